From an optimization exercise on the open Yosys and OpenROAD flow, aimed at small area; shortcuts taken in it are not production practice.
At most, simulation tests tie the RTL to the original design; equivalence was not proved.
Runs are listed by start time; runs that overlapped did not see each other's results, and the first one shown may already differ from the original design.
Not every run is shown, and edits may drop behaviour that the tests do not exercise.
For runs 1 to 7, 10 and 11, only the layout was checked, not whether the RTL still works.

==> design.v <==
module	top(clk, reset_n, M0_req, M0_address, M0_wr, M0_dout, M0_grant, M_din, timer_interrupt, fifo_cnt, fifo_flag);
	input					clk;
	input					reset_n;
	input					M0_req;
	input		[7:0]		M0_address;
	input					M0_wr;
	input		[7:0]		M0_dout;
	output				M0_grant;
	output	[7:0]		M_din;
	output				timer_interrupt;
	output	[3:0]		fifo_cnt;
	output	[5:0]		fifo_flag;
	wire		[7:0]		M_din_w;
	wire					fifo_sel_w, timer_sel_w;
	wire					S_wr_w;
	wire		[7:0]		S_address_w;
	wire		[7:0]		S_din_w;
	wire		[7:0]		fifo_dout_w;
	wire		[7:0]		timer_dout_w;
	wire 					M1_req_w;
	wire					M1_grant_w;
	wire					M1_wr_w;
	wire		[7:0]		M1_address_w;
	wire		[7:0]		M1_dout_w;
	bus				U0_bus(.clk(clk), 						.reset_n(reset_n),	 .M0_req(M0_req), 			.M0_address(M0_address),
								 .M0_wr(M0_wr),					.M0_dout(M0_dout), 	 .M0_grant(M0_grant), 		.M1_req(M1_req_w),
								 .M1_address(M1_address_w), 	.M1_wr(M1_wr_w), 		 .M1_dout(M1_dout_w), 		.M1_grant(M1_grant_w),
								 .M_din(M_din_w), 				.S0_sel(fifo_sel_w),	 .S1_sel(timer_sel_w), 		.S_address(S_address_w),
								 .S_wr(S_wr_w), 					.S_din(S_din_w), 		 .S0_dout(fifo_dout_w), 	.S1_dout(timer_dout_w));
	fifo_top		U1_fifo_top(.clk(clk), 		.reset_n(reset_n),	 .sel(fifo_sel_w), 	.wr(S_wr_w), 	.address(S_address_w),
									.din(S_din_w), .dout(fifo_dout_w), 	 .fifo_cnt(fifo_cnt), 		.fifo_flag(fifo_flag));
	timer			U2_timer(.clk(clk), 					.reset_n(reset_n), 				 .M_req(M1_req_w), 		.M_address(M1_address_w),
								.M_wr(M1_wr_w), 			.M_dout(M1_dout_w), 				 .M_din(M_din_w), 		.M_grant(M1_grant_w),
								.S_sel(timer_sel_w), 	.S_address(S_address_w), 		 .S_wr(S_wr_w), 			.S_din(S_din_w),
								.S_dout(timer_dout_w), 	.interrupt(timer_interrupt));
	assign	M_din = M_din_w;
endmodule
module	bus(clk, reset_n, M0_req, M0_address, M0_wr, M0_dout, M0_grant, M1_req, M1_address, M1_wr, M1_dout, M1_grant, M_din, S0_sel, S1_sel, S_address, S_wr, S_din, S0_dout, S1_dout);
	input					clk;
	input					reset_n;
	input					M0_req;
	input		[7:0]		M0_address;
	input					M0_wr;
	input		[7:0]		M0_dout;
	input					M1_req;
	input		[7:0]		M1_address;
	input					M1_wr;
	input		[7:0]		M1_dout;
	input		[7:0]		S0_dout;
	input		[7:0]		S1_dout;
	output				M0_grant;
	output				M1_grant;
	output	[7:0]		M_din;
	output				S0_sel;
	output				S1_sel;
	output	[7:0]		S_address;
	output				S_wr;
	output	[7:0]		S_din;
	reg					bus_mx_S1, bus_mx_S2;					 
	reg					NEXT_bus_mx_S1, NEXT_bus_mx_S2;
	wire					M0_grant_w;
	wire		[7:0]		S_address_w;
	wire					S0_sel_w, S1_sel_w;
	wire		[7:0]		M_din_1_w, M_din_2_w;					 
	Arbitrator		 U0_Arbitrator(clk, reset_n, M0_req, M1_req, M0_grant_w, M1_grant);
	mx2_bus				U1_S_wr_mx2(M1_wr, 		M0_wr,	 	M0_grant_w, 	S_wr);
	mx2_addr			 U2_S_addr_mx2(M1_address,	M0_address,	M0_grant_w,		S_address_w);
	mx2_addr			  U3_S_din_mx2(M1_dout,		M0_dout,		M0_grant_w,		S_din);
	Address_decoder U4_addr_decoder(S_address_w, S0_sel_w, S1_sel_w);
	mx2_addr			 U5_M_din_mx2(8'b0,			S0_dout,		bus_mx_S1,		M_din_1_w);
	mx2_addr			 U6_M_din_mx2(S1_dout,		8'b0,			bus_mx_S1,		M_din_2_w);
	mx2_addr			 U7_M_din_mx2(M_din_1_w,	M_din_2_w,	bus_mx_S2,		M_din);
	always @ (posedge clk or negedge reset_n)
	begin
		if(reset_n == 1'b0)
			begin
				bus_mx_S1	<= 1'b0;
				bus_mx_S2 	<= 1'b0;
			end
		else
			begin
				bus_mx_S1	<= NEXT_bus_mx_S1;
				bus_mx_S2 	<= NEXT_bus_mx_S2;
			end
	end
	always @ (S0_sel_w or S1_sel_w)
	begin
		if((S0_sel_w == 1'b1) && (S1_sel_w == 1'b0))
			begin
				NEXT_bus_mx_S1	<=	1'b1;
				NEXT_bus_mx_S2	<=	1'b0;
			end
		else if((S0_sel_w == 1'b0) && (S1_sel_w == 1'b1))
			begin
				NEXT_bus_mx_S1 <= 1'b0;
				NEXT_bus_mx_S2 <= 1'b1;
			end
		else if((S0_sel_w == 1'b0) && (S1_sel_w == 1'b0))
			begin
				NEXT_bus_mx_S1 <= 1'b0;
				NEXT_bus_mx_S2 <= 1'b0;
			end
		else
			begin
				NEXT_bus_mx_S1 <= 1'b1;
				NEXT_bus_mx_S2 <= 1'b1;			
			end
	end
	assign	M0_grant  = M0_grant_w;															 
	assign	S_address = S_address_w;														 
	assign	S0_sel	 = S0_sel_w;
	assign	S1_sel	 = S1_sel_w;
endmodule
module	mx2_addr(d0, d1, s, y);
	input		[7:0]		d0, d1;
	input					s;
	output	[7:0]		y;
	assign	y = (s == 0) ? d0 : d1;
endmodule
module	mx2_bus(d0, d1, s, y);
	input		d0, d1, s;
	output	y;
	assign	y = (s == 0) ? d0 : d1;
endmodule
module	Arbitrator(clk, reset_n, M0_req, M1_req, M0_grant, M1_grant);
	input			clk, reset_n, M0_req, M1_req;
	output reg	M0_grant, M1_grant;
	parameter	M0GRANT	= 1'b0;
	parameter	M1GRANT	= 1'b1;
	reg			Arbit_STATE;														
	reg			Arbit_NEXT_STATE;
	always @ (posedge clk or negedge reset_n)
	begin
	if(reset_n == 1'b0)	Arbit_STATE <= M0GRANT;
	else 						Arbit_STATE <= Arbit_NEXT_STATE;
	end
	always @ (reset_n or M0_req or M1_req or Arbit_STATE or M0GRANT or M1GRANT)
	begin
	case(Arbit_STATE)
	M0GRANT:
		begin
			if(reset_n == 1'b0)									 Arbit_NEXT_STATE <= M0GRANT;
			else if((M0_req == 1'b0) && (M1_req == 1'b0)) Arbit_NEXT_STATE <= M0GRANT;
			else if(M0_req == 1'b1)								 Arbit_NEXT_STATE <= M0GRANT;
			else if((M0_req == 1'b0) && (M1_req == 1'b1)) Arbit_NEXT_STATE <= M1GRANT;
			else														 Arbit_NEXT_STATE <= M0GRANT;
		end
	M1GRANT:
		begin
			if(reset_n == 1'b0) 									 Arbit_NEXT_STATE <= M0GRANT;
			else if(M1_req == 1'b1) 							 Arbit_NEXT_STATE <= M1GRANT;
			else if(M1_req == 1'b0) 							 Arbit_NEXT_STATE <= M0GRANT;
			else														 Arbit_NEXT_STATE <= M0GRANT;
		end
	default:															 Arbit_NEXT_STATE <= M0GRANT;
	endcase
	end
	always @ (Arbit_STATE)
	begin
	case(Arbit_STATE)
		M0GRANT : 
		begin
			M0_grant = 1'b1;
			M1_grant = 1'b0;
		end
		M1GRANT : 
		begin
			M0_grant = 1'b0;
			M1_grant = 1'b1;
		end
	endcase
	end
endmodule
module	Address_decoder(sel_address, S0_sel, S1_sel);   
	input			[7:0]	sel_address;
	output reg			S0_sel, S1_sel;
	always @ (sel_address)										   
	begin
		if((sel_address[4] == 1) && (sel_address[5] == 0) && (sel_address[6] == 0) && (sel_address[7] == 0))
			begin
				S0_sel <= 1'b1;
				S1_sel <= 1'b0;
			end
		else if((sel_address[4] == 0) && (sel_address[5] == 1) && (sel_address[6] == 0) && (sel_address[7] == 0))
			begin
				S0_sel <= 1'b0;
				S1_sel <= 1'b1;
			end
		else
			begin
				S0_sel <= 1'b0;
				S1_sel <= 1'b0;			
			end
	end
endmodule
module	fifo_top(clk, reset_n, sel, wr, address, din, dout, fifo_cnt, fifo_flag);
	input						clk;
	input						reset_n;
	input						sel;
	input						wr;
	input			[7:0]		address;
	input			[7:0]		din;
	output 		[7:0]		dout;
	output 		[3:0]		fifo_cnt;
	output 		[5:0]		fifo_flag;
	reg						cur_sel;
	reg			[7:0]		next_address;
	wire						cur_sel_w;
	wire 			[3:0]		wr_dec;														 
	wire						F0WR_EN, F1WR_EN, F2WR_EN, F3WR_EN;									 
	wire						F0RD_EN, F1RD_EN, F2RD_EN, F3RD_EN;									 
	wire						wr_wr, rd_wr;												 
	wire						wr_wr1, rd_wr1;											 
	wire			[7:0]		dout1, 		dout2, 		dout3, 		dout4;
	wire			[3:0]		fifo_cnt1, 	fifo_cnt2, 	fifo_cnt3, 	fifo_cnt4;
	wire						full1, 		full2, 		full3, 		full4;
	wire						empty1, 		empty2, 		empty3, 		empty4;
	wire						wr_ack1,		wr_ack2,		wr_ack3,		wr_ack4;
	wire						wr_err1,		wr_err2,		wr_err3,		wr_err4;
	wire						rd_ack1,		rd_ack2,		rd_ack3,		rd_ack4;
	wire						rd_err1,		rd_err2,		rd_err3,		rd_err4;
	wire			[7:0]		mx_out_U0_w1,	mx_out_U0_w2,	mx_out_U0_w3,	mx_out_U0_w4;
	wire			[7:0]		mx_out_U0_w5,	mx_out_U0_w6,	mx_out_U0_w7,	mx_out_U0_w8;
	wire			[7:0]		mx_out_U1_w1,	mx_out_U1_w2,	mx_out_U1_w3,	mx_out_U1_w4;
	wire			[7:0]		mx_out_U2_w1,	mx_out_U2_w2;
	wire			[7:0]		mx_out_U3_w1;
	wire			[3:0]		mx_cnt_U0_w1,	mx_cnt_U0_w2,	mx_cnt_U0_w3,	mx_cnt_U0_w4;
	wire			[3:0]		mx_cnt_U0_w5,	mx_cnt_U0_w6,	mx_cnt_U0_w7,	mx_cnt_U0_w8;
	wire			[3:0]		mx_cnt_U1_w1,	mx_cnt_U1_w2,	mx_cnt_U1_w3,	mx_cnt_U1_w4;
	wire			[3:0]		mx_cnt_U2_w1,	mx_cnt_U2_w2;
	wire			[3:0]		mx_cnt_U3_w1;
	wire						mx_ful_U0_w1,	mx_ful_U0_w2,	mx_ful_U0_w3,	mx_ful_U0_w4;
	wire						mx_ful_U0_w5,	mx_ful_U0_w6,	mx_ful_U0_w7,	mx_ful_U0_w8;
	wire						mx_ful_U1_w1,	mx_ful_U1_w2,	mx_ful_U1_w3,	mx_ful_U1_w4;
	wire						mx_ful_U2_w1,	mx_ful_U2_w2;
	wire						mx_ful_U3_w1;
	wire						mx_emp_U0_w1,	mx_emp_U0_w2,	mx_emp_U0_w3,	mx_emp_U0_w4;
	wire						mx_emp_U0_w5,	mx_emp_U0_w6,	mx_emp_U0_w7,	mx_emp_U0_w8;
	wire						mx_emp_U1_w1,	mx_emp_U1_w2,	mx_emp_U1_w3,	mx_emp_U1_w4;
	wire						mx_emp_U2_w1,	mx_emp_U2_w2;
	wire						mx_emp_U3_w1;
	wire						mx_wr_ack_U0_w1,	mx_wr_ack_U0_w2,	mx_wr_ack_U0_w3,	mx_wr_ack_U0_w4;
	wire						mx_wr_ack_U0_w5,	mx_wr_ack_U0_w6,	mx_wr_ack_U0_w7,	mx_wr_ack_U0_w8;
	wire						mx_wr_ack_U1_w1,	mx_wr_ack_U1_w2,	mx_wr_ack_U1_w3,	mx_wr_ack_U1_w4;
	wire						mx_wr_ack_U2_w1,	mx_wr_ack_U2_w2;
	wire						mx_wr_ack_U3_w1;
	wire						mx_wr_err_U0_w1,	mx_wr_err_U0_w2,	mx_wr_err_U0_w3,	mx_wr_err_U0_w4;
	wire						mx_wr_err_U0_w5,	mx_wr_err_U0_w6,	mx_wr_err_U0_w7,	mx_wr_err_U0_w8;
	wire						mx_wr_err_U1_w1,	mx_wr_err_U1_w2,	mx_wr_err_U1_w3,	mx_wr_err_U1_w4;
	wire						mx_wr_err_U2_w1,	mx_wr_err_U2_w2;
	wire						mx_wr_err_U3_w1;
	wire						mx_rd_ack_U0_w1,	mx_rd_ack_U0_w2,	mx_rd_ack_U0_w3,	mx_rd_ack_U0_w4;
	wire						mx_rd_ack_U0_w5,	mx_rd_ack_U0_w6,	mx_rd_ack_U0_w7,	mx_rd_ack_U0_w8;
	wire						mx_rd_ack_U1_w1,	mx_rd_ack_U1_w2,	mx_rd_ack_U1_w3,	mx_rd_ack_U1_w4;
	wire						mx_rd_ack_U2_w1,	mx_rd_ack_U2_w2;
	wire						mx_rd_ack_U3_w1;
	wire						mx_rd_err_U0_w1,	mx_rd_err_U0_w2,	mx_rd_err_U0_w3,	mx_rd_err_U0_w4;
	wire						mx_rd_err_U0_w5,	mx_rd_err_U0_w6,	mx_rd_err_U0_w7,	mx_rd_err_U0_w8;
	wire						mx_rd_err_U1_w1,	mx_rd_err_U1_w2,	mx_rd_err_U1_w3,	mx_rd_err_U1_w4;
	wire						mx_rd_err_U2_w1,	mx_rd_err_U2_w2;
	wire						mx_rd_err_U3_w1;
	wire			 [7:0]	sel_dout_w;
	wire	 		 [3:0]	sel_fifo_cnt_w;
	wire						sel_full_w;
	wire						sel_empty_w;
	wire						sel_wr_ack_w;
	wire						sel_wr_err_w;
	wire						sel_rd_ack_w;
	wire						sel_rd_err_w;
	wire			 [7:0]	last_dout_w;
	wire	 		 [3:0]	last_fifo_cnt_w;
	wire						last_full_w;
	wire						last_empty_w;
	wire						last_wr_ack_w;
	wire						last_wr_err_w;
	wire						last_rd_ack_w;
	wire						last_rd_err_w;
	mx2			 U00_read_mx2(1'b1, 1'b0, wr, rd_wr1);
	mx2			U11_write_mx2(1'b0, 1'b1, wr, wr_wr1);
	mx2			 U00_sel_mx2(1'b0, rd_wr1, sel, rd_wr);
	mx2			 U11_sel_mx2(1'b0, wr_wr1, sel, wr_wr);
	decoder 		U0_decoder(reset_n, address, wr_dec);
	_andcn 		U1_wr_and(wr_dec[0], wr_wr, F0WR_EN);
	_andcn 		U2_wr_and(wr_dec[1], wr_wr, F1WR_EN);
	_andcn 		U3_wr_and(wr_dec[2], wr_wr, F2WR_EN);
	_andcn 		U4_wr_and(wr_dec[3], wr_wr, F3WR_EN);
	_andcn 		U1_rd_and(wr_dec[0], rd_wr, F0RD_EN);
	_andcn 		U2_rd_and(wr_dec[1], rd_wr, F1RD_EN);
	_andcn 		U3_rd_and(wr_dec[2], rd_wr, F2RD_EN);
	_andcn 		U4_rd_and(wr_dec[3], rd_wr, F3RD_EN);
	fifo			U0_fifo(.clk(clk), .reset_n(reset_n), .wr_en(F0WR_EN), .rd_en(F0RD_EN), .din(din), .dout(dout1), .data_count(fifo_cnt1), .full(full1), .empty(empty1), .wr_ack(wr_ack1), .wr_err(wr_err1), .rd_ack(rd_ack1), .rd_err(rd_err1));
	fifo			U1_fifo(.clk(clk), .reset_n(reset_n), .wr_en(F1WR_EN), .rd_en(F1RD_EN), .din(din), .dout(dout2), .data_count(fifo_cnt2), .full(full2), .empty(empty2), .wr_ack(wr_ack2), .wr_err(wr_err2), .rd_ack(rd_ack2), .rd_err(rd_err2));
	fifo			U2_fifo(.clk(clk), .reset_n(reset_n), .wr_en(F2WR_EN), .rd_en(F2RD_EN), .din(din), .dout(dout3), .data_count(fifo_cnt3), .full(full3), .empty(empty3), .wr_ack(wr_ack3), .wr_err(wr_err3), .rd_ack(rd_ack3), .rd_err(rd_err3));
	fifo			U3_fifo(.clk(clk), .reset_n(reset_n), .wr_en(F3WR_EN), .rd_en(F3RD_EN), .din(din), .dout(dout4), .data_count(fifo_cnt4), .full(full4), .empty(empty4), .wr_ack(wr_ack4), .wr_err(wr_err4), .rd_ack(rd_ack4), .rd_err(rd_err4));
	ot_mx2		U0_1_ot_mx2(8'b0,		dout1,	next_address[0],	mx_out_U0_w1);
	ot_mx2		U0_2_ot_mx2(dout2,	dout3,	next_address[0],	mx_out_U0_w2);
	ot_mx2		U0_3_ot_mx2(dout4,	8'b0,		next_address[0],	mx_out_U0_w3);
	ot_mx2		U0_4_ot_mx2(8'b0,		8'b0,		next_address[0],	mx_out_U0_w4);
	ot_mx2		U0_5_ot_mx2(8'b0,		8'b0,		next_address[0],	mx_out_U0_w5);
	ot_mx2		U0_6_ot_mx2(8'b0,		8'b0,		next_address[0],	mx_out_U0_w6);
	ot_mx2		U0_7_ot_mx2(8'b0,		8'b0,		next_address[0],	mx_out_U0_w7);
	ot_mx2		U0_8_ot_mx2(8'b0,		8'b0,		next_address[0],	mx_out_U0_w8);
	ot_mx2		U1_1_ot_mx2(mx_out_U0_w1,		mx_out_U0_w2,		next_address[1],	mx_out_U1_w1);
	ot_mx2		U1_2_ot_mx2(mx_out_U0_w3,		mx_out_U0_w4,		next_address[1],	mx_out_U1_w2);
	ot_mx2		U1_3_ot_mx2(mx_out_U0_w5,		mx_out_U0_w6,		next_address[1],	mx_out_U1_w3);
	ot_mx2		U1_4_ot_mx2(mx_out_U0_w7,		mx_out_U0_w8,		next_address[1],	mx_out_U1_w4);
	ot_mx2		U2_1_ot_mx2(mx_out_U1_w1,		mx_out_U1_w2,		next_address[2],	mx_out_U2_w1);
	ot_mx2		U2_2_ot_mx2(mx_out_U1_w3,		mx_out_U1_w4,		next_address[2],	mx_out_U2_w2);
	ot_mx2		U3_1_ot_mx2(mx_out_U2_w1,		mx_out_U2_w2,		next_address[3],	mx_out_U3_w1);
	cnt_mx2		U0_1_cnt_mx2(4'b0,			fifo_cnt1,		next_address[0],	mx_cnt_U0_w1);
	cnt_mx2		U0_2_cnt_mx2(fifo_cnt2,		fifo_cnt3,		next_address[0],	mx_cnt_U0_w2);
	cnt_mx2		U0_3_cnt_mx2(fifo_cnt4,		4'b0,				next_address[0],	mx_cnt_U0_w3);
	cnt_mx2		U0_4_cnt_mx2(4'b0,			4'b0,				next_address[0],	mx_cnt_U0_w4);
	cnt_mx2		U0_5_cnt_mx2(4'b0,			4'b0,				next_address[0],	mx_cnt_U0_w5);
	cnt_mx2		U0_6_cnt_mx2(4'b0,			4'b0,				next_address[0],	mx_cnt_U0_w6);
	cnt_mx2		U0_7_cnt_mx2(4'b0,			4'b0,				next_address[0],	mx_cnt_U0_w7);
	cnt_mx2		U0_8_cnt_mx2(4'b0,			4'b0,				next_address[0],	mx_cnt_U0_w8);
	cnt_mx2		U1_1_cnt_mx2(mx_cnt_U0_w1,	mx_cnt_U0_w2,	next_address[1],	mx_cnt_U1_w1);
	cnt_mx2		U1_2_cnt_mx2(mx_cnt_U0_w3,	mx_cnt_U0_w4,	next_address[1],	mx_cnt_U1_w2);
	cnt_mx2		U1_3_cnt_mx2(mx_cnt_U0_w5,	mx_cnt_U0_w6,	next_address[1],	mx_cnt_U1_w3);
	cnt_mx2		U1_4_cnt_mx2(mx_cnt_U0_w7,	mx_cnt_U0_w8,	next_address[1],	mx_cnt_U1_w4);
	cnt_mx2		U2_1_cnt_mx2(mx_cnt_U1_w1,	mx_cnt_U1_w2,	next_address[2],	mx_cnt_U2_w1);
	cnt_mx2		U2_2_cnt_mx2(mx_cnt_U1_w3,	mx_cnt_U1_w4,	next_address[2],	mx_cnt_U2_w2);
	cnt_mx2		U3_1_cnt_mx2(mx_cnt_U2_w1,	mx_cnt_U2_w2,	next_address[3],	mx_cnt_U3_w1);
	mx2			U0_1_full_mx2(1'b0,			full1,			next_address[0],	mx_ful_U0_w1);
	mx2			U0_2_full_mx2(full2,			full3,			next_address[0],	mx_ful_U0_w2);
	mx2			U0_3_full_mx2(full4,			1'b0,				next_address[0],	mx_ful_U0_w3);
	mx2			U0_4_full_mx2(1'b0,			1'b0,				next_address[0],	mx_ful_U0_w4);
	mx2			U0_5_full_mx2(1'b0,			1'b0,				next_address[0],	mx_ful_U0_w5);
	mx2			U0_6_full_mx2(1'b0,			1'b0,				next_address[0],	mx_ful_U0_w6);
	mx2			U0_7_full_mx2(1'b0,			1'b0,				next_address[0],	mx_ful_U0_w7);
	mx2			U0_8_full_mx2(1'b0,			1'b0,				next_address[0],	mx_ful_U0_w8);
	mx2			U1_1_full_mx2(mx_ful_U0_w1,	mx_ful_U0_w2,		next_address[1],	mx_ful_U1_w1);
	mx2			U1_2_full_mx2(mx_ful_U0_w3,	mx_ful_U0_w4,		next_address[1],	mx_ful_U1_w2);
	mx2			U1_3_full_mx2(mx_ful_U0_w5,	mx_ful_U0_w6,		next_address[1],	mx_ful_U1_w3);
	mx2			U1_4_full_mx2(mx_ful_U0_w7,	mx_ful_U0_w8,		next_address[1],	mx_ful_U1_w4);
	mx2			U2_1_full_mx2(mx_ful_U1_w1,	mx_ful_U1_w2,		next_address[2],	mx_ful_U2_w1);
	mx2			U2_2_full_mx2(mx_ful_U1_w3,	mx_ful_U1_w4,		next_address[2],	mx_ful_U2_w2);
	mx2			U3_1_full_mx2(mx_ful_U2_w1,	mx_ful_U2_w2,		next_address[3],	mx_ful_U3_w1);
	mx2			U0_1_empty_mx2(1'b0,			empty1,			next_address[0],	mx_emp_U0_w1);
	mx2			U0_2_empty_mx2(empty2,		empty3,			next_address[0],	mx_emp_U0_w2);
	mx2			U0_3_empty_mx2(empty4,		1'b0,				next_address[0],	mx_emp_U0_w3);
	mx2			U0_4_empty_mx2(1'b0,			1'b0,				next_address[0],	mx_emp_U0_w4);
	mx2			U0_5_empty_mx2(1'b0,			1'b0,				next_address[0],	mx_emp_U0_w5);
	mx2			U0_6_empty_mx2(1'b0,			1'b0,				next_address[0],	mx_emp_U0_w6);
	mx2			U0_7_empty_mx2(1'b0,			1'b0,				next_address[0],	mx_emp_U0_w7);
	mx2			U0_8_empty_mx2(1'b0,			1'b0,				next_address[0],	mx_emp_U0_w8);
	mx2			U1_1_empty_mx2(mx_emp_U0_w1,	mx_emp_U0_w2,		next_address[1],	mx_emp_U1_w1);
	mx2			U1_2_empty_mx2(mx_emp_U0_w3,	mx_emp_U0_w4,		next_address[1],	mx_emp_U1_w2);
	mx2			U1_3_empty_mx2(mx_emp_U0_w5,	mx_emp_U0_w6,		next_address[1],	mx_emp_U1_w3);
	mx2			U1_4_empty_mx2(mx_emp_U0_w7,	mx_emp_U0_w8,		next_address[1],	mx_emp_U1_w4);
	mx2			U2_1_empty_mx2(mx_emp_U1_w1,	mx_emp_U1_w2,		next_address[2],	mx_emp_U2_w1);
	mx2			U2_2_empty_mx2(mx_emp_U1_w3,	mx_emp_U1_w4,		next_address[2],	mx_emp_U2_w2);
	mx2			U3_1_empty_mx2(mx_emp_U2_w1,	mx_emp_U2_w2,		next_address[3],	mx_emp_U3_w1);
	mx2			U0_1_wr_ack_mx2(1'b0,		wr_ack1,			next_address[0],	mx_wr_ack_U0_w1);
	mx2			U0_2_wr_ack_mx2(wr_ack2,	wr_ack3,			next_address[0],	mx_wr_ack_U0_w2);
	mx2			U0_3_wr_ack_mx2(wr_ack4,	1'b0,				next_address[0],	mx_wr_ack_U0_w3);
	mx2			U0_4_wr_ack_mx2(1'b0,		1'b0,				next_address[0],	mx_wr_ack_U0_w4);
	mx2			U0_5_wr_ack_mx2(1'b0,		1'b0,				next_address[0],	mx_wr_ack_U0_w5);
	mx2			U0_6_wr_ack_mx2(1'b0,		1'b0,				next_address[0],	mx_wr_ack_U0_w6);
	mx2			U0_7_wr_ack_mx2(1'b0,		1'b0,				next_address[0],	mx_wr_ack_U0_w7);
	mx2			U0_8_wr_ack_mx2(1'b0,		1'b0,				next_address[0],	mx_wr_ack_U0_w8);
	mx2			U1_1_wr_ack_mx2(mx_wr_ack_U0_w1,		mx_wr_ack_U0_w2,		next_address[1],	mx_wr_ack_U1_w1);
	mx2			U1_2_wr_ack_mx2(mx_wr_ack_U0_w3,		mx_wr_ack_U0_w4,		next_address[1],	mx_wr_ack_U1_w2);
	mx2			U1_3_wr_ack_mx2(mx_wr_ack_U0_w5,		mx_wr_ack_U0_w6,		next_address[1],	mx_wr_ack_U1_w3);
	mx2			U1_4_wr_ack_mx2(mx_wr_ack_U0_w7,		mx_wr_ack_U0_w8,		next_address[1],	mx_wr_ack_U1_w4);
	mx2			U2_1_wr_ack_mx2(mx_wr_ack_U1_w1,		mx_wr_ack_U1_w2,		next_address[2],	mx_wr_ack_U2_w1);
	mx2			U2_2_wr_ack_mx2(mx_wr_ack_U1_w3,		mx_wr_ack_U1_w4,		next_address[2],	mx_wr_ack_U2_w2);
	mx2			U3_1_wr_ack_mx2(mx_wr_ack_U2_w1,		mx_wr_ack_U2_w2,		next_address[3],	mx_wr_ack_U3_w1);
	mx2			U0_1_wr_err_mx2(1'b0,		wr_err1,			next_address[0],	mx_wr_err_U0_w1);
	mx2			U0_2_wr_err_mx2(wr_err2,	wr_err3,			next_address[0],	mx_wr_err_U0_w2);
	mx2			U0_3_wr_err_mx2(wr_err4,	1'b0,				next_address[0],	mx_wr_err_U0_w3);
	mx2			U0_4_wr_err_mx2(1'b0,		1'b0,				next_address[0],	mx_wr_err_U0_w4);
	mx2			U0_5_wr_err_mx2(1'b0,		1'b0,				next_address[0],	mx_wr_err_U0_w5);
	mx2			U0_6_wr_err_mx2(1'b0,		1'b0,				next_address[0],	mx_wr_err_U0_w6);
	mx2			U0_7_wr_err_mx2(1'b0,		1'b0,				next_address[0],	mx_wr_err_U0_w7);
	mx2			U0_8_wr_err_mx2(1'b0,		1'b0,				next_address[0],	mx_wr_err_U0_w8);
	mx2			U1_1_wr_err_mx2(mx_wr_err_U0_w1,		mx_wr_err_U0_w2,		next_address[1],	mx_wr_err_U1_w1);
	mx2			U1_2_wr_err_mx2(mx_wr_err_U0_w3,		mx_wr_err_U0_w4,		next_address[1],	mx_wr_err_U1_w2);
	mx2			U1_3_wr_err_mx2(mx_wr_err_U0_w5,		mx_wr_err_U0_w6,		next_address[1],	mx_wr_err_U1_w3);
	mx2			U1_4_wr_err_mx2(mx_wr_err_U0_w7,		mx_wr_err_U0_w8,		next_address[1],	mx_wr_err_U1_w4);
	mx2			U2_1_wr_err_mx2(mx_wr_err_U1_w1,		mx_wr_err_U1_w2,		next_address[2],	mx_wr_err_U2_w1);
	mx2			U2_2_wr_err_mx2(mx_wr_err_U1_w3,		mx_wr_err_U1_w4,		next_address[2],	mx_wr_err_U2_w2);
	mx2			U3_1_wr_err_mx2(mx_wr_err_U2_w1,		mx_wr_err_U2_w2,		next_address[3],	mx_wr_err_U3_w1);
	mx2			U0_1_rd_ack_mx2(1'b0,		rd_ack1,			next_address[0],	mx_rd_ack_U0_w1);
	mx2			U0_2_rd_ack_mx2(rd_ack2,	rd_ack3,			next_address[0],	mx_rd_ack_U0_w2);
	mx2			U0_3_rd_ack_mx2(rd_ack4,	1'b0,				next_address[0],	mx_rd_ack_U0_w3);
	mx2			U0_4_rd_ack_mx2(1'b0,		1'b0,				next_address[0],	mx_rd_ack_U0_w4);
	mx2			U0_5_rd_ack_mx2(1'b0,		1'b0,				next_address[0],	mx_rd_ack_U0_w5);
	mx2			U0_6_rd_ack_mx2(1'b0,		1'b0,				next_address[0],	mx_rd_ack_U0_w6);
	mx2			U0_7_rd_ack_mx2(1'b0,		1'b0,				next_address[0],	mx_rd_ack_U0_w7);
	mx2			U0_8_rd_ack_mx2(1'b0,		1'b0,				next_address[0],	mx_rd_ack_U0_w8);
	mx2			U1_1_rd_ack_mx2(mx_rd_ack_U0_w1,		mx_rd_ack_U0_w2,		next_address[1],	mx_rd_ack_U1_w1);
	mx2			U1_2_rd_ack_mx2(mx_rd_ack_U0_w3,		mx_rd_ack_U0_w4,		next_address[1],	mx_rd_ack_U1_w2);
	mx2			U1_3_rd_ack_mx2(mx_rd_ack_U0_w5,		mx_rd_ack_U0_w6,		next_address[1],	mx_rd_ack_U1_w3);
	mx2			U1_4_rd_ack_mx2(mx_rd_ack_U0_w7,		mx_rd_ack_U0_w8,		next_address[1],	mx_rd_ack_U1_w4);
	mx2			U2_1_rd_ack_mx2(mx_rd_ack_U1_w1,		mx_rd_ack_U1_w2,		next_address[2],	mx_rd_ack_U2_w1);
	mx2			U2_2_rd_ack_mx2(mx_rd_ack_U1_w3,		mx_rd_ack_U1_w4,		next_address[2],	mx_rd_ack_U2_w2);
	mx2			U3_1_rd_ack_mx2(mx_rd_ack_U2_w1,		mx_rd_ack_U2_w2,		next_address[3],	mx_rd_ack_U3_w1);
	mx2			U0_1_rd_err_mx2(1'b0,		rd_err1,			next_address[0],	mx_rd_err_U0_w1);
	mx2			U0_2_rd_err_mx2(rd_err2,	rd_err3,			next_address[0],	mx_rd_err_U0_w2);
	mx2			U0_3_rd_err_mx2(rd_err4,	1'b0,				next_address[0],	mx_rd_err_U0_w3);
	mx2			U0_4_rd_err_mx2(1'b0,		1'b0,				next_address[0],	mx_rd_err_U0_w4);
	mx2			U0_5_rd_err_mx2(1'b0,		1'b0,				next_address[0],	mx_rd_err_U0_w5);
	mx2			U0_6_rd_err_mx2(1'b0,		1'b0,				next_address[0],	mx_rd_err_U0_w6);
	mx2			U0_7_rd_err_mx2(1'b0,		1'b0,				next_address[0],	mx_rd_err_U0_w7);
	mx2			U0_8_rd_err_mx2(1'b0,		1'b0,				next_address[0],	mx_rd_err_U0_w8);
	mx2			U1_1_rd_err_mx2(mx_rd_err_U0_w1,		mx_rd_err_U0_w2,		next_address[1],	mx_rd_err_U1_w1);
	mx2			U1_2_rd_err_mx2(mx_rd_err_U0_w3,		mx_rd_err_U0_w4,		next_address[1],	mx_rd_err_U1_w2);
	mx2			U1_3_rd_err_mx2(mx_rd_err_U0_w5,		mx_rd_err_U0_w6,		next_address[1],	mx_rd_err_U1_w3);
	mx2			U1_4_rd_err_mx2(mx_rd_err_U0_w7,		mx_rd_err_U0_w8,		next_address[1],	mx_rd_err_U1_w4);
	mx2			U2_1_rd_err_mx2(mx_rd_err_U1_w1,		mx_rd_err_U1_w2,		next_address[2],	mx_rd_err_U2_w1);
	mx2			U2_2_rd_err_mx2(mx_rd_err_U1_w3,		mx_rd_err_U1_w4,		next_address[2],	mx_rd_err_U2_w2);
	mx2			U3_1_rd_err_mx2(mx_rd_err_U2_w1,		mx_rd_err_U2_w2,		next_address[3],	mx_rd_err_U3_w1);
	always @ (posedge clk or negedge reset_n)
	begin
		if(reset_n == 1'b0)
			cur_sel <= 1'b0;
		else
			cur_sel <= sel;
	end
	assign 	cur_sel_w = cur_sel;
	ot_mx2	U1_dout_last_mx(8'b00000000, 8'b11111111, cur_sel_w, sel_dout_w);
	_andcn8	U1_dout_last_and(sel_dout_w, mx_out_U3_w1, last_dout_w);
	cnt_mx2	U2_fifo_cnt_last_mx(4'b0000, 4'b1111, cur_sel_w, sel_fifo_cnt_w);
	_andcn4	U2_fifo_cnt_last_and(sel_fifo_cnt_w, mx_cnt_U3_w1, last_fifo_cnt_w);
	mx2		U3_full_last_mx(1'b0, 1'b1, cur_sel_w, sel_full_w);
	_andcn	U3_full_last_and(sel_full_w, mx_ful_U3_w1, last_full_w);
	mx2		U4_empty_last_mx(1'b0, 1'b1, cur_sel_w, sel_empty_w);
	_andcn	U4_empty_last_and(sel_empty_w, mx_emp_U3_w1, last_empty_w);
	mx2		U5_wr_ack_last_mx(1'b0, 1'b1, cur_sel_w, sel_wr_ack_w);
	_andcn	U5_wr_ack_last_and(sel_wr_ack_w, mx_wr_ack_U3_w1, last_wr_ack_w);
	mx2		U6_wr_err_last_mx(1'b0, 1'b1, cur_sel_w, sel_wr_err_w);
	_andcn	U6_wr_err_last_and(sel_wr_err_w, mx_wr_err_U3_w1, last_wr_err_w);
	mx2		U7_rd_ack_last_mx(1'b0, 1'b1, cur_sel_w, sel_rd_ack_w);
	_andcn	U7_rd_ack_last_and(sel_rd_ack_w, mx_rd_ack_U3_w1, last_rd_ack_w);	
	mx2		U8_rd_err_last_mx(1'b0, 1'b1, cur_sel_w, sel_rd_err_w);
	_andcn	U8_rd_err_last_and(sel_rd_err_w, mx_rd_err_U3_w1, last_rd_err_w);	
	assign		dout 				= last_dout_w;
	assign		fifo_cnt 		= last_fifo_cnt_w;
	assign		fifo_flag[5]	= last_full_w;
	assign		fifo_flag[4]	= last_empty_w;
	assign		fifo_flag[3]	= last_wr_ack_w;
	assign		fifo_flag[2]	= last_wr_err_w;
	assign		fifo_flag[1]	= last_rd_ack_w;
	assign		fifo_flag[0]	= last_rd_err_w;
	always @ (posedge clk or negedge reset_n)
	begin
		if(reset_n == 1'b0)
			next_address <= 8'b0;
		else
			next_address <= address;
	end
endmodule
module	decoder(reset_n, address, wr_dec);   
	input					reset_n;
	input			[7:0]	address;
	output reg	[3:0]	wr_dec;
	always @ (reset_n or address)
	begin
	if(reset_n == 1'b0)
			wr_dec = 4'b0000;
	else if(reset_n == 1'b1)
		begin
		  if((address[0] == 1) && (address[1] == 0) && (address[2] == 0) && (address[3] == 0))
			wr_dec = 4'b0001;
		else if((address[0] == 0) && (address[1] == 1) && (address[2] == 0) && (address[3] == 0))
			wr_dec = 4'b0010;
		else if((address[0] == 1) && (address[1] == 1) && (address[2] == 0) && (address[3] == 0))
			wr_dec = 4'b0100;
		else if((address[0] == 0) && (address[1] == 0) && (address[2] == 1) && (address[3] == 0))
			wr_dec = 4'b1000;
		else
			wr_dec = 4'b0000;
		end
	else
			wr_dec = 4'b0000;
	end
endmodule
module	_andcn(a, b, y);					 
	input	a, b;
	output	y;
	assign y = a & b;
endmodule
module	_andcn4(a, b, y);					 
	input		[3:0]		a, b;
	output	[3:0]		y;
	assign	y = a & b;
endmodule
module	_andcn8(a, b, y);					 
	input		[7:0]		a, b;
	output	[7:0]		y;
	assign	y = a & b;
endmodule
module	cnt_mx2(d0, d1, s, y);				 
	input		s;
	input		[3:0] d0, d1;
	output	[3:0]	y;
	assign	y = (s == 0 ) ? d0 : d1; 
endmodule
module	ot_mx2(d0, d1, s, y);				 
	input		s;
	input		[7:0] d0, d1;
	output	[7:0]	y;
	assign	y = (s == 0 ) ? d0 : d1; 
endmodule
module	mx2(d0, d1, s, y);
	input		d0, d1, s;
	output	y;
	assign y = (s == 0) ? d0 : d1;
endmodule
module fifo(clk, reset_n, wr_en, rd_en, din, dout, data_count, full, empty, wr_ack, wr_err, rd_ack, rd_err);
	input 				clk, reset_n, wr_en, rd_en;
	input			[7:0]	din;
	output reg	[7:0]	dout;
	output reg	[3:0]	data_count;
	output reg			full, empty, wr_ack, wr_err, rd_ack, rd_err;
	reg			[3:0] fifo_STATE;										 
	reg			[3:0]	NEXT_fifo_STATE;								 
	reg 			[2:0]	head;  
	reg 			[2:0]	tail;  
	reg			[2:0]	NEXT_head;
	reg			[2:0]	NEXT_tail;
	reg			[3:0]	NEXT_data_count;
	reg			[7:0]	NEXT_dout;
	parameter	fifo_INIT_STATE				= 4'b0000;
	parameter	fifo_INIT_READ_ERR_STATE 	= 4'b0001;
	parameter	fifo_WRITE_STATE 				= 4'b0010;
	parameter	fifo_FULL_STATE 				= 4'b0011;
	parameter	fifo_WRITE_ERR_STATE  		= 4'b0100;
	parameter	fifo_READ_STATE				= 4'b0101;
	parameter	fifo_EMPTY_STATE				= 4'b0110;
	parameter	fifo_READ_ERR_STATE			= 4'b0111;
	parameter	fifo_NOP_STATE					= 4'b1000;
	wire			[7:0]	reg_r_out;		 
	wire					we_w;
	register_file	U0_register_file(.clk(clk), .wAddr(NEXT_tail), .wData(din), .we(wr_en), .no_full(we_w), .rAddr(NEXT_head), .rData(reg_r_out));
	fifo_mx2				  U0_rf_mx_we(1'b1, 1'b0, full, we_w);
	always @ (posedge clk or negedge reset_n)
	begin
	if(reset_n==1'b0)												 
		begin
			data_count	<= 4'b0000;
			tail 			<= 3'b000;
			head 			<= 3'b000;
		end
	else 
		begin
			data_count	<= NEXT_data_count;
			tail 			<= NEXT_tail;
			head 			<= NEXT_head;
		end
	end
		always @ (fifo_STATE or wr_en or rd_en or full or empty or tail or head or data_count)
	begin
				if((wr_en==1'b1) && (rd_en==1'b0))
					begin
						if(full == 1'b1)
							begin
								NEXT_data_count 	<= data_count;
								NEXT_head 		 	<= head;
								NEXT_tail		 	<= tail;
							end						
						else
							begin
								NEXT_data_count 	<= data_count + 4'b0001;
								NEXT_head 			<= head;
								if(tail == 3'b111)
									NEXT_tail 		<= 3'b000;
								else
									NEXT_tail 		<= tail + 3'b001;
							end
					end
				else if((wr_en==1'b0) && (rd_en==1'b1))
					begin
						if(empty == 1'b1)
							begin
								NEXT_data_count 	<= data_count;
								NEXT_tail 		 	<= tail;
								NEXT_head 		 	<= head;
							end
						else
							begin
								NEXT_data_count 	<= data_count - 4'b0001;
								NEXT_tail 		 	<= tail;
								if(head == 3'b111)
									NEXT_head 		<= 3'b000;
								else
									NEXT_head 	 	<= head + 3'b001;
							end
					end
				else if((wr_en==1'b0) && (rd_en==1'b0))
					begin
								NEXT_data_count	<= data_count;
								NEXT_tail			<= tail;
								NEXT_head			<= head;					
					end
				else
					begin
								NEXT_data_count	<= data_count;
								NEXT_tail			<= tail;
								NEXT_head			<= head;						
					end
	end
	always @ (posedge clk or negedge reset_n)
	begin
		if(reset_n == 1'b0) 		fifo_STATE <= fifo_INIT_STATE;
		else							fifo_STATE <= NEXT_fifo_STATE;
	end
	always @ (fifo_STATE or reset_n or rd_en or wr_en or full or empty or data_count )
	begin
	case(fifo_STATE)
	fifo_INIT_STATE:
		begin
			if(~reset_n) 													NEXT_fifo_STATE <= fifo_INIT_STATE;
			else
				begin
					if((wr_en==1'b0) && (rd_en==1'b1))				NEXT_fifo_STATE <= fifo_INIT_READ_ERR_STATE;
					else if((wr_en==1'b1) && (rd_en==1'b0))		NEXT_fifo_STATE <= fifo_WRITE_STATE;
					else if((wr_en==1'b0) && (rd_en==1'b0))		NEXT_fifo_STATE <= fifo_NOP_STATE;
					else														NEXT_fifo_STATE <= fifo_NOP_STATE;
				end
		end
	fifo_INIT_READ_ERR_STATE:
		begin
			if(~reset_n) 													NEXT_fifo_STATE <= fifo_INIT_STATE;
			else
				begin
					if((wr_en==1'b0) && (rd_en==1'b1))				NEXT_fifo_STATE <= fifo_INIT_READ_ERR_STATE;
					else if((wr_en==1'b1) && (rd_en==1'b0))		NEXT_fifo_STATE <= fifo_WRITE_STATE;
					else if((wr_en==1'b0) && (rd_en==1'b0))		NEXT_fifo_STATE <= fifo_NOP_STATE;
					else														NEXT_fifo_STATE <= fifo_NOP_STATE;
				end
		end
	fifo_WRITE_STATE:
		begin
			if(~reset_n) 													NEXT_fifo_STATE <= fifo_INIT_STATE;
			else
				begin
					if((wr_en==1'b1) && (rd_en==1'b0)) 
					begin
						if(data_count == 4'b0111)						NEXT_fifo_STATE <= fifo_FULL_STATE;
						else													NEXT_fifo_STATE <= fifo_WRITE_STATE;
					end
					else if((wr_en==1'b0) && (rd_en==1'b1))		NEXT_fifo_STATE <= fifo_READ_STATE;
					else if((wr_en==1'b0) && (rd_en==1'b0))		NEXT_fifo_STATE <= fifo_NOP_STATE;
					else														NEXT_fifo_STATE <= fifo_NOP_STATE;
				end
		end
	fifo_FULL_STATE:
		begin
			if(~reset_n) 													NEXT_fifo_STATE <= fifo_INIT_STATE;
			else
				begin
					if((wr_en==1'b1) && (rd_en==1'b0))				NEXT_fifo_STATE <= fifo_WRITE_ERR_STATE;
					else if((wr_en==1'b0) && (rd_en==1'b1))	 	NEXT_fifo_STATE <= fifo_READ_STATE;
					else if((wr_en==1'b0) && (rd_en==1'b0))		NEXT_fifo_STATE <= fifo_NOP_STATE;
					else														NEXT_fifo_STATE <= fifo_NOP_STATE;
				end
		end
	fifo_WRITE_ERR_STATE:
		begin
			if(~reset_n)		 											NEXT_fifo_STATE <= fifo_INIT_STATE;
			else
				begin
					if((wr_en==1'b1) && (rd_en==1'b0))				NEXT_fifo_STATE <= fifo_WRITE_ERR_STATE;
					else if((wr_en==1'b0) && (rd_en==1'b1))	 	NEXT_fifo_STATE <= fifo_READ_STATE;
					else if((wr_en==1'b0) && (rd_en==1'b0))		NEXT_fifo_STATE <= fifo_NOP_STATE;
					else														NEXT_fifo_STATE <= fifo_NOP_STATE;
				end
		end
	fifo_READ_STATE:
		begin
			if(~reset_n) 													NEXT_fifo_STATE <= fifo_INIT_STATE;
			else
				begin
					if((wr_en==1'b1) && (rd_en==1'b0))				NEXT_fifo_STATE <= fifo_WRITE_STATE;
					else if((wr_en==1'b0) && (rd_en==1'b1))
					begin
						if(data_count == 4'b0001)						NEXT_fifo_STATE <= fifo_EMPTY_STATE;
						else													NEXT_fifo_STATE <= fifo_READ_STATE;
					end
					else if((wr_en==1'b0) && (rd_en==1'b0))		NEXT_fifo_STATE <= fifo_NOP_STATE;
					else														NEXT_fifo_STATE <= fifo_NOP_STATE;
				end
		end
	fifo_EMPTY_STATE:
		begin
			if(~reset_n) 													NEXT_fifo_STATE <= fifo_INIT_STATE;
			else
				begin
					if((wr_en==1'b1) && (rd_en==1'b0))				NEXT_fifo_STATE <= fifo_WRITE_STATE;
					else if((wr_en==1'b0) && (rd_en==1'b1))		NEXT_fifo_STATE <= fifo_READ_ERR_STATE;
					else if((wr_en==1'b0) && (rd_en==1'b0))		NEXT_fifo_STATE <= fifo_NOP_STATE;
					else														NEXT_fifo_STATE <= fifo_NOP_STATE;
				end
		end
	fifo_READ_ERR_STATE:
		begin
			if(~reset_n) 													NEXT_fifo_STATE <= fifo_INIT_STATE;
			else
			begin
					if((wr_en==1'b1) && (rd_en==1'b0))				NEXT_fifo_STATE <= fifo_WRITE_STATE;
					else if((wr_en==1'b0) && (rd_en==1'b1))		NEXT_fifo_STATE <= fifo_READ_ERR_STATE;
					else if((wr_en==1'b0) && (rd_en==1'b0))		NEXT_fifo_STATE <= fifo_NOP_STATE;
					else														NEXT_fifo_STATE <= fifo_NOP_STATE;
			end
		end
	fifo_NOP_STATE:
		begin
			if(~reset_n) 													NEXT_fifo_STATE <= fifo_INIT_STATE;
			else
				begin
					if((wr_en==1'b1) && (rd_en==1'b0))
					begin
						if(data_count==4'b0111)							NEXT_fifo_STATE <= fifo_FULL_STATE;		
						else if(full == 1'b1)							NEXT_fifo_STATE <= fifo_WRITE_ERR_STATE;
						else													NEXT_fifo_STATE <= fifo_WRITE_STATE;
					end
					else if((wr_en==1'b0) && (rd_en==1'b1))
					begin
						if(data_count==4'b0001)							NEXT_fifo_STATE <= fifo_EMPTY_STATE;
						else if(empty == 1'b1)							NEXT_fifo_STATE <= fifo_READ_ERR_STATE;
						else													NEXT_fifo_STATE <= fifo_READ_STATE;
					end
					else if((wr_en==1'b0) && (rd_en==1'b0))		NEXT_fifo_STATE <= fifo_NOP_STATE;
					else														NEXT_fifo_STATE <= fifo_NOP_STATE;					
				end
		end
	default:																	NEXT_fifo_STATE <= fifo_INIT_STATE;
	endcase
	end
	always @ (posedge clk or negedge reset_n)
	begin
		if(reset_n == 1'b0)
			dout <= 8'b0;
		else
			dout <= NEXT_dout;
	end
	always @ (wr_en or rd_en or reg_r_out or empty)
	begin
		if((wr_en == 1'b0) && (rd_en == 1'b1))
			begin
				if(empty == 1'b1)
					NEXT_dout	<= 8'b0;
				else
					NEXT_dout	<= reg_r_out;
			end
		else if((wr_en==1'b0) && (rd_en==1'b0))
					NEXT_dout	<= 8'b0;
		else
					NEXT_dout	<= 8'b0;
	end
	always @ (fifo_STATE or data_count)
	begin
		case(fifo_STATE)
		fifo_INIT_STATE : 
		begin
			full			<= 1'b0;
			empty			<= 1'b1;
			wr_ack		<= 1'b0;
			wr_err		<= 1'b0;
			rd_ack		<= 1'b0;
			rd_err		<= 1'b0;
		end
		fifo_INIT_READ_ERR_STATE:
		begin
			full			<= 1'b0;
			empty			<= 1'b1;
			wr_ack		<= 1'b0;
			wr_err		<= 1'b0;
			rd_ack		<= 1'b0;
			rd_err		<= 1'b1;
		end
		fifo_WRITE_STATE:
		begin
			empty			<= 1'b0;
			wr_ack		<= 1'b1;
			wr_err		<= 1'b0;
			rd_ack		<= 1'b0;
			rd_err		<= 1'b0;
			if(data_count == 4'b1000)
				full		<= 1'b1;
			else
				full		<= 1'b0;
		end
		fifo_FULL_STATE:
		begin
			full			<= 1'b1;
			empty			<= 1'b0;
			wr_ack		<= 1'b1;	
			wr_err		<= 1'b0;
			rd_ack		<= 1'b0;
			rd_err		<= 1'b0;
		end
		fifo_WRITE_ERR_STATE:
		begin
			full			<= 1'b1;
			empty			<= 1'b0;		
			wr_ack		<= 1'b0;
			wr_err		<= 1'b1;
			rd_ack		<= 1'b0;
			rd_err		<= 1'b0;
		end
		fifo_READ_STATE:
		begin
			full			<= 1'b0;
			wr_ack		<= 1'b0;
			wr_err		<= 1'b0;
			rd_ack		<= 1'b1;
			rd_err		<= 1'b0;
			if(data_count == 4'b0000)
				empty		<= 1'b1;
			else
				empty		<= 1'b0;
		end
		fifo_EMPTY_STATE:
		begin
			full			<= 1'b0;
			empty			<= 1'b1;
			wr_ack		<= 1'b0;
			wr_err		<= 1'b0;
			rd_ack		<= 1'b1;
			rd_err		<= 1'b0;
		end
		fifo_READ_ERR_STATE:
		begin			
			full			<= 1'b0;
			empty			<= 1'b1;
			wr_ack		<= 1'b0;
			wr_err		<= 1'b0;
			rd_ack		<= 1'b0;
			rd_err		<= 1'b1;
		end
		fifo_NOP_STATE:
		begin
			wr_ack		<= 1'b0;
			wr_err		<= 1'b0;
			rd_ack		<= 1'b0;
			rd_err		<= 1'b0;
			if(data_count == 4'b1000)
				begin
				full		<= 1'b1;
				empty		<= 1'b0;
				end
			else if(data_count == 4'b0000)
				begin
				full		<= 1'b0;
				empty		<= 1'b1;
				end
			else
				begin
				full		<= 1'b0;
				empty		<= 1'b0;						
				end
		end
		default:
		begin
			full			<= 1'bx;
			empty			<= 1'bx;
			wr_ack		<= 1'bx;
			wr_err		<= 1'bx;
			rd_ack		<= 1'bx;
			rd_err		<= 1'bx;
		end
		endcase
	end
endmodule
module	register_file(clk, wAddr, wData, we, no_full, rAddr, rData);
	input					clk;
	input			[2:0]	wAddr;			 
	input			[7:0]	wData;			 
	input					we;
	input					no_full;
	input			[2:0]	rAddr;
	output reg	[7:0]	rData;
	reg			[7:0]	wDecoder;
	reg			[7:0]	reg0;
	reg			[7:0]	reg1;
	reg			[7:0]	reg2;
	reg			[7:0]	reg3;
	reg			[7:0]	reg4;
	reg			[7:0]	reg5;
	reg			[7:0]	reg6;
	reg			[7:0]	reg7;
	reg			[7:0]	NEXT_reg0;
	reg			[7:0]	NEXT_reg1;
	reg			[7:0]	NEXT_reg2;
	reg			[7:0]	NEXT_reg3;
	reg			[7:0]	NEXT_reg4;
	reg			[7:0]	NEXT_reg5;
	reg			[7:0]	NEXT_reg6;
	reg			[7:0]	NEXT_reg7;
	wire					we_w;
	always @ (wAddr)
	begin
	case(wAddr)						
	3'b000: wDecoder = 8'b00000001;	 
	3'b001: wDecoder = 8'b00000010;	 
	3'b010: wDecoder = 8'b00000100;	 
	3'b011: wDecoder = 8'b00001000;	 
	3'b100: wDecoder = 8'b00010000;	 
	3'b101: wDecoder = 8'b00100000;	 
	3'b110: wDecoder = 8'b01000000;	 
	3'b111: wDecoder = 8'b10000000;	 
	endcase							
	end
	always @ (posedge clk)
	begin
		reg0 	<=		NEXT_reg0;
		reg1 	<=		NEXT_reg1;
		reg2 	<=		NEXT_reg2;
		reg3 	<=		NEXT_reg3;
		reg4 	<=		NEXT_reg4;
		reg5 	<=		NEXT_reg5;
		reg6 	<=		NEXT_reg6;
		reg7 	<=		NEXT_reg7;
	end
	fifo_and1		U0_rf_we(we, no_full, we_w);
	always @ (wDecoder or we_w or wData or reg0 or reg1 or reg2 or reg3 or reg4 or reg5 or reg6 or reg7)
	begin
		if(we_w == 1'b1)
			begin
				if(wDecoder == 8'b00000001)
					begin
						NEXT_reg0 <= reg0;
						NEXT_reg1 <= reg1;
						NEXT_reg2 <= reg2;
						NEXT_reg3 <= reg3;
						NEXT_reg4 <= reg4;
						NEXT_reg5 <= reg5;
						NEXT_reg6 <= reg6;
						NEXT_reg7 <= wData;
					end
				else if(wDecoder == 8'b00000010)
					begin
						NEXT_reg0 <= wData;				
						NEXT_reg1 <= reg1;
						NEXT_reg2 <= reg2;
						NEXT_reg3 <= reg3;
						NEXT_reg4 <= reg4;
						NEXT_reg5 <= reg5;
						NEXT_reg6 <= reg6;
						NEXT_reg7 <= reg7;
					end
				else if(wDecoder == 8'b00000100)
					begin
						NEXT_reg0 <= reg0;
						NEXT_reg1 <= wData;				
						NEXT_reg2 <= reg2;
						NEXT_reg3 <= reg3;
						NEXT_reg4 <= reg4;
						NEXT_reg5 <= reg5;
						NEXT_reg6 <= reg6;
						NEXT_reg7 <= reg7;						
					end
				else if(wDecoder == 8'b00001000)
					begin
						NEXT_reg0 <= reg0;
						NEXT_reg1 <= reg1;
						NEXT_reg2 <= wData;
						NEXT_reg3 <= reg3;
						NEXT_reg4 <= reg4;
						NEXT_reg5 <= reg5;
						NEXT_reg6 <= reg6;
						NEXT_reg7 <= reg7;						
					end
				else if(wDecoder == 8'b00010000)
					begin
						NEXT_reg0 <= reg0;
						NEXT_reg1 <= reg1;
						NEXT_reg2 <= reg2;
						NEXT_reg3 <= wData;
						NEXT_reg4 <= reg4;
						NEXT_reg5 <= reg5;
						NEXT_reg6 <= reg6;
						NEXT_reg7 <= reg7;					
					end
				else if(wDecoder == 8'b00100000)
					begin
						NEXT_reg0 <= reg0;
						NEXT_reg1 <= reg1;
						NEXT_reg2 <= reg2;
						NEXT_reg3 <= reg3;
						NEXT_reg4 <= wData;						
						NEXT_reg5 <= reg5;
						NEXT_reg6 <= reg6;
						NEXT_reg7 <= reg7;						
					end
				else if(wDecoder == 8'b01000000)
					begin
						NEXT_reg0 <= reg0;
						NEXT_reg1 <= reg1;
						NEXT_reg2 <= reg2;
						NEXT_reg3 <= reg3;
						NEXT_reg4 <= reg4;
						NEXT_reg5 <= wData;						
						NEXT_reg6 <= reg6;
						NEXT_reg7 <= reg7;						
					end
				else if(wDecoder == 8'b10000000)
					begin
						NEXT_reg0 <= reg0;
						NEXT_reg1 <= reg1;
						NEXT_reg2 <= reg2;
						NEXT_reg3 <= reg3;
						NEXT_reg4 <= reg4;
						NEXT_reg5 <= reg5;
						NEXT_reg6 <= wData;						
						NEXT_reg7 <= reg7;		
					end
				else
					begin
						NEXT_reg0 <= reg0;
						NEXT_reg1 <= reg1;
						NEXT_reg2 <= reg2;
						NEXT_reg3 <= reg3;
						NEXT_reg4 <= reg4;
						NEXT_reg5 <= reg5;
						NEXT_reg6 <= reg6;
						NEXT_reg7 <= reg7;
					end
			end
		else
			begin
						NEXT_reg0 <= reg0;
						NEXT_reg1 <= reg1;
						NEXT_reg2 <= reg2;
						NEXT_reg3 <= reg3;
						NEXT_reg4 <= reg4;
						NEXT_reg5 <= reg5;
						NEXT_reg6 <= reg6;
						NEXT_reg7 <= reg7;			
			end
	end
	always @ (rAddr or reg0 or reg1 or reg2 or reg3 or reg4 or reg5 or reg6 or reg7)
	begin
		if(rAddr == 3'b001)
			rData	<= reg0;
		else if(rAddr == 3'b010)
			rData <= reg1;
		else if(rAddr == 3'b011)
			rData <= reg2;
		else if(rAddr == 3'b100)
			rData <= reg3;
		else if(rAddr == 3'b101)
			rData	<= reg4;
		else if(rAddr == 3'b110)
			rData <= reg5;
		else if(rAddr == 3'b111)
			rData <= reg6;
		else if(rAddr == 3'b000)
			rData <= reg7;
		else
			rData <= 8'b0;
	end
endmodule
module	fifo_mx2(d0, d1, s, y);
	input		d0, d1, s;
	output	y;
	assign	y = (s == 0) ? d0 : d1;
endmodule
module	fifo_and1(a, b, y);
	input		a, b;
	output	y;
	assign	y = a & b;
endmodule
module	timer(clk, reset_n, M_req, M_address, M_wr, M_dout, M_din, M_grant, S_sel, S_address, S_wr, S_din, S_dout, interrupt);
	input						clk;
	input						reset_n;
	input			[7:0]		M_din;
	input						M_grant;
	input						S_sel;
	input			[7:0]		S_address;
	input						S_wr;
	input			[7:0]		S_din;
	output					M_req;
	output		[7:0]		M_address;
	output					M_wr;
	output		[7:0]		M_dout;
	output 		[7:0]		S_dout;
	output					interrupt;
	wire						CNT_EN;
	wire						read_req, int_clear, CNT_CON;
	wire			[7:0]		LOAD_ADDRESS;
	wire			[2:0]		NEXT_master_state;
	wire			[7:0]		NEXT_LOAD_VALUE, LOAD_VALUE, NEXT_COUNT_VALUE;
	wire			[1:0]		NEXT_counter_state;
	timer_reg			U0_timer_reg(clk, reset_n, S_sel, S_address, S_wr, S_din, NEXT_master_state, NEXT_LOAD_VALUE,
											 NEXT_COUNT_VALUE, NEXT_counter_state, S_dout, read_req, LOAD_ADDRESS, int_clear,
											 CNT_CON, interrupt);
	timer_master	U1_timer_master(clk, reset_n, read_req, LOAD_ADDRESS, M_grant, M_din, NEXT_master_state,
											 NEXT_LOAD_VALUE, LOAD_VALUE, CNT_EN, M_req, M_address, M_wr, M_dout);
	timer_counter	U2_timer_counter(clk, reset_n, CNT_EN, LOAD_VALUE, int_clear, CNT_CON, NEXT_COUNT_VALUE, NEXT_counter_state);
endmodule
module	timer_reg(clk, reset_n, S_sel, S_address, S_wr, S_din, NEXT_master_state, NEXT_LOAD_VALUE, NEXT_COUNT_VALUE, NEXT_counter_state, S_dout, read_req, LOAD_ADDRESS, int_clear, CNT_CON, interrupt);
	input						clk, reset_n;
	input						S_sel;
	input			[7:0]		S_address;
	input						S_wr;
	input			[7:0]		S_din;
	input			[2:0]		NEXT_master_state;
	input			[7:0]		NEXT_LOAD_VALUE, NEXT_COUNT_VALUE;
	input			[1:0]		NEXT_counter_state;
	output reg	[7:0]		S_dout;
	output reg				read_req;
	output reg	[7:0]		LOAD_ADDRESS;
	output reg				int_clear;
	output reg				CNT_CON;
	output					interrupt;
	parameter				CNT_EN_IDLE_STATE  = 1'b0;
	parameter				CNT_EN_READ_REQ	 = 1'b1;
	parameter				INTRRT_IDLE_STATE	 = 1'b0;
	parameter				INTRRT_CLEAR_STATE = 1'b1;
	reg			[7:0]		NEXT_S_dout;
	reg						CNT_EN_NEXT_STATE;			 
	reg						CNT_EN_STATE;					 
	reg						INTRRT_NEXT_STATE;
	reg						INTRRT_STATE;
	reg						NEXT_INTRRUPT;
	reg						INTRRUPT;
	reg						NEXT_CNT_CON;
	reg			[7:0]		NEXT_LOAD_ADDRESS;
	reg			[7:0]		CUR_STATE;
	wire			[7:0]		CUR_STATE_w;
	timer_reg_mx2	U0_counter_state0_mx2(1'b0, 1'b1, NEXT_counter_state[0], CUR_STATE_w[0]);
	timer_reg_mx2	U1_counter_state1_mx2(1'b0, 1'b1, NEXT_counter_state[1], CUR_STATE_w[1]);
	timer_reg_mx2	 U2_master_state0_mx2(1'b0, 1'b1, NEXT_master_state[0],  CUR_STATE_w[2]);
	timer_reg_mx2	 U3_master_state1_mx2(1'b0, 1'b1, NEXT_master_state[1],  CUR_STATE_w[3]);
	timer_reg_mx2	 U4_master_state2_mx2(1'b0, 1'b1, NEXT_master_state[2],  CUR_STATE_w[4]);
	assign	CUR_STATE_w[7:5]	= 3'b0;								 
	assign	interrupt = INTRRUPT;
	always @ (posedge clk or negedge reset_n)
	begin
		if(reset_n == 1'b0)			S_dout <= 8'b0;
		else								S_dout <= NEXT_S_dout;
	end	
	always @ (NEXT_INTRRUPT or NEXT_CNT_CON or NEXT_LOAD_ADDRESS or NEXT_LOAD_VALUE or NEXT_COUNT_VALUE or CUR_STATE_w or S_sel  or S_address or S_wr)
	begin
			if((S_sel == 1'b1) && (S_address == 8'b00100001) && (S_wr == 1'b0) && (NEXT_INTRRUPT == 1'b0))
					NEXT_S_dout <= 8'b00000000;
			else if((S_sel == 1'b1) && (S_address == 8'b00100001) && (S_wr == 1'b0) && (NEXT_INTRRUPT == 1'b1))
					NEXT_S_dout <= 8'b00000001;
			else if((S_sel == 1'b1) && (S_address == 8'b00100010) && (S_wr == 1'b0) && (NEXT_CNT_CON == 1'b0))
					NEXT_S_dout <= 8'b00000000;
			else if((S_sel == 1'b1) && (S_address == 8'b00100010) && (S_wr == 1'b0) && (NEXT_CNT_CON == 1'b1))
					NEXT_S_dout <= 8'b00000001;
			else if((S_sel == 1'b1) && (S_address == 8'b00100011) && (S_wr == 1'b0))
					NEXT_S_dout <= NEXT_LOAD_ADDRESS;
			else if((S_sel == 1'b1) && (S_address == 8'b00100100) && (S_wr == 1'b0))
					NEXT_S_dout <= NEXT_LOAD_VALUE;
			else if((S_sel == 1'b1) && (S_address == 8'b00100101) && (S_wr == 1'b0))
					NEXT_S_dout <= NEXT_COUNT_VALUE;
			else if((S_address == 8'b00100110) && (S_sel==1'b1) && (S_wr == 1'b0))
					NEXT_S_dout <= CUR_STATE_w;
			else	NEXT_S_dout <= 8'b00000000;			
	end
	always @ (posedge clk or negedge reset_n)
	begin
	if(reset_n == 1'b0)
		begin
			CNT_EN_STATE <= CNT_EN_IDLE_STATE;
		end
		else
		begin
			CNT_EN_STATE <= CNT_EN_NEXT_STATE;
		end
	end
	always @ (CNT_EN_STATE or reset_n or CUR_STATE or S_wr or S_sel or S_address or S_din)
	begin
	case(CNT_EN_STATE)
		CNT_EN_IDLE_STATE:
		begin
				if(reset_n == 0)			CNT_EN_NEXT_STATE <= CNT_EN_IDLE_STATE;
				else if((CUR_STATE == 8'b0) && (S_wr == 1'b1) && (S_sel == 1'b1) && (S_address == 8'b00100000) && (S_din == 8'b00000001))
												CNT_EN_NEXT_STATE <= CNT_EN_READ_REQ;
				else							CNT_EN_NEXT_STATE <= CNT_EN_IDLE_STATE;
		end
		CNT_EN_READ_REQ:
		begin
			CNT_EN_NEXT_STATE <= CNT_EN_IDLE_STATE;
		end
		default:
		begin
			CNT_EN_NEXT_STATE <= CNT_EN_IDLE_STATE;
		end
	endcase
	end
		always @ (CNT_EN_STATE)
	begin
		case(CNT_EN_STATE)
		CNT_EN_IDLE_STATE:	read_req <= 1'b0;	
		CNT_EN_READ_REQ:		read_req <= 1'b1;			
		default:					read_req <= 1'b0;		
		endcase
	end
	always @ (posedge clk or negedge reset_n)
	begin
	if(reset_n == 1'b0)
		begin
			INTRRT_STATE <= INTRRT_IDLE_STATE;
			INTRRUPT	 	 <= 1'b0;
		end
		else
		begin
			INTRRT_STATE <= INTRRT_NEXT_STATE;
			INTRRUPT		 <= NEXT_INTRRUPT;
		end
	end
	always @ (INTRRT_STATE or reset_n or interrupt or S_wr or S_sel or S_address or S_din)
	begin
	case(INTRRT_STATE)
		INTRRT_IDLE_STATE:
			begin
				if(reset_n == 1'b0)		INTRRT_NEXT_STATE <= INTRRT_IDLE_STATE;
				else if((interrupt == 1'b1) && (S_wr == 1'b1) && (S_sel == 1'b1) && (S_address == 8'b00100001) && (S_din == 8'b00000000))
												INTRRT_NEXT_STATE <= INTRRT_CLEAR_STATE;
				else							INTRRT_NEXT_STATE <= INTRRT_IDLE_STATE;			
			end
		INTRRT_CLEAR_STATE:				INTRRT_NEXT_STATE <= INTRRT_IDLE_STATE;
		default:								INTRRT_NEXT_STATE <= INTRRT_IDLE_STATE;	
	endcase
	end
	always @ (INTRRT_STATE or NEXT_counter_state or NEXT_COUNT_VALUE)
	begin
		case(INTRRT_STATE)
		INTRRT_IDLE_STATE:
		begin
				if((NEXT_counter_state == 2'b10) && (NEXT_COUNT_VALUE == 8'b00000000))
										NEXT_INTRRUPT 		<= 1'b1;
				else
										NEXT_INTRRUPT 		<= 1'b0;	
		end
		INTRRT_CLEAR_STATE:		NEXT_INTRRUPT		<= 1'b0;
		default:						NEXT_INTRRUPT		<= 1'b0;
		endcase
	end
	always @ (INTRRT_STATE)
	begin
		case(INTRRT_STATE)
		INTRRT_IDLE_STATE:	int_clear <= 1'b0;
		INTRRT_CLEAR_STATE:	int_clear <= 1'b1;
		default: 				int_clear <= 1'bx;
		endcase
	end
	always @ (posedge clk or negedge reset_n)
	begin
		if(reset_n == 1'b0)	CNT_CON <= 1'b0;
		else 						CNT_CON <= NEXT_CNT_CON;
	end
	always @ (S_sel or S_address or S_wr or S_din or CNT_CON)
	begin
			if((S_sel == 1'b1) && (S_address == 8'b00100010) && (S_wr == 1'b1) && (S_din == 8'b00000001))
					NEXT_CNT_CON <= 1'b1;
			else if((S_sel == 1'b1) && (S_address == 8'b00100010) && (S_wr == 1'b1) && (S_din == 8'b00000000))
					NEXT_CNT_CON <= 1'b0;
			else	NEXT_CNT_CON <= CNT_CON;
	end
	always @ (posedge clk or negedge reset_n)
	begin
		if(reset_n == 1'b0)	LOAD_ADDRESS <= 8'b0;
		else 						LOAD_ADDRESS <= NEXT_LOAD_ADDRESS;
	end		
	always @ (S_sel or S_address or S_wr or S_din or LOAD_ADDRESS)
	begin
			if((S_sel == 1'b1) && (S_address == 8'b00100011) && (S_wr == 1'b1))
					NEXT_LOAD_ADDRESS <= S_din;
			else
					NEXT_LOAD_ADDRESS <= LOAD_ADDRESS;
	end	
	always @ (posedge clk or negedge reset_n)
	begin
		if(reset_n == 1'b0)
			CUR_STATE <= 8'b0;
		else
			CUR_STATE <= CUR_STATE_w;
	end
endmodule
module	timer_reg_mx2(d0, d1, s, y);
	input		d0, d1, s;
	output	y;
	assign	y = (s == 0) ? d0 : d1;
endmodule
module	timer_master(clk, reset_n, read_req, LOAD_ADDRESS, M_grant, M_din, NEXT_master_state, NEXT_LOAD_VALUE, LOAD_VALUE, CNT_EN, M_req, M_address, M_wr, M_dout);
	input						clk, reset_n;
	input						read_req;
	input			[7:0]		LOAD_ADDRESS;
	input						M_grant;
	input			[7:0]		M_din;
	output reg	[2:0]		NEXT_master_state;
	output reg	[7:0]		NEXT_LOAD_VALUE;
	output reg	[7:0]		LOAD_VALUE;
	output reg				CNT_EN;
	output reg				M_req;
	output reg	[7:0]		M_address;
	output reg				M_wr;
	output reg	[7:0]		M_dout;
	reg			[2:0]		master_state;
	parameter	master_IDLE_STATE			=	3'b000;
	parameter	master_READ_REQ_STATE	=	3'b001;
	parameter	master_READ_GRA_STATE	=	3'b010;
	parameter	master_READ_DEL_STATE 	= 	3'b011;
	parameter	master_CNT_EN_STATE		=	3'b100;
	always @ (posedge clk or negedge reset_n)
	begin
		if(reset_n == 1'b0) 			master_state <= master_IDLE_STATE;
		else								master_state <= NEXT_master_state;
	end
	always @ (master_state or reset_n or read_req or M_grant)
	begin
	case(master_state)
	master_IDLE_STATE:
		begin
			if(reset_n==1'b0)									NEXT_master_state <= master_IDLE_STATE;
			else if(read_req == 1'b0)						NEXT_master_state <= master_IDLE_STATE;
			else if(read_req == 1'b1)						NEXT_master_state <= master_READ_REQ_STATE;
			else													NEXT_master_state <= master_IDLE_STATE;
		end
	master_READ_REQ_STATE:
		begin
			if(reset_n==1'b0)									NEXT_master_state <= master_IDLE_STATE;
			else if(M_grant == 1'b0)						NEXT_master_state <= master_READ_REQ_STATE;
			else if(M_grant == 1'b1)						NEXT_master_state <= master_READ_GRA_STATE;
			else													NEXT_master_state <= master_READ_REQ_STATE;
		end
	master_READ_GRA_STATE:
		begin
			if(reset_n==0)										NEXT_master_state <= master_IDLE_STATE;
			else													NEXT_master_state <= master_READ_DEL_STATE;
		end
	master_READ_DEL_STATE:
		begin
			if(reset_n==0)										NEXT_master_state <= master_IDLE_STATE;
			else													NEXT_master_state <= master_CNT_EN_STATE;
		end
	master_CNT_EN_STATE:
		begin
																	NEXT_master_state <= master_IDLE_STATE;
		end
	default:
		begin
																	NEXT_master_state <= master_IDLE_STATE;
		end
	endcase
	end
	always @ (posedge clk or negedge reset_n)
	begin
		if(reset_n == 1'b0)
				LOAD_VALUE	 <= 8'b0;
		else
				LOAD_VALUE	 <= NEXT_LOAD_VALUE;
	end
	always @ (master_state or LOAD_VALUE or M_din)
	begin
		case(master_state)
		master_IDLE_STATE:		NEXT_LOAD_VALUE	<= LOAD_VALUE;
		master_READ_REQ_STATE:	NEXT_LOAD_VALUE	<= LOAD_VALUE;
		master_READ_GRA_STATE:	NEXT_LOAD_VALUE	<= LOAD_VALUE;
		master_READ_DEL_STATE:	NEXT_LOAD_VALUE	<= M_din;
		master_CNT_EN_STATE:		NEXT_LOAD_VALUE	<= LOAD_VALUE;
		default:						NEXT_LOAD_VALUE	<=	8'bx;
		endcase
	end
	always @ (master_state or LOAD_ADDRESS)
	begin
		case(master_state)
		master_IDLE_STATE:
		begin
				M_req 				<= 1'b0;
				M_wr					<= 1'b0;
				M_dout				<= 8'b0;
				CNT_EN 				<= 1'b0;
				M_address 			<= 8'b0;
		end
		master_READ_REQ_STATE:
		begin	
				M_req 				<= 1'b1;
				M_wr					<= 1'b0;
				M_dout				<= 8'b0;
				CNT_EN 				<= 1'b0;
				M_address	  		<= 8'b0;
		end
		master_READ_GRA_STATE:
		begin
				M_req 				<= 1'b1;
				M_wr					<= 1'b0;
				M_dout				<= 8'b0;		
				CNT_EN 				<= 1'b0;
				M_address			<= LOAD_ADDRESS;
		end
		master_READ_DEL_STATE:
		begin
				M_req 				<= 1'b0;
				M_wr					<= 1'b0;
				M_dout				<= 8'b0;		
				CNT_EN 				<= 1'b0;
				M_address 			<= 8'b0;				
		end
		master_CNT_EN_STATE:
		begin
				M_req 				<= 1'b0;
				M_wr					<= 1'b0;
				M_dout				<= 8'b0;		
				CNT_EN 				<= 1'b1;
				M_address 			<= 8'b0;				
		end
		default:
		begin
				M_req 				<= 1'bx;
				M_wr					<= 1'bx;
				M_dout				<= 8'bx;		
				CNT_EN 				<= 1'bx;
				M_address 			<= 8'bx;		
		end
		endcase
	end
endmodule
module	timer_counter(clk, reset_n, CNT_EN, LOAD_VALUE, int_clear, CNT_CON, NEXT_COUNT_VALUE, NEXT_counter_state);
	input					clk, reset_n;
	input					CNT_EN;
	input			[7:0]	LOAD_VALUE;
	input					int_clear;
	input					CNT_CON;
	output reg	[7:0]	NEXT_COUNT_VALUE;				 
	output reg	[1:0]	NEXT_counter_state;			 
	reg			[1:0]	counter_state;
	reg			[7:0]	COUNT_VALUE;
	parameter		counter_IDLE_STATE  		=	2'b00;
	parameter		counter_COUNT_STATE 		=	2'b01;
	parameter		counter_INTRRUPT_STATE	=	2'b10;
	always @ (posedge clk or negedge reset_n)
	begin
		if(reset_n == 1'b0) 			counter_state <= counter_IDLE_STATE;
		else								counter_state <= NEXT_counter_state;
	end
	always @ (counter_state or reset_n or LOAD_VALUE or CNT_EN or COUNT_VALUE or int_clear or CNT_CON)
	begin
	case(counter_state)
	counter_IDLE_STATE:
		begin
		if(reset_n==1'b0)												NEXT_counter_state <= counter_IDLE_STATE;
		else if(CNT_EN == 1'b0)										NEXT_counter_state <= counter_IDLE_STATE;
		else if(LOAD_VALUE == 8'b0)								NEXT_counter_state <= counter_IDLE_STATE;
		else if((CNT_EN == 1'b1) && (LOAD_VALUE != 8'b0))	NEXT_counter_state <= counter_COUNT_STATE;
		else																NEXT_counter_state <= counter_IDLE_STATE;
		end
	counter_COUNT_STATE:
		begin
		if(reset_n==1'b0)												NEXT_counter_state <= counter_IDLE_STATE;
		else if(COUNT_VALUE == 8'b0)								NEXT_counter_state <= counter_INTRRUPT_STATE;
		else																NEXT_counter_state <= counter_COUNT_STATE;
		end
	counter_INTRRUPT_STATE:
		begin
		if(reset_n == 1'b0)											NEXT_counter_state <= counter_IDLE_STATE;
		else if((int_clear == 1'b1) && (CNT_CON == 1'b0))	NEXT_counter_state <= counter_IDLE_STATE;
		else if((int_clear == 1'b1) && (CNT_CON == 1'b1))	NEXT_counter_state <= counter_COUNT_STATE;
		else																NEXT_counter_state <= counter_INTRRUPT_STATE;
		end
	default:
		begin
				NEXT_counter_state 	<= counter_IDLE_STATE;
		end
	endcase
	end	
	always @ (posedge clk or negedge reset_n)
	begin
		if(reset_n == 1'b0)			COUNT_VALUE <= 8'b0;
		else								COUNT_VALUE <= NEXT_COUNT_VALUE;
	end
	always @ (counter_state or CNT_EN or LOAD_VALUE or COUNT_VALUE or int_clear or CNT_CON)
	begin
		case(counter_state)
		counter_IDLE_STATE:
		begin
			if((CNT_EN == 1'b1) && (LOAD_VALUE != 8'b0))
				NEXT_COUNT_VALUE <= LOAD_VALUE;
			else
				NEXT_COUNT_VALUE <= 8'b0;
		end
		counter_COUNT_STATE:
		begin
				if(COUNT_VALUE == 8'b00000001)
					NEXT_COUNT_VALUE <= 8'b0;
				else if(COUNT_VALUE != 8'b00000000)
					NEXT_COUNT_VALUE <= COUNT_VALUE - 8'b00000001;
				else
					NEXT_COUNT_VALUE <= 8'b0;
		end
		counter_INTRRUPT_STATE:
		begin
				if((int_clear == 1'b1) && (CNT_CON == 1'b1))
					NEXT_COUNT_VALUE <= LOAD_VALUE;
				else
					NEXT_COUNT_VALUE <= 8'b0;
		end
		default:
		begin
				NEXT_COUNT_VALUE	  <= 8'b0;
		end
		endcase
	end
endmodule
==> run.sh <==
#!/bin/bash
# synth_recipe.tcl (not shown) runs the flow's synth.tcl, then flattens the netlist and writes it again
# the make line also repeats each setting of config.mk as NAME=value (left out here)
make -C /OpenROAD-flow-scripts/flow DESIGN_CONFIG=/design/flow/config.mk WORK_HOME=/design/flow/orfs CLKGATE_MAP_FILE= SYNTH_SCRIPT=/design/flow/synth_recipe.tcl finish
==> config.mk <==
export PLATFORM = sky130hd
export DESIGN_NAME = top
export DESIGN_NICKNAME = top
export VERILOG_FILES = /design/flow/design.v
export SDC_FILE = /design/flow/constraint.sdc
export NUM_CORES = 4
export LEC_CHECK = 0
export CAP_MARGIN = 20
export CORE_MARGIN = 2
export CORE_UTILIZATION = 40
export SLEW_MARGIN = 20
==> constraint.sdc <==
create_clock -name core_clock -period 6.0 [get_ports {clk}]
set_input_delay 1.2000 -clock core_clock [delete_from_list [all_inputs] [get_ports {clk}]]
set_output_delay 1.2000 -clock core_clock [all_outputs]
set_load 0.01 [all_outputs]
==> flow_summary.yaml, run 1 <==
outcome:
  status: "no timing/DRC/antenna violations"
placement:
  gpl.final_weighted_congestion: 0.885
  dp_hpwl_um: 31600
  portBuffers: 39
  numPlacedInstances: 2179
  dpl-instance-area_um2: 19800
die:
  rows: 79
  die_h_um: 220
  dieArea_um2: 48500
  ios: 40
  initial_core_util: 0.403
  core_um2: 46400
  die_w_um: 220
sta:
  tightest_slew_ns: 0.933
  period_share: 0.837
  maxSlewHeadroom: 0.378
  skew_ns: 0.0122
  period_minus_slack_ns: 5.02
  whs_ns: 0.507
  finalHoldViolCount: 0
  finalSetupViolations: 0
  setup_tns_ns: 0
  fmax_mhz: 199
  rsz0062_at_grt: "no"
  finalMaxSlewViolations: 0
layout:
  multi_input_area_um2: 7010
  final_area_um2: 21200
  fillers: 4156
  layout.nets: 1677
  mostFrequentLayoutCells: "256 x edfxtp_1, 144 x nand2_1, 137 x dfrtp_1"
  area_delta_synth_final_pct: 13.3
  drive_above_1_share: 0.121
  diodes: 0
  final_common_cell: "edfxtp_1"
  seqCellArea_um2: 11100
  layout.cells.non_filler: 2256
synth:
  yosys_warnings: 10
  ys_async_sr_fraction: 0.349
  synth_cells: 1567
  synthMuxAreaShare: 0.0666
  netlist_area_um2: 18700
  synth_top_area_cell: "edfxtp_1"
  synth_simple_gate_area_frac: 0.137
  synth_seq_area_share: 0.594
  synth_xor_area_frac: 0.0141
  synth_top_family_by_area: "simple AND/OR/NAND/NOR gates"
  synth_compound_area_frac: 0.128
  avgSynthCellArea_um2: 11.9
  synthDistinctLibCells: 81
  synth-seq-cells: 393
  synth_top_area_frac: 0.411
  yosys_most_used_dff: "edfxtp_1"
  synth-adder-area-share: 0.0280
  synth_area_leaders: "edfxtp_1 41%, dfrtp_1 18%, mux2_2 3.0%"
  synth_edf_count: 256
worst_setup_path:
  r2r-start: "U2_timer.U1_timer_master.master_state[0]$_DFF_PN0_"
  crit_path_top_delay_cell: "mux2i_4"
  critPathLaunchType: "input port"
  path_max_fanout: 16
  cp-end-kind: "flop"
  setup.worst_path.start: "M0_address[7]"
  crit_chain: "clkdlybuf4s50_1 > nor2_1 > o22a_1 > nor3b_2 > and3_1 > nand2_1 > inv_1 > ha_1 > nor2b_1 > o21ai_0 > nor2_2 > mux2i_4 > inv_4 > mux2_4 > a221oi_1 > o32ai_1"
  cp_data_required_time_ns: 6.40
  critPathKind: "input port to flop"
  cp_slowest_stage_delay_ns: 0.50
  crit_arrival_ns: 5.42
clock_tree:
  cts_resized: 0
  clockBufferDepth: 3
  clock_sinks: 393
  cts-root-buf: "clkbuf_16"
  clkTransAtPathRegs_ns: 0.06
  clk_latency_ns: 0.56
  numCtsBuffers: 42
  tritoncts: "done"
  h-tree-depth: 2
  cts_setup_buffers: 0
  hold_buffers: 0
detailed_routing:
  initialDrtViolationCount: 1410
  firstDrtPassIters: 5
  wl_per_cell_um: 20.9
  wirelength_um: 47100
  antenna_left: 0
  drc: 0
  num_vias: 12800
  avgViaCountPerCell: 5.67
hold_path:
  hp-class: "flop to flop"
  min-delay-start: "U2_timer.U0_timer_reg.INTRRT_STATE$_DFF_PN0_"
flow_run:
  maxCapViolCount: 0
grt:
  gr-total-overflow: 0
  grt_max_degree: 64
  track_usage: 0.195
  grt_pass1_vias: 12400
  grt_pass1_wl_um: 73300
  antenna_found_initial: 0
critical path: cells and delay by family:
family | cells | cell delay, ns
buffers and inverters | 3 | 0.66
AND/OR/NAND/NOR | 6 | 1.63
multiplexers | 2 | 0.84
adder cells (fa/ha/maj) | 1 | 0.26
AO/OA/AOI/OAI | 4 | 0.81
cell type report:
cell class              count  share of cell area
inverters                  68              0.0122
multi-input cells        1030               0.331
flip-flops and latches    393               0.525
clock inverters            22             0.00738
repair buffers             81              0.0334
clock buffers              55              0.0558
well taps                 607              0.0359
synth_stat cells (all sizes together) (18+ instances only):
cell / number
nor2b: 29
mux2i: 57
inv: 67
and3: 33
nand3: 19
edfxtp: 256
o21ai: 81
nor3: 56
mux2: 52
nand2: 144
a211oi: 19
nor2: 94
buf: 27
o221ai: 28
dfrtp: 137
a21oi: 76
a22oi: 27
o22ai: 18
clkbuf: 49
ha: 41
and2: 21
per-stage QoR:
stage                util  setup slack [ns]
global placement    0.428             0.586
detailed placement  0.428             0.504
finish              0.457             0.979
CTS                 0.457              1.03
floorplan               -              1.75
global route        0.457             0.744
final timing paths:
| check | cells past startpoint | slack, ns | endpoint |
|---|---|---|---|
| worst max register to register | 14 | 1.08 | U1_fifo_top.U1_fifo.dout[0]$_DFF_PN0_ |
| worst min-delay path | 1 | 0.51 | U2_timer.U0_timer_reg.INTRRT_STATE$_DFF_PN0_ |
| worst max-delay path | 16 | 0.98 | U1_fifo_top.U0_fifo.dout[2]$_DFF_PN0_ |
| min in group asynchronous | 1 | 0.63 | U2_timer.U1_timer_master.LOAD_VALUE[7]$_DFF_PN0_ |
| max in group asynchronous | 3 | 3.61 | U1_fifo_top.U0_fifo.tail[1]$_DFF_PN0_ |
| worst min register to register | 1 | 0.51 | U2_timer.U0_timer_reg.INTRRT_STATE$_DFF_PN0_ |
routing by layer:
layer | part of all wire | vias up | global-route usage
met5 | 0 | - | 0
met4 | 0.016 | 0 | 0.0414
met3 | 0.052 | 49 | 0.0261
met2 | 0.46 | 395 | 0.308
met1 | 0.47 | 6404 | 0.287
li1 | - | 5950 | -
cell families after synthesis:
logic type                 after synthesis
and+or+nand+nor                        496
DFF                                    393
AOI/OAI and AO/OA                      353
buffers and inverters                  144
muxes                                  109
adders and majority gates               42
xor gates and xnor gates                30
Power of run 1 is not shown: the default activity estimate is doubtful for this run.
==> run 2: changes to the inputs <==
==> design.v (replaced) <==
module top(clk, reset_n, M0_req, M0_address, M0_wr, M0_dout, M0_grant, M_din, timer_interrupt, fifo_cnt, fifo_flag);
	input			clk;
	input			reset_n;
	input			M0_req;
	input	[7:0]	M0_address;
	input			M0_wr;
	input	[7:0]	M0_dout;
	output			M0_grant;
	output	[7:0]	M_din;
	output			timer_interrupt;
	output	[3:0]	fifo_cnt;
	output	[5:0]	fifo_flag;
	localparam MS_IDLE = 3'b000;	 
	localparam MS_IREQ = 3'b110;	 
	localparam MS_REQ  = 3'b001;	 
	localparam MS_REQG = 3'b111;	 
	localparam MS_GRA  = 3'b010;
	localparam MS_DEL  = 3'b011;
	localparam MS_CNT  = 3'b100;
	reg		[2:0]	ms;
	reg		[1:0]	cs;
	reg		[7:0]	cv;		 
	reg		[7:0]	lv;		 
	reg		[7:0]	la;		 
	reg				con;	 
	localparam C_NONE  = 3'b000;
	localparam C_READ  = 3'b001;
	localparam C_EMPTY = 3'b011;
	localparam C_RERR  = 3'b010;
	localparam C_WRITE = 3'b101;
	localparam C_FULL  = 3'b111;
	localparam C_WERR  = 3'b110;
	reg		[2:0]	cat;
	reg		[1:0]	fr;		 
	reg		[2:0]	rsrc;	 
	reg		[15:0]	cnt_all;
	reg		[11:0]	hd_all;
	reg		[7:0]	mem [0:31];
	wire			m1_own = ms[1] & (ms[0] | ~ms[2]);
	assign			M0_grant = ~m1_own;
	wire	[7:0]	addr = m1_own ? ((ms == MS_GRA) ? la : 8'h00) : M0_address;
	wire			wr = ~m1_own & M0_wr;
	wire	[7:0]	din = M0_dout;
	wire			fhit = (addr[7:4] == 4'h1) && (addr[3:0] != 4'h0) && (addr[3:0] <= 4'h4);
	wire	[1:0]	f = addr[1:0] - 2'd1;
	wire	[3:0]	c = cnt_all[f*4 +: 4];
	wire	[2:0]	h = hd_all[f*3 +: 3];
	wire			c_full = c[3];
	wire			c_empty = (c == 4'h0);
	wire			do_w = fhit & wr & ~c_full;
	wire			do_r = fhit & ~wr & ~c_empty;
	wire	[2:0]	wslot = h + c[2:0] + 3'd1;
	always @(posedge clk or negedge reset_n)
	begin
		if (!reset_n)
		begin
			cnt_all <= 16'h0;
			hd_all <= 12'h0;
		end
		else
		begin
			if (do_w)
				cnt_all[f*4 +: 4] <= c + 4'h1;
			if (do_r)
			begin
				cnt_all[f*4 +: 4] <= c - 4'h1;
				hd_all[f*3 +: 3] <= h + 3'h1;
			end
		end
	end
	always @(posedge clk)
		if (do_w)
			mem[{f, wslot}] <= din;
	wire	[2:0]	p = (fr == f) ? cat : C_NONE;
	reg		[2:0]	ncat;
	always @*
	begin
		if (!fhit)
			ncat = C_NONE;
		else if (wr)
		begin
			if (p[2] & p[1])
				ncat = C_WERR;
			else if (p == C_WRITE)
				ncat = (c == 4'h7) ? C_FULL : C_WRITE;
			else if (p != C_NONE)
				ncat = C_WRITE;
			else
				ncat = (c == 4'h7) ? C_FULL : c_full ? C_WERR : C_WRITE;
		end
		else
		begin
			if (~p[2] & p[1])
				ncat = C_RERR;
			else if (p == C_READ)
				ncat = (c == 4'h1) ? C_EMPTY : C_READ;
			else if (p != C_NONE)
				ncat = C_READ;
			else
				ncat = (c == 4'h1) ? C_EMPTY : c_empty ? C_RERR : C_READ;
		end
	end
	wire			trd = ~wr & (addr[7:3] == 5'b00100) & (addr[2:0] != 3'd0) & (addr[2:0] != 3'd7);
	wire	[2:0]	nrsrc = do_r ? 3'd7 : trd ? addr[2:0] : 3'd0;
	always @(posedge clk or negedge reset_n)
	begin
		if (!reset_n)
		begin
			cat <= C_NONE;
			rsrc <= 3'd0;
		end
		else
		begin
			cat <= ncat;
			rsrc <= nrsrc;
		end
	end
	always @(posedge clk)
		fr <= f;
	wire			twr = wr & (addr[7:4] == 4'h2);
	wire			start = twr & (addr[3:0] == 4'h0) & (din == 8'h01) & (ms == MS_IDLE) & (cs == 2'b00);
	wire			clr = twr & (addr[3:0] == 4'h1) & (din == 8'h00);
	always @(posedge clk or negedge reset_n)
	begin
		if (!reset_n)
			ms <= MS_IDLE;
		else
			case (ms)
			MS_IDLE:	ms <= start ? MS_IREQ : MS_IDLE;
			MS_IREQ:	ms <= MS_REQ;
			MS_REQ:		ms <= M0_req ? MS_REQ : MS_REQG;
			MS_REQG:	ms <= MS_GRA;
			MS_GRA:		ms <= MS_DEL;
			MS_DEL:		ms <= MS_CNT;
			default:	ms <= MS_IDLE;
			endcase
	end
	wire	[2:0]	msd = (ms[2] & ms[1]) ? {2'b00, ms[0]} : ms;
	wire	[1:0]	csd = {cs[1], cs[0] & ~cs[1]};
	always @(posedge clk or negedge reset_n)
	begin
		if (!reset_n)
		begin
			cs <= 2'b00;
			cv <= 8'h00;
		end
		else
			case (cs)
			2'b00:
				if ((ms == MS_CNT) && (lv != 8'h00))
				begin
					cs <= 2'b01;
					cv <= lv;
				end
			2'b01:
				if (cv == 8'h00)
					cs <= 2'b10;
				else
					cv <= cv - 8'h01;
			2'b10:
				if (clr)
					cs <= 2'b11;
			default:
				if (con)
				begin
					cs <= 2'b01;
					cv <= lv;
				end
				else
					cs <= 2'b00;
			endcase
	end
	always @(posedge clk or negedge reset_n)
	begin
		if (!reset_n)
		begin
			con <= 1'b0;
			la <= 8'h00;
			lv <= 8'h00;
		end
		else
		begin
			if (twr & (addr[3:0] == 4'h2) & (din[7:1] == 7'h00))
				con <= din[0];
			if (twr & (addr[3:0] == 4'h3))
				la <= din;
			if (ms == MS_DEL)
				lv <= M_din;
		end
	end
	assign timer_interrupt = cs[1];
	wire	[2:0]	hr = hd_all[fr*3 +: 3];
	wire	[7:0]	fdata = mem[{fr, hr}];
	reg		[7:0]	rdata;
	always @*
		case (rsrc)
		3'd1:		rdata = {7'h00, cs[1]};
		3'd2:		rdata = {7'h00, con};
		3'd3:		rdata = la;
		3'd4:		rdata = lv;
		3'd5:		rdata = cv;
		3'd6:		rdata = {3'b000, msd, csd};
		3'd7:		rdata = fdata;
		default:	rdata = 8'h00;
		endcase
	assign M_din = rdata;
	wire			fvalid = (cat != C_NONE);
	wire	[3:0]	rc = fvalid ? cnt_all[fr*4 +: 4] : 4'h0;
	assign fifo_cnt = rc;
	assign fifo_flag[5] = rc[3];
	assign fifo_flag[4] = fvalid & (rc == 4'h0);
	assign fifo_flag[3] = cat[2] & cat[0];
	assign fifo_flag[2] = cat[2] & cat[1] & ~cat[0];
	assign fifo_flag[1] = ~cat[2] & cat[0];
	assign fifo_flag[0] = ~cat[2] & cat[1] & ~cat[0];
endmodule
==> run 2 against run 1 <==
Net effect:
- still clean on timing, DRC and antenna
- fmax shrank 8.2%
- register-to-register slack worse by 0.07 ns
- clock-buffer cell count down 13
- worst setup slack worse by 0.45 ns
- cell area shrank 20%
- global-route usage up 1.0 points
- area after synthesis down 22%
- sequential cell count is 71 lower
- first-iteration DRC count fell by 29%
- sequential share of layout area increased by 2.9 points
- final cell count fell by 30%
- critical path type is now flop to output pin
- highest routed layer unchanged
==> flow_summary.yaml, run 2 <==
outcome:
  status: "no timing/DRC/antenna violations"
clock_tree:
  cts_resized: 0
  tritoncts: "done"
  clkTransAtPathRegs_ns: 0.06
  hold_buffers: 0
  cts_setup_buffers: 0
  clock_sinks: 322
  numCtsBuffers: 35
  clockBufferDepth: 3
  h-tree-depth: 2
  cts-root-buf: "clkbuf_16"
  clk_latency_ns: 0.53
sta:
  tightest_slew_ns: 1.19
  finalHoldViolCount: 0
  setup_tns_ns: 0
  rsz0062_at_grt: "no"
  maxSlewHeadroom: 0.204
  finalMaxSlewViolations: 0
  period_share: 0.911
  finalSetupViolations: 0
  skew_ns: 0.0203
  fmax_mhz: 183
  period_minus_slack_ns: 5.47
die:
  dieArea_um2: 38200
  die_w_um: 196
  initial_core_util: 0.404
  core_um2: 36300
  rows: 70
  ios: 40
  die_h_um: 196
grt:
  antenna_found_initial: 0
  grt_pass1_vias: 9439
  track_usage: 0.205
  grt_max_degree: 65
  grt_pass1_wl_um: 59300
  gr-total-overflow: 0
layout:
  drive_above_1_share: 0.161
  layout.nets: 1113
  mostFrequentLayoutCells: "256 x edfxtp_1, 73 x nand2_1, 71 x mux2i_1"
  largest_reg_flops: 256
  fillers: 3182
  reg_top3: "mem (256), cnt_all (16), hd_all (12)"
  final_common_cell: "edfxtp_1"
  diodes: 0
  regMostFlops: "mem"
  area_delta_synth_final_pct: 14.8
synth:
  ys_async_sr_fraction: 0.199
  synth_top_area_cell: "edfxtp_1"
  synth_most_common_cell: "edfxtp_1"
  yosys_most_used_dff: "edfxtp_1"
  synth_top_area_frac: 0.524
  synthTopCellsByCount: "256 x edfxtp_1, 73 x nand2_1, 71 x mux2i_1, 64 x dfrtp_1, 45 x nor2_1"
  synth_cells: 1016
  avgSynthCellArea_um2: 14.4
  synth_edf_count: 256
  yosys_warnings: 1
  synthDistinctLibCells: 75
  synth_seq_area_share: 0.636
  synth-seq-cells: 322
  synth_area_leaders: "edfxtp_1 52%, dfrtp_1 11%, mux4_2 6.4%"
  netlist_area_um2: 14700
detailed_routing:
  initialDrtViolationCount: 1008
  num_vias: 9321
  avgViaCountPerCell: 5.94
  firstDrtPassIters: 5
  wl_per_cell_um: 24.8
  wirelength_um: 38800
  drc: 0
  antenna_left: 0
worst_setup_path:
  critPathKind: "flop to output pin"
  crit_arrival_ns: 4.27
  cp_slowest_stage_delay_ns: 0.86
  rrSetupSlack_ns: 1.01
  setup.worst_path.start: "fr[0]$_DFF_P_"
  crit_chain: "mux4_2 > mux4_2 > a22oi_1 > o21ai_1 > or4b_4 > clkdlybuf4s50_1"
  r2r-end: "mem[8][1]$_DFFE_PP_"
  path_max_fanout: 19
  r2r-start: "ms[0]$_DFF_PN0_"
  critPathLaunchType: "flop"
  worst_path_most_repeated_cell: "mux4_2"
  r2r_cells: 10
  crit_path_top_delay_cell: "mux4_2"
  critical-path-top-delay-family: "multiplexers"
  cp_data_required_time_ns: 4.80
  cp-end-kind: "output pin"
  cp_num_buf_inv: 1
hold_path:
  hold_depth: 1
  worstHoldEndpoint: "hd_all[3]$_DFFE_PN0P_"
  hp-class: "flop to flop"
  min-delay-start: "hd_all[3]$_DFFE_PN0P_"
flow_run:
  maxCapViolCount: 0
placement:
  gpl.final_weighted_congestion: 0.892
  dp_hpwl_um: 25700
  portBuffers: 39
run 2: cell count changes in the layout (fill, tap and decap cells not counted), moves of 41 or more:
cell     delta
nand2_1    -71
inv_1      -46
o21ai_0    -53
nor2_1     -47
a21oi_1    -54
dfrtp_1    -73
mux4_2     +41
run 2: cell families (layout without fill, tap and decap cells):
| logic type | Yosys count | after routing | share of synthesized area |
|---|---|---|---|
| buffers and inverters | 74 | 159 | 0.0253 |
| muxes | 137 | 137 | 0.132 |
| xor gates and xnor gates | 7 | 7 | 0.00648 |
| and+or+nand+nor | 278 | 278 | 0.0969 |
| adders and majority gates | 17 | 17 | 0.0150 |
| DFF | 322 | 322 | 0.636 |
| AOI/OAI and AO/OA | 181 | 181 | 0.0882 |
run 2: worst max path at each step:
| stage | slack (ns) | depth (start not counted) | endpoint |
|---|---|---|---|
| finish | 0.53 | 6 | M_din[5] |
| global route | 0.42 | 8 | M_din[3] |
| CTS | 0.54 | 8 | M_din[3] |
| detailed placement | 0.33 | 9 | mem[8][0]$_DFFE_PP_ |
| global placement | 0.51 | 9 | mem[4][0]$_DFFE_PP_ |
| floorplan | 1.25 | 10 | mem[11][0]$_DFFE_PP_ |
run 2: worst reg2reg max path: stages (launching register included):
cell,delay (ns)
dfrtp_1,0.59
nand2b_1,0.20
nand2_1,0.14
a22oi_1,0.61
ha_1,0.43
mux4_2,0.35
inv_1,0.10
ha_1,0.21
fa_1,0.59
nand2_1,0.40
nor3_1,1.00
run 2: metal layers:
layer,wire length [um],vias to the layer above,global-route usage
met5,0,-,0
met4,921,0,0.0560
met3,2440,64,0.0280
met2,18300,382,0.330
met1,17200,4741,0.293
li1,-,4134,-
run 2: layout make-up:
type                    instances  area [um^2]  share of cell area
flip-flops and latches        322         9330               0.554
multi-input cells             620         5040               0.299
clock buffers                  42          912              0.0541
repair buffers                 76          676              0.0401
well taps                     468          586              0.0348
clock inverters                20          221              0.0131
inverters                      21         78.8             0.00468
run 2: through the flow:
step                      instance area, um^2  setup slack, ns  hold slack, ns  cells  utilization
after floorplan                         14700             1.25           0.467   1016            -
after global placement                  15600            0.513           0.497   1502        0.430
after detailed placement                15600            0.332           0.500   1502        0.430
after CTS                               16800            0.536           0.515   1564        0.461
after global routing                    16800            0.420           0.550   1569        0.463
final                                   16800            0.533           0.516   1569        0.463
Power of run 2 is not shown: the default activity estimate is doubtful for this run.
==> run 3: changes to the inputs <==
--- a/config.mk
+++ b/config.mk
@@ -9,3 +9,4 @@
 export CORE_MARGIN = 2
 export CORE_UTILIZATION = 40
+export CTS_BUF_LIST = sky130_fd_sc_hd__clkbuf_4
 export SLEW_MARGIN = 20
==> run 3 against run 2 <==
Net effect:
- area after synthesis is the same
- sequential share of layout area rose by 0.26 points
- sequential cell count unchanged
- hold slack better by 0.0093 ns
- global-route usage grew 0.39 points
- core utilization shrank 0.21 points
- clock skew grew 0.027 ns
- fmax down 3.8%
- die area unchanged
- via count increased by 3.1%
- critical path depth rose by 2
- worst setup slack lost 0.22 ns
- critical path type unchanged
- critical endpoint is now M_din[3]
==> flow_summary.yaml, run 3 <==
outcome:
  status: "no timing/DRC/antenna violations"
sta:
  finalSetupViolations: 0
  period_share: 0.947
  skew_ns: 0.0470
  tightest_slew_ns: 1.20
  finalMaxSlewViolations: 0
  period_minus_slack_ns: 5.68
  maxSlewHeadroom: 0.197
  fin_ws_ns: 0.317
  rsz0062_at_grt: "no"
  setup_tns_ns: 0
  fmax_mhz: 176
  finalHoldViolCount: 0
detailed_routing:
  wl_per_cell_um: 23.8
  initialDrtViolationCount: 961
  num_vias: 9613
  wirelength_um: 39300
  firstDrtPassIters: 7
  avgViaCountPerCell: 5.83
  antenna_left: 0
  drc: 0
clock_tree:
  cts_resized: 0
  tritoncts: "done"
  clk_latency_ns: 0.74
  clock_sinks: 322
  cts-root-buf: "clkbuf_4"
  cts_setup_buffers: 0
  clkTransAtPathRegs_ns: 0.07
  clockBufferDepth: 3
  hold_buffers: 0
  numCtsBuffers: 85
  h-tree-depth: 3
synth:
  yosys_warnings: 1
  synthDistinctLibCells: 75
  yosys_most_used_dff: "edfxtp_1"
  synth_cells: 1016
  synth_most_common_cell: "edfxtp_1"
  synth-seq-cells: 322
  ys_async_sr_fraction: 0.199
  netlist_area_um2: 14700
  synth_top_area_cell: "edfxtp_1"
  synthTopCellsByCount: "256 x edfxtp_1, 73 x nand2_1, 71 x mux2i_1, 64 x dfrtp_1, 45 x nor2_1"
  synth_edf_count: 256
  synth_top_area_frac: 0.524
  synth_area_leaders: "edfxtp_1 52%, dfrtp_1 11%, mux4_2 6.4%"
  synth_seq_area_share: 0.636
  avgSynthCellArea_um2: 14.4
worst_setup_path:
  r2r-start: "ms[0]$_DFF_PN0_"
  critPathKind: "flop to output pin"
  rrSetupSlack_ns: 0.92
  cp_slowest_stage_delay_ns: 0.81
  cp-end-kind: "output pin"
  cp_data_required_time_ns: 4.80
  crit_chain: "mux4_4 > buf_12 > buf_4 > mux2i_1 > a2111oi_0 > a31oi_1 > nand4_1 > clkdlybuf4s50_1"
  crit_arrival_ns: 4.48
  r2r_cells: 10
  path_max_fanout: 27
  r2r-end: "mem[8][3]$_DFFE_PP_"
  crit_path_top_delay_cell: "mux4_4"
  cp-endpoint: "M_din[3]"
  setup.worst_path.start: "fr[0]$_DFF_P_"
  critPathLaunchType: "flop"
layout:
  final_common_cell: "edfxtp_1"
  largest_reg_flops: 256
  layout.nets: 1161
  fillers: 3227
  regMostFlops: "mem"
  area_delta_synth_final_pct: 14.3
  mostFrequentLayoutCells: "256 x edfxtp_1, 121 x clkbuf_4, 73 x nand2_1"
  drive_above_1_share: 0.215
  multi_input_area_um2: 5040
  reg_top3: "mem (256), cnt_all (16), hd_all (12)"
  finalCoreUtilization: 0.461
  seqCellArea_um2: 9330
  layout.cells.non_filler: 1650
die:
  die_w_um: 196
  rows: 70
  initial_core_util: 0.404
  core_um2: 36300
  die_h_um: 196
  ios: 40
  dieArea_um2: 38200
placement:
  gpl.final_weighted_congestion: 0.892
  numPlacedInstances: 1502
  portBuffers: 39
  post-place-ws_ns: 0.332
  dp_hpwl_um: 25700
grt:
  grt_max_degree: 65
  antenna_found_initial: 1
  track_usage: 0.209
  gr-total-overflow: 0
  grt_pass1_vias: 9856
  grt_pass1_wl_um: 60200
hold_path:
  hold_depth: 1
  hp-class: "flop to flop"
flow_run:
  maxCapViolCount: 0
run 3: cell counts after synthesis:
No cell type changed its count.
run 3: worst min-delay path by stage:
stage / to / slack (ns) / from
3_3_place_gp: hd_all[3]$_DFFE_PN0P_ / 0.50 / hd_all[3]$_DFFE_PN0P_
3_5_place_dp: hd_all[3]$_DFFE_PN0P_ / 0.50 / hd_all[3]$_DFFE_PN0P_
4_1_cts: hd_all[3]$_DFFE_PN0P_ / 0.52 / hd_all[3]$_DFFE_PN0P_
5_1_grt: hd_all[6]$_DFFE_PN0P_ / 0.55 / hd_all[6]$_DFFE_PN0P_
6_report: hd_all[3]$_DFFE_PN0P_ / 0.52 / hd_all[3]$_DFFE_PN0P_
2_1_floorplan: hd_all[6]$_DFFE_PN0P_ / 0.47 / hd_all[6]$_DFFE_PN0P_
run 3: layout make-up:
| class | instances | share of cell area |
|---|---|---|
| Clock buffer | 121 | 0.0542 |
| Timing Repair Buffer | 74 | 0.0397 |
| Tap cell | 468 | 0.0349 |
| Multi-Input combinational cell | 620 | 0.301 |
| Clock inverter | 23 | 0.00925 |
| Antenna cell | 1 | 0.000149 |
| Inverter | 21 | 0.00470 |
| Sequential cell | 322 | 0.556 |
run 3: layer usage:
metal,up-vias,wire length [um],GRT usage
li1,4284,-,-
met1,4837,17000,0.289
met2,428,18500,0.333
met3,64,2940,0.0373
met4,0,835,0.0738
met5,-,0,0
run 3: per-stage QoR:
stage	hold slack [ns]	instance area, um^2
2_1_floorplan	0.467	14700
3_3_place_gp	0.497	15600
3_5_place_dp	0.500	15600
4_1_cts	0.519	16700
5_1_grt	0.552	16800
6_report	0.525	16800
run 3: cells by family (layout without fill, tap and decap cells):
| logic type | after synthesis | in the layout | share of synthesized area |
|---|---|---|---|
| DFF | 322 | 322 | 0.636 |
| and+or+nand+nor | 278 | 278 | 0.0969 |
| AOI/OAI and AO/OA | 181 | 181 | 0.0882 |
| muxes | 137 | 137 | 0.132 |
| buffers and inverters | 74 | 239 | 0.0253 |
| adders and majority gates | 17 | 17 | 0.0150 |
| xor gates and xnor gates | 7 | 7 | 0.00648 |
| other | 0 | 1 | 0 |
run 3: worst max-delay path: cells and delay by family, from the launching register on:
kind                   cells  cell delay, ns
buffers and inverters      3            1.05
muxes                      2            0.95
AOI/OAI and AO/OA          2            0.81
DFF                        1            0.66
and+or+nand+nor            1            0.25
Power of run 3 is not shown: the default activity estimate is doubtful for this run.
==> run 4: changes to the inputs <==
--- a/config.mk
+++ b/config.mk
@@ -8,5 +8,5 @@
 export CAP_MARGIN = 20
 export CORE_MARGIN = 2
-export CORE_UTILIZATION = 40
-export CTS_BUF_LIST = sky130_fd_sc_hd__clkbuf_4
+export CORE_UTILIZATION = 70
+export CTS_BUF_LIST = sky130_fd_sc_hd__clkbuf_8
 export SLEW_MARGIN = 20
==> run 4 against run 3 <==
Net effect:
- routed wire length decreased by 3.0%
- register-to-register slack gained 0.25 ns
- fmax increased by 2.4%
- still clean
- global-route usage grew 14 points
- die area is 42% lower
- clock skew decreased by 0.0049 ns
- core utilization up 34 points
- largest cell class unchanged
==> flow_summary.yaml, run 4 <==
outcome:
  status: "no timing/DRC/antenna violations"
synth:
  avgSynthCellArea_um2: 14.4
  ys_async_sr_fraction: 0.199
  synth_area_leaders: "edfxtp_1 52%, dfrtp_1 11%, mux4_2 6.4%"
  synth_cells: 1016
  synth_most_common_cell: "edfxtp_1"
  synth_top_area_frac: 0.524
  netlist_area_um2: 14700
  synth-seq-cells: 322
  yosys_warnings: 1
  synthTopCellsByCount: "256 x edfxtp_1, 73 x nand2_1, 71 x mux2i_1, 64 x dfrtp_1, 45 x nor2_1"
  synth_edf_count: 256
  synth_top_area_cell: "edfxtp_1"
  synth_seq_area_share: 0.636
  synthDistinctLibCells: 75
  yosys_most_used_dff: "edfxtp_1"
sta:
  fmax_mhz: 180
  finalMaxSlewViolations: 0
  period_share: 0.925
  tightest_slew_ns: 1.13
  setup_tns_ns: 0
  finalHoldViolCount: 0
  rsz0062_at_grt: "no"
  maxSlewHeadroom: 0.239
  skew_ns: 0.0421
  period_minus_slack_ns: 5.55
  finalSetupViolations: 0
die:
  ios: 40
  rows: 52
  dieArea_um2: 22100
  die_w_um: 149
  die_h_um: 149
  core_um2: 20400
  initial_core_util: 0.718
layout:
  diodes: 0
  multi_input_area_um2: 5060
  area_delta_synth_final_pct: 11.5
  drive_above_1_share: 0.169
  mostFrequentLayoutCells: "256 x edfxtp_1, 73 x nand2_1, 71 x mux2i_1"
  regMostFlops: "mem"
  fillers: 1140
  reg_top3: "mem (256), cnt_all (16), hd_all (12)"
  layout.nets: 1123
  largest_reg_flops: 256
  final_common_cell: "edfxtp_1"
  seqCellArea_um2: 9330
detailed_routing:
  avgViaCountPerCell: 7.10
  initialDrtViolationCount: 1414
  antenna_left: 0
  num_vias: 9886
  firstDrtPassIters: 6
  drc: 0
  wirelength_um: 38100
  wl_per_cell_um: 27.4
clock_tree:
  tritoncts: "done"
  cts_setup_buffers: 0
  cts_resized: 0
  hold_buffers: 0
  cts-root-buf: "clkbuf_8"
  h-tree-depth: 2
  clock_sinks: 322
  clk_latency_ns: 0.61
  numCtsBuffers: 51
  clkTransAtPathRegs_ns: 0.06
  clockBufferDepth: 3
grt:
  grt_pass1_vias: 9714
  grt_max_degree: 65
  gr-total-overflow: 0
  track_usage: 0.349
  grt_pass1_wl_um: 57400
  antenna_found_initial: 0
hold_path:
  hold_depth: 1
  hp-class: "flop to flop"
  min-delay-start: "cnt_all[4]$_DFF_PN0_"
  worstHoldEndpoint: "cnt_all[4]$_DFF_PN0_"
worst_setup_path:
  critical-path-top-delay-family: "multiplexers"
  path_max_fanout: 28
  crit_arrival_ns: 4.35
  cp-end-kind: "output pin"
  r2r-start: "ms[1]$_DFF_PN0_"
  r2r-end: "mem[10][7]$_DFFE_PP_"
  cp_data_required_time_ns: 4.80
  critPathKind: "flop to output pin"
  cp_num_buf_inv: 3
  crit_path_top_delay_cell: "mux4_2"
  crit_chain: "buf_4 > mux4_2 > buf_4 > mux4_2 > a22oi_1 > o21ai_0 > nand4b_1 > clkdlybuf4s50_1"
  cp_slowest_stage_delay_ns: 0.76
  critPathLaunchType: "flop"
  r2r_cells: 10
  rrSetupSlack_ns: 1.17
placement:
  gpl.final_weighted_congestion: 0.936
  portBuffers: 39
  dp_hpwl_um: 24500
flow_run:
  maxCapViolCount: 0
[run 4: cell types whose count changed in the layout (fill, tap and decap cells not counted), sizes merged]
cell      before  now
diode          1    0
clkbuf       122   56
bufinv         2    0
clkinv        20   25
buf           35   31
inv           21   30
clkinvlp       1    0
[run 4: worst reg2reg max path, stage by stage, from the launching register on]
cell and delay [ns]:
dfrtp_1 0.59, nor3b_4 0.42, nand2_1 0.12, nand2_1 0.21, ha_1 0.37, mux4_2 0.43, inv_1 0.11, ha_1 0.16
fa_1 0.48, nand2b_1 0.51, nor3_1 1.06
[run 4: logic make-up (layout without fill, tap and decap cells)]
group	count (synthesis)	count (layout)	synth area share
AO/OA/AOI/OAI	181	181	0.0882
buffers and inverters	74	180	0.0253
XOR/XNOR	7	7	0.00648
flip-flops	322	322	0.636
adder cells (fa/ha/maj)	17	17	0.0150
multiplexers	137	137	0.132
AND/OR/NAND/NOR	278	278	0.0969
[run 4: area by class of cell]
class                   instances  area share
clock buffers                  55      0.0463
clock inverters                34      0.0100
multi-input cells             620       0.309
well taps                     270      0.0206
flip-flops and latches        322       0.570
repair buffers                 70      0.0388
inverters                      21     0.00482
[run 4: worst max-delay path by stage]
stage	startpoint	slack, ns	end	cells past startpoint
floorplan	M0_address[1]	1.25	mem[11][0]$_DFFE_PP_	10
global placement	M0_address[0]	0.76	mem[26][2]$_DFFE_PP_	10
detailed placement	M0_address[0]	0.56	mem[1][1]$_DFFE_PP_	11
CTS	fr[0]$_DFF_P_	0.47	M_din[1]	7
global route	fr[0]$_DFF_P_	0.34	M_din[1]	7
finish	fr[1]$_DFF_P_	0.45	M_din[2]	8
[run 4: metrics by stage]
step / util / worst slack (ns) / instance area (um^2) / cells / hold WS (ns)
global placement: 0.751 / 0.759 / 15300 / 1300 / 0.509
CTS: 0.796 / 0.473 / 16300 / 1389 / 0.525
detailed placement: 0.751 / 0.556 / 15300 / 1300 / 0.506
global route: 0.801 / 0.345 / 16400 / 1392 / 0.551
floorplan: - / 1.25 / 14700 / 1016 / 0.467
finish: 0.801 / 0.450 / 16400 / 1392 / 0.540
[run 4: per-layer routing]
metal / wire length [um] / track usage
met1: 14000 / 0.475
met2: 18800 / 0.578
met5: 0 / 0
met3: 4010 / 0.0627
met4: 1340 / 0.126
Power of run 4 is not shown: the default activity estimate is doubtful for this run.
==> run 5: changes to the inputs <==
--- a/design.v
+++ b/design.v
@@ -36,5 +36,5 @@
 	reg		[15:0]	cnt_all;
 	reg		[11:0]	hd_all;
-	reg		[7:0]	mem [0:31];
+	reg		[255:0]	mq;		 
 	wire			m1_own = ms[1] & (ms[0] | ~ms[2]);
 	assign			M0_grant = ~m1_own;
@@ -51,25 +51,47 @@
 	wire			do_r = fhit & ~wr & ~c_empty;
 	wire	[2:0]	wslot = h + c[2:0] + 3'd1;
-	always @(posedge clk or negedge reset_n)
-	begin
-		if (!reset_n)
-		begin
-			cnt_all <= 16'h0;
-			hd_all <= 12'h0;
-		end
-		else
-		begin
-			if (do_w)
-				cnt_all[f*4 +: 4] <= c + 4'h1;
-			if (do_r)
+	wire	[3:0]	fdec = {4{fhit}} & (4'b0001 << f);
+	wire	[3:0]	c_inc = c + 4'h1;
+	wire	[3:0]	c_dec = c - 4'h1;
+	wire	[2:0]	h_inc = h + 3'h1;
+	genvar gi;
+	generate
+		for (gi = 0; gi < 4; gi = gi + 1)
+		begin : g_fifo
+			always @(posedge clk or negedge reset_n)
 			begin
-				cnt_all[f*4 +: 4] <= c - 4'h1;
-				hd_all[f*3 +: 3] <= h + 3'h1;
+				if (!reset_n)
+				begin
+					cnt_all[gi*4 +: 4] <= 4'h0;
+					hd_all[gi*3 +: 3] <= 3'h0;
+				end
+				else if (fdec[gi])
+				begin
+					if (do_w)
+						cnt_all[gi*4 +: 4] <= c_inc;
+					if (do_r)
+					begin
+						cnt_all[gi*4 +: 4] <= c_dec;
+						hd_all[gi*3 +: 3] <= h_inc;
+					end
+				end
 			end
 		end
-	end
+	endgenerate
+	wire	[31:0]	we = {32{do_w}} & (32'h1 << {f, wslot});
+	wire	[31:0]	wen = ~we;
+	wire	[255:0]	mnext;
+	genvar gk, gb;
+	generate
+		for (gk = 0; gk < 32; gk = gk + 1)
+		begin : g_slot
+			for (gb = 0; gb < 8; gb = gb + 1)
+			begin : g_bit
+				ao22 u_hold(.a1(we[gk]), .a2(din[gb]), .b1(wen[gk]), .b2(mq[gk*8 + gb]), .y(mnext[gk*8 + gb]));
+			end
+		end
+	endgenerate
 	always @(posedge clk)
-		if (do_w)
-			mem[{f, wslot}] <= din;
+		mq <= mnext;
 	wire	[2:0]	p = (fr == f) ? cat : C_NONE;
 	reg		[2:0]	ncat;
@@ -190,6 +212,25 @@
 	end
 	assign timer_interrupt = cs[1];
-	wire	[2:0]	hr = hd_all[fr*3 +: 3];
-	wire	[7:0]	fdata = mem[{fr, hr}];
+	wire	[3:0]	frd = {4{rsrc == 3'd7}} & (4'b0001 << fr);
+	wire	[31:0]	rsel;
+	genvar gs;
+	generate
+		for (gs = 0; gs < 32; gs = gs + 1)
+		begin : g_rsel
+			assign rsel[gs] = frd[gs >> 3] & (hd_all[(gs >> 3)*3 +: 3] == (gs & 7));
+		end
+	endgenerate
+	wire	[7:0]	fdata;
+	generate
+		for (gb = 0; gb < 8; gb = gb + 1)
+		begin : g_rbit
+			wire	[31:0]	col;
+			for (gk = 0; gk < 32; gk = gk + 1)
+			begin : g_col
+				assign col[gk] = mq[gk*8 + gb];
+			end
+			rd32 u_rd(.m(col), .s(rsel), .y(fdata[gb]));
+		end
+	endgenerate
 	reg		[7:0]	rdata;
 	always @*
@@ -201,6 +242,5 @@
 		3'd5:		rdata = cv;
 		3'd6:		rdata = {3'b000, msd, csd};
-		3'd7:		rdata = fdata;
-		default:	rdata = 8'h00;
+		default:	rdata = fdata;
 		endcase
 	assign M_din = rdata;
@@ -215,2 +255,37 @@
 	assign fifo_flag[0] = ~cat[2] & cat[1] & ~cat[0];
 endmodule
+module ao22(a1, a2, b1, b2, y);
+	input	a1, a2, b1, b2;
+	output	y;
+	assign y = (a1 & a2) | (b1 & b2);
+endmodule
+module ao222n(a1, a2, b1, b2, c1, c2, y);
+	input	a1, a2, b1, b2, c1, c2;
+	output	y;
+	assign y = ~((a1 & a2) | (b1 & b2) | (c1 & c2));
+endmodule
+module ao22n(a1, a2, b1, b2, y);
+	input	a1, a2, b1, b2;
+	output	y;
+	assign y = ~((a1 & a2) | (b1 & b2));
+endmodule
+module nand11(a, y);
+	input	[10:0]	a;
+	output	y;
+	assign y = ~&a;
+endmodule
+module rd32(m, s, y);
+	input	[31:0]	m;
+	input	[31:0]	s;
+	output	y;
+	wire	[10:0]	t;
+	genvar i;
+	generate
+		for (i = 0; i < 10; i = i + 1)
+		begin : g_t
+			ao222n u(.a1(m[3*i]), .a2(s[3*i]), .b1(m[3*i+1]), .b2(s[3*i+1]), .c1(m[3*i+2]), .c2(s[3*i+2]), .y(t[i]));
+		end
+	endgenerate
+	ao22n u10(.a1(m[30]), .a2(s[30]), .b1(m[31]), .b2(s[31]), .y(t[10]));
+	nand11 u_or(.a(t), .y(y));
+endmodule
--- a/config.mk
+++ b/config.mk
@@ -8,5 +8,8 @@
 export CAP_MARGIN = 20
 export CORE_MARGIN = 2
-export CORE_UTILIZATION = 70
+export CORE_UTILIZATION = 60
 export CTS_BUF_LIST = sky130_fd_sc_hd__clkbuf_8
+export CTS_CLUSTER_DIAMETER = 60
+export CTS_CLUSTER_SIZE = 15
 export SLEW_MARGIN = 20
+export SYNTH_HIERARCHICAL = 1
==> run 5 against run 4 <==
Net effect:
- still clean on timing, DRC and antenna
- worst setup slack worse by 0.030 ns
- hold slack got worse by 0.060 ns
- first-iteration DRC count rose by 3.9%
- critical path type unchanged
- largest cell class unchanged
==> flow_summary.yaml, run 5 <==
synth:
  synth_simple_gate_area_frac: 0.123
  synth_compound_area_frac: 0.283
  synthDistinctLibCells: 68
  synth_cells: 1241
  ys_async_sr_fraction: 0.199
  synthTopCellsByCount: "260 x a22o_1, 258 x dfxtp_1, 101 x nand2_1, 81 x a222oi_1, 80 x nor2_1"
  synth_area_leaders: "dfxtp_1 38%, a22o_1 17%, dfrtp_1 12%"
  synth_top_family_by_area: "compound AO/OA/AOI/OAI gates"
  netlist_area_um2: 13500
  synth-seq-cells: 322
  synth_top_area_frac: 0.382
  synth_top_area_cell: "dfxtp_1"
  synth_xor_area_frac: 0.00621
  yosys_warnings: 7
  synth_edf_count: 0
  synth-adder-area-share: 0.0126
  yosys_most_used_dff: "dfxtp_1"
  synth_most_common_cell: "a22o_1"
  synthMuxAreaShare: 0.0540
  avgSynthCellArea_um2: 10.9
  synth_seq_area_share: 0.501
placement:
  gpl.final_weighted_congestion: 0.889
  portBuffers: 39
  dp_hpwl_um: 26600
clock_tree:
  cts_resized: 0
  tritoncts: "done"
  hold_buffers: 0
  clockBufferDepth: 3
  cts-root-buf: "clkbuf_8"
  h-tree-depth: 1
  clk_latency_ns: 0.61
  cts_setup_buffers: 0
  numCtsBuffers: 28
  clock_sinks: 322
  clkTransAtPathRegs_ns: 0.09
worst_setup_path:
  crit_arrival_ns: 4.38
  cp_data_required_time_ns: 4.80
  critPathKind: "flop to output pin"
  r2r-end: "mq[182]$_DFF_P_"
  rrSetupSlack_ns: 1.35
  critPathLaunchType: "flop"
  cp-end-kind: "output pin"
  r2r_cells: 11
  r2r-start: "ms[1]$_DFF_PN0_"
  path_max_fanout: 20
grt:
  grt_max_degree: 65
  track_usage: 0.322
  grt_pass1_vias: 10400
  gr-total-overflow: 0
  grt_pass1_wl_um: 60500
  antenna_found_initial: 0
layout:
  reg_top3: "mq (256), cnt_all (16), hd_all (12)"
  layout.nets: 1339
  drive_above_1_share: 0.104
  seqCellArea_um2: 6770
  multi_input_area_um2: 6470
  mostFrequentLayoutCells: "260 x a22o_1, 258 x dfxtp_1, 101 x nand2_1"
  regMostFlops: "mq"
  largest_reg_flops: 256
  final_common_cell: "a22o_1"
  diodes: 0
  area_delta_synth_final_pct: 9.66
  fillers: 1759
flow_run:
  maxCapViolCount: 0
sta:
  maxSlewHeadroom: 0.353
  finalHoldViolCount: 0
  tightest_slew_ns: 0.964
  period_share: 0.930
  skew_ns: 0.0387
  fmax_mhz: 179
  setup_tns_ns: 0
  finalMaxSlewViolations: 0
  rsz0062_at_grt: "no"
  period_minus_slack_ns: 5.58
  finalSetupViolations: 0
detailed_routing:
  num_vias: 11200
  initialDrtViolationCount: 1469
  firstDrtPassIters: 9
  antenna_left: 0
  wirelength_um: 39200
  drc: 0
  wl_per_cell_um: 24.5
  avgViaCountPerCell: 7.04
die:
  rows: 54
  die_h_um: 154
  ios: 40
  core_um2: 22000
  dieArea_um2: 23700
  die_w_um: 154
  initial_core_util: 0.615
hold_path:
  hold_depth: 1
  min-delay-start: "mq[217]$_DFF_P_"
  hp-class: "flop to flop"
  worstHoldEndpoint: "mq[217]$_DFF_P_"
outcome:
  status: "no timing/DRC/antenna violations"
run 5: changes by cell type after synthesis, sizes merged, moves of 34 or more:
cell,before,now
nor2,46,80
mux2i,71,11
edfxtp,256,0
a22o,10,260
dfxtp,2,258
a222oi,0,81
run 5: worst max-delay path, stage by stage, from the launching register on:
cell             delay (ns)
dfrtp_1                0.33
buf_4                  0.23
nand3_1                0.17
nor2_1                 0.24
nand3_1                0.24
nor2_1                 0.63
a222oi_1               0.32
nand4_1                0.24
or3_1                  0.21
nor2_1                 0.05
a222oi_1               0.49
clkdlybuf4s50_1        0.63
run 5: kinds of logic (layout without fill, tap and decap cells):
family,count (synthesis),in the layout
fa+ha+maj,13,13
simple gates,330,330
flops,322,322
mux,56,56
compound gates,450,450
buf+inv,63,140
xor+xnor,7,7
run 5: per-stage QoR:
stage / hold WS, ns / std cells / area, um^2 / utilization / worst slack, ns
CTS: 0.479 / 1598 / 14800 / 0.675 / 0.464
global route: 0.489 / 1598 / 14800 / 0.675 / 0.186
detailed placement: 0.452 / 1556 / 14300 / 0.652 / 0.728
finish: 0.480 / 1598 / 14800 / 0.675 / 0.421
floorplan: 0.439 / 1241 / 13500 / - / 1.54
global placement: 0.452 / 1556 / 14300 / 0.652 / 0.832
run 5: routing by layer:
metal  wire length, um  vias to the layer above  global-route usage
met4              1500                        0               0.126
met3              3460                       83              0.0459
met1             17200                     5472               0.480
met2             17000                      595               0.475
met5                 0                        -                   0
li1                  -                     5095                   -
run 5: area by class of cell:
type                       instances  share of cell area
clock buffer                      30              0.0279
clock inverter                    12             0.00574
sequential                       322               0.457
multi-input combinational        856               0.437
tap                              280              0.0237
timing repair buffer              71              0.0422
inverter                          27             0.00701
run 5: worst max-delay path by stage:
stage                                 start         endpoint  slack (ns)  depth (start not counted)
after detailed placement      M0_address[1]  mq[168]$_DFF_P_        0.73                         11
final                     rsrc[0]$_DFF_PN0_         M_din[0]        0.42                         11
after floorplan               M0_address[0]  mq[176]$_DFF_P_        1.54                         13
after global routing      rsrc[0]$_DFF_PN0_         M_din[0]        0.19                         11
after global placement        M0_address[1]  mq[174]$_DFF_P_        0.83                         11
after CTS                     fr[1]$_DFF_P_         M_din[2]        0.46                         10
run 5: Yosys stat by module (local to each module, per instance), a selection:
module  cells  times used
ao22n       1           8
ao222n      1          80
top       865           1
ao22        1         256
nand11      4           8
Power of run 5 is not shown: the default activity estimate is doubtful for this run.
==> run 6: changes to the inputs <==
--- a/config.mk
+++ b/config.mk
@@ -9,7 +9,7 @@
 export CORE_MARGIN = 2
 export CORE_UTILIZATION = 60
-export CTS_BUF_LIST = sky130_fd_sc_hd__clkbuf_8
-export CTS_CLUSTER_DIAMETER = 60
-export CTS_CLUSTER_SIZE = 15
+export CTS_BUF_LIST = sky130_fd_sc_hd__clkbuf_16
+export CTS_CLUSTER_DIAMETER = 50
+export CTS_CLUSTER_SIZE = 20
 export SLEW_MARGIN = 20
 export SYNTH_HIERARCHICAL = 1
==> run 6 against run 5 <==
Net effect:
- core utilization up 2.3 points
- still clean on timing, DRC and antenna
- clock skew fell by 0.0069 ns
- register-to-register slack about the same
- worst setup slack gained 0.0025 ns
- non-clock buffer count unchanged
- synthesized cell count unchanged
- via count is essentially flat
- global-route usage rose by 0.40 points
- highest routed layer unchanged
- clock-buffer cell count shrank 1
- routed wire length increased by 0.57%
- die area stayed put
- sequential share of layout area shrank 1.5 points
==> flow_summary.yaml, run 6 <==
clock_tree:
  numCtsBuffers: 28
  cts_resized: 0
  cts_setup_buffers: 0
  cts-root-buf: "clkbuf_16"
  tritoncts: "done"
  clockBufferDepth: 3
  clkTransAtPathRegs_ns: 0.07
  clock_sinks: 322
  h-tree-depth: 1
  hold_buffers: 0
  clk_latency_ns: 0.58
worst_setup_path:
  crit_path_top_delay_cell: "clkdlybuf4s50_1"
  cp_slowest_stage_delay_ns: 0.64
  critPathKind: "flop to output pin"
  worst_path_most_repeated_cell: "nor2_1"
  r2r-start: "ms[1]$_DFF_PN0_"
  rrSetupSlack_ns: 1.35
  critPathLaunchType: "flop"
  cp_data_required_time_ns: 4.80
  r2r-end: "mq[22]$_DFF_P_"
  cp-endpoint: "M_din[0]"
  crit_chain: "buf_4 > nand3_1 > nor2_1 > nand3_1 > nor2_1 > a222oi_1 > nand4_1 > or3_1 > nor2_1 > a222oi_1 > clkdlybuf4s50_1"
  path_max_fanout: 20
  r2r_cells: 11
  setup.worst_path.start: "rsrc[0]$_DFF_PN0_"
  crit_arrival_ns: 4.38
  cp-end-kind: "output pin"
synth:
  synth_edf_count: 0
  synth_area_leaders: "dfxtp_1 38%, a22o_1 17%, dfrtp_1 12%"
  avgSynthCellArea_um2: 10.9
  synth-seq-cells: 322
  yosys_most_used_dff: "dfxtp_1"
  synthTopCellsByCount: "260 x a22o_1, 258 x dfxtp_1, 101 x nand2_1, 81 x a222oi_1, 80 x nor2_1"
  synthDistinctLibCells: 68
  synth_cells: 1241
  netlist_area_um2: 13500
  synth_top_area_cell: "dfxtp_1"
  synth_top_area_frac: 0.382
  yosys_warnings: 7
  synth_seq_area_share: 0.501
  synth_most_common_cell: "a22o_1"
  ys_async_sr_fraction: 0.199
sta:
  skew_ns: 0.0318
  finalSetupViolations: 0
  setup_tns_ns: 0
  fmax_mhz: 179
  period_minus_slack_ns: 5.58
  maxSlewHeadroom: 0.334
  fin_ws_ns: 0.423
  finalHoldViolCount: 0
  period_share: 0.929
  rsz0062_at_grt: "no"
  tightest_slew_ns: 0.991
  finalMaxSlewViolations: 0
grt:
  antenna_found_initial: 0
  grt_pass1_vias: 10600
  grt_max_degree: 65
  track_usage: 0.326
  gr-total-overflow: 0
  grt_pass1_wl_um: 61400
die:
  die_w_um: 154
  core_um2: 22000
  initial_core_util: 0.615
  rows: 54
  dieArea_um2: 23700
  die_h_um: 154
  ios: 40
placement:
  gpl.final_weighted_congestion: 0.889
  portBuffers: 39
  dp_hpwl_um: 26600
  post-place-ws_ns: 0.728
layout:
  area_delta_synth_final_pct: 13.3
  mostFrequentLayoutCells: "260 x a22o_1, 258 x dfxtp_1, 101 x nand2_1"
  final_common_cell: "a22o_1"
  drive_above_1_share: 0.111
  finalCoreUtilization: 0.697
  layout.nets: 1339
  largest_reg_flops: 256
  regMostFlops: "mq"
  reg_top3: "mq (256), cnt_all (16), hd_all (12)"
detailed_routing:
  num_vias: 11200
  drc: 0
  initialDrtViolationCount: 1572
  avgViaCountPerCell: 6.99
  firstDrtPassIters: 9
  wl_per_cell_um: 24.5
  antenna_left: 0
  wirelength_um: 39400
hold_path:
  hp-class: "flop to flop"
flow_run:
  maxCapViolCount: 0
outcome:
  status: "no timing/DRC/antenna violations"
## run 6: cell counts after synthesis
No cell type changed its count.
## run 6: worst max-delay path, delay by kind of cell (launching register included)
kind                   cells  cell delay [ns]
and+or+nand+nor            7             1.79
buffers and inverters      2             0.87
AOI/OAI and AO/OA          2             0.84
DFF                        1             0.32
## run 6: logic make-up after synthesis
logic type                 count (synthesis)  share of synthesized area
buffers and inverters                     63                     0.0202
adders and majority gates                 13                     0.0126
DFF                                      322                      0.501
muxes                                     56                     0.0540
and+or+nand+nor                          330                      0.123
xor gates and xnor gates                   7                    0.00621
AOI/OAI and AO/OA                        450                      0.283
## run 6: metrics by stage
step           instance area (um^2)  hold slack [ns]  cells
6_report                      15300            0.474   1609
5_1_grt                       15300            0.485   1608
4_1_cts                       15300            0.475   1608
3_5_place_dp                  14300            0.452   1556
3_3_place_gp                  14300            0.452   1556
2_1_floorplan                 13500            0.439   1241
## run 6: worst min path at each step
stage	startpoint	end	slack (ns)	cells past startpoint
final	mq[20]$_DFF_P_	mq[20]$_DFF_P_	0.47	1
after floorplan	mq[0]$_DFF_P_	mq[0]$_DFF_P_	0.44	1
after detailed placement	mq[147]$_DFF_P_	mq[147]$_DFF_P_	0.45	1
after CTS	mq[219]$_DFF_P_	mq[219]$_DFF_P_	0.48	1
after global routing	mq[59]$_DFF_P_	mq[59]$_DFF_P_	0.49	1
after global placement	mq[48]$_DFF_P_	mq[48]$_DFF_P_	0.45	1
## run 6: metal layers
layer / wire (um) / up-vias / share of wire / global-route usage
met5: 0 / - / 0 / 0
met4: 1630 / 0 / 0.041 / 0.131
met3: 3530 / 90 / 0.089 / 0.0448
met2: 17100 / 577 / 0.43 / 0.487
met1: 17100 / 5463 / 0.43 / 0.480
li1: - / 5119 / - / -
## run 6: area by class of cell
| cell class | count | area, um^2 |
|---|---|---|
| flip-flops and latches | 322 | 6770 |
| clock buffers | 29 | 726 |
| clock inverters | 23 | 265 |
| well taps | 280 | 350 |
| multi-input cells | 856 | 6470 |
| diodes | 1 | 2.50 |
| repair buffers | 71 | 626 |
| inverters | 27 | 104 |
| fillers | 1665 | 6650 |
## run 6: modules after synthesis, one instance, submodules excluded, excerpt
module,copies in the design,cell area (um^2),cells inside,flip-flops and latches
top,1,10200,865,322
nand11,8,23.8,4,0
ao22n,8,12.5,1,0
ao222n,80,10.0,1,0
ao22,256,8.76,1,0
Power of run 6 is not shown: the default activity estimate is doubtful for this run.
==> run 7: changes to the inputs <==
==> design.v (replaced) <==
module top(clk, reset_n, M0_req, M0_address, M0_wr, M0_dout, M0_grant, M_din, timer_interrupt, fifo_cnt, fifo_flag);
	input			clk;
	input			reset_n;
	input			M0_req;
	input	[7:0]	M0_address;
	input			M0_wr;
	input	[7:0]	M0_dout;
	output			M0_grant;
	output	[7:0]	M_din;
	output			timer_interrupt;
	output	[3:0]	fifo_cnt;
	output	[5:0]	fifo_flag;
	localparam MS_IDLE = 3'b000;	 
	localparam MS_IREQ = 3'b110;	 
	localparam MS_REQ  = 3'b001;	 
	localparam MS_REQG = 3'b111;	 
	localparam MS_GRA  = 3'b010;
	localparam MS_DEL  = 3'b011;
	localparam MS_CNT  = 3'b100;
	localparam C_NONE  = 3'b000;
	localparam C_READ  = 3'b001;
	localparam C_EMPTY = 3'b011;
	localparam C_RERR  = 3'b010;
	localparam C_WRITE = 3'b101;
	localparam C_FULL  = 3'b111;
	localparam C_WERR  = 3'b110;
	reg		[2:0]	ms;
	reg		[1:0]	cs;		 
	reg		[7:0]	cv;		 
	reg		[7:0]	lv;		 
	reg		[7:0]	la;		 
	reg				con;	 
	reg		[2:0]	cat;	 
	reg		[1:0]	fr;		 
	reg		[2:0]	rsrc;	 
	reg		[15:0]	cnt_all;	 
	reg		[11:0]	hd_all;		 
	reg		[255:0]	mq;			 
	genvar gi, gk, gb;
	wire			m1_own = ms[1] & (ms[0] | ~ms[2]);
	assign			M0_grant = ~m1_own;
	wire			gra = (ms == MS_GRA);
	wire	[7:0]	addr = m1_own ? ({8{gra}} & la) : M0_address;
	wire			wr = ~m1_own & M0_wr;
	wire	[7:0]	din = M0_dout;
	wire			hi1 = (addr[7:4] == 4'h1);
	wire	[3:0]	fdec;
	assign fdec[0] = hi1 & (addr[3:0] == 4'h1);
	assign fdec[1] = hi1 & (addr[3:0] == 4'h2);
	assign fdec[2] = hi1 & (addr[3:0] == 4'h3);
	assign fdec[3] = hi1 & (addr[3:0] == 4'h4);
	wire			fhit = |fdec;
	wire	[1:0]	f = addr[1:0] - 2'd1;
	wire	[3:0]	c;
	wire	[2:0]	h;
	generate
		for (gb = 0; gb < 4; gb = gb + 1)
		begin : g_csel
			mx4 u(.s(addr[1:0]), .d0(cnt_all[12 + gb]), .d1(cnt_all[gb]), .d2(cnt_all[4 + gb]), .d3(cnt_all[8 + gb]), .y(c[gb]));
		end
		for (gb = 0; gb < 3; gb = gb + 1)
		begin : g_hsel
			mx4 u(.s(addr[1:0]), .d0(hd_all[9 + gb]), .d1(hd_all[gb]), .d2(hd_all[3 + gb]), .d3(hd_all[6 + gb]), .y(h[gb]));
		end
	endgenerate
	wire			c_empty = ~(c[3] | c[2] | c[1] | c[0]);
	wire			c_is7 = c[2] & c[1] & c[0];
	wire			c_is1 = c[0] & ~(c[2] | c[1]);
	wire			do_w = wr & ~c[3];
	wire			do_r = ~wr & ~c_empty;
	wire	[3:0]	c_new = do_w ? (c + 4'h1) : (c - 4'h1);
	wire	[2:0]	h_inc = h + 3'h1;
	wire	[15:0]	cnt_nx;
	wire	[11:0]	hd_nx;
	generate
		for (gi = 0; gi < 4; gi = gi + 1)
		begin : g_fifo
			wire	en_c = fdec[gi] & (do_w | do_r);
			wire	en_h = fdec[gi] & do_r;
			for (gb = 0; gb < 4; gb = gb + 1)
			begin : g_c
				ao22 u(.a1(en_c), .a2(c_new[gb]), .b1(~en_c), .b2(cnt_all[gi*4 + gb]), .y(cnt_nx[gi*4 + gb]));
			end
			for (gb = 0; gb < 3; gb = gb + 1)
			begin : g_h
				ao22 u(.a1(en_h), .a2(h_inc[gb]), .b1(~en_h), .b2(hd_all[gi*3 + gb]), .y(hd_nx[gi*3 + gb]));
			end
		end
	endgenerate
	always @(posedge clk or negedge reset_n)
	begin
		if (!reset_n)
		begin
			cnt_all <= 16'h0;
			hd_all <= 12'h0;
		end
		else
		begin
			cnt_all <= cnt_nx;
			hd_all <= hd_nx;
		end
	end
	wire	[2:0]	wslot = h + c[2:0] + 3'd1;
	wire	[7:0]	wsdec = 8'h01 << wslot;
	wire	[31:0]	we;
	wire	[255:0]	mnext;
	generate
		for (gi = 0; gi < 4; gi = gi + 1)
		begin : g_wf
			for (gk = 0; gk < 8; gk = gk + 1)
			begin : g_we
				assign we[gi*8 + gk] = fdec[gi] & do_w & wsdec[gk];
			end
		end
		for (gk = 0; gk < 32; gk = gk + 1)
		begin : g_slot
			wire	wen = ~we[gk];
			for (gb = 0; gb < 8; gb = gb + 1)
			begin : g_bit
				ao22 u_hold(.a1(we[gk]), .a2(din[gb]), .b1(wen), .b2(mq[gk*8 + gb]), .y(mnext[gk*8 + gb]));
			end
		end
	endgenerate
	always @(posedge clk)
		mq <= mnext;
	wire	[2:0]	p = (fr == f) ? cat : C_NONE;
	reg		[2:0]	ncat;
	always @*
	begin
		if (!fhit)
			ncat = C_NONE;
		else if (wr)
		begin
			if (p[2] & p[1])
				ncat = C_WERR;
			else if (p == C_WRITE)
				ncat = c_is7 ? C_FULL : C_WRITE;
			else if (p != C_NONE)
				ncat = C_WRITE;
			else
				ncat = c_is7 ? C_FULL : c[3] ? C_WERR : C_WRITE;
		end
		else
		begin
			if (~p[2] & p[1])
				ncat = C_RERR;
			else if (p == C_READ)
				ncat = c_is1 ? C_EMPTY : C_READ;
			else if (p != C_NONE)
				ncat = C_READ;
			else
				ncat = c_is1 ? C_EMPTY : c_empty ? C_RERR : C_READ;
		end
	end
	wire			trd = ~wr & (addr[7:3] == 5'b00100) & (addr[2:0] != 3'd0) & (addr[2:0] != 3'd7);
	wire	[2:0]	nrsrc = (fhit & do_r) ? 3'd7 : trd ? addr[2:0] : 3'd0;
	always @(posedge clk or negedge reset_n)
	begin
		if (!reset_n)
		begin
			cat <= C_NONE;
			rsrc <= 3'd0;
		end
		else
		begin
			cat <= ncat;
			rsrc <= nrsrc;
		end
	end
	always @(posedge clk)
		fr <= f;
	wire			twr = wr & (addr[7:4] == 4'h2);
	wire			start = twr & (addr[3:0] == 4'h0) & (din == 8'h01) & (ms == MS_IDLE) & (cs == 2'b00);
	wire			clr = twr & (addr[3:0] == 4'h1) & (din == 8'h00);
	always @(posedge clk or negedge reset_n)
	begin
		if (!reset_n)
			ms <= MS_IDLE;
		else
			case (ms)
			MS_IDLE:	ms <= start ? MS_IREQ : MS_IDLE;
			MS_IREQ:	ms <= MS_REQ;
			MS_REQ:		ms <= M0_req ? MS_REQ : MS_REQG;
			MS_REQG:	ms <= MS_GRA;
			MS_GRA:		ms <= MS_DEL;
			MS_DEL:		ms <= MS_CNT;
			default:	ms <= MS_IDLE;
			endcase
	end
	wire	[2:0]	msd = (ms[2] & ms[1]) ? {2'b00, ms[0]} : ms;
	wire	[1:0]	csd = {cs[1], cs[0] & ~cs[1]};
	wire			cv_zero = (cv == 8'h00);
	wire			load = ((cs == 2'b00) & (ms == MS_CNT) & (lv != 8'h00)) | ((cs == 2'b11) & con);
	wire	[7:0]	cv_dec = cv - {7'h00, ~cv_zero};
	always @(posedge clk or negedge reset_n)
	begin
		if (!reset_n)
		begin
			cs <= 2'b00;
			cv <= 8'h00;
		end
		else
		begin
			cv <= load ? lv : cv_dec;
			case (cs)
			2'b00:		cs <= load ? 2'b01 : 2'b00;
			2'b01:		cs <= cv_zero ? 2'b10 : 2'b01;
			2'b10:		cs <= clr ? 2'b11 : 2'b10;
			default:	cs <= con ? 2'b01 : 2'b00;
			endcase
		end
	end
	wire			en_con = twr & (addr[3:0] == 4'h2) & (din[7:1] == 7'h00);
	wire			en_la = twr & (addr[3:0] == 4'h3);
	wire			en_lv = (ms == MS_DEL);
	wire			con_nx;
	wire	[7:0]	la_nx;
	wire	[7:0]	lv_nx;
	ao22 u_con(.a1(en_con), .a2(din[0]), .b1(~en_con), .b2(con), .y(con_nx));
	generate
		for (gb = 0; gb < 8; gb = gb + 1)
		begin : g_tr
			ao22 u_la(.a1(en_la), .a2(din[gb]), .b1(~en_la), .b2(la[gb]), .y(la_nx[gb]));
			ao22 u_lv(.a1(en_lv), .a2(M_din[gb]), .b1(~en_lv), .b2(lv[gb]), .y(lv_nx[gb]));
		end
	endgenerate
	always @(posedge clk or negedge reset_n)
	begin
		if (!reset_n)
		begin
			con <= 1'b0;
			la <= 8'h00;
			lv <= 8'h00;
		end
		else
		begin
			con <= con_nx;
			la <= la_nx;
			lv <= lv_nx;
		end
	end
	assign timer_interrupt = cs[1];
	wire	[3:0]	frdec = 4'b0001 << fr;
	wire			rv = (rsrc == 3'd7);
	wire	[31:0]	rsel;
	generate
		for (gi = 0; gi < 4; gi = gi + 1)
		begin : g_rsel
			wire	[7:0]	hdec = 8'h01 << hd_all[gi*3 +: 3];
			for (gk = 0; gk < 8; gk = gk + 1)
			begin : g_k
				assign rsel[gi*8 + gk] = rv & frdec[gi] & hdec[gk];
			end
		end
	endgenerate
	wire	[7:0]	rs = 8'h01 << rsrc;
	wire	[7:0]	xsrc;		 
	assign xsrc[0] = ~((rs[1] & cs[1]) | (rs[2] & con) | (rs[6] & csd[0]));
	assign xsrc[1] = ~(rs[6] & csd[1]);
	assign xsrc[2] = ~(rs[6] & msd[0]);
	assign xsrc[3] = ~(rs[6] & msd[1]);
	assign xsrc[4] = ~(rs[6] & msd[2]);
	assign xsrc[7:5] = 3'b111;
	generate
		for (gb = 0; gb < 8; gb = gb + 1)
		begin : g_rbit
			wire	[31:0]	col;
			for (gk = 0; gk < 32; gk = gk + 1)
			begin : g_col
				assign col[gk] = mq[gk*8 + gb];
			end
			wire	[12:0]	t;
			for (gk = 0; gk < 10; gk = gk + 1)
			begin : g_t
				ao222n u(.a1(col[3*gk]), .a2(rsel[3*gk]), .b1(col[3*gk+1]), .b2(rsel[3*gk+1]), .c1(col[3*gk+2]), .c2(rsel[3*gk+2]), .y(t[gk]));
			end
			ao22n u10(.a1(col[30]), .a2(rsel[30]), .b1(col[31]), .b2(rsel[31]), .y(t[10]));
			ao222n u11(.a1(la[gb]), .a2(rs[3]), .b1(lv[gb]), .b2(rs[4]), .c1(cv[gb]), .c2(rs[5]), .y(t[11]));
			assign t[12] = xsrc[gb];
			nand13 u_or(.a(t), .y(M_din[gb]));
		end
	endgenerate
	wire			fvalid = (cat != C_NONE);
	wire	[3:0]	rc;
	generate
		for (gb = 0; gb < 4; gb = gb + 1)
		begin : g_rc
			wire	m;
			mx4 u(.s(fr), .d0(cnt_all[gb]), .d1(cnt_all[4 + gb]), .d2(cnt_all[8 + gb]), .d3(cnt_all[12 + gb]), .y(m));
			assign rc[gb] = fvalid & m;
		end
	endgenerate
	assign fifo_cnt = rc;
	assign fifo_flag[5] = rc[3];
	assign fifo_flag[4] = fvalid & ~(rc[3] | rc[2] | rc[1] | rc[0]);
	assign fifo_flag[3] = cat[2] & cat[0];
	assign fifo_flag[2] = cat[2] & cat[1] & ~cat[0];
	assign fifo_flag[1] = ~cat[2] & cat[0];
	assign fifo_flag[0] = ~cat[2] & cat[1] & ~cat[0];
endmodule
module ao22(a1, a2, b1, b2, y);
	input	a1, a2, b1, b2;
	output	y;
	assign y = (a1 & a2) | (b1 & b2);
endmodule
module ao222n(a1, a2, b1, b2, c1, c2, y);
	input	a1, a2, b1, b2, c1, c2;
	output	y;
	assign y = ~((a1 & a2) | (b1 & b2) | (c1 & c2));
endmodule
module ao22n(a1, a2, b1, b2, y);
	input	a1, a2, b1, b2;
	output	y;
	assign y = ~((a1 & a2) | (b1 & b2));
endmodule
module nand13(a, y);
	input	[12:0]	a;
	output	y;
	assign y = ~&a;
endmodule
module mx4(s, d0, d1, d2, d3, y);
	input	[1:0]	s;
	input	d0, d1, d2, d3;
	output	y;
	assign y = s[1] ? (s[0] ? d3 : d2) : (s[0] ? d1 : d0);
endmodule
--- a/config.mk
+++ b/config.mk
@@ -9,7 +9,8 @@
 export CORE_MARGIN = 2
 export CORE_UTILIZATION = 60
-export CTS_BUF_LIST = sky130_fd_sc_hd__clkbuf_16
-export CTS_CLUSTER_DIAMETER = 50
-export CTS_CLUSTER_SIZE = 20
+export CTS_BUF_LIST = sky130_fd_sc_hd__clkbuf_8
+export CTS_CLUSTER_DIAMETER = 60
+export CTS_CLUSTER_SIZE = 15
+export GPL_TIMING_DRIVEN = 0
 export SLEW_MARGIN = 20
 export SYNTH_HIERARCHICAL = 1
==> run 7 against run 6 <==
Net effect:
- still clean
- final cell count fell by 6.4%
- worst setup slack improved by 0.072 ns
- non-clock buffer count decreased by 8
- area after synthesis fell by 4.1%
- synthesized cell count is 8.2% lower
- die area is 4.0% lower
- sequential share of layout area is 2.9 points higher
- critical path depth is 2 higher
- register-to-register slack worse by 0.35 ns
- via count decreased by 4.5%
- critical endpoint is now mq[219]$_DFF_P_
- highest routed layer unchanged
==> flow_summary.yaml, run 7 <==
layout:
  area_delta_synth_final_pct: 11.1
  final_common_cell: "a22o_1"
  reg_top3: "mq (256), cnt_all (16), hd_all (12)"
  final_area_um2: 14400
  layout.cells.non_filler: 1506
  drive_above_1_share: 0.0780
  regMostFlops: "mq"
  layout.nets: 1251
  largest_reg_flops: 256
  mostFrequentLayoutCells: "303 x a22o_1, 258 x dfxtp_1, 88 x a222oi_1"
  diodes: 0
worst_setup_path:
  crit_arrival_ns: 5.98
  path_max_fanout: 9
  r2r-end: "mq[219]$_DFF_P_"
  cp-end-kind: "flop"
  cp_data_required_time_ns: 6.48
  worst_path_most_repeated_cell: "inv_1"
  r2r-start: "ms[2]$_DFF_PN0_"
  critPathLaunchType: "input port"
  r2r_cells: 13
  rrSetupSlack_ns: 1.00
  cp_slowest_stage_delay_ns: 0.74
  critPathKind: "input port to flop"
  crit_chain: "clkdlybuf4s50_1 > and3b_1 > a221oi_4 > inv_1 > mux4_2 > inv_1 > ha_1 > fa_1 > xnor2_1 > xor2_1 > nor3_1 > nand2_1 > a22o_1"
  setup.worst_path.start: "M0_address[0]"
  cp-endpoint: "mq[219]$_DFF_P_"
  crit_path_top_delay_cell: "nor3_1"
detailed_routing:
  antenna_left: 0
  initialDrtViolationCount: 1288
  drc: 0
  avgViaCountPerCell: 7.13
  wl_per_cell_um: 25.8
  num_vias: 10700
  wirelength_um: 38900
  firstDrtPassIters: 10
grt:
  gr-total-overflow: 0
  grt_pass1_vias: 10000
  grt_pass1_wl_um: 59300
  top_usage_layer: "met2"
  antenna_found_initial: 1
  grt_max_degree: 41
  grtUsageMet2: 0.515
  use_met1: 0.492
  grtUsageMet3: 0.0590
  track_usage: 0.339
flow_run:
  maxCapViolCount: 0
placement:
  numPlacedInstances: 1463
  dp_hpwl_um: 27300
  gpl.final_weighted_congestion: 0.925
  dpl-instance-area_um2: 13900
  portBuffers: 39
clock_tree:
  cts_resized: 0
  clock_sinks: 322
  clk_latency_ns: 0.60
  h-tree-depth: 1
  cts_setup_buffers: 0
  tritoncts: "done"
  clkTransAtPathRegs_ns: 0.09
  hold_buffers: 0
  cts-root-buf: "clkbuf_8"
  numCtsBuffers: 28
  clockBufferDepth: 3
die:
  dieArea_um2: 22800
  rows: 53
  core_um2: 21100
  die_w_um: 151
  die_h_um: 151
  initial_core_util: 0.614
  ios: 40
sta:
  whs_ns: 0.476
  period_minus_slack_ns: 5.50
  skew_ns: 0.0313
  finalMaxSlewViolations: 0
  finalSetupViolations: 0
  maxSlewHeadroom: 0.213
  finalHoldViolCount: 0
  fmax_mhz: 182
  tightest_slew_ns: 1.18
  setup_tns_ns: 0
  period_share: 0.917
  rsz0062_at_grt: "no"
hold_path:
  hp-class: "flop to flop"
synth:
  synthDistinctLibCells: 58
  synth_seq_area_share: 0.523
  synth_cells: 1139
  avgSynthCellArea_um2: 11.4
  synth-seq-cells: 322
  netlist_area_um2: 12900
  synth_edf_count: 0
  synth_area_leaders: "dfxtp_1 40%, a22o_1 20%, dfrtp_1 12%"
  yosys_warnings: 7
  ys_async_sr_fraction: 0.199
  yosys_most_used_dff: "dfxtp_1"
  synthTopCellsByCount: "303 x a22o_1, 258 x dfxtp_1, 88 x a222oi_1, 77 x nand2_1, 68 x nor2_1"
  synth_most_common_cell: "a22o_1"
  synth_top_area_cell: "dfxtp_1"
  synth_top_area_frac: 0.399
outcome:
  status: "no timing/DRC/antenna violations"
## run 7: stage by stage
stage          setup slack, ns  utilization
5_1_grt                  0.262        0.682
3_3_place_gp            0.0591        0.649
4_1_cts                  0.548        0.682
6_report                 0.495        0.682
2_1_floorplan             1.52            -
3_5_place_dp           -0.0145        0.657
## run 7: cell type report
class	instances	area [um^2]
sequential	322	6770
fill	1653	6710
multi-input combinational	777	6040
timing repair buffer	48	543
clock buffer	30	413
tap	275	344
clock inverter	12	109
inverter	27	101
buffer	15	67.6
## run 7: Yosys stat by module, one instance, submodules excluded
module | flip-flops and latches | area [um^2]
ao22 | 0 | 8.76
mx4 | 0 | 22.5
ao222n | 0 | 10.0
nand13 | 0 | 28.8
ao22n | 0 | 12.5
top | 322 | 8850
## run 7: worst min-delay path by stage
stage | cells after the start | slack, ns | end | startpoint
floorplan | 1 | 0.44 | mq[0]$_DFF_P_ | mq[0]$_DFF_P_
global placement | 1 | 0.45 | mq[98]$_DFF_P_ | mq[98]$_DFF_P_
detailed placement | 1 | 0.45 | mq[108]$_DFF_P_ | mq[108]$_DFF_P_
CTS | 1 | 0.48 | hd_all[0]$_DFF_PN0_ | reset_n
global route | 1 | 0.49 | mq[67]$_DFF_P_ | mq[67]$_DFF_P_
finish | 1 | 0.48 | mq[105]$_DFF_P_ | mq[105]$_DFF_P_
## run 7: cell families (layout without fill, tap and decap cells)
family,after synthesis,count (layout),synth area share
compound gates,440,440,0.303
flops,322,322,0.523
simple gates,296,296,0.119
buf+inv,42,132,0.0130
xor+xnor,14,14,0.00947
fa+ha+maj,12,12,0.0128
mux,12,12,0.0199
other cells,1,3,0.000290
## run 7: worst max-delay path, delay by kind of cell
kind / cells / cell delay, ns
mux: 1 / 0.53
compound gates: 2 / 0.67
fa+ha+maj: 2 / 0.64
xor+xnor: 2 / 0.55
buf+inv: 3 / 0.98
simple gates: 3 / 1.40
## run 7: per-layer routing
metal,up-vias,part of all wire
met5,-,0
met3,86,0.082
li1,4843,-
met4,0,0.037
met1,5291,0.44
met2,522,0.44
Power of run 7 is not shown: the default activity estimate is doubtful for this run.
==> run 8: changes to the inputs <==
--- a/design.v
+++ b/design.v
@@ -35,5 +35,4 @@
 	reg		[2:0]	rsrc;	 
 	reg		[15:0]	cnt_all;	 
-	reg		[11:0]	hd_all;		 
 	reg		[255:0]	mq;			 
 	genvar gi, gk, gb;
@@ -53,5 +52,4 @@
 	wire	[1:0]	f = addr[1:0] - 2'd1;
 	wire	[3:0]	c;
-	wire	[2:0]	h;
 	generate
 		for (gb = 0; gb < 4; gb = gb + 1)
@@ -59,8 +57,4 @@
 			mx4 u(.s(addr[1:0]), .d0(cnt_all[12 + gb]), .d1(cnt_all[gb]), .d2(cnt_all[4 + gb]), .d3(cnt_all[8 + gb]), .y(c[gb]));
 		end
-		for (gb = 0; gb < 3; gb = gb + 1)
-		begin : g_hsel
-			mx4 u(.s(addr[1:0]), .d0(hd_all[9 + gb]), .d1(hd_all[gb]), .d2(hd_all[3 + gb]), .d3(hd_all[6 + gb]), .y(h[gb]));
-		end
 	endgenerate
 	wire			c_empty = ~(c[3] | c[2] | c[1] | c[0]);
@@ -70,20 +64,13 @@
 	wire			do_r = ~wr & ~c_empty;
 	wire	[3:0]	c_new = do_w ? (c + 4'h1) : (c - 4'h1);
-	wire	[2:0]	h_inc = h + 3'h1;
 	wire	[15:0]	cnt_nx;
-	wire	[11:0]	hd_nx;
 	generate
 		for (gi = 0; gi < 4; gi = gi + 1)
 		begin : g_fifo
 			wire	en_c = fdec[gi] & (do_w | do_r);
-			wire	en_h = fdec[gi] & do_r;
 			for (gb = 0; gb < 4; gb = gb + 1)
 			begin : g_c
 				ao22 u(.a1(en_c), .a2(c_new[gb]), .b1(~en_c), .b2(cnt_all[gi*4 + gb]), .y(cnt_nx[gi*4 + gb]));
 			end
-			for (gb = 0; gb < 3; gb = gb + 1)
-			begin : g_h
-				ao22 u(.a1(en_h), .a2(h_inc[gb]), .b1(~en_h), .b2(hd_all[gi*3 + gb]), .y(hd_nx[gi*3 + gb]));
-			end
 		end
 	endgenerate
@@ -91,32 +78,25 @@
 	begin
 		if (!reset_n)
-		begin
 			cnt_all <= 16'h0;
-			hd_all <= 12'h0;
-		end
 		else
-		begin
 			cnt_all <= cnt_nx;
-			hd_all <= hd_nx;
-		end
 	end
-	wire	[2:0]	wslot = h + c[2:0] + 3'd1;
-	wire	[7:0]	wsdec = 8'h01 << wslot;
-	wire	[31:0]	we;
 	wire	[255:0]	mnext;
 	generate
 		for (gi = 0; gi < 4; gi = gi + 1)
 		begin : g_wf
+			wire	we = fdec[gi] & do_w;
+			wire	wen = ~we;
 			for (gk = 0; gk < 8; gk = gk + 1)
-			begin : g_we
-				assign we[gi*8 + gk] = fdec[gi] & do_w & wsdec[gk];
-			end
-		end
-		for (gk = 0; gk < 32; gk = gk + 1)
-		begin : g_slot
-			wire	wen = ~we[gk];
-			for (gb = 0; gb < 8; gb = gb + 1)
-			begin : g_bit
-				ao22 u_hold(.a1(we[gk]), .a2(din[gb]), .b1(wen), .b2(mq[gk*8 + gb]), .y(mnext[gk*8 + gb]));
+			begin : g_slot
+				for (gb = 0; gb < 8; gb = gb + 1)
+				begin : g_bit
+					wire	d;
+					if (gk == 0)
+						assign d = din[gb];
+					else
+						assign d = mq[(gi*8 + gk - 1)*8 + gb];
+					ao22 u_hold(.a1(we), .a2(d), .b1(wen), .b2(mq[(gi*8 + gk)*8 + gb]), .y(mnext[(gi*8 + gk)*8 + gb]));
+				end
 			end
 		end
@@ -247,5 +227,5 @@
 		for (gi = 0; gi < 4; gi = gi + 1)
 		begin : g_rsel
-			wire	[7:0]	hdec = 8'h01 << hd_all[gi*3 +: 3];
+			wire	[7:0]	hdec = 8'h01 << cnt_all[gi*4 +: 3];
 			for (gk = 0; gk < 8; gk = gk + 1)
 			begin : g_k
==> run 8 against run 7 <==
Net effect:
- register-to-register slack improved by 1.3 ns
- final cell count fell by 11%
- sequential cell count fell by 12
- cell area fell by 7.8%
- non-clock buffer count fell by 9
- via count fell by 10%
- area after synthesis fell by 7.6%
- critical endpoint is now M_din[1]
==> flow_summary.yaml, run 8 <==
die:
  die_h_um: 145
  initial_core_util: 0.613
  core_um2: 19500
  ios: 40
  dieArea_um2: 21100
  die_w_um: 145
  rows: 51
flow_run:
  maxCapViolCount: 0
detailed_routing:
  dr_wl_met2_um: 14100
  top_layer_used: "met4"
  wl_met3_um: 2330
  initialDrtViolationCount: 1292
  num_vias: 9617
  wirelength_um: 32100
  antenna_left: 0
  wl_per_cell_um: 23.8
  avgViaCountPerCell: 7.14
  drc: 0
  wirelength_met1_um: 15000
  firstDrtPassIters: 10
sta:
  skew_ns: 0.0234
  tightest_slew_ns: 1.11
  rsz0062_at_grt: "no"
  finalSetupViolations: 0
  finalHoldViolCount: 0
  period_minus_slack_ns: 5.34
  fmax_mhz: 187
  finalMaxSlewViolations: 0
  period_share: 0.890
  maxSlewHeadroom: 0.253
clock_tree:
  clkTransAtPathRegs_ns: 0.09
  tritoncts: "done"
  h-tree-depth: 1
  numCtsBuffers: 25
  cts_setup_buffers: 0
  clock_sinks: 310
  clk_latency_ns: 0.56
  clockBufferDepth: 3
  hold_buffers: 0
  cts-root-buf: "clkbuf_8"
  cts_resized: 0
layout:
  layout.nets: 1106
  finalCoreUtilization: 0.679
  largest_reg_flops: 256
  fillers: 1541
  regMostFlops: "mq"
  reg_top3: "mq (256), cnt_all (16)"
  diodes: 0
  final_common_cell: "a22o_1"
  drive_above_1_share: 0.0684
  mostFrequentLayoutCells: "291 x a22o_1, 258 x dfxtp_1, 88 x a222oi_1"
  area_delta_synth_final_pct: 10.8
placement:
  gpl.final_weighted_congestion: 0.902
  dp_hpwl_um: 21800
  portBuffers: 39
synth:
  netlist_area_um2: 12000
  synth_edf_count: 0
  synth_top_area_cell: "dfxtp_1"
  avgSynthCellArea_um2: 11.9
  synth_cells: 1003
  synthDistinctLibCells: 58
  yosys_warnings: 7
  synth_seq_area_share: 0.541
  synth_area_leaders: "dfxtp_1 43%, a22o_1 21%, dfrtp_1 11%"
  yosys_most_used_dff: "dfxtp_1"
  synth_most_common_cell: "a22o_1"
  synth_top_area_frac: 0.432
  synthTopCellsByCount: "291 x a22o_1, 258 x dfxtp_1, 88 x a222oi_1, 52 x dfrtp_1, 46 x nand2_1"
  synth-seq-cells: 310
  ys_async_sr_fraction: 0.168
worst_setup_path:
  critPathLaunchType: "flop"
  crit_arrival_ns: 4.14
  cp_slowest_stage_delay_ns: 0.92
  path_max_fanout: 8
  cp_data_required_time_ns: 4.80
  cp-end-kind: "output pin"
  crit_path_top_delay_cell: "nor3b_1"
  crit_chain: "clkbuf_1 > nand3_1 > nor2_1 > nand3b_1 > nor3b_1 > a222oi_1 > nand4_1 > or4_1 > clkdlybuf4s50_1"
  critPathKind: "flop to output pin"
grt:
  antenna_found_initial: 0
  grt_pass1_vias: 8333
  gr-total-overflow: 0
  track_usage: 0.296
  grt_max_degree: 66
  grt_pass1_wl_um: 50400
hold_path:
  hp-class: "flop to flop"
outcome:
  status: "no timing/DRC/antenna violations"
run 8: cell count changes in the layout (fill, tap and decap cells not counted), moves of 4 or more:
cell / change
a22o_1: -12
buf_2: -15
clkbuf_8: -4
clkdlybuf4s50_1: +8
dfrtp_1: -12
inv_1: -11
nand2_1: -34
nand4_1: -6
nor2_1: -36
or3_1: -6
run 8: metrics by stage:
stage	instances	area, um^2	hold slack, ns	worst slack, ns	TNS [ns]
finish	1347	13300	0.478	0.657	0
global route	1347	13300	0.494	0.409	0
CTS	1347	13200	0.483	0.713	0
detailed placement	1315	12900	0.457	1.32	0
global placement	1309	12700	0.452	-1.33	-84.82
floorplan	1005	12000	0.439	0.762	0
run 8: final timing paths:
| kind | start | end | slack (ns) | depth (start not counted) |
|---|---|---|---|---|
| max in group asynchronous | reset_n | lv[4]$_DFF_PN0_ | 4.88 | 1 |
| hold / removal | mq[58]$_DFF_P_ | mq[58]$_DFF_P_ | 0.48 | 1 |
| hold reg to reg | mq[58]$_DFF_P_ | mq[58]$_DFF_P_ | 0.48 | 1 |
| setup reg to reg | ms[2]$_DFF_PN0_ | mq[121]$_DFF_P_ | 2.33 | 9 |
| min in group asynchronous | reset_n | cat[2]$_DFF_PN0_ | 0.66 | 1 |
| setup / recovery | rsrc[2]$_DFF_PN0_ | M_din[1] | 0.66 | 9 |
run 8: routing by layer:
layer	vias to the layer above	global-route usage
met2	406	0.429
met3	47	0.0318
met4	0	0.0598
met1	4797	0.478
met5	-	0
li1	4367	-
run 8: logic make-up after synthesis:
group	synth area share
other	0.000313
AND/OR/NAND/NOR	0.0970
XOR/XNOR	0.00795
AO/OA/AOI/OAI	0.316
buffers and inverters	0.00973
flip-flops	0.541
multiplexers	0.0184
adder cells (fa/ha/maj)	0.0100
run 8: layout make-up:
class                      instances  area [um^2]  share of cell area
sequential                       310         6470               0.488
multi-input combinational        669         5430               0.410
timing repair buffer              45          515              0.0389
clock buffer                      26          358              0.0270
tap                              265          332              0.0250
inverter                          17         63.8             0.00481
buffer                             9         52.6             0.00396
clock inverter                     6         35.0             0.00264
run 8: per-module statistics from Yosys (local to each module, per instance):
module	cell area, um^2	flops+latches	cells inside
ao22	8.76	0	1
ao222n	10.0	0	1
ao22n	12.5	0	1
mx4	22.5	0	1
nand13	28.8	0	5
top	8040	310	570
run 8: critical path: cells and delay by family, from the launching register on:
kind	cells	cell delay, ns
and+or+nand+nor	6	2.03
DFF	1	0.33
AOI/OAI and AO/OA	1	0.35
buffers and inverters	2	0.88
Power of run 8 is not shown: the default activity estimate is doubtful for this run.
==> run 9: changes to the inputs <==
==> flow/run.sh (new file) <==
#!/bin/bash
# Own layout flow: the standard flow (standard.sh) with three changes:
#  - synthesis maps logic with an area-oriented ABC script (flow/abc_map.script)
#    in place of ORFS's speed script; registers are inferred and mapped exactly
#    as in the standard synthesis,
#  - ports are buffered with buf_1 cells,
#  - CTS inserts no dummy loads.
# Each run's full output goes to a log file in the work folder.
set -euo pipefail
W="$(pwd)"
rm -rf "$W/scripts_mod"
cp -r "$FLOW_HOME/scripts" "$W/scripts_mod"
cp "$W/flow/abc_map.script" "$W/scripts_mod/abc_speed.script"
export SCRIPTS_DIR="$W/scripts_mod"
export BUFFER_PORTS_ARGS="-buffer_cell sky130_fd_sc_hd__buf_1"
export CTS_ARGS="-sink_clustering_enable -repair_clock_nets -sink_clustering_size 15 -sink_clustering_max_diameter 60 -buf_list sky130_fd_sc_hd__clkbuf_8 -dont_use_dummy_load"
bash "$W/standard.sh" > "$W/flow_make.log" 2>&1
==> flow/abc_map.script (new file) <==
&get -n
&st
&syn2
&dch -f
&nf -R 1000
&st
&syn2
&dch -f
&nf -R 1000
&put
==> standard.sh (new file) <==
#!/bin/bash
# synth_recipe.tcl (not shown) runs the flow's synth.tcl, then flattens the netlist and writes it again
# the make line also repeats each setting of config.mk as NAME=value (left out here)
make -C /OpenROAD-flow-scripts/flow DESIGN_CONFIG=/design/flow/config.mk WORK_HOME=/design/flow/orfs CLKGATE_MAP_FILE= SYNTH_SCRIPT=/design/flow/synth_recipe.tcl "${@:-finish}"
removed: run.sh
==> run 9 against run 8 <==
Net effect:
- largest cell class unchanged
- clock skew up 0.045 ns
- hold slack worse by 0.013 ns
- still clean
- register-to-register slack worse by 1.3 ns
==> flow_summary.yaml, run 9 <==
outcome:
  status: "no timing/DRC/antenna violations"
synth:
  synth_area_leaders: "dfxtp_1 44%, a22o_1 22%, dfrtp_1 11%"
  synth-seq-cells: 310
  synthTopCellsByCount: "291 x a22o_1, 258 x dfxtp_1, 88 x a222oi_1, 52 x dfrtp_1, 41 x nand2_1"
  synthDistinctLibCells: 40
  avgSynthCellArea_um2: 11.9
  synth_edf_count: 0
  synth_seq_area_share: 0.552
  ys_async_sr_fraction: 0.168
  synth_most_common_cell: "a22o_1"
  synth_top_area_cell: "dfxtp_1"
  netlist_area_um2: 11700
  yosys_warnings: 7
  synth_top_area_frac: 0.441
  yosys_most_used_dff: "dfxtp_1"
  synth_cells: 982
worst_setup_path:
  path_max_fanout: 65
  crit_chain: "nor2b_1 > a21oi_1 > a22oi_1 > clkinv_1 > mux4_2 > or2_0 > nor2_1 > nand2_4 > clkinv_2 > buf_12 > a22o_1"
  critPathLaunchType: "flop"
  cp-end-kind: "flop"
  crit_path_top_delay_cell: "mux4_2"
  crit_arrival_ns: 5.39
  cp_slowest_stage_delay_ns: 0.59
  r2r_cells: 11
  cp_data_required_time_ns: 6.47
  r2r-end: "mq[27]$_DFF_P_"
  critPathKind: "flop to flop"
  rrSetupSlack_ns: 1.07
  r2r-start: "ms[2]$_DFF_PN0_"
layout:
  diodes: 0
  layout.cells.non_filler: 1319
  reg_top3: "mq (256), cnt_all (16)"
  multi_input_area_um2: 5230
  regMostFlops: "mq"
  seqCellArea_um2: 6470
  drive_above_1_share: 0.0512
  mostFrequentLayoutCells: "291 x a22o_1, 258 x dfxtp_1, 88 x a222oi_1"
  final_common_cell: "a22o_1"
  largest_reg_flops: 256
  fillers: 1570
  layout.nets: 1085
  area_delta_synth_final_pct: 8.56
clock_tree:
  clkTransAtPathRegs_ns: 0.09
  cts_resized: 0
  cts_setup_buffers: 0
  h-tree-depth: 1
  tritoncts: "done"
  numCtsBuffers: 26
  cts-root-buf: "clkbuf_8"
  clk_latency_ns: 0.59
  clockBufferDepth: 3
  hold_buffers: 0
  clock_sinks: 310
hold_path:
  hold_depth: 1
  hp-class: "flop to flop"
  worstHoldEndpoint: "mq[35]$_DFF_P_"
  min-delay-start: "mq[27]$_DFF_P_"
sta:
  skew_ns: 0.0687
  rsz0062_at_grt: "no"
  maxSlewHeadroom: 0.244
  finalHoldViolCount: 0
  finalMaxSlewViolations: 0
  whs_ns: 0.465
  tightest_slew_ns: 1.13
  setup_tns_ns: 0
  period_minus_slack_ns: 4.93
  fmax_mhz: 203
  period_share: 0.821
  finalSetupViolations: 0
placement:
  gpl.final_weighted_congestion: 0.887
  dp_hpwl_um: 20500
  portBuffers: 39
  numPlacedInstances: 1293
detailed_routing:
  antenna_left: 0
  num_vias: 9078
  wl_per_cell_um: 23.1
  drc: 0
  avgViaCountPerCell: 6.88
  firstDrtPassIters: 6
  initialDrtViolationCount: 1169
  wirelength_um: 30500
grt:
  track_usage: 0.292
  grt_pass1_wl_um: 46600
  grt_pass1_vias: 8088
  antenna_found_initial: 0
  grt_max_degree: 66
  gr-total-overflow: 0
die:
  core_um2: 19300
  rows: 51
  ios: 40
  die_h_um: 144
  die_w_um: 144
  initial_core_util: 0.606
  dieArea_um2: 20700
flow_run:
  maxCapViolCount: 0
[run 9: cell count changes in the layout (fill, tap and decap cells not counted), moves of 5 or more]
cell,delta
buf_1,+38
clkinv_1,+15
inv_1,-19
clkbuf_1,-5
a22oi_2,-8
nor2_1,+6
nand2_1,-5
a22oi_1,+13
a21oi_1,+8
and2_1,-9
clkdlybuf4s50_1,-38
[run 9: logic make-up after synthesis]
logic type                 count (synthesis)  share of synthesized area
AOI/OAI and AO/OA                        430                      0.319
xor gates and xnor gates                   9                    0.00673
adders and majority gates                  9                     0.0103
buffers and inverters                     20                    0.00673
DFF                                      310                      0.552
muxes                                     10                     0.0171
other                                      1                   0.000320
and+or+nand+nor                          193                     0.0878
[run 9: critical path: cells and delay by family (launching register included)]
family / cells / cell delay, ns
buf+inv: 3 / 1.03
mux: 1 / 0.59
flops: 1 / 0.42
compound gates: 3 / 1.00
simple gates: 4 / 1.70
[run 9: worst max path at each step]
| stage | start | end | slack (ns) | depth (start not counted) |
|---|---|---|---|---|
| after global routing | ms[2]$_DFF_PN0_ | mq[114]$_DFF_P_ | 0.69 | 11 |
| after global placement | M0_address[0] | mq[4]$_DFF_P_ | -1.72 | 9 |
| final | ms[2]$_DFF_PN0_ | mq[27]$_DFF_P_ | 1.07 | 11 |
| after CTS | fr[0]$_DFF_P_ | M_din[6] | 1.04 | 8 |
| after detailed placement | M0_address[0] | mq[114]$_DFF_P_ | 0.92 | 10 |
| after floorplan | M0_address[0] | mq[192]$_DFF_P_ | 0.17 | 7 |
[run 9: through the flow]
stage          worst slack [ns]  area [um^2]  utilization
3_5_place_dp              0.916        12300        0.638
4_1_cts                    1.04        12700        0.657
5_1_grt                   0.694        12700        0.658
2_1_floorplan             0.174        11700            -
6_report                   1.07        12700        0.658
3_3_place_gp              -1.72        12200        0.631
[run 9: routing by layer]
metal  global-route usage  share of wire  routed length, um  vias to the layer above
met5                    0              0                  0                        -
met4                0.100          0.034               1050                        0
met3               0.0427          0.061               1870                       58
met2                0.416           0.42              12900                      269
met1                0.451           0.48              14700                     4466
li1                     -              -                  -                     4285
[run 9: Yosys stat by module, one instance, submodules excluded]
| module | flops+latches | copies in the design |
|---|---|---|
| ao22 | 0 | 289 |
| ao222n | 0 | 88 |
| nand13 | 0 | 8 |
| top | 310 | 1 |
| mx4 | 0 | 8 |
| ao22n | 0 | 8 |
[run 9: cell type report]
class,count,share of cell area
sequential,310,0.509
multi-input combinational,654,0.411
buffer,1,0.000590
timing repair buffer,44,0.0195
tap,265,0.0261
inverter,19,0.00600
clock buffer,26,0.0281
Power of run 9 is not shown: the default activity estimate is doubtful for this run.
==> run 10: changes to the inputs <==
--- a/design.v
+++ b/design.v
@@ -223,12 +223,19 @@
 	wire	[3:0]	frdec = 4'b0001 << fr;
 	wire			rv = (rsrc == 3'd7);
+	wire	[3:0]	cl;
+	generate
+		for (gb = 0; gb < 4; gb = gb + 1)
+		begin : g_cl
+			mx4 u(.s(fr), .d0(cnt_all[gb]), .d1(cnt_all[4 + gb]), .d2(cnt_all[8 + gb]), .d3(cnt_all[12 + gb]), .y(cl[gb]));
+		end
+	endgenerate
+	wire	[7:0]	row = {8{rv}} & (8'h01 << cl[2:0]);
 	wire	[31:0]	rsel;
 	generate
 		for (gi = 0; gi < 4; gi = gi + 1)
 		begin : g_rsel
-			wire	[7:0]	hdec = 8'h01 << cnt_all[gi*4 +: 3];
 			for (gk = 0; gk < 8; gk = gk + 1)
 			begin : g_k
-				assign rsel[gi*8 + gk] = rv & frdec[gi] & hdec[gk];
+				assign rsel[gi*8 + gk] = frdec[gi] & row[gk];
 			end
 		end
@@ -262,13 +269,5 @@
 	endgenerate
 	wire			fvalid = (cat != C_NONE);
-	wire	[3:0]	rc;
-	generate
-		for (gb = 0; gb < 4; gb = gb + 1)
-		begin : g_rc
-			wire	m;
-			mx4 u(.s(fr), .d0(cnt_all[gb]), .d1(cnt_all[4 + gb]), .d2(cnt_all[8 + gb]), .d3(cnt_all[12 + gb]), .y(m));
-			assign rc[gb] = fvalid & m;
-		end
-	endgenerate
+	wire	[3:0]	rc = {4{fvalid}} & cl;
 	assign fifo_cnt = rc;
 	assign fifo_flag[5] = rc[3];
--- a/flow/run.sh
+++ b/flow/run.sh
@@ -14,4 +14,4 @@
 export SCRIPTS_DIR="$W/scripts_mod"
 export BUFFER_PORTS_ARGS="-buffer_cell sky130_fd_sc_hd__buf_1"
-export CTS_ARGS="-sink_clustering_enable -repair_clock_nets -sink_clustering_size 15 -sink_clustering_max_diameter 60 -buf_list sky130_fd_sc_hd__clkbuf_8 -dont_use_dummy_load"
+export CTS_ARGS="-sink_clustering_enable -repair_clock_nets -sink_clustering_size 18 -sink_clustering_max_diameter 60 -buf_list sky130_fd_sc_hd__clkbuf_8 -dont_use_dummy_load"
 bash "$W/standard.sh" > "$W/flow_make.log" 2>&1
--- a/config.mk
+++ b/config.mk
@@ -8,5 +8,5 @@
 export CAP_MARGIN = 20
 export CORE_MARGIN = 2
-export CORE_UTILIZATION = 60
+export CORE_UTILIZATION = 70
 export CTS_BUF_LIST = sky130_fd_sc_hd__clkbuf_8
 export CTS_CLUSTER_DIAMETER = 60
==> run 10 against run 9 <==
Net effect:
- still clean
- die area is 15% lower
- synthesized cell count is 0.41% higher
- worst setup slack worse by 0.34 ns
- routed wire length is 1.2% lower
- via count is 2.5% higher
- sequential cell count stayed put
- area after synthesis is 0.74% lower
- first-iteration DRC count is 2.1% higher
- non-clock buffer count is 4 higher
- register-to-register slack worse by 0.23 ns
==> flow_summary.yaml, run 10 <==
synth:
  synth_edf_count: 0
  synth_top_area_frac: 0.444
  yosys_most_used_dff: "dfxtp_1"
  ys_async_sr_fraction: 0.168
  synth_area_leaders: "dfxtp_1 44%, a22o_1 22%, dfrtp_1 11%"
  synth_seq_area_share: 0.556
  synthDistinctLibCells: 38
  netlist_area_um2: 11600
  synth_top_area_cell: "dfxtp_1"
  synthTopCellsByCount: "293 x a22o_1, 258 x dfxtp_1, 88 x a222oi_1, 60 x nor2_1, 52 x dfrtp_1"
  synth_cells: 986
  synth-seq-cells: 310
  avgSynthCellArea_um2: 11.8
  synth_most_common_cell: "a22o_1"
  yosys_warnings: 7
grt:
  grt_max_degree: 66
  antenna_found_initial: 0
  track_usage: 0.336
  gr-total-overflow: 0
  grt_pass1_wl_um: 47300
  grt_pass1_vias: 8564
clock_tree:
  hold_buffers: 0
  clock_sinks: 310
  tritoncts: "done"
  cts_setup_buffers: 0
  cts_resized: 0
  numCtsBuffers: 21
  clockBufferDepth: 3
  h-tree-depth: 1
  clk_latency_ns: 0.55
  clkTransAtPathRegs_ns: 0.11
  cts-root-buf: "clkbuf_8"
layout:
  mostFrequentLayoutCells: "293 x a22o_1, 258 x dfxtp_1, 88 x a222oi_1"
  reg_top3: "mq (256), cnt_all (16)"
  seqCellArea_um2: 6470
  layout.cells.non_filler: 1278
  area_delta_synth_final_pct: 7.82
  largest_reg_flops: 256
  regMostFlops: "mq"
  multi_input_area_um2: 5100
  drive_above_1_share: 0.0445
  fillers: 1135
  final_common_cell: "a22o_1"
  layout.nets: 1088
worst_setup_path:
  cp-endpoint: "M_din[6]"
  setup.worst_path.start: "fr[0]$_DFF_P_"
  critPathLaunchType: "flop"
  path_max_fanout: 9
  critPathKind: "flop to output pin"
  crit_arrival_ns: 4.06
  r2r-start: "ms[1]$_DFF_PN0_"
  r2r-end: "mq[34]$_DFF_P_"
  rrSetupSlack_ns: 0.84
  cp-end-kind: "output pin"
  cp_data_required_time_ns: 4.80
  r2r_cells: 13
detailed_routing:
  firstDrtPassIters: 8
  wl_per_cell_um: 23.6
  initialDrtViolationCount: 1194
  drc: 0
  antenna_left: 0
  num_vias: 9302
  avgViaCountPerCell: 7.28
  wirelength_um: 30100
flow_run:
  maxCapViolCount: 0
die:
  initial_core_util: 0.709
  ios: 40
  core_um2: 16400
  die_h_um: 133
  rows: 47
  dieArea_um2: 17700
  die_w_um: 133
placement:
  dp_hpwl_um: 20900
  gpl.final_weighted_congestion: 0.928
  portBuffers: 39
  numPlacedInstances: 1256
sta:
  period_minus_slack_ns: 5.26
  finalSetupViolations: 0
  period_share: 0.877
  finalMaxSlewViolations: 0
  maxSlewHeadroom: 0.316
  tightest_slew_ns: 1.03
  fmax_mhz: 190
  finalHoldViolCount: 0
  rsz0062_at_grt: "no"
  skew_ns: 0.0424
outcome:
  status: "no timing/DRC/antenna violations"
hold_path:
  hp-class: "flop to flop"
-- run 10: cell count changes in the layout (fill, tap and decap cells not counted), moves of 4 or more --
cell / change
nor2_1: +22
nand2b_1: -7
nor3b_1: -7
nand2_1: +6
and3b_1: -5
clkbuf_8: -5
nor3_1: -5
clkinv_1: +4
nand3b_1: -4
-- run 10: final cells by class --
cell class,count,share of cell area
antenna,1,0.000200
buffer,1,0.000599
clock buffer,21,0.0231
inverter,23,0.00729
multi-input combinational,654,0.407
sequential,310,0.516
tap,220,0.0220
timing repair buffer,48,0.0246
-- run 10: how the worst min path moves through the flow --
| stage | cells after the start | slack (ns) | to | from |
|---|---|---|---|---|
| detailed placement | 1 | 0.46 | mq[185]$_DFF_P_ | mq[185]$_DFF_P_ |
| finish | 1 | 0.48 | mq[63]$_DFF_P_ | mq[63]$_DFF_P_ |
| floorplan | 1 | 0.44 | mq[120]$_DFF_P_ | mq[120]$_DFF_P_ |
| CTS | 1 | 0.48 | mq[56]$_DFF_P_ | mq[56]$_DFF_P_ |
| global route | 1 | 0.50 | mq[56]$_DFF_P_ | mq[56]$_DFF_P_ |
| global placement | 1 | 0.45 | mq[61]$_DFF_P_ | mq[61]$_DFF_P_ |
-- run 10: cell families after synthesis --
| group | share of synthesized area |
|---|---|
| AO/OA/AOI/OAI | 0.324 |
| XOR/XNOR | 0.00678 |
| adder cells (fa/ha/maj) | 0.0103 |
| buffers and inverters | 0.00807 |
| flip-flops | 0.556 |
| multiplexers | 0.0155 |
| other | 0.000323 |
| AND/OR/NAND/NOR | 0.0793 |
-- run 10: metal layers --
metal | wire length, um | share of wire | GRT usage
met5 | 0 | 0 | 0
met4 | 1140 | 0.038 | 0.114
met3 | 3060 | 0.10 | 0.0728
met2 | 13200 | 0.44 | 0.506
met1 | 12700 | 0.42 | 0.485
-- run 10: modules after synthesis, one instance, submodules excluded --
module | flops+latches | times used | area (um^2)
ao22 | 0 | 289 | 8.76
ao222n | 0 | 88 | 10.0
ao22n | 0 | 8 | 7.51
mx4 | 0 | 8 | 22.5
nand13 | 0 | 8 | 28.8
top | 310 | 1 | 7740
-- run 10: per-stage QoR --
stage           util  hold slack [ns]  setup TNS, ns  setup slack [ns]  area, um^2
6_report       0.764            0.484              0             0.737       12500
5_1_grt        0.764            0.497              0             0.477       12500
4_1_cts        0.764            0.485              0             0.881       12500
3_5_place_dp   0.746            0.457              0             0.806       12200
3_3_place_gp   0.735            0.453        -354.52             -1.50       12100
2_1_floorplan      -            0.439              0             0.286       11600
-- run 10: critical path, cell delays in order (launching register included) --
cell and delay (ns):
dfxtp_1 0.69, mux4_2 0.65, nor2b_1 0.18, nand2_1 0.26, nor2_1 0.24, a222oi_1 0.53
nand4_1 0.16, or4_1 0.64, buf_1 0.18
Power of run 10 is not shown: the default activity estimate is doubtful for this run.
==> run 11: changes to the inputs <==
--- a/config.mk
+++ b/config.mk
@@ -8,5 +8,5 @@
 export CAP_MARGIN = 20
 export CORE_MARGIN = 2
-export CORE_UTILIZATION = 70
+export CORE_UTILIZATION = 80
 export CTS_BUF_LIST = sky130_fd_sc_hd__clkbuf_8
 export CTS_CLUSTER_DIAMETER = 60
==> run 11 against run 10 <==
Net effect:
- non-clock buffer count increased by 4
- critical path depth unchanged
- synthesized cell count unchanged
- critical path type unchanged
==> flow_summary.yaml, run 11 <==
die:
  rows: 44
  die_w_um: 125
  initial_core_util: 0.809
  dieArea_um2: 15500
  die_h_um: 125
  core_um2: 14400
  ios: 40
clock_tree:
  hold_buffers: 0
  clk_latency_ns: 0.55
  numCtsBuffers: 21
  clock_sinks: 310
  cts_setup_buffers: 0
  h-tree-depth: 1
  clockBufferDepth: 3
  clkTransAtPathRegs_ns: 0.08
  cts-root-buf: "clkbuf_8"
  tritoncts: "done"
  cts_resized: 0
synth:
  synth-seq-cells: 310
  synth_seq_area_share: 0.556
  synth_area_leaders: "dfxtp_1 44%, a22o_1 22%, dfrtp_1 11%"
  netlist_area_um2: 11600
  yosys_warnings: 7
  synth_top_area_cell: "dfxtp_1"
  synth_top_area_frac: 0.444
  synth_most_common_cell: "a22o_1"
  synthDistinctLibCells: 38
  synth_cells: 986
  synthTopCellsByCount: "293 x a22o_1, 258 x dfxtp_1, 88 x a222oi_1, 60 x nor2_1, 52 x dfrtp_1"
  avgSynthCellArea_um2: 11.8
  yosys_most_used_dff: "dfxtp_1"
  synth_edf_count: 0
  ys_async_sr_fraction: 0.168
layout:
  seqCellArea_um2: 6470
  mostFrequentLayoutCells: "293 x a22o_1, 258 x dfxtp_1, 88 x a222oi_1"
  fillers: 704
  reg_top3: "mq (256), cnt_all (16)"
  layout.nets: 1092
  drive_above_1_share: 0.0481
  diodes: 0
  area_delta_synth_final_pct: 8.01
  largest_reg_flops: 256
  multi_input_area_um2: 5080
  final_common_cell: "a22o_1"
  regMostFlops: "mq"
worst_setup_path:
  critical-path-top-delay-family: "simple AND/OR/NAND/NOR gates"
  path_max_fanout: 9
  critPathLaunchType: "flop"
  r2r-start: "ms[1]$_DFF_PN0_"
  cp_data_required_time_ns: 4.80
  cp-endpoint: "M_din[0]"
  crit_path_top_delay_cell: "dfxtp_1"
  r2r-end: "mq[120]$_DFF_P_"
  cp_slowest_stage_delay_ns: 0.70
  crit_arrival_ns: 4.18
  rrSetupSlack_ns: 0.73
  cp-end-kind: "output pin"
  cp_num_buf_inv: 1
  crit_cells: 8
  critPathKind: "flop to output pin"
  setup.worst_path.start: "fr[0]$_DFF_P_"
  crit_chain: "mux4_2 > nor2b_1 > nand2_1 > nor2_1 > a222oi_1 > nand4_1 > or4_1 > buf_1"
  r2r_cells: 14
grt:
  grt_max_degree: 54
  grt_pass1_vias: 9012
  antenna_found_initial: 0
  track_usage: 0.395
  gr-total-overflow: 0
  grt_pass1_wl_um: 49400
sta:
  rsz0062_at_grt: "no"
  finalSetupViolations: 0
  tightest_slew_ns: 1.10
  skew_ns: 0.0398
  finalHoldViolCount: 0
  period_share: 0.897
  period_minus_slack_ns: 5.38
  fmax_mhz: 186
  maxSlewHeadroom: 0.270
  setup_tns_ns: 0
  finalMaxSlewViolations: 0
detailed_routing:
  drc: 0
  wl_per_cell_um: 25.3
  firstDrtPassIters: 10
  initialDrtViolationCount: 1519
  num_vias: 9787
  antenna_left: 0
  wirelength_um: 31500
  avgViaCountPerCell: 7.86
placement:
  dp_hpwl_um: 21500
  gpl.final_weighted_congestion: 0.937
  portBuffers: 39
hold_path:
  hp-class: "flop to flop"
outcome:
  status: "no timing/DRC/antenna violations"
flow_run:
  maxCapViolCount: 0
==> run 11: changes by cell type in the layout (fill, tap and decap cells not counted), sizes merged <==
cell and delta:
buf +4, diode -1
==> run 11: layer usage <==
layer | vias to the layer above | track usage | part of all wire
met5 | - | 0 | 0
met2 | 675 | 0.596 | 0.44
met3 | 115 | 0.0752 | 0.11
li1 | 4278 | - | -
met4 | 0 | 0.153 | 0.045
met1 | 4719 | 0.573 | 0.40
==> run 11: kinds of logic (layout without fill, tap and decap cells) <==
kind of cell / Yosys count / after routing / synth area share
AO/OA/AOI/OAI: 434 / 434 / 0.324
XOR/XNOR: 9 / 9 / 0.00678
adder cells (fa/ha/maj): 9 / 9 / 0.0103
buffers and inverters: 24 / 97 / 0.00807
flip-flops: 310 / 310 / 0.556
multiplexers: 8 / 8 / 0.0155
other: 1 / 3 / 0.000323
AND/OR/NAND/NOR: 191 / 191 / 0.0793
==> run 11: metrics by stage <==
stage	hold WS (ns)	util	instance area [um^2]	setup slack [ns]	instances
after global routing	0.493	0.874	12600	0.557	1245
final	0.487	0.874	12600	0.615	1245
after detailed placement	0.458	0.854	12300	0.901	1224
after global placement	0.452	0.836	12000	-1.37	1211
after floorplan	0.439	-	11600	0.286	988
after CTS	0.482	0.874	12600	0.763	1245
==> run 11: cell type report <==
| cell class | count | area share |
|---|---|---|
| tap | 184 | 0.0183 |
| clock buffer | 21 | 0.0230 |
| timing repair buffer | 52 | 0.0312 |
| multi-input combinational | 654 | 0.405 |
| buffer | 1 | 0.000598 |
| inverter | 23 | 0.00727 |
| sequential | 310 | 0.515 |
==> run 11: worst min-delay path by stage <==
| stage | from | to | slack [ns] | cells after the start |
|---|---|---|---|---|
| 6_report | mq[252]$_DFF_P_ | mq[252]$_DFF_P_ | 0.49 | 1 |
| 2_1_floorplan | mq[120]$_DFF_P_ | mq[120]$_DFF_P_ | 0.44 | 1 |
| 4_1_cts | mq[252]$_DFF_P_ | mq[252]$_DFF_P_ | 0.48 | 1 |
| 5_1_grt | mq[248]$_DFF_P_ | mq[248]$_DFF_P_ | 0.49 | 1 |
| 3_3_place_gp | mq[255]$_DFF_P_ | mq[255]$_DFF_P_ | 0.45 | 1 |
| 3_5_place_dp | mq[251]$_DFF_P_ | mq[251]$_DFF_P_ | 0.46 | 1 |
==> run 11: modules after synthesis, one instance, submodules excluded <==
module  cells inside  cell area (um^2)
ao22               1              8.76
mx4                1              22.5
ao222n             1              10.0
nand13             5              28.8
top              553              7740
ao22n              1              7.51
Power of run 11 is not shown: the default activity estimate is doubtful for this run.
==> run 12: changes to the inputs <==
--- a/design.v
+++ b/design.v
@@ -242,11 +242,5 @@
 	endgenerate
 	wire	[7:0]	rs = 8'h01 << rsrc;
-	wire	[7:0]	xsrc;		 
-	assign xsrc[0] = ~((rs[1] & cs[1]) | (rs[2] & con) | (rs[6] & csd[0]));
-	assign xsrc[1] = ~(rs[6] & csd[1]);
-	assign xsrc[2] = ~(rs[6] & msd[0]);
-	assign xsrc[3] = ~(rs[6] & msd[1]);
-	assign xsrc[4] = ~(rs[6] & msd[2]);
-	assign xsrc[7:5] = 3'b111;
+	wire	[4:0]	xd = {msd, csd};
 	generate
 		for (gb = 0; gb < 8; gb = gb + 1)
@@ -257,13 +251,27 @@
 				assign col[gk] = mq[gk*8 + gb];
 			end
-			wire	[12:0]	t;
+			wire	[11:0]	t;
 			for (gk = 0; gk < 10; gk = gk + 1)
 			begin : g_t
 				ao222n u(.a1(col[3*gk]), .a2(rsel[3*gk]), .b1(col[3*gk+1]), .b2(rsel[3*gk+1]), .c1(col[3*gk+2]), .c2(rsel[3*gk+2]), .y(t[gk]));
 			end
-			ao22n u10(.a1(col[30]), .a2(rsel[30]), .b1(col[31]), .b2(rsel[31]), .y(t[10]));
 			ao222n u11(.a1(la[gb]), .a2(rs[3]), .b1(lv[gb]), .b2(rs[4]), .c1(cv[gb]), .c2(rs[5]), .y(t[11]));
-			assign t[12] = xsrc[gb];
-			nand13 u_or(.a(t), .y(M_din[gb]));
+			if (gb == 0)
+			begin : g_b0
+				wire	t12, t13;
+				ao222n u10(.a1(col[30]), .a2(rsel[30]), .b1(col[31]), .b2(rsel[31]), .c1(cs[1]), .c2(rs[1]), .y(t[10]));
+				ao22n u12(.a1(con), .a2(rs[2]), .b1(xd[0]), .b2(rs[6]), .y(t12));
+				nand13 u_or(.a({t12, t}), .y(M_din[gb]));
+			end
+			else if (gb < 5)
+			begin : g_b14
+				ao222n u10(.a1(col[30]), .a2(rsel[30]), .b1(col[31]), .b2(rsel[31]), .c1(xd[gb]), .c2(rs[6]), .y(t[10]));
+				nand12 u_or(.a(t), .y(M_din[gb]));
+			end
+			else
+			begin : g_b57
+				ao22n u10(.a1(col[30]), .a2(rsel[30]), .b1(col[31]), .b2(rsel[31]), .y(t[10]));
+				nand12 u_or(.a(t), .y(M_din[gb]));
+			end
 		end
 	endgenerate
@@ -293,4 +301,9 @@
 	assign y = ~((a1 & a2) | (b1 & b2));
 endmodule
+module nand12(a, y);
+	input	[11:0]	a;
+	output	y;
+	assign y = ~&a;
+endmodule
 module nand13(a, y);
 	input	[12:0]	a;
--- a/config.mk
+++ b/config.mk
@@ -8,5 +8,5 @@
 export CAP_MARGIN = 20
 export CORE_MARGIN = 2
-export CORE_UTILIZATION = 80
+export CORE_UTILIZATION = 70
 export CTS_BUF_LIST = sky130_fd_sc_hd__clkbuf_8
 export CTS_CLUSTER_DIAMETER = 60
==> run 12 against run 11 <==
Net effect:
- routed wire length fell by 2.0%
- area after synthesis shrank 0.18%
- critical path depth grew 4
- fmax increased by 2.1%
- core utilization fell by 11 points
- first-iteration DRC count fell by 14%
==> flow_summary.yaml, run 12 <==
synth:
  synth_seq_area_share: 0.557
  netlist_area_um2: 11600
  synth_cells: 970
  synth_edf_count: 0
  synth-seq-cells: 310
  yosys_warnings: 7
  synth_area_leaders: "dfxtp_1 45%, a22o_1 22%, dfrtp_1 11%"
  yosys_most_used_dff: "dfxtp_1"
  ys_async_sr_fraction: 0.168
  synth_top_area_frac: 0.445
  synthDistinctLibCells: 39
  synth_most_common_cell: "a22o_1"
  synthTopCellsByCount: "290 x a22o_1, 258 x dfxtp_1, 93 x a222oi_1, 53 x nor2_1, 52 x dfrtp_1"
  avgSynthCellArea_um2: 12.0
  synth_top_area_cell: "dfxtp_1"
sta:
  maxSlewHeadroom: 0.402
  tightest_slew_ns: 0.894
  finalMaxSlewViolations: 0
  rsz0062_at_grt: "no"
  whs_ns: 0.485
  skew_ns: 0.0371
  finalSetupViolations: 0
  fin_ws_ns: 0.724
  finalHoldViolCount: 0
  period_share: 0.879
  setup_tns_ns: 0
  fmax_mhz: 190
  period_minus_slack_ns: 5.28
die:
  initial_core_util: 0.707
  dieArea_um2: 17600
  ios: 40
  die_w_um: 133
  die_h_um: 133
  rows: 47
  core_um2: 16400
layout:
  largest_reg_flops: 256
  layout.cells.non_filler: 1257
  mostFrequentLayoutCells: "290 x a22o_1, 258 x dfxtp_1, 93 x a222oi_1"
  diodes: 0
  drive_above_1_share: 0.0444
  final_common_cell: "a22o_1"
  regMostFlops: "mq"
  layout.nets: 1068
  reg_top3: "mq (256), cnt_all (16)"
  area_delta_synth_final_pct: 7.66
worst_setup_path:
  critPathKind: "flop to flop"
  cp-end-kind: "flop"
  r2r_cells: 12
  cp_data_required_time_ns: 6.49
  crit_arrival_ns: 5.76
  rrSetupSlack_ns: 0.72
  critPathLaunchType: "flop"
  path_max_fanout: 65
flow_run:
  maxCapViolCount: 0
detailed_routing:
  initialDrtViolationCount: 1309
  firstDrtPassIters: 10
  num_vias: 9463
  antenna_left: 0
  wl_per_cell_um: 24.5
  avgViaCountPerCell: 7.53
  drc: 0
  wirelength_um: 30900
clock_tree:
  clockBufferDepth: 3
  numCtsBuffers: 21
  cts-root-buf: "clkbuf_8"
  clkTransAtPathRegs_ns: 0.11
  cts_resized: 0
  clk_latency_ns: 0.55
  cts_setup_buffers: 0
  h-tree-depth: 1
  tritoncts: "done"
  hold_buffers: 0
  clock_sinks: 310
grt:
  gr-total-overflow: 0
  antenna_found_initial: 1
  track_usage: 0.342
  grt_pass1_vias: 8389
  grt_max_degree: 66
  grt_pass1_wl_um: 48000
placement:
  portBuffers: 39
  post-place-ws_ns: 0.785
  gpl.final_weighted_congestion: 0.931
  numPlacedInstances: 1236
  dp_hpwl_um: 21000
hold_path:
  hp-class: "flop to flop"
  hold_depth: 1
outcome:
  status: "no timing/DRC/antenna violations"
[run 12: logic make-up after synthesis]
logic type / count (synthesis) / synth area share
buffers and inverters: 23 / 0.00776
AND/OR/NAND/NOR: 189 / 0.0815
flip-flops: 310 / 0.557
AO/OA/AOI/OAI: 418 / 0.317
XOR/XNOR: 10 / 0.00755
multiplexers: 11 / 0.0182
adder cells (fa/ha/maj): 9 / 0.0103
[run 12: per-layer routing]
metal | part of all wire | global-route usage
met2 | 0.46 | 0.537
met5 | 0 | 0
met4 | 0.026 | 0.0920
met1 | 0.42 | 0.505
met3 | 0.089 | 0.0460
[run 12: through the flow]
| stage | util | instance area, um^2 |
|---|---|---|
| floorplan | - | 11600 |
| global placement | 0.733 | 12000 |
| detailed placement | 0.744 | 12200 |
| CTS | 0.762 | 12500 |
| global route | 0.762 | 12500 |
| finish | 0.762 | 12500 |
[run 12: final timing paths]
check | start | to
max | ms[1]$_DFF_PN0_ | mq[25]$_DFF_P_
min | mq[190]$_DFF_P_ | mq[190]$_DFF_P_
max reg2reg | ms[1]$_DFF_PN0_ | mq[25]$_DFF_P_
min reg2reg | mq[190]$_DFF_P_ | mq[190]$_DFF_P_
max in group asynchronous | reset_n | cs[0]$_DFF_PN0_
min in group asynchronous | reset_n | cnt_all[4]$_DFF_PN0_
[run 12: per-module statistics from Yosys, one instance, submodules excluded]
module	times used	cell area (um^2)	flops+latches
nand12	7	25.0	0
ao22n	4	7.51	0
ao222n	93	10.0	0
mx4	8	22.5	0
nand13	1	28.8	0
top	1	7730	310
ao22	289	8.76	0
[run 12: layout make-up]
| cell class | count | area, um^2 |
|---|---|---|
| fillers | 1100 | 3910 |
| well taps | 220 | 275 |
| plain buffers | 1 | 7.51 |
| inverters | 22 | 87.6 |
| flip-flops and latches | 310 | 6470 |
| repair buffers | 46 | 295 |
| multi-input cells | 637 | 5070 |
| clock buffers | 21 | 289 |
[run 12: worst max-delay path: stages, from the launching register on]
cell and delay [ns]:
dfrtp_1 0.47, nor2b_1 0.40, a21oi_1 0.28, a22oi_1 0.61, clkinv_1 0.44, mux4_2 0.60
nor2_1 0.29, clkinv_1 0.24, nor2_1 0.43, nand2_4 0.48, clkinv_2 0.46, buf_12 0.26
a22o_1 0.19
Power of run 12 is not shown: the default activity estimate is doubtful for this run.
==> run 13: changes to the inputs <==
--- a/config.mk
+++ b/config.mk
@@ -8,5 +8,5 @@
 export CAP_MARGIN = 20
 export CORE_MARGIN = 2
-export CORE_UTILIZATION = 70
+export CORE_UTILIZATION = 65
 export CTS_BUF_LIST = sky130_fd_sc_hd__clkbuf_8
 export CTS_CLUSTER_DIAMETER = 60
==> run 13 against run 12 <==
Net effect:
- still clean
- sequential cell count stayed put
- cell area is 0.29% lower
- area after synthesis stayed put
- global-route usage is 1.3 points lower
- clock skew is 0.0067 ns higher
- non-clock buffer count is 2 lower
- largest cell class unchanged
==> flow_summary.yaml, run 13 <==
outcome:
  status: "no timing/DRC/antenna violations"
worst_setup_path:
  critPathKind: "flop to flop"
  crit_arrival_ns: 5.78
  path_max_fanout: 65
  critPathLaunchType: "flop"
  cp-end-kind: "flop"
  cp_data_required_time_ns: 6.48
grt:
  track_usage: 0.330
  grt_pass1_vias: 8403
  gr-total-overflow: 0
  grt_max_degree: 66
  antenna_found_initial: 0
  grt_pass1_wl_um: 48400
layout:
  final_common_cell: "a22o_1"
  area_delta_synth_final_pct: 7.35
  drive_above_1_share: 0.0425
  reg_top3: "mq (256), cnt_all (16)"
  finalCoreUtilization: 0.718
  largest_reg_flops: 256
  regMostFlops: "mq"
  diodes: 0
  layout.nets: 1066
  mostFrequentLayoutCells: "290 x a22o_1, 258 x dfxtp_1, 93 x a222oi_1"
synth:
  synth_most_common_cell: "a22o_1"
  synth_top_area_frac: 0.445
  netlist_area_um2: 11600
  synthTopCellsByCount: "290 x a22o_1, 258 x dfxtp_1, 93 x a222oi_1, 53 x nor2_1, 52 x dfrtp_1"
  yosys_most_used_dff: "dfxtp_1"
  synth_area_leaders: "dfxtp_1 45%, a22o_1 22%, dfrtp_1 11%"
  ys_async_sr_fraction: 0.168
  synth_seq_area_share: 0.557
  avgSynthCellArea_um2: 12.0
  synthDistinctLibCells: 39
  synth_top_area_cell: "dfxtp_1"
  synth-seq-cells: 310
  synth_edf_count: 0
  synth_cells: 970
  yosys_warnings: 7
sta:
  rsz0062_at_grt: "no"
  finalMaxSlewViolations: 0
  maxSlewHeadroom: 0.406
  period_minus_slack_ns: 5.30
  finalSetupViolations: 0
  whs_ns: 0.481
  finalHoldViolCount: 0
  skew_ns: 0.0437
  period_share: 0.884
  fmax_mhz: 189
  tightest_slew_ns: 0.889
detailed_routing:
  num_vias: 9365
  initialDrtViolationCount: 1269
  firstDrtPassIters: 9
  avgViaCountPerCell: 7.43
  antenna_left: 0
  wl_per_cell_um: 24.8
  wirelength_um: 31200
  drc: 0
clock_tree:
  cts-root-buf: "clkbuf_8"
  clkTransAtPathRegs_ns: 0.11
  tritoncts: "done"
  clockBufferDepth: 3
  hold_buffers: 0
  numCtsBuffers: 21
  clk_latency_ns: 0.56
  clock_sinks: 310
  cts_setup_buffers: 0
  cts_resized: 0
  h-tree-depth: 1
die:
  die_w_um: 138
  core_um2: 17400
  ios: 40
  rows: 48
  initial_core_util: 0.669
  die_h_um: 138
  dieArea_um2: 18900
placement:
  dp_hpwl_um: 21500
  gpl.final_weighted_congestion: 0.918
  portBuffers: 39
flow_run:
  maxCapViolCount: 0
hold_path:
  hp-class: "flop to flop"
run 13: layer usage:
metal | share of wire | global-route usage | vias up
met5 | 0 | 0 | -
met4 | 0.022 | 0.0756 | 0
met3 | 0.083 | 0.0511 | 53
met2 | 0.46 | 0.523 | 456
met1 | 0.44 | 0.478 | 4645
li1 | - | - | 4211
run 13: logic make-up (layout without fill, tap and decap cells):
logic type,count (synthesis),in the layout,share of synthesized area
buf+inv,23,88,0.00776
compound gates,418,418,0.317
fa+ha+maj,9,9,0.0103
xor+xnor,10,10,0.00755
flops,310,310,0.557
mux,11,11,0.0182
simple gates,189,189,0.0815
run 13: layout make-up:
cell class	instances	area, um^2
Multi-Input combinational cell	637	5080
Inverter	22	87.6
Sequential cell	310	6470
Buffer	1	7.51
Timing Repair Buffer	44	248
Fill cell	1325	4900
Clock buffer	21	289
Tap cell	225	282
run 13: final timing paths:
check	startpoint	to	slack, ns	depth (start not counted)
worst min register to register	mq[187]$_DFF_P_	mq[187]$_DFF_P_	0.48	1
min in group asynchronous	reset_n	cnt_all[4]$_DFF_PN0_	0.61	1
worst min-delay path	mq[187]$_DFF_P_	mq[187]$_DFF_P_	0.48	1
worst max register to register	ms[1]$_DFF_PN0_	mq[60]$_DFF_P_	0.70	12
worst max-delay path	ms[1]$_DFF_PN0_	mq[60]$_DFF_P_	0.70	12
max in group asynchronous	reset_n	ms[2]$_DFF_PN0_	4.84	2
run 13: per-module statistics from Yosys, one instance, submodules excluded:
module	cells	cell area (um^2)	copies in the design
mx4	1	22.5	8
ao22n	1	7.51	4
ao22	1	8.76	289
nand13	5	28.8	1
nand12	4	25.0	7
ao222n	1	10.0	93
top	543	7730	1
run 13: metrics by stage:
| step | cell area [um^2] | cells | setup WS (ns) | TNS, ns |
|---|---|---|---|---|
| after floorplan | 11600 | 970 | 0.304 | 0 |
| after global placement | 12000 | 1234 | -1.69 | -389.41 |
| after detailed placement | 12200 | 1239 | 0.619 | 0 |
| after CTS | 12500 | 1260 | 0.775 | 0 |
| after global routing | 12500 | 1260 | 0.306 | 0 |
| final | 12500 | 1260 | 0.698 | 0 |
run 13: worst max-delay path, cell delays in order (launching register included):
cell,delay [ns]
dfrtp_1,0.45
nor2b_1,0.35
a21oi_1,0.25
a22oi_1,0.61
clkinv_1,0.43
mux4_2,0.60
nor2_1,0.29
clkinv_1,0.25
nor2_1,0.48
nand2_4,0.50
clkinv_2,0.53
buf_12,0.26
a22o_1,0.19
Power of run 13 is not shown: the default activity estimate is doubtful for this run.

[what the ideal ports hide]
No port has a modelled driver above. Below, the same layouts with a new extraction and two added sets of constraints. Step 1: set_driving_cell puts a clkbuf_16 on clk and a buf_2 on each other input, an assumption about the parent block. Step 2, shift: input delay + t, output delay - t, t = (earliest + latest rising clock arrival at the registers) / 2. This alone moves slack from input paths to output paths. Slacks: no drivers / after step 1 / after step 2; pairs: no drivers / after step 1.
run | t, ns | setup slack, ns | worst setup path at the end
run 1 | 0.603 | 0.979 / 1.012 / 0.409 | input to register
run 2 | 0.570 | 0.533 / 0.484 / 0.329 | input to register
run 3 | 0.764 | 0.317 / 0.267 / 0.267 | input to register
run 4 | 0.627 | 0.450 / 0.411 / 0.433 | input to register
run 5 | 0.633 | 0.421 / 0.376 / 0.643 | input to register
run 6 | 0.608 | 0.423 / 0.375 / 0.649 | input to register
run 7 | 0.629 | 0.495 / 0.462 / -0.115 | input to register
run 8 | 0.600 | 0.657 / 0.610 / 1.210 | register to output
run 9 | 0.596 | 1.073 / 1.073 / 0.810 | input to register
run 10 | 0.577 | 0.737 / 0.698 / 0.744 | input to register
run 11 | 0.577 | 0.615 / 0.574 / 0.680 | input to register
run 12 | 0.568 | 0.724 / 0.724 / 0.666 | input to register
run 13 | 0.579 | 0.698 / 0.698 / 0.519 | input to register
With both steps, setup timing fails in run 7, where it was met with ideal ports. For run 7, which loses most, drivers alone change the setup slack by -0.033 ns; drivers and shift together by -0.610 ns.
